From an optimization exercise on the open Yosys and OpenROAD flow, aimed at small area; shortcuts taken in it are not production practice. Where RTL was checked, it was by simulation tests only, not by an equivalence proof against the original. The runs stand in the order in which they began. Some may have run side by side, so a run need not build on the results above it, and the first need not be the original design. The series may have gaps, and a smaller design here may also do less where the tests do not look. Only the layout flow was run in runs 3 and 18; the RTL was not checked for function there. The clock port is modelled as an ideal driver; clocking choices that lean on that would not hold on a real chip. No activity file was given, so power comes from the tool's default toggle rates.

==> design/flow/design.v <==
module keypad_scan(clk, rst, scan_rst, key_col, key_row, key_data);
  input clk, rst;  
  input scan_rst;
  input [3:0] key_row;
  output [2:0] key_col;
  output [11:0] key_data;
  reg [11:0] key_data;
  reg [2:0] state_q;
  wire [2:0] state;
  wire key_stop;
  parameter no_scan = 3'b000;
  parameter column1 = 3'b001;
  parameter column2 = 3'b010;
  parameter column3 = 3'b100;
  assign key_stop=key_row[0] | key_row[1] | key_row[2] | key_row[3];
  assign state = scan_rst ? no_scan : state_q;
  assign key_col = state;
  always @(posedge clk) begin
    if (rst) state_q <= no_scan;
    else begin
      if (!key_stop) begin
        case (state)
          no_scan: state_q <= column1;
          column1: state_q <= column2;
          column2: state_q <= column3;
          column3: state_q <= column1;
          default: state_q <= no_scan;
        endcase
      end
      else state_q <= state;
    end
  end
  always @ (posedge clk) begin
    if (rst) key_data <= 12'b0000_0000_0000;
    else
    case (state)
      column1: case(key_row)
        4'b0001: key_data <= 12'b0000_0000_0001;
        4'b0010: key_data <= 12'b0000_0000_1000;
        4'b0100: key_data <= 12'b0000_0100_0000;
        4'b1000: key_data <= 12'b0010_0000_0000;  
        default: key_data <= 12'b0000_0000_0000;
      endcase
      column2: case(key_row)
        4'b0001: key_data <= 12'b0000_0000_0010;
        4'b0010: key_data <= 12'b0000_0001_0000;
        4'b0100: key_data <= 12'b0000_1000_0000;
        4'b1000: key_data <= 12'b0100_0000_0000;  
        default: key_data <= 12'b0000_0000_0000;
      endcase
      column3: case(key_row)
        4'b0001: key_data <= 12'b0000_0000_0100;
        4'b0010: key_data <= 12'b0000_0010_0000;
        4'b0100: key_data <= 12'b0001_0000_0000;
        4'b1000: key_data <= 12'b1000_0000_0000;  
        default: key_data <= 12'b0000_0000_0000;
      endcase
      default: key_data <= 12'b0000_0000_0000;
    endcase
  end
endmodule
module demux(inData, switch, clk, rst, sw, t);
  input [11:0] inData;
  input switch, clk, rst;
  output [11:0] sw, t;
  reg [11:0] sw, t;
  always @ (posedge clk) begin
    if (rst) begin
      sw <= 0;
      t <= 0;
    end
    else if (switch) begin
      sw <= inData;
      t <= 0;
    end
    else begin
    sw <= 0;
    t <= inData;
    end
  end
endmodule
module mux(swData, tData, switch, clk, rst, O);
  input [23:0] swData, tData;
  input switch;
  input clk, rst;
  output [23:0] O;
  reg [23:0] O;
  always @ (posedge clk) begin
    if (rst) O <= 0;
    else if (switch) O <= swData;
    else O <= tData;
  end
endmodule
module smallMux(s, t, switch, clk, rst, out);
  input s, t, switch;
  input clk, rst;
  output out;
  reg out;
  always @ (posedge clk) begin
    if (rst) out <= 0;
    else if(switch == 0) out <= t;
    else out <= s;
  end
endmodule
module light_distributor(i, clk, rst, o);
  input i, clk, rst;
  output [7:0] o;
  reg [7:0] o;
  always @ (posedge clk) begin
    if (rst) o <= 8'b0;
    else if (i==1) begin
      o[0] <= 1;
      o[1] <= 1;
      o[2] <= 1;
      o[3] <= 1;
      o[4] <= 1;
      o[5] <= 1;
      o[6] <= 1;
      o[7] <= 1;
    end
    else begin
      o[0] <= 0;
      o[1] <= 0;
      o[2] <= 0;
      o[3] <= 0;
      o[4] <= 0;
      o[5] <= 0;
      o[6] <= 0;
      o[7] <= 0;
    end
  end
endmodule
module outBuffer(in_data, clk, rst, seg_data, seg_position);
  input [23:0] in_data;
  input clk, rst;
  output [7:0] seg_data;
  output [5:0] seg_position;
  reg		[13:0]	clk_counter;
	reg				slow_clk;
	reg				slow_rise;
	reg		[2:0]	state;
	reg [7:0] seg_data;
	reg [5:0] seg_position;
	reg		[3:0]	min_10, min_1, sec_10, sec_1, tm_10, tm_1;
  parameter tm_1_s = 0;
  parameter tm_10_s = 1;
  parameter sec_1_s = 2;
  parameter sec_10_s = 3;
  parameter min_1_s = 4;
  parameter min_10_s = 5;
  parameter SCAN_HALF = 8;
  parameter SCAN_FULL = 16;
  function [7:0] myfunc;
    input [3:0] digit;
    begin
      case (digit)
        0: myfunc = 8'b11111100;  
        1: myfunc = 8'b01100000; 
        2: myfunc = 8'b11011010;  
        3: myfunc = 8'b11110010;  
        4: myfunc = 8'b01100110;  
        5: myfunc = 8'b10110110;  
        6: myfunc = 8'b00111110;  
        7: myfunc = 8'b11100000;  
        8: myfunc = 8'b11111110;  
        9: myfunc = 8'b11100110;  
        default: myfunc = 8'b00000000;
      endcase 
    end
  endfunction
  always @(posedge clk) begin
		if (rst) begin
			clk_counter <= 0;
			slow_clk <= 0;
		end
		else begin
			slow_clk <= (clk_counter < SCAN_HALF);
			if (clk_counter + 14'd1 == SCAN_FULL) clk_counter <= 0;
			else clk_counter <= clk_counter + 14'd1;
		end
	end
	always @ (posedge clk) begin
	  if (rst) begin
	    tm_1 <= 0;
	    tm_10 <= 0;
	    sec_1 <= 0;
	    sec_10 <= 0;
	    min_1 <= 0;
	    min_10 <= 0;
	  end
	  else begin
	    tm_1 <= in_data[3:0];
	    tm_10 <= in_data[7:4];
	    sec_1 <= in_data[11:8];
	    sec_10 <= in_data[15:12];
	    min_1 <= in_data[19:16];
	    min_10 <= in_data[23:20];
	  end
	end
  always @(posedge clk) begin
		if (rst) begin
			seg_data <= 0;
			seg_position <= 0;
			state <= tm_1_s;
		end
		else if (!slow_clk && (clk_counter < SCAN_HALF)) begin
			case (state)
				tm_1_s: begin	seg_data <= myfunc(tm_1);	seg_position <= 6'b111110;	end
				tm_10_s: begin	seg_data <= myfunc(tm_10);	seg_position <= 6'b111101;	end
				sec_1_s: begin	seg_data <= myfunc(sec_1);	seg_position <= 6'b111011;	end
				sec_10_s: begin	seg_data <= myfunc(sec_10);	seg_position <= 6'b110111;	end
				min_1_s: begin	seg_data <= myfunc(min_1);	seg_position <= 6'b101111;	end
				min_10_s: begin	seg_data <= myfunc(min_10);	seg_position <= 6'b011111;	end
				default: ;
			endcase
			if (state == 3'd5 || state == 3'd6 || state == 3'd7) state <= 0;
			else state <= state + 3'd1;
		end
	end
endmodule
module stopWatch(clk, rst, switch, in_data, rst_out, out_data);
	input			clk;
	input rst;
	input switch;
	input [11:0] in_data;
	output rst_out;
	output [23:0] out_data;
	reg rst_out;
	reg [23:0] out_data;
	reg		[31:0]	cycle_cnt;
	reg		[6:0]	min;
	reg		[6:0]	sec;
	reg		[7:0]	tm_sec;
	reg		[12:0]	fnd_cnt;
	reg [1:0] state;
	reg [1:0] n_state;
	reg n_rst_out;
	reg [31:0] n_cycle_cnt;
	reg [12:0] n_fnd_cnt;
	reg [6:0] n_min, n_sec;
	reg [7:0] n_tm_sec;
	parameter disabled = 0;
	parameter reset_state = 1;
	parameter count_state = 2;
	parameter stop_state = 3;
	parameter CYC_HALF = 2;
	parameter CYC_FULL = 4;
	parameter TICK = 1;
	always @ (posedge clk) begin
	 if (rst) begin
	   state <= disabled;
	   rst_out <= 0;
	   out_data <= 0;
	   cycle_cnt <= 0;
	   fnd_cnt <= 0;
	   min <= 0;
	   sec <= 0;
	   tm_sec <= 0;
	 end
	 else begin
	 n_state = state;
	 n_rst_out = rst_out;
	 n_cycle_cnt = cycle_cnt;
	 n_fnd_cnt = fnd_cnt;
	 n_min = min;
	 n_sec = sec;
	 n_tm_sec = tm_sec;
	 if(switch == 1 && state == disabled) begin  
	   n_state = reset_state;
	 end
	 else if (switch == 0) begin
	   n_state = disabled;
	 end
	 if (in_data == 12'b0010_0000_0000) begin  
	   n_rst_out = 1;
	   n_state = reset_state;
	 end
	 else if (in_data == 12'b1000_0000_0000) begin  
	   n_rst_out = 1;
	   if (state == count_state)
	     n_state = stop_state;
	   else 
	     n_state = count_state;
	 end
	 else begin
	   n_rst_out = 0;
	 end
	 if (state == reset_state) begin
	   n_rst_out = 0;
	   n_cycle_cnt = 0;
	   n_fnd_cnt = 0;
	   n_min = 0;
	   n_sec = 0;
	   n_tm_sec = 0;
	 end
	 if (state == count_state) begin
		  if (n_cycle_cnt == CYC_HALF) n_fnd_cnt = n_fnd_cnt + 1;
		  n_cycle_cnt = n_cycle_cnt + 1;
		  if (n_cycle_cnt == CYC_FULL)		n_cycle_cnt = 0;
	   if (n_fnd_cnt == TICK)	begin	
		    n_tm_sec = n_tm_sec + 1;
		    n_fnd_cnt = 0;
	   end
	   if (n_tm_sec == 100) begin	
		    n_tm_sec = 0;	
		    n_sec = n_sec + 1;			
	   end
	   if (n_sec == 60) begin	
		    n_sec = 0;				
		    n_min = n_min + 1;			
	   end
	   if (n_min == 60) begin 	
		   n_min = 0;
	   end
	 end
	 state <= n_state;
	 rst_out <= n_rst_out;
	 cycle_cnt <= n_cycle_cnt;
	 fnd_cnt <= n_fnd_cnt;
	 min <= n_min;
	 sec <= n_sec;
	 tm_sec <= n_tm_sec;
	 out_data[3:0] <= n_tm_sec % 10; 
	 out_data[7:4] <= n_tm_sec / 10;
	 out_data[11:8] <= n_sec % 10;
	 out_data[15:12] <= n_sec / 10;
	 out_data[19:16] <= n_min % 10;
	 out_data[23:20] <= n_min / 10;
	 end
	end
endmodule
module timer(clk, rst, switch, in_data, rst_out, light_out, out_data);
  input clk;
  input rst;
  input switch;
  input [11:0] in_data;
  output rst_out;
  output light_out;
  output [23:0] out_data;
  reg rst_out;
  reg light_out;
  reg [23:0] out_data;
  reg		[31:0]	cycle_cnt;
  reg		[6:0]	min;
	reg		[6:0]	sec;
	reg		[7:0]	tm_sec;
	reg		[12:0]	fnd_cnt;
	reg [2:0] state;
	reg [2:0] n_state;
	reg n_rst_out, n_light_out, load;
	reg [23:0] n_out_data;
	reg [31:0] n_cycle_cnt;
	reg [12:0] n_fnd_cnt;
	reg [6:0] n_min, n_sec;
	reg [7:0] n_tm_sec;
	reg [3:0] digit;
	parameter disabled = 0;
  parameter reset_state = 1;
  parameter key_input_state = 2;
  parameter ready_state = 3;
  parameter countdown_state = 4;
  parameter zero_state = 5;
  parameter CYC_HALF = 2;
  parameter CYC_FULL = 4;
  parameter TICK = 1;
  parameter BLINK = 100;
	always @ (posedge clk) begin
	 if (rst) begin
	   state <= disabled;
	   rst_out <= 0;
	   light_out <= 0;
	   out_data <= 0;
	   cycle_cnt <= 0;
	   fnd_cnt <= 0;
	   min <= 0;
	   sec <= 0;
	   tm_sec <= 0;
	 end
	 else begin
	  n_state = state;
	  n_rst_out = rst_out;
	  n_light_out = light_out;
	  n_out_data = out_data;
	  n_cycle_cnt = cycle_cnt;
	  n_fnd_cnt = fnd_cnt;
	  n_min = min;
	  n_sec = sec;
	  n_tm_sec = tm_sec;
	  load = 0;
	  digit = 0;
	 if(switch == 0 && state==disabled) begin
	   n_state = reset_state;
	 end
	 else if (switch == 1) begin
	   n_state = disabled;
	 end
	 if (in_data == 12'b0010_0000_0000) begin  
	   n_rst_out = 1;
	   case (state)
	     reset_state: n_state = key_input_state;
	     key_input_state: begin
	       n_state = ready_state;
	       load = 1;
	     end
	     default: n_state = reset_state;
	   endcase  
	 end
	 else if (in_data == 12'b1000_0000_0000) begin  
	   n_rst_out = 1;
	   case (state)
	     ready_state: n_state = countdown_state;
	     countdown_state: n_state = ready_state;
	     default: n_state = reset_state;
	   endcase
	 end
	 else if (in_data == 12'b0000_0000_0000) begin  
	   n_rst_out = 0;
	 end
	 else begin  
	   if (state == key_input_state) begin
	     n_rst_out = 1;
	     case (in_data)
	       12'b0000_0000_0001: digit = 1;
	       12'b0000_0000_0010: digit = 2;
	       12'b0000_0000_0100: digit = 3;
	       12'b0000_0000_1000: digit = 4;
	       12'b0000_0001_0000: digit = 5;
	       12'b0000_0010_0000: digit = 6;
	       12'b0000_0100_0000: digit = 7;
	       12'b0000_1000_0000: digit = 8;
	       12'b0001_0000_0000: digit = 9;
	       default: digit = 0;
	     endcase
	     n_out_data = {out_data[19:0], digit};
	   end    
	  end
	  if (load) begin
	    n_min = out_data[23:20] * 7'd10 + out_data[19:16];
	    n_sec = out_data[15:12] * 7'd10 + out_data[11:8];
	    n_tm_sec = out_data[7:4] * 8'd10 + out_data[3:0];
	  end
	  if(state == reset_state) begin
	    n_rst_out = 0;
      n_light_out = 0;
      n_out_data = 0;
      n_cycle_cnt = 0;
      n_fnd_cnt = 0;
      n_min = 0;
      n_sec = 0;
      n_tm_sec = 0;
	  end
	  if (state == countdown_state || state == zero_state) begin
		  if (n_cycle_cnt == CYC_HALF) n_fnd_cnt = n_fnd_cnt + 1;
		  n_cycle_cnt = n_cycle_cnt + 1;
		  if (n_cycle_cnt == CYC_FULL)		n_cycle_cnt = 0;
	  end
	  if (state == countdown_state) begin
	    if (min==0 && sec==0 && tm_sec==0) begin
		    n_state = zero_state;
		    n_fnd_cnt = 0;
		    n_light_out = 1;
		  end
		  else if (n_fnd_cnt == TICK) begin
		    n_fnd_cnt = 0;
		    if (n_tm_sec != 0) n_tm_sec = n_tm_sec - 1;
		    else if (n_sec != 0) begin
		      n_sec = n_sec - 1;
		      n_tm_sec = 99;
		    end
		    else begin
		      n_min = n_min - 1;
		      n_sec = 59;
		      n_tm_sec = 99;
		    end
		  end
		end
		if (state == zero_state) begin
	   if (n_fnd_cnt == BLINK)	begin	
	     n_light_out = ~light_out;
		   n_fnd_cnt = 0;
		 end
	  end
	  if(state != key_input_state) begin
	   n_out_data[3:0] = n_tm_sec % 10; 
	   n_out_data[7:4] = n_tm_sec / 10;
	   n_out_data[11:8] = n_sec % 10;
	   n_out_data[15:12] = n_sec / 10;
	   n_out_data[19:16] = n_min % 10;
	   n_out_data[23:20] = n_min / 10;
	  end
	  state <= n_state;
	  rst_out <= n_rst_out;
	  light_out <= n_light_out;
	  out_data <= n_out_data;
	  cycle_cnt <= n_cycle_cnt;
	  fnd_cnt <= n_fnd_cnt;
	  min <= n_min;
	  sec <= n_sec;
	  tm_sec <= n_tm_sec;
	 end
	end
endmodule
module topModule(clk, rst, switch, key_row, key_col, seg_data, seg_position, light_out);
  input clk, rst, switch;
  input [3:0] key_row;
  output [2:0] key_col;
  output [7:0] seg_data;
  output [5:0] seg_position;
  output [7:0] light_out;
  wire [11:0] scannerToDemux;
  wire scannerRst;
  wire [11:0] toSWData, toTimerData;
  wire [23:0] fromSWData, fromTimerData, finalData;
  wire rst_out_s, rst_out_t;
  wire light;
  keypad_scan myks(clk, rst, scannerRst, key_col, key_row, scannerToDemux);
  demux mydemux(scannerToDemux, switch, clk, rst, toSWData, toTimerData);
  stopWatch mysw(clk, rst, switch, toSWData, rst_out_s, fromSWData);
  timer mytimer(clk, rst, switch, toTimerData, rst_out_t, light, fromTimerData);
  smallMux mysmallmux(rst_out_s, rst_out_t, switch, clk, rst, scannerRst);
  light_distributor myld(light, clk, rst, light_out);
  mux mymux(fromSWData, fromTimerData, switch, clk, rst, finalData);
  outBuffer mybuffer(finalData, clk, rst, seg_data, seg_position);
endmodule
==> design/flow/run.sh <==
#!/bin/bash
# synth_recipe.tcl (not shown) runs the flow's synth.tcl, then flattens the netlist and writes it again
# the make line also repeats each setting of config.mk as NAME=value (left out here)
make -C /OpenROAD-flow-scripts/flow DESIGN_CONFIG=/design/flow/config.mk WORK_HOME=/design/flow/orfs CLKGATE_MAP_FILE= SYNTH_SCRIPT=/design/flow/synth_recipe.tcl finish
==> design/flow/config.mk <==
export PLATFORM = sky130hd
export DESIGN_NAME = topModule
export DESIGN_NICKNAME = topModule
export VERILOG_FILES = /design/flow/design.v
export SDC_FILE = /design/flow/constraint.sdc
export NUM_CORES = 4
export LEC_CHECK = 0
export CAP_MARGIN = 20
export CORE_MARGIN = 2
export CORE_UTILIZATION = 40
export SLEW_MARGIN = 20
==> design/flow/constraint.sdc <==
create_clock -name core_clock -period 10.0 [get_ports {clk}]
set_input_delay 2.0000 -clock core_clock [delete_from_list [all_inputs] [get_ports {clk}]]
set_output_delay 2.0000 -clock core_clock [all_outputs]
set_load 0.01 [all_outputs]
==> summary.txt, run 1 <==
Status
  – Outcome: complete, no violations

Clock network
  – Worst-skew pair later-pin latency: 0.57 ns
  – Root buf cell: clkbuf_16
  – Setup bufs post-CTS: 0
  – Num CTS Buffers: 41
  – CTS tree: done
  – CTS sink count: 325
  – Longest Clk Path Bufs: 3
  – Htree depth: 2
  – # hold bufs at CTS: 0
  – Worst-path clk slew: 0.06 ns
  – Post-CTS Resized: 0

Worst setup path
  – CP dominant cell by count: ha_1
  – R2R depth: 26
  – Worst setup path end: mytimer.out_data[18]
  – R2R Path Start: mytimer.state[1]
  – Startpoint types: register
  – Top delay family on crit path: simple AND/OR/NAND/NOR gates
  – R2r setup slk: 1.31 ns
  – Crit path DAT: 9.14 ns
  – Crit. End Element: register
  – CP max stage cell: or3b_2
  – Worst path depth: 26
  – Max incr delay on CP: 0.81 ns
  – Crit Path Class: register to register
  – Worst Path Buf+Inv: 2
  – Worst Setup SP: mytimer.state[1]
  – Crit path max fanout: 39
  – Critical Path RT: 10.45 ns
  – Worst r2r dst: mytimer.out_data[18]

Detailed routing
  – DRC: 0
  – Routed via count: 21400
  – Routed wire length: 61.1 mm
  – Via-per-instance ratio: 5.95
  – Drt pass-1 iters: 7
  – Antenna-violating nets left: 0
  – WL/cell: 17.0 µm
  – DRT iter0 DRCs: 1601

Floorplan
  – Die Area: 0.0571 mm²
  – Die Y: 239 µm
  – Starting Density: 40.3%
  – # IOs: 32
  – Row count: 86
  – Core area: 0.0548 mm²
  – Die width: 239 µm

Synthesis
  – Yosys reg bits: 325
  – Synth Flop Type: dfxtp_1
  – Synthesized area per cell: 7.46 µm²
  – Synth Instances: 2958
  – Synth unique cells: 112
  – Async SR Flop Fraction: 0%
  – Syn Std Cell Area: 0.0221 mm²
  – Ranking of synthesized cells by area: dfxtp_1 29%, nor2_1 7.1%, nand2_1 5.5%, ha_1 4.8%, o21ai_0 3.6%
  – Synth top area share: 29.5%
  – YS warnings: 8
  – Syn Nets: 3055
  – Post-synthesis sequential area ratio: 29.5%
  – Number of enable flip-flop cells after synthesis: 0
  – Synth area leader: dfxtp_1

Job
  – Max-cap violations: 0

Timing
  – Final Hold Viols: 0
  – Clk_skew: 0.0268 ns
  – Unrepaired setup endpoints after global routing: false
  – Final period util: 86.9%
  – Max-slew violation count: 0
  – Slew @ Worst Pin: 1.07 ns
  – Max_slew headroom: 28.0%
  – Fmax: 0.115 GHz
  – Min Tclk post-route: 8.69 ns
  – Setup TNS Final: 0 ns
  – Setup Viol. Count Final: 0

Placed design
  – Port buffer count: 30
  – Placed Cells: 3514
  – RD Place Congestion: 0.883
  – Post-DP HPWL: 42.6 mm

Layout
  – Layout Cells excl Fill: 3586
  – Fraction of layout cells with a size suffix above 1: 5.59%
  – FILL cells: 5497
  – Fin nets: 2951
  – Area growth, synth to finish: 8.56%

Power
  – Int Pwr: 2220 µW
  – Power share of the combinational group: 4.4%
  – Pleak: 0.00890 µW
  – Sw power: 691 µW
  – Clock share of power: 50.5%
  – P per Cell Area: 122 mW/mm²
  – Part of the power in registers: 45.1%
  – Switching part of the total: 23.7%
  – Max VDD drop: 0.120 mV

Global routing
  – Overflow after GRT: 0
  – First-pass GRT wire length: 100 mm
  – Vias in the first global route: 20000
  – Initial antenna violation count: 0
  – GRT Total Usage: 21.1%
  – Pin count of the biggest net entering global routing: 98

Hold path
  – Worst hold path class: register to register
cell type report:
cell class,count,area (µm²),share of cell area (%)
multi-input combinational,2350,14500,60.3
sequential,325,6510,27.2
clock buffer,60,1230,5.13
tap,704,881,3.68
timing repair buffer,55,487,2.03
inverter,81,304,1.27
clock inverter,10,87.6,0.366
antenna,1,2.50,0.0104
power groups by stage:
stage | Combinational [µW] | Clock (µW) | Sequential (µW)
after global placement | 128 | 0 | 1340
after CTS | 130 | 1510 | 1310
after global routing | 141 | 1560 | 1310
final | 129 | 1470 | 1310
after detailed placement | 129 | 0 | 1340
after floorplan | 79.4 | 0 | 1340
kinds of logic after synthesis:
| family | count (synthesis) | share of synthesized area, % |
|---|---|---|
| AO/OA/AOI/OAI | 721 | 22.2 |
| buffers and inverters | 283 | 5.13 |
| flip-flops | 325 | 29.5 |
| adder cells (fa/ha/maj) | 95 | 5.54 |
| XOR/XNOR | 112 | 4.51 |
| other | 1 | 0.0170 |
| AND/OR/NAND/NOR | 1346 | 29.5 |
| multiplexers | 75 | 3.61 |
how the worst min path moves through the flow:
| stage | startpoint | to | slack (ns) | cells past startpoint |
|---|---|---|---|---|
| 5_1_grt | myks.key_data[5] | mydemux.sw[5] | 0.47 | 1 |
| 2_1_floorplan | myks.key_data[0] | mydemux.sw[0] | 0.42 | 1 |
| 4_1_cts | myks.key_data[5] | mydemux.sw[5] | 0.45 | 1 |
| 3_5_place_dp | myks.key_data[3] | mydemux.sw[3] | 0.44 | 1 |
| 3_3_place_gp | myks.key_data[6] | mydemux.sw[6] | 0.45 | 1 |
| 6_report | myks.key_data[5] | mydemux.sw[5] | 0.45 | 1 |
cell usage in the layout, fill, tap and decap left out, types with 32 or more instances in the layout:
master	n
nor2_1	416
nand2_1	324
dfxtp_1	323
o21ai_0	158
a21oi_1	149
nand3_1	127
nor3_1	87
ha_1	84
inv_1	74
xnor2_1	64
and2_1	57
mux2i_1	54
nor4_1	50
nand4_1	48
xor2_1	47
clkbuf_16	43
a211oi_1	42
nor2b_1	42
and3_1	42
o211ai_1	33
a22oi_1	33
a31oi_1	32
through the flow:
stage	cell area [µm²]	util, %	hold WS, ns	power, µW	setup WS, ns
after detailed placement	22600	41.3	0.437	1470	1.47
after global placement	22600	41.3	0.446	1470	1.77
after global routing	24000	43.7	0.472	3010	0.555
after CTS	23900	43.7	0.453	2950	1.41
after floorplan	22100	-	0.421	1420	1.88
final	24000	43.7	0.451	2910	1.31
metal layers:
metal,share of wire (%),vias up,global-route usage [%]
li1,-,10500,-
met5,0,-,0
met3,5.2,140,3.08
met4,3.5,0,8.43
met2,46,602,34.9
met1,46,10100,27.6
Yosys cell counts (20+ instances only):
| master | instances |
|---|---|
| nand4_1 | 48 |
| xnor2_1 | 64 |
| and2_1 | 57 |
| a311oi_1 | 20 |
| a31oi_1 | 32 |
| buf_2 | 20 |
| o22ai_1 | 23 |
| nand3_1 | 127 |
| nor4_1 | 51 |
| nor2b_1 | 42 |
| a211oi_1 | 42 |
| mux2i_1 | 54 |
| o21a_1 | 26 |
| nand2b_1 | 22 |
| or3_1 | 29 |
| clkbuf_1 | 153 |
| o21ai_0 | 158 |
| inv_1 | 75 |
| and3_1 | 42 |
| o31ai_1 | 22 |
| o211ai_1 | 33 |
| a22oi_1 | 33 |
| ha_1 | 84 |
| nand2_1 | 324 |
| dfxtp_1 | 325 |
| a21oi_1 | 150 |
| xor2_1 | 47 |
| nor2_1 | 416 |
| nor3_1 | 88 |
==> run 2: changes to the inputs <==
==> design/flow/design.v (replaced) <==
module keypad_scan(clk, rst, scan_rst, key_col, key_row, kc, kr);
  input clk, rst;
  input scan_rst;
  input [3:0] key_row;
  output [2:0] key_col;
  output reg [1:0] kc;
  output reg [1:0] kr;
  reg [1:0] sq;
  wire [1:0] s = scan_rst ? 2'd0 : sq;
  wire key_stop = |key_row;
  wire one_row = (key_row == 4'b0001) | (key_row == 4'b0010) |
                 (key_row == 4'b0100) | (key_row == 4'b1000);
  assign key_col = {s == 2'd3, s == 2'd2, s == 2'd1};
  always @(posedge clk) begin
    if (rst) sq <= 2'd0;
    else if (!key_stop) sq <= (s == 2'd3) ? 2'd1 : s + 2'd1;
    else sq <= s;
  end
  always @(posedge clk) begin
    if (rst) kc <= 2'd0;
    else kc <= one_row ? s : 2'd0;
    kr <= {key_row[3] | key_row[2], key_row[3] | key_row[1]};
  end
endmodule
module demux(clk, rst, switch, kc, kr, dc, dr, dsw);
  input clk, rst, switch;
  input [1:0] kc, kr;
  output reg [1:0] dc, dr;
  output reg dsw;
  always @(posedge clk) begin
    if (rst) dc <= 2'd0;
    else dc <= kc;
    dr <= kr;
    dsw <= switch;
  end
endmodule
module mux(switch, pos, sw_digits, t_digits, t_zero, digit);
  input switch;
  input [2:0] pos;
  input [21:0] sw_digits;
  input [23:0] t_digits;
  input t_zero;
  output reg [3:0] digit;
  always @(*) begin
    digit = 4'd0;
    if (switch) begin
      case (pos)
        3'd0: digit = sw_digits[3:0];
        3'd1: digit = sw_digits[7:4];
        3'd2: digit = sw_digits[11:8];
        3'd3: digit = {1'b0, sw_digits[14:12]};
        3'd4: digit = sw_digits[18:15];
        3'd5: digit = {1'b0, sw_digits[21:19]};
        default: digit = 4'd0;
      endcase
    end else begin
      case (pos)
        3'd0: digit = t_zero ? 4'd0 : t_digits[3:0];
        3'd1: digit = t_zero ? 4'd0 : t_digits[7:4];
        3'd2: digit = t_digits[11:8];
        3'd3: digit = t_digits[15:12];
        3'd4: digit = t_digits[19:16];
        3'd5: digit = t_digits[23:20];
        default: digit = 4'd0;
      endcase
    end
  end
endmodule
module smallMux(s, t, switch, clk, rst, out);
  input s, t, switch;
  input clk, rst;
  output reg out;
  always @(posedge clk) begin
    if (rst) out <= 1'b0;
    else out <= switch ? s : t;
  end
endmodule
module light_distributor(i, clk, rst, o);
  input i, clk, rst;
  output [7:0] o;
  reg l;
  always @(posedge clk) begin
    if (rst) l <= 1'b0;
    else l <= i;
  end
  assign o = {8{l}};
endmodule
module outBuffer(clk, rst, digit, pos, seg_data, seg_position);
  input clk, rst;
  input [3:0] digit;
  output [2:0] pos;
  output reg [7:0] seg_data;
  output [5:0] seg_position;
  reg [3:0] cnt;
  reg [2:0] q;
  reg [3:0] nd, sd;
  assign pos = (q == 3'd5 || q == 3'd7) ? 3'd0 : q + 3'd1;
  always @(posedge clk) begin
    if (rst) begin
      cnt <= 4'd0;
      q <= 3'd7;
      nd <= 4'd0;
      sd <= 4'd15;
    end else begin
      cnt <= cnt + 4'd1;
      if (cnt == 4'd14) nd <= digit;
      if (cnt == 4'd0) begin
        q <= pos;
        sd <= nd;
      end
    end
  end
  assign seg_position = {q != 3'd5 && q != 3'd7, q != 3'd4 && q != 3'd7, q != 3'd3 && q != 3'd7,
                         q != 3'd2 && q != 3'd7, q != 3'd1 && q != 3'd7, q != 3'd0 && q != 3'd7};
  always @(*) begin
    case (sd)
      4'd0: seg_data = 8'b11111100;
      4'd1: seg_data = 8'b01100000;
      4'd2: seg_data = 8'b11011010;
      4'd3: seg_data = 8'b11110010;
      4'd4: seg_data = 8'b01100110;
      4'd5: seg_data = 8'b10110110;
      4'd6: seg_data = 8'b00111110;
      4'd7: seg_data = 8'b11100000;
      4'd8: seg_data = 8'b11111110;
      4'd9: seg_data = 8'b11100110;
      default: seg_data = 8'b00000000;
    endcase
  end
endmodule
module stopWatch(clk, rst, switch, k_star, k_hash, rst_out, t1, t10, s1, s10, m1, m10);
  input clk, rst, switch;
  input k_star, k_hash;
  output reg rst_out;
  output reg [3:0] t1, t10, s1, m1;
  output reg [2:0] s10, m10;
  localparam DIS = 2'd0, RST = 2'd1, CNT = 2'd2, STP = 2'd3;
  reg [1:0] state, n_state;
  reg [1:0] cyc;
  always @(*) begin
    n_state = state;
    if (switch && state == DIS) n_state = RST;
    else if (!switch) n_state = DIS;
    if (k_star) n_state = RST;
    else if (k_hash) n_state = (state == CNT) ? STP : CNT;
  end
  wire tick = (state == CNT) && (cyc == 2'd2);
  wire t1_9 = (t1 == 4'd9), t10_9 = (t10 == 4'd9);
  wire s1_9 = (s1 == 4'd9), s10_5 = (s10 == 3'd5);
  wire m1_9 = (m1 == 4'd9), m10_5 = (m10 == 3'd5);
  always @(posedge clk) begin
    if (rst) begin
      state <= DIS; rst_out <= 1'b0; cyc <= 2'd0;
      t1 <= 0; t10 <= 0; s1 <= 0; s10 <= 0; m1 <= 0; m10 <= 0;
    end else begin
      state <= n_state;
      rst_out <= (k_star | k_hash) && (state != RST);
      if (state == RST) begin
        cyc <= 2'd0;
        t1 <= 0; t10 <= 0; s1 <= 0; s10 <= 0; m1 <= 0; m10 <= 0;
      end else if (state == CNT) begin
        cyc <= cyc + 2'd1;
        if (tick) begin
          t1 <= t1_9 ? 4'd0 : t1 + 4'd1;
          if (t1_9) begin
            t10 <= t10_9 ? 4'd0 : t10 + 4'd1;
            if (t10_9) begin
              s1 <= s1_9 ? 4'd0 : s1 + 4'd1;
              if (s1_9) begin
                s10 <= s10_5 ? 3'd0 : s10 + 3'd1;
                if (s10_5) begin
                  m1 <= m1_9 ? 4'd0 : m1 + 4'd1;
                  if (m1_9) m10 <= m10_5 ? 3'd0 : m10 + 3'd1;
                end
              end
            end
          end
        end
      end
    end
  end
endmodule
module timer(clk, rst, switch, k_star, k_hash, k_dig, digit, rst_out, light_out, zero,
             t1, t10, s1, s10, m1, m10);
  input clk, rst, switch;
  input k_star, k_hash, k_dig;
  input [3:0] digit;
  output reg rst_out;
  output reg light_out;
  output zero;
  output reg [3:0] t1, t10, s1, s10, m1, m10;
  localparam DIS = 3'd0, RST = 3'd1, KEY = 3'd2, RDY = 3'd3, CD = 3'd4, ZRO = 3'd5, DIS2 = 3'd6;
  reg [2:0] state, n_state;
  reg [1:0] cyc;
  wire dis = (state == DIS) || (state == DIS2);
  assign zero = (state == ZRO);
  always @(*) begin
    n_state = state;
    if (!switch && dis) n_state = RST;
    else if (switch) n_state = DIS;
    if (k_star) begin
      case (state)
        RST: n_state = KEY;
        KEY: n_state = RDY;
        default: n_state = RST;
      endcase
    end else if (k_hash) begin
      case (state)
        RDY: n_state = CD;
        CD: n_state = RDY;
        default: n_state = RST;
      endcase
    end
    if (state == CD && t1 == 0 && t10 == 0 && s1 == 0 && s10 == 0 && m1 == 0 && m10 == 0)
      n_state = ZRO;
    if (state == KEY && n_state == DIS) n_state = DIS2;
  end
  wire run = (state == CD) || (state == ZRO);
  wire tick = run && (cyc == 2'd2);
  wire tm0 = (t1 == 0) && (t10 == 0);
  wire sc0 = (s1 == 0) && (s10 == 0);
  wire [3:0] t1_d = (t1 == 0) ? 4'd9 : t1 - 4'd1;
  wire [3:0] t10_d = (t10 == 0) ? 4'd9 : t10 - 4'd1;
  wire [3:0] s1_d = (s1 == 0) ? 4'd9 : s1 - 4'd1;
  wire [3:0] s10_d = (s10 == 0) ? 4'd5 : s10 - 4'd1;
  wire [3:0] m1_d = (m1 == 0) ? 4'd9 : m1 - 4'd1;
  wire [3:0] m10_d = m10 - 4'd1;
  always @(posedge clk) begin
    if (rst) begin
      state <= DIS; rst_out <= 1'b0; light_out <= 1'b0; cyc <= 2'd0;
      t1 <= 0; t10 <= 0; s1 <= 0; s10 <= 0; m1 <= 0; m10 <= 0;
    end else begin
      state <= n_state;
      if (k_star | k_hash | (k_dig & (state == KEY))) rst_out <= 1'b1;
      else if (!k_dig) rst_out <= 1'b0;
      if (run) cyc <= cyc + 2'd1;
      if (state == RST) begin
        rst_out <= 1'b0; light_out <= 1'b0; cyc <= 2'd0;
        t1 <= 0; t10 <= 0; s1 <= 0; s10 <= 0; m1 <= 0; m10 <= 0;
      end else if (state == KEY) begin
        if (k_dig) begin
          m10 <= m1; m1 <= s10; s10 <= s1; s1 <= t10; t10 <= t1; t1 <= digit;
        end
      end else if (state == CD) begin
        if (n_state == ZRO) light_out <= 1'b1;
        else if (tick) begin
          t1 <= t1_d;
          if (t1 == 0) t10 <= t10_d;
          if (tm0) begin
            s1 <= s1_d;
            if (s1 == 0) s10 <= s10_d;
            if (sc0) begin
              m1 <= m1_d;
              if (m1 == 0) m10 <= m10_d;
            end
          end
        end
      end else if (state == ZRO) begin
        if (tick) begin
          if (t1 == 4'd1 && t10 == 0) light_out <= ~light_out;
          t1 <= t1_d;
          if (t1 == 0) t10 <= t10_d;
        end
        if (n_state != ZRO) begin
          t1 <= 0; t10 <= 0;
        end
      end else if (state == DIS2) begin
        t1 <= 0; t10 <= 0; s1 <= 0; s10 <= 0; m1 <= 0; m10 <= 0;
      end
    end
  end
endmodule
module topModule(clk, rst, switch, key_row, key_col, seg_data, seg_position, light_out);
  input clk, rst, switch;
  input [3:0] key_row;
  output [2:0] key_col;
  output [7:0] seg_data;
  output [5:0] seg_position;
  output [7:0] light_out;
  wire scannerRst;
  wire [1:0] kc, kr, dc, dr;
  wire dsw;
  wire rst_out_s, rst_out_t, light, t_zero;
  wire [3:0] st1, st10, ss1, sm1;
  wire [2:0] ss10, sm10;
  wire [3:0] tt1, tt10, ts1, ts10, tm1, tm10;
  wire [2:0] pos;
  wire [3:0] digit;
  wire valid = (dc != 2'd0);
  wire star = valid && dr == 2'd3 && dc == 2'd1;
  wire hash = valid && dr == 2'd3 && dc == 2'd3;
  wire dig = valid && !star && !hash;
  wire [3:0] dval = (dr == 2'd3) ? 4'd0 : {2'b00, dr} * 4'd3 + {2'b00, dc};
  keypad_scan myks(clk, rst, scannerRst, key_col, key_row, kc, kr);
  demux mydemux(clk, rst, switch, kc, kr, dc, dr, dsw);
  stopWatch mysw(clk, rst, switch, star & dsw, hash & dsw, rst_out_s,
                 st1, st10, ss1, ss10, sm1, sm10);
  timer mytimer(clk, rst, switch, star & !dsw, hash & !dsw, dig & !dsw, dval,
                rst_out_t, light, t_zero, tt1, tt10, ts1, ts10, tm1, tm10);
  smallMux mysmallmux(rst_out_s, rst_out_t, switch, clk, rst, scannerRst);
  light_distributor myld(light, clk, rst, light_out);
  mux mymux(switch, pos, {sm10, sm1, ss10, ss1, st10, st1},
            {tm10, tm1, ts10, ts1, tt10, tt1}, t_zero, digit);
  outBuffer mybuffer(clk, rst, digit, pos, seg_data, seg_position);
endmodule
==> run 2 against run 1 <==
Against the previous run: still clean; global-route usage shrank 1.6 points; combinational power grew 6%; hold slack lost 0.12 ns; first-iteration DRC count shrank 74%; sequential share of layout area grew 3.3 points; critical path depth shrank 22; via count shrank 77%; clock skew shrank 0.021 ns; utilization grew 2.0 points; maximum frequency grew 100%; critical path type is now register to primary output; largest power group is now sequential cells.
==> summary.txt, run 2 <==
Status
  – Outcome: complete, no violations (unchanged)

Global routing
  – Vias in the first global route: 4650 (was 20000)
  – Met1 GRT Util: 26.8% (was 27.6%)
  – Initial antenna violation count: 0 (unchanged)
  – Met2 usage: 30.7% (was 34.9%)
  – First-pass GRT wire length: 23.1 mm (was 100 mm)
  – Met3 Usage GRT: 2.77% (was 3.08%)
  – Pin count of the biggest net entering global routing: 26 (was 98)
  – GRT Total Usage: 19.4% (was 21.1%)
  – GRT busiest layer: met2 (unchanged)
  – Overflow after GRT: 0 (unchanged)

Hold path
  – Worst Hold Launch: myks.kr[1] (was myks.key_data[5])
  – Worst hold path class: register to register (unchanged)
  – Hold Crit Depth: 0 (was 1)
  – WHS Endpoint: mydemux.dr[1] (was mydemux.sw[5])

Layout
  – Fraction of layout cells with a size suffix above 1: 6.42% (was 5.59%)
  – Area growth, synth to finish: 10.8% (was 8.56%)
  – Largest register FFs: 7
  – Fin nets: 716 (was 2951)
  – Final design utilization: 45.8% (was 43.7%)
  – Number of diodes: 0 (was 1)
  – Commonest non-fill, non-tap cells in the layout: 93 x dfxtp_1, 67 x a21oi_1, 58 x nor2_1, 47 x nand2_1, 42 x inv_1 (was 416 x nor2_1, 324 x nand2_1, 323 x dfxtp_1, 158 x o21ai_0, 149 x a21oi_1)
  – Layout Cells excl Fill: 861 (was 3586)
  – Commonest non-fill, non-tap cell in the layout: dfxtp_1 (was nor2_1)

Timing
  – Setup TNS Final: 0 ns (unchanged)
  – Fmax: 0.232 GHz (was 0.115 GHz)
  – Max_slew headroom: 36.0% (was 28.0%)
  – Clk_skew: 0.00592 ns (was 0.0268 ns)
  – Hold Slack: 0.327 ns (was 0.451 ns)
  – Unrepaired setup endpoints after global routing: false (unchanged)
  – Slew @ Worst Pin: 0.958 ns (was 1.07 ns)
  – Max-slew violation count: 0 (unchanged)
  – Setup Viol. Count Final: 0 (unchanged)
  – Final period util: 43.0% (was 86.9%)
  – Final Hold Viols: 0 (unchanged)
  – Min Tclk post-route: 4.30 ns (was 8.69 ns)

Synthesis
  – Most frequent cell after synthesis: dfxtp_1 (was nor2_1)
  – Post-synthesis sequential area ratio: 33.8% (was 29.5%)
  – Async SR Flop Fraction: 0% (unchanged)
  – Post-synth top cells: 93 x dfxtp_1, 67 x a21oi_1, 58 x nor2_1, 47 x nand2_1, 42 x inv_1 (was 416 x nor2_1, 325 x dfxtp_1, 324 x nand2_1, 158 x o21ai_0, 153 x clkbuf_1)
  – YS warnings: 8 (unchanged)
  – Synth top area share: 33.8% (was 29.5%)
  – Synth Flop Type: dfxtp_1 (unchanged)
  – Ranking of synthesized cells by area: dfxtp_1 34%, a21oi_1 6.1%, ha_1 5.9%, nor2_1 3.9%, o21ai_0 3.4% (was dfxtp_1 29%, nor2_1 7.1%, nand2_1 5.5%, ha_1 4.8%, o21ai_0 3.6%)
  – Synth area leader: dfxtp_1 (unchanged)
  – Synth Instances: 685 (was 2958)
  – Syn Nets: 720 (was 3055)
  – Yosys reg bits: 93 (was 325)
  – Synth unique cells: 70 (was 112)
  – Number of enable flip-flop cells after synthesis: 0 (unchanged)
  – Synthesized area per cell: 8.05 µm² (was 7.46 µm²)
  – Syn Std Cell Area: 0.00551 mm² (was 0.0221 mm²)

Worst setup path
  – Worst Setup SP: mybuffer.q[0] (was mytimer.state[1])
  – Crit-path cells: ha_1 > ha_1 > a21oi_1 > clkdlybuf4s50_1
  – CP dominant cell by count: ha_1 (unchanged)
  – Startpoint types: register (unchanged)
  – Critical Path RT: 8.00 ns (was 10.45 ns)
  – Crit path max fanout: 8 (was 39)
  – R2R depth: 7 (was 26)
  – Crit Path Class: register to primary output (was register to register)
  – Crit. End Element: primary output (was register)
  – R2r setup slk: 6.84 ns (was 1.31 ns)
  – CP max stage cell: clkdlybuf4s50_1 (was or3b_2)
  – Crit path DAT: 2.30 ns (was 9.14 ns)
  – Worst r2r dst: mytimer.t1[1] (was mytimer.out_data[18])
  – Max incr delay on CP: 0.65 ns (was 0.81 ns)
  – R2R Path Start: mytimer.m1[0] (was mytimer.state[1])

Floorplan
  – Row count: 42 (was 86)
  – Die width: 121 µm (was 239 µm)
  – Core area: 0.0133 mm² (was 0.0548 mm²)
  – Die Y: 121 µm (was 239 µm)
  – # IOs: 32 (unchanged)
  – Die Area: 0.0147 mm² (was 0.0571 mm²)
  – Starting Density: 41.3% (was 40.3%)

Placed design
  – RD Place Congestion: 0.876 (was 0.883)
  – Placed Cells: 846 (was 3514)
  – Port buffer count: 30 (unchanged)
  – Post-DP HPWL: 9.67 mm (was 42.6 mm)

Job
  – Max-cap violations: 0 (unchanged)

Detailed routing
  – Antenna-violating nets left: 0 (unchanged)
  – Drt pass-1 iters: 5 (was 7)
  – WL/cell: 16.1 µm (was 17.0 µm)
  – Routed wire length: 13.8 mm (was 61.1 mm)
  – DRT iter0 DRCs: 418 (was 1601)
  – Via-per-instance ratio: 5.82 (was 5.95)
  – DRC: 0 (unchanged)
  – Routed via count: 5015 (was 21400)

Power
  – Tot Pwr: 854 µW (was 2910 µW)
  – P per Cell Area: 140 mW/mm² (was 122 mW/mm²)
  – Pleak: 0.00216 µW (was 0.00890 µW)
  – Max VDD drop: 0.0802 mV (was 0.120 mV)

Clock network
  – Num CTS Buffers: 9 (was 41)
  – Htree depth: 3 (was 2)
  – Worst-skew pair later-pin latency: 0.35 ns (was 0.57 ns)
  – Setup bufs post-CTS: 0 (unchanged)
  – Post-CTS Resized: 0 (unchanged)
  – Root buf cell: clkbuf_16 (unchanged)
  – Longest Clk Path Bufs: 2 (was 3)
  – CTS sink count: 93 (was 325)
  – Worst-path clk slew: 0.07 ns (was 0.06 ns)
  – CTS tree: done (unchanged)
  – # hold bufs at CTS: 0 (unchanged)
-- run 2: changes by cell type after synthesis, moves of 55 or more --
cell	delta
nand3_1	-108
and2_1	-56
a21oi_1	-83
o21ai_0	-120
dfxtp_1	-232
xnor2_1	-55
nor3_1	-64
nand2_1	-277
clkbuf_1	-118
nor2_1	-358
ha_1	-58
-- run 2: cell type report --
cell class	count	area, µm²
fillers	1289	7240
multi-input cells	500	3250
flip-flops and latches	93	1860
repair buffers	35	338
clock buffers	10	239
well taps	176	220
inverters	42	158
clock inverters	5	37.5
-- run 2: worst max-delay path: cells and delay by family, from the launching register on --
| family | cells | cell delay [ns] |
|---|---|---|
| AO/OA/AOI/OAI | 1 | 0.46 |
| adder cells (fa/ha/maj) | 2 | 0.49 |
| flip-flops | 1 | 0.36 |
| buffers and inverters | 1 | 0.65 |
-- run 2: cell families (layout without fill, tap and decap cells) --
logic type               count (synthesis)  in the layout  share of synthesized area [%]
AO/OA/AOI/OAI                          206            206                           24.9
XOR/XNOR                                14             14                           2.22
adder cells (fa/ha/maj)                 28             28                           6.63
buffers and inverters                   92             92                           7.19
flip-flops                              93             93                           33.8
multiplexers                            15             15                           2.81
other                                    1              1                         0.0680
AND/OR/NAND/NOR                        236            236                           22.4
-- run 2: worst max path at each step --
stage	depth (start not counted)	end	slack (ns)
after global routing	4	seg_position[5]	5.57
after global placement	8	seg_data[3]	5.97
after detailed placement	9	seg_data[4]	5.87
after floorplan	5	seg_position[0]	6.71
after CTS	4	seg_position[5]	5.70
final	4	seg_position[5]	5.70
-- run 2: routing by layer --
layer / part of all wire, % / routed length, µm
met1: 47 / 6530
met2: 46 / 6360
met3: 5.2 / 713
met4: 1.6 / 216
met5: 0 / 0
-- run 2: through the flow --
step	cell area [µm²]	worst slack (ns)
3_3_place_gp	5830	5.97
2_1_floorplan	5510	6.71
3_5_place_dp	5830	5.87
6_report	6110	5.70
5_1_grt	6110	5.57
4_1_cts	6110	5.70
-- run 2: report_power, final --
part | switching [µW] | internal (µW)
clock | 152 | 174
combinational | 82.4 | 54.4
sequential | 8.98 | 382
total | 243 | 611
==> run 3: changes to the inputs <==
--- a/design/flow/design.v
+++ b/design/flow/design.v
@@ -89,7 +89,7 @@
   input clk, rst;
   input [3:0] digit;
   output [2:0] pos;
-  output reg [7:0] seg_data;
+  output [7:0] seg_data;
   output [5:0] seg_position;
   reg [3:0] cnt;
   reg [2:0] q;
@@ -112,21 +112,15 @@
   end
   assign seg_position = {q != 3'd5 && q != 3'd7, q != 3'd4 && q != 3'd7, q != 3'd3 && q != 3'd7,
                          q != 3'd2 && q != 3'd7, q != 3'd1 && q != 3'd7, q != 3'd0 && q != 3'd7};
-  always @(*) begin
-    case (sd)
-      4'd0: seg_data = 8'b11111100;
-      4'd1: seg_data = 8'b01100000;
-      4'd2: seg_data = 8'b11011010;
-      4'd3: seg_data = 8'b11110010;
-      4'd4: seg_data = 8'b01100110;
-      4'd5: seg_data = 8'b10110110;
-      4'd6: seg_data = 8'b00111110;
-      4'd7: seg_data = 8'b11100000;
-      4'd8: seg_data = 8'b11111110;
-      4'd9: seg_data = 8'b11100110;
-      default: seg_data = 8'b00000000;
-    endcase
-  end
+  wire s3 = sd[3], s2 = sd[2], s1 = sd[1], s0 = sd[0];
+  assign seg_data[7] = ~(~s3 & ~s2 & ~s1 & s0 | s3 & s2 | s2 & ~s0);
+  assign seg_data[6] = ~s3 & s1 & s0 | ~s2 | ~s1 & ~s0;
+  assign seg_data[5] = ~s3 & s2 | ~s3 & s0 | ~s1;
+  assign seg_data[4] = ~s2 & s1 | ~s2 & ~s0 | s2 & ~s1 & s0 | s1 & ~s0;
+  assign seg_data[3] = ~(s2 & ~s1 | s0);
+  assign seg_data[2] = ~(~s3 & ~s2 & s0 | ~s2 & s1 | s1 & s0);
+  assign seg_data[1] = ~(~s3 & ~s2 & ~s1 | s2 & s1 & s0);
+  assign seg_data[0] = 1'b0;
 endmodule
 module stopWatch(clk, rst, switch, k_star, k_hash, rst_out, t1, t10, s1, s10, m1, m10);
   input clk, rst, switch;
--- a/design/flow/config.mk
+++ b/design/flow/config.mk
@@ -7,5 +7,6 @@
 export LEC_CHECK = 0
 export CAP_MARGIN = 20
 export CORE_MARGIN = 2
-export CORE_UTILIZATION = 40
+export CORE_UTILIZATION = 70
+export CTS_BUF_LIST = sky130_fd_sc_hd__clkbuf_8
 export SLEW_MARGIN = 20
==> run 3 against run 2 <==
Against the previous run: largest cell class unchanged; hold slack gained 0.0074 ns; synthesized area is 4.0% lower; via count fell by 0.76%; maximum frequency decreased by 7.4%; first-iteration DRC count decreased by 3.8%; largest power group unchanged; still clean; combinational power down 6%.
==> summary.txt, run 3 <==
Status
  – Outcome: complete, no violations (unchanged)

Layout
  – Commonest non-fill, non-tap cells in the layout: 86 x dfxtp_1, 68 x nor2_1, 55 x a21oi_1, 41 x nand2_1, 33 x inv_1 (was 93 x dfxtp_1, 67 x a21oi_1, 58 x nor2_1, 47 x nand2_1, 42 x inv_1)
  – Fin nets: 678 (was 716)
  – Area growth, synth to finish: 7.40% (was 10.8%)
  – Finished Cell Area: 0.00568 mm² (was 0.00611 mm²)
  – Fraction of layout cells with a size suffix above 1: 6.28% (was 6.42%)
  – FILL cells: 533 (was 1289)
  – FF/Latch Area: 0.00172 mm² (was 0.00186 mm²)
  – Number of diodes: 0 (unchanged)
  – Area occupied by multi-input gates: 0.00322 mm² (was 0.00325 mm²)
  – Commonest non-fill, non-tap cell in the layout: dfxtp_1 (unchanged)

Detailed routing
  – Routed via count: 4977 (was 5015)
  – DRC: 0 (unchanged)
  – Antenna-violating nets left: 0 (unchanged)
  – Routed wire length: 13.1 mm (was 13.8 mm)
  – Via-per-instance ratio: 6.62 (was 5.82)
  – DRT iter0 DRCs: 402 (was 418)
  – WL/cell: 17.4 µm (was 16.1 µm)
  – Drt pass-1 iters: 7 (was 5)

Worst setup path
  – Crit. End Element: primary output (unchanged)
  – Crit path max fanout: 14 (was 8)
  – Startpoint types: register (unchanged)
  – R2r setup slk: 6.78 ns (was 6.84 ns)
  – Worst Setup SP: mybuffer.q[0] (unchanged)
  – R2R depth: 7 (unchanged)
  – Critical Path RT: 8.00 ns (about the same)
  – Worst r2r dst: mybuffer.nd[2] (was mytimer.t1[1])
  – Crit path DAT: 2.65 ns (was 2.30 ns)
  – R2R Path Start: mybuffer.q[0] (was mytimer.m1[0])
  – Crit Path Class: register to primary output (unchanged)
  – Worst setup path end: seg_position[5] (unchanged)

Synthesis
  – Syn Std Cell Area: 0.00529 mm² (was 0.00551 mm²)
  – Yosys reg bits: 86 (was 93)
  – YS warnings: 8 (unchanged)
  – Synth unique cells: 75 (was 70)
  – Synth area leader: dfxtp_1 (unchanged)
  – Most frequent cell after synthesis: dfxtp_1 (unchanged)
  – Async SR Flop Fraction: 0% (unchanged)
  – Number of enable flip-flop cells after synthesis: 0 (unchanged)
  – Post-synth top cells: 86 x dfxtp_1, 68 x nor2_1, 55 x a21oi_1, 41 x nand2_1, 37 x clkbuf_1 (was 93 x dfxtp_1, 67 x a21oi_1, 58 x nor2_1, 47 x nand2_1, 42 x inv_1)
  – Ranking of synthesized cells by area: dfxtp_1 33%, a21oi_1 5.2%, ha_1 5.0%, nor2_1 4.8%, nand2_1 2.9% (was dfxtp_1 34%, a21oi_1 6.1%, ha_1 5.9%, nor2_1 3.9%, o21ai_0 3.4%)
  – Synthesized area per cell: 8.07 µm² (was 8.05 µm²)
  – Synth Instances: 656 (was 685)
  – Synth Flop Type: dfxtp_1 (unchanged)
  – Syn Nets: 686 (was 720)
  – Synth top area share: 32.5% (was 33.8%)
  – Post-synthesis sequential area ratio: 32.5% (was 33.8%)

Clock network
  – Htree depth: 3 (unchanged)
  – CTS tree: done (unchanged)
  – Num CTS Buffers: 9 (unchanged)
  – Root buf cell: clkbuf_8 (was clkbuf_16)
  – # hold bufs at CTS: 0 (unchanged)
  – Longest Clk Path Bufs: 2 (unchanged)
  – CTS sink count: 86 (was 93)
  – Worst-skew pair later-pin latency: 0.37 ns (was 0.35 ns)
  – Post-CTS Resized: 0 (unchanged)
  – Worst-path clk slew: 0.09 ns (was 0.07 ns)
  – Setup bufs post-CTS: 0 (unchanged)

Timing
  – Max_slew headroom: 35.0% (was 36.0%)
  – Smallest setup slack after layout: 5.35 ns (was 5.70 ns)
  – Fmax: 0.215 GHz (was 0.232 GHz)
  – Max-slew violation count: 0 (unchanged)
  – Setup TNS Final: 0 ns (unchanged)
  – Slew @ Worst Pin: 0.967 ns (was 0.958 ns)
  – Final Hold Viols: 0 (unchanged)
  – Clk_skew: 0.0101 ns (was 0.00592 ns)
  – Unrepaired setup endpoints after global routing: false (unchanged)
  – Setup Viol. Count Final: 0 (unchanged)
  – Min Tclk post-route: 4.65 ns (was 4.30 ns)
  – Final period util: 46.5% (was 43.0%)

Floorplan
  – Die width: 90.9 µm (was 121 µm)
  – Die Y: 90.9 µm (was 121 µm)
  – Core area: 0.00729 mm² (was 0.0133 mm²)
  – Starting Density: 72.6% (was 41.3%)
  – # IOs: 32 (unchanged)
  – Die Area: 0.00827 mm² (was 0.0147 mm²)
  – Row count: 31 (was 42)

Placed design
  – Dpl ws: 5.79 ns (was 5.87 ns)
  – Port buffer count: 30 (unchanged)
  – Post-DP HPWL: 9.31 mm (was 9.67 mm)
  – RD Place Congestion: 0.976 (was 0.876)
  – Placed cell areas: 0.00549 mm² (was 0.00583 mm²)

Global routing
  – GRT Total Usage: 32.4% (was 19.4%)
  – Pin count of the biggest net entering global routing: 32 (was 26)
  – Vias in the first global route: 4755 (was 4650)
  – Initial antenna violation count: 0 (unchanged)
  – Overflow after GRT: 0 (unchanged)
  – First-pass GRT wire length: 22.2 mm (was 23.1 mm)

Power
  – Switching part of the total: 30.9% (was 28.5%)
  – Max VDD drop: 0.109 mV (was 0.0802 mV)
  – Part of the power in registers: 49.7% (was 45.8%)
  – Sw power: 224 µW (was 243 µW)
  – Clock share of power: 32.6% (was 38.2%)
  – Int Pwr: 502 µW (was 611 µW)
  – P per Cell Area: 128 mW/mm² (was 140 mW/mm²)
  – Pleak: 0.00204 µW (was 0.00216 µW)
  – Power share of the combinational group: 17.7% (was 16.0%)

Hold path
  – Worst hold path class: register to register (unchanged)

Job
  – Max-cap violations: 0 (unchanged)
[run 3: cell types whose count changed in the layout (fill, tap and decap cells not counted), sizes merged, moves of 7 or more]
cell,before,now
a31oi,2,11
o211ai,9,2
dfxtp,93,86
a21oi,67,55
a22oi,15,8
o31ai,4,14
o21ai,40,25
nor2,58,69
[run 3: layer usage]
| layer | wire length (µm) | GRT usage [%] | up-vias |
|---|---|---|---|
| met5 | 0 | 0 | - |
| met4 | 323 | 12.2 | 0 |
| met3 | 875 | 6.64 | 45 |
| met2 | 6410 | 54.8 | 225 |
| met1 | 5450 | 40.6 | 2334 |
| li1 | - | - | 2373 |
[run 3: worst min-delay path by stage]
stage	slack, ns	depth (start not counted)	endpoint	start
2_1_floorplan	0.31	0	mydemux.dr[0]	myks.kr[0]
3_3_place_gp	0.31	0	mydemux.dr[0]	myks.kr[0]
3_5_place_dp	0.31	0	mydemux.dr[0]	myks.kr[0]
4_1_cts	0.33	0	mydemux.dr[0]	myks.kr[0]
5_1_grt	0.34	0	mydemux.dr[0]	myks.kr[0]
6_report	0.33	0	mydemux.dr[0]	myks.kr[0]
[run 3: cell families (layout without fill, tap and decap cells)]
family                   after synthesis  after routing  share of synthesized area [%]
AND/OR/NAND/NOR                      250            250                           25.4
adder cells (fa/ha/maj)               23             23                           5.72
other                                  1              1                         0.0709
buffers and inverters                 83             80                           6.67
XOR/XNOR                              16             16                           2.65
flip-flops                            86             86                           32.5
multiplexers                          12             12                           2.34
AO/OA/AOI/OAI                        185            185                           24.6
[run 3: cell type report]
class                           count  area share (%)
Sequential cell                    86            30.3
Timing Repair Buffer               31            5.42
Inverter                           33            2.18
Clock inverter                      6           0.903
Clock buffer                       10            2.42
Tap cell                           99            2.18
Multi-Input combinational cell    487            56.6
[run 3: power groups by stage]
stage,Clock (µW),Sequential [µW],Combinational [µW]
floorplan,0,361,89.9
global placement,0,368,123
detailed placement,0,369,127
CTS,240,361,127
global route,255,363,140
finish,236,361,129
[run 3: per-stage QoR]
| step | power (µW) | hold slack (ns) | util, % | std cells |
|---|---|---|---|---|
| after floorplan | 451 | 0.310 | - | 656 |
| after global placement | 490 | 0.311 | 75.3 | 736 |
| after detailed placement | 496 | 0.312 | 75.3 | 736 |
| after CTS | 728 | 0.335 | 77.9 | 752 |
| after global routing | 758 | 0.343 | 77.9 | 752 |
| final | 726 | 0.334 | 77.9 | 752 |
[run 3: worst max-delay path, cell delays in order, from the launching register on]
cell and delay [ns]:
dfxtp_1 0.37, ha_1 0.28, ha_1 0.24, a21oi_1 0.71
clkdlybuf4s50_1 0.69
==> run 4: changes to the inputs <==
--- a/design/flow/design.v
+++ b/design/flow/design.v
@@ -139,40 +139,40 @@
     else if (k_hash) n_state = (state == CNT) ? STP : CNT;
   end
   wire tick = (state == CNT) && (cyc == 2'd2);
-  wire t1_9 = (t1 == 4'd9), t10_9 = (t10 == 4'd9);
-  wire s1_9 = (s1 == 4'd9), s10_5 = (s10 == 3'd5);
-  wire m1_9 = (m1 == 4'd9), m10_5 = (m10 == 3'd5);
+  function [3:0] inc9;
+    input [3:0] b;
+    inc9 = {b[3] & ~b[0] | b[2] & b[1] & b[0], b[2] ^ (b[1] & b[0]), ~b[3] & (b[1] ^ b[0]), ~b[0]};
+  endfunction
+  function [2:0] inc5;
+    input [2:0] b;
+    inc5 = {b[2] & ~b[0] | b[1] & b[0], ~b[2] & (b[1] ^ b[0]), ~b[0]};
+  endfunction
+  wire t1_9 = t1[3] & t1[0], t10_9 = t10[3] & t10[0];
+  wire s1_9 = s1[3] & s1[0], s10_5 = s10[2] & s10[0];
+  wire m1_9 = m1[3] & m1[0], m10_5 = m10[2] & m10[0];
+  wire clr = (state == RST);
+  wire inc_t10 = tick && t1_9;
+  wire inc_s1 = inc_t10 && t10_9;
+  wire inc_s10 = inc_s1 && s1_9;
+  wire inc_m1 = inc_s10 && s10_5;
+  wire inc_m10 = inc_m1 && m1_9;
   always @(posedge clk) begin
     if (rst) begin
-      state <= DIS; rst_out <= 1'b0; cyc <= 2'd0;
-      t1 <= 0; t10 <= 0; s1 <= 0; s10 <= 0; m1 <= 0; m10 <= 0;
+      state <= DIS; rst_out <= 1'b0;
     end else begin
       state <= n_state;
-      rst_out <= (k_star | k_hash) && (state != RST);
-      if (state == RST) begin
-        cyc <= 2'd0;
-        t1 <= 0; t10 <= 0; s1 <= 0; s10 <= 0; m1 <= 0; m10 <= 0;
-      end else if (state == CNT) begin
-        cyc <= cyc + 2'd1;
-        if (tick) begin
-          t1 <= t1_9 ? 4'd0 : t1 + 4'd1;
-          if (t1_9) begin
-            t10 <= t10_9 ? 4'd0 : t10 + 4'd1;
-            if (t10_9) begin
-              s1 <= s1_9 ? 4'd0 : s1 + 4'd1;
-              if (s1_9) begin
-                s10 <= s10_5 ? 3'd0 : s10 + 3'd1;
-                if (s10_5) begin
-                  m1 <= m1_9 ? 4'd0 : m1 + 4'd1;
-                  if (m1_9) m10 <= m10_5 ? 3'd0 : m10 + 3'd1;
-                end
-              end
-            end
-          end
-        end
-      end
+      rst_out <= (k_star | k_hash) && !clr;
     end
   end
+  always @(posedge clk) begin
+    if (rst || clr) cyc <= 2'd0; else if (state == CNT) cyc <= cyc + 2'd1;
+    if (rst || clr) t1 <= 0; else if (tick) t1 <= inc9(t1);
+    if (rst || clr) t10 <= 0; else if (inc_t10) t10 <= inc9(t10);
+    if (rst || clr) s1 <= 0; else if (inc_s1) s1 <= inc9(s1);
+    if (rst || clr) s10 <= 0; else if (inc_s10) s10 <= inc5(s10);
+    if (rst || clr) m1 <= 0; else if (inc_m1) m1 <= inc9(m1);
+    if (rst || clr) m10 <= 0; else if (inc_m10) m10 <= inc5(m10);
+  end
 endmodule
 module timer(clk, rst, switch, k_star, k_hash, k_dig, digit, rst_out, light_out, zero,
              t1, t10, s1, s10, m1, m10);
@@ -213,56 +213,60 @@
   wire tick = run && (cyc == 2'd2);
   wire tm0 = (t1 == 0) && (t10 == 0);
   wire sc0 = (s1 == 0) && (s10 == 0);
-  wire [3:0] t1_d = (t1 == 0) ? 4'd9 : t1 - 4'd1;
-  wire [3:0] t10_d = (t10 == 0) ? 4'd9 : t10 - 4'd1;
-  wire [3:0] s1_d = (s1 == 0) ? 4'd9 : s1 - 4'd1;
-  wire [3:0] s10_d = (s10 == 0) ? 4'd5 : s10 - 4'd1;
-  wire [3:0] m1_d = (m1 == 0) ? 4'd9 : m1 - 4'd1;
-  wire [3:0] m10_d = m10 - 4'd1;
+  function [3:0] dec9;
+    input [3:0] b;
+    reg z;
+    begin
+      z = ~(b[3] | b[2] | b[1] | b[0]);
+      dec9 = {b[3] & b[0] | z, b[2] & (b[1] | b[0]) | b[3] & ~b[0],
+              b[1] & b[0] | ~b[1] & ~b[0] & (b[2] | b[3]), ~b[0]};
+    end
+  endfunction
+  function [3:0] dec5;
+    input [3:0] b;
+    reg z;
+    begin
+      z = ~(b[3] | b[2] | b[1] | b[0]);
+      dec5 = {b[3] & b[0], b[2] & (b[1] | b[0]) | b[3] & ~b[0] | z,
+              b[1] & b[0] | ~b[1] & ~b[0] & (b[2] | b[3]), ~b[0]};
+    end
+  endfunction
+  wire [3:0] t1_d = dec9(t1), t10_d = dec9(t10), s1_d = dec9(s1), s10_d = dec5(s10);
+  wire [3:0] m1_d = dec9(m1), m10_d = dec9(m10);
+  wire st_rst = (state == RST), st_key = (state == KEY), st_cd = (state == CD), st_zro = (state == ZRO);
+  wire allz = tm0 && sc0 && (m1 == 0) && (m10 == 0);
+  wire clr = st_rst || (state == DIS2);
+  wire clr_t = clr || (st_zro && (switch || k_star || k_hash));
+  wire shift = st_key && k_dig;
+  wire dec_t1 = tick && !(st_cd && allz);
+  wire dec_t10 = dec_t1 && (t1 == 0);
+  wire dec_s1 = tick && st_cd && tm0 && !allz;
+  wire dec_s10 = dec_s1 && (s1 == 0);
+  wire dec_m1 = dec_s1 && sc0;
+  wire dec_m10 = dec_m1 && (m1 == 0);
   always @(posedge clk) begin
     if (rst) begin
       state <= DIS; rst_out <= 1'b0; light_out <= 1'b0; cyc <= 2'd0;
-      t1 <= 0; t10 <= 0; s1 <= 0; s10 <= 0; m1 <= 0; m10 <= 0;
     end else begin
       state <= n_state;
-      if (k_star | k_hash | (k_dig & (state == KEY))) rst_out <= 1'b1;
+      if (st_rst) rst_out <= 1'b0;
+      else if (k_star | k_hash | (k_dig & st_key)) rst_out <= 1'b1;
       else if (!k_dig) rst_out <= 1'b0;
-      if (run) cyc <= cyc + 2'd1;
-      if (state == RST) begin
-        rst_out <= 1'b0; light_out <= 1'b0; cyc <= 2'd0;
-        t1 <= 0; t10 <= 0; s1 <= 0; s10 <= 0; m1 <= 0; m10 <= 0;
-      end else if (state == KEY) begin
-        if (k_dig) begin
-          m10 <= m1; m1 <= s10; s10 <= s1; s1 <= t10; t10 <= t1; t1 <= digit;
-        end
-      end else if (state == CD) begin
-        if (n_state == ZRO) light_out <= 1'b1;
-        else if (tick) begin
-          t1 <= t1_d;
-          if (t1 == 0) t10 <= t10_d;
-          if (tm0) begin
-            s1 <= s1_d;
-            if (s1 == 0) s10 <= s10_d;
-            if (sc0) begin
-              m1 <= m1_d;
-              if (m1 == 0) m10 <= m10_d;
-            end
-          end
-        end
-      end else if (state == ZRO) begin
-        if (tick) begin
-          if (t1 == 4'd1 && t10 == 0) light_out <= ~light_out;
-          t1 <= t1_d;
-          if (t1 == 0) t10 <= t10_d;
-        end
-        if (n_state != ZRO) begin
-          t1 <= 0; t10 <= 0;
-        end
-      end else if (state == DIS2) begin
-        t1 <= 0; t10 <= 0; s1 <= 0; s10 <= 0; m1 <= 0; m10 <= 0;
-      end
+      if (st_rst) cyc <= 2'd0;
+      else if (run) cyc <= cyc + 2'd1;
+      if (st_rst) light_out <= 1'b0;
+      else if (st_cd && allz) light_out <= 1'b1;
+      else if (st_zro && tick && t1 == 4'd1 && t10 == 0) light_out <= ~light_out;
     end
   end
+  always @(posedge clk) begin
+    if (rst || clr_t) t1 <= 0; else if (shift) t1 <= digit; else if (dec_t1) t1 <= t1_d;
+    if (rst || clr_t) t10 <= 0; else if (shift) t10 <= t1; else if (dec_t10) t10 <= t10_d;
+    if (rst || clr) s1 <= 0; else if (shift) s1 <= t10; else if (dec_s1) s1 <= s1_d;
+    if (rst || clr) s10 <= 0; else if (shift) s10 <= s1; else if (dec_s10) s10 <= s10_d;
+    if (rst || clr) m1 <= 0; else if (shift) m1 <= s10; else if (dec_m1) m1 <= m1_d;
+    if (rst || clr) m10 <= 0; else if (shift) m10 <= m1; else if (dec_m10) m10 <= m10_d;
+  end
 endmodule
 module topModule(clk, rst, switch, key_row, key_col, seg_data, seg_position, light_out);
   input clk, rst, switch;
==> design/flow/flow/run.sh (new file) <==
#!/bin/bash
# Standard layout, with the smallest buffer on the ports and a clock tree
# of few large buffers without dummy loads.
export BUFFER_PORTS_ARGS="-buffer_cell sky130_fd_sc_hd__buf_1"
export CTS_ARGS="-sink_clustering_enable -repair_clock_nets -dont_use_dummy_load -buf_list sky130_fd_sc_hd__clkbuf_16 -sink_clustering_size 50 -sink_clustering_max_diameter 300"
bash standard.sh > standard.log 2>&1
==> design/flow/standard.sh (new file) <==
#!/bin/bash
# synth_recipe.tcl (not shown) runs the flow's synth.tcl, then flattens the netlist and writes it again
# the make line also repeats each setting of config.mk as NAME=value (left out here)
make -C /OpenROAD-flow-scripts/flow DESIGN_CONFIG=/design/flow/config.mk WORK_HOME=/design/flow/orfs CLKGATE_MAP_FILE= SYNTH_SCRIPT=/design/flow/synth_recipe.tcl "${@:-finish}"
--- a/design/flow/config.mk
+++ b/design/flow/config.mk
@@ -8,5 +8,4 @@
 export CAP_MARGIN = 20
 export CORE_MARGIN = 2
 export CORE_UTILIZATION = 70
-export CTS_BUF_LIST = sky130_fd_sc_hd__clkbuf_8
 export SLEW_MARGIN = 20
removed: design/flow/run.sh
==> run 4 against run 3 <==
Against the previous run: sequential share of layout area up 3.4 points; sequential power about the same; first-iteration DRC count down 35%; combinational power down 13%; non-clock buffer count up 2; synthesized cell count down 11%; count of clock-buffer cells in the layout down 1.
==> summary.txt, run 4 <==
Timing
  – Max-slew violation count: 0 (unchanged)
  – Final period util: 42.5% (was 46.5%)
  – Hold Slack: 0.331 ns (was 0.334 ns)
  – Smallest setup slack after layout: 5.75 ns (was 5.35 ns)
  – Unrepaired setup endpoints after global routing: false (unchanged)
  – Setup TNS Final: 0 ns (unchanged)
  – Fmax: 0.235 GHz (was 0.215 GHz)
  – Clk_skew: 0.0138 ns (was 0.0101 ns)
  – Slew @ Worst Pin: 1.07 ns (was 0.967 ns)
  – Max_slew headroom: 28.4% (was 35.0%)
  – Setup Viol. Count Final: 0 (unchanged)
  – Final Hold Viols: 0 (unchanged)
  – Min Tclk post-route: 4.25 ns (was 4.65 ns)

Floorplan
  – Row count: 30 (was 31)
  – Starting Density: 72.0% (was 72.6%)
  – Die Area: 0.00763 mm² (was 0.00827 mm²)
  – Die width: 87.4 µm (was 90.9 µm)
  – Die Y: 87.4 µm (was 90.9 µm)
  – Core area: 0.00676 mm² (was 0.00729 mm²)
  – # IOs: 32 (unchanged)

Worst setup path
  – Crit. End Element: primary output (unchanged)
  – Worst Path Buf+Inv: 1 (unchanged)
  – Startpoint types: register (unchanged)
  – Top delay family on crit path: compound AO/OA/AOI/OAI gates (unchanged)
  – CP max stage cell: a21oi_1 (unchanged)
  – Max incr delay on CP: 0.82 ns (was 0.71 ns)
  – Critical Path RT: 8.00 ns (about the same)
  – Crit path max fanout: 15 (was 14)
  – Crit path DAT: 2.25 ns (was 2.65 ns)
  – Crit Path Class: register to primary output (unchanged)
  – CP dominant cell by count: ha_1 (unchanged)
  – Crit-path cells: ha_1 > ha_1 > a21oi_1 > buf_1 (was ha_1 > ha_1 > a21oi_1 > clkdlybuf4s50_1)

Power
  – Max VDD drop: 0.110 mV (was 0.109 mV)
  – P per Cell Area: 147 mW/mm² (was 128 mW/mm²)
  – Pleak: 0.00188 µW (was 0.00204 µW)

Detailed routing
  – Drt pass-1 iters: 5 (was 7)
  – Routed wire length: 10.7 mm (was 13.1 mm)
  – DRT iter0 DRCs: 260 (was 402)
  – Routed via count: 4264 (was 4977)
  – Antenna-violating nets left: 0 (unchanged)
  – WL/cell: 16.2 µm (was 17.4 µm)
  – DRC: 0 (unchanged)
  – Via-per-instance ratio: 6.47 (was 6.62)

Synthesis
  – Syn Std Cell Area: 0.00486 mm² (was 0.00529 mm²)
  – Synth unique cells: 70 (was 75)
  – Post-synthesis sequential area ratio: 35.4% (was 32.5%)
  – Synthesized area per cell: 8.36 µm² (was 8.07 µm²)
  – Compound-Gate Fraction of Synth Area: 21.5% (was 24.6%)
  – Xor/xnor cell area share of the yosys netlist: 3.42% (was 2.65%)
  – Yosys reg bits: 86 (unchanged)
  – Most frequent cell after synthesis: dfxtp_1 (unchanged)
  – Synthesized-area fraction occupied by adder cells: 6.22% (was 5.72%)
  – Post-synthesis mux area share: 3.16% (was 2.34%)
  – Syn Nets: 612 (was 686)
  – YS warnings: 8 (unchanged)
  – Synth Instances: 582 (was 656)
  – Synth Flop Type: dfxtp_1 (unchanged)
  – Synth top area share: 35.4% (was 32.5%)
  – Ranking of synthesized cells by area: dfxtp_1 35%, ha_1 5.4%, nor2_1 4.8%, o21ai_0 4.1%, a21oi_1 3.5% (was dfxtp_1 33%, a21oi_1 5.2%, ha_1 5.0%, nor2_1 4.8%, nand2_1 2.9%)
  – Combinational family with the most area after synthesis: simple AND/OR/NAND/NOR gates (unchanged)
  – Synth area leader: dfxtp_1 (unchanged)
  – Simple-Gate Fraction of Synth Area: 23.8% (was 25.4%)
  – Post-synth top cells: 86 x dfxtp_1, 62 x nor2_1, 44 x nand2_1, 40 x o21ai_0, 34 x a21oi_1 (was 86 x dfxtp_1, 68 x nor2_1, 55 x a21oi_1, 41 x nand2_1, 37 x clkbuf_1)
  – Async SR Flop Fraction: 0% (unchanged)
  – Number of enable flip-flop cells after synthesis: 0 (unchanged)

Clock network
  – Num CTS Buffers: 9 (unchanged)
  – Setup bufs post-CTS: 0 (unchanged)
  – Htree depth: 3 (unchanged)
  – Worst-path clk slew: 0.05 ns (was 0.09 ns)
  – Post-CTS Resized: 0 (unchanged)
  – # hold bufs at CTS: 0 (unchanged)
  – Root buf cell: clkbuf_16 (was clkbuf_8)
  – CTS tree: done (unchanged)
  – Longest Clk Path Bufs: 2 (unchanged)
  – CTS sink count: 86 (unchanged)
  – Worst-skew pair later-pin latency: 0.34 ns (was 0.37 ns)

Layout
  – Fin nets: 611 (was 678)
  – FF/Latch Area: 0.00172 mm² (unchanged)
  – Commonest non-fill, non-tap cell in the layout: dfxtp_1 (unchanged)
  – Final design utilization: 75.6% (was 77.9%)
  – FILL cells: 521 (was 533)
  – Commonest non-fill, non-tap cells in the layout: 86 x dfxtp_1, 62 x nor2_1, 44 x nand2_1, 40 x o21ai_0, 34 x a21oi_1 (was 86 x dfxtp_1, 68 x nor2_1, 55 x a21oi_1, 41 x nand2_1, 33 x inv_1)
  – Area occupied by multi-input gates: 0.00283 mm² (was 0.00322 mm²)
  – Fraction of layout cells with a size suffix above 1: 5.18% (was 6.28%)
  – Area growth, synth to finish: 5.04% (was 7.40%)
  – Number of diodes: 0 (unchanged)

Global routing
  – Initial antenna violation count: 0 (unchanged)
  – Overflow after GRT: 0 (unchanged)
  – First-pass GRT wire length: 18.6 mm (was 22.2 mm)
  – GRT busiest layer: met2 (unchanged)
  – GRT Total Usage: 30.2% (was 32.4%)
  – Met2 usage: 51.8% (was 54.8%)
  – Vias in the first global route: 3945 (was 4755)
  – Met3 Usage GRT: 4.64% (was 6.64%)
  – Pin count of the biggest net entering global routing: 36 (was 32)
  – Met1 GRT Util: 38.9% (was 40.6%)

Job
  – Max-cap violations: 0 (unchanged)

Hold path
  – Worst hold path class: register to register (unchanged)

Status
  – Outcome: complete, no violations (unchanged)

Placed design
  – Post-DP HPWL: 7.54 mm (was 9.31 mm)
  – Dpl ws: 6.18 ns (was 5.79 ns)
  – Port buffer count: 30 (unchanged)
  – RD Place Congestion: 0.870 (was 0.976)
-- run 4: cell count changes after synthesis, sizes merged, moves of 8 or more --
cell	delta
a21oi	-21
clkbuf	-10
inv	-8
nor3	-10
nor3b	-8
o21ai	+15
o31ai	-9
-- run 4: worst reg2reg max path: stages, from the launching register on --
cell and delay (ns):
dfxtp_1 0.36, ha_1 0.28, ha_1 0.23, a21oi_1 0.82, nand2_1 0.60, a32o_1 0.44, a2111oi_0 0.60, o31ai_1 0.11
-- run 4: logic make-up (layout without fill, tap and decap cells) --
group / Yosys count / count (layout)
muxes: 15 / 15
DFF: 86 / 86
adders and majority gates: 23 / 23
and+or+nand+nor: 210 / 210
buffers and inverters: 70 / 67
xor gates and xnor gates: 19 / 19
other: 1 / 1
AOI/OAI and AO/OA: 158 / 158
-- run 4: path summary, 6_finish.rpt --
| path | slack (ns) | end | depth (start not counted) | start |
|---|---|---|---|---|
| min reg2reg | 0.33 | mydemux.dr[1] | 0 | myks.kr[1] |
| max | 5.75 | seg_position[5] | 4 | mybuffer.q[0] |
| min | 0.33 | mydemux.dr[1] | 0 | myks.kr[1] |
| max reg2reg | 6.42 | mybuffer.nd[0] | 7 | mybuffer.q[0] |
-- run 4: where the power goes --
part / leakage (µW) / switching (µW) / internal [µW]
clock network: 0.000111 / 118 / 158
registers: 0.000698 / 10.9 / 350
logic: 0.00107 / 77.1 / 35.0
total: 0.00188 / 206 / 543
-- run 4: area by class of cell --
| class | instances | area share, % |
|---|---|---|
| Sequential cell | 86 | 33.7 |
| Inverter | 25 | 1.84 |
| Tap cell | 80 | 1.96 |
| Clock buffer | 9 | 4.41 |
| Multi-Input combinational cell | 426 | 55.5 |
| Timing Repair Buffer | 33 | 2.64 |
-- run 4: per-layer routing --
metal  up-vias  share of wire (%)
li1       2101                  -
met1      2035                 45
met2       115                 49
met3        13                4.4
met4         0                1.3
met5         -                  0
-- run 4: through the flow --
| stage | instance area [µm²] | cells | power (µW) |
|---|---|---|---|
| 4_1_cts | 5100 | 659 | 746 |
| 6_report | 5110 | 659 | 749 |
| 3_5_place_dp | 4880 | 650 | 476 |
| 5_1_grt | 5110 | 659 | 781 |
| 2_1_floorplan | 4860 | 582 | 449 |
| 3_3_place_gp | 4880 | 650 | 471 |
==> run 5: changes to the inputs <==
==> design/flow/flow/run.sh (replaced) <==
#!/bin/bash
# Standard layout, with the smallest buffer on the ports and a clock tree
# of small clusters without dummy loads.
export BUFFER_PORTS_ARGS="-buffer_cell sky130_fd_sc_hd__buf_1"
export CTS_ARGS="-sink_clustering_enable -repair_clock_nets -dont_use_dummy_load -buf_list {sky130_fd_sc_hd__clkbuf_4 sky130_fd_sc_hd__clkbuf_8} -sink_clustering_size 12"
bash standard.sh > standard.log 2>&1
==> run 5 against run 4 <==
Against the previous run: via count hardly changed; global-route usage fell by 1.1 points; synthesized cell count is the same; still clean on timing, DRC and antenna; maximum frequency decreased by 1.2%; synthesized area unchanged.
==> summary.txt, run 5 <==
Clock network
  – # hold bufs at CTS: 0 (unchanged)
  – Root buf cell: clkbuf_8 (was clkbuf_16)
  – Worst-path clk slew: 0.07 ns (was 0.05 ns)
  – Setup bufs post-CTS: 0 (unchanged)
  – Longest Clk Path Bufs: 2 (unchanged)
  – Num CTS Buffers: 9 (unchanged)
  – Post-CTS Resized: 0 (unchanged)
  – Htree depth: 3 (unchanged)
  – CTS tree: done (unchanged)
  – Worst-skew pair later-pin latency: 0.35 ns (was 0.34 ns)
  – CTS sink count: 86 (unchanged)

Hold path
  – Worst Hold Launch: myks.kr[0] (was myks.kr[1])
  – WHS Endpoint: mydemux.dr[0] (was mydemux.dr[1])
  – Hold Crit Depth: 0 (unchanged)
  – Worst hold path class: register to register (unchanged)

Synthesis
  – Synthesized area per cell: 8.36 µm² (unchanged)
  – Syn Std Cell Area: 0.00486 mm² (unchanged)
  – Post-synthesis mux area share: 3.16% (unchanged)
  – Yosys reg bits: 86 (unchanged)
  – Ranking of synthesized cells by area: dfxtp_1 35%, ha_1 5.4%, nor2_1 4.8%, o21ai_0 4.1%, a21oi_1 3.5% (unchanged)
  – Post-synthesis sequential area ratio: 35.4% (unchanged)
  – Synth area leader: dfxtp_1 (unchanged)
  – Syn Nets: 612 (unchanged)
  – Synth top area share: 35.4% (unchanged)
  – Most frequent cell after synthesis: dfxtp_1 (unchanged)
  – YS warnings: 8 (unchanged)
  – Synth Instances: 582 (unchanged)
  – Xor/xnor cell area share of the yosys netlist: 3.42% (unchanged)
  – Number of enable flip-flop cells after synthesis: 0 (unchanged)
  – Post-synth top cells: 86 x dfxtp_1, 62 x nor2_1, 44 x nand2_1, 40 x o21ai_0, 34 x a21oi_1 (unchanged)
  – Synth unique cells: 70 (unchanged)
  – Simple-Gate Fraction of Synth Area: 23.8% (unchanged)
  – Async SR Flop Fraction: 0% (unchanged)
  – Combinational family with the most area after synthesis: simple AND/OR/NAND/NOR gates (unchanged)
  – Synth Flop Type: dfxtp_1 (unchanged)
  – Synthesized-area fraction occupied by adder cells: 6.22% (unchanged)
  – Compound-Gate Fraction of Synth Area: 21.5% (unchanged)

Worst setup path
  – Crit Path Class: register to primary output (unchanged)
  – R2r setup slk: 6.35 ns (was 6.42 ns)
  – Max incr delay on CP: 0.85 ns (was 0.82 ns)
  – Top delay family on crit path: compound AO/OA/AOI/OAI gates (unchanged)
  – Worst path depth: 4 (unchanged)
  – R2R depth: 7 (unchanged)
  – R2R Path Start: mybuffer.q[0] (unchanged)
  – Worst r2r dst: mybuffer.nd[0] (unchanged)
  – Crit. End Element: primary output (unchanged)
  – CP dominant cell by count: ha_1 (unchanged)
  – Crit path DAT: 2.30 ns (was 2.25 ns)
  – Startpoint types: register (unchanged)
  – Worst Path Buf+Inv: 1 (unchanged)
  – Critical Path RT: 8.00 ns (about the same)
  – Crit-path cells: ha_1 > ha_1 > a21oi_1 > buf_1 (unchanged)
  – Crit path max fanout: 15 (unchanged)
  – CP max stage cell: a21oi_1 (unchanged)

Timing
  – Min Tclk post-route: 4.30 ns (was 4.25 ns)
  – Unrepaired setup endpoints after global routing: false (unchanged)
  – Final Hold Viols: 0 (unchanged)
  – Setup Viol. Count Final: 0 (unchanged)
  – Max-slew violation count: 0 (unchanged)
  – Final period util: 43.0% (was 42.5%)
  – Max_slew headroom: 26.2% (was 28.4%)
  – Slew @ Worst Pin: 1.11 ns (was 1.07 ns)
  – Setup TNS Final: 0 ns (unchanged)
  – Clk_skew: 0.0174 ns (was 0.0138 ns)
  – Fmax: 0.232 GHz (was 0.235 GHz)

Layout
  – Commonest non-fill, non-tap cell in the layout: dfxtp_1 (unchanged)
  – Final design utilization: 74.1% (was 75.6%)
  – Commonest non-fill, non-tap cells in the layout: 86 x dfxtp_1, 62 x nor2_1, 44 x nand2_1, 40 x o21ai_0, 34 x a21oi_1 (unchanged)
  – Area occupied by multi-input gates: 0.00283 mm² (unchanged)
  – Fraction of layout cells with a size suffix above 1: 5.18% (unchanged)
  – FILL cells: 542 (was 521)
  – Number of diodes: 0 (unchanged)
  – Area growth, synth to finish: 2.96% (was 5.04%)
  – Fin nets: 611 (unchanged)
  – FF/Latch Area: 0.00172 mm² (unchanged)

Power
  – P per Cell Area: 132 mW/mm² (was 147 mW/mm²)
  – Pleak: 0.00184 µW (was 0.00188 µW)
  – Sw power: 195 µW (was 206 µW)
  – Int Pwr: 465 µW (was 543 µW)
  – Part of the power in registers: 54.6% (was 48.1%)
  – Max VDD drop: 0.0985 mV (was 0.110 mV)
  – Switching part of the total: 29.5% (was 27.5%)
  – Power share of the combinational group: 17.0% (was 15.0%)
  – Clock share of power: 28.4% (was 36.9%)

Detailed routing
  – Via-per-instance ratio: 6.47 (about the same)
  – WL/cell: 15.9 µm (was 16.2 µm)
  – Routed wire length: 10.5 mm (was 10.7 mm)
  – Drt pass-1 iters: 5 (unchanged)
  – DRC: 0 (unchanged)
  – DRT iter0 DRCs: 267 (was 260)
  – Routed via count: 4267 (was 4264)
  – Antenna-violating nets left: 0 (unchanged)

Global routing
  – Vias in the first global route: 3942 (was 3945)
  – GRT Total Usage: 29.1% (was 30.2%)
  – First-pass GRT wire length: 18.1 mm (was 18.6 mm)
  – Overflow after GRT: 0 (unchanged)
  – Pin count of the biggest net entering global routing: 36 (unchanged)
  – Initial antenna violation count: 0 (unchanged)

Floorplan
  – Starting Density: 72.0% (unchanged)
  – Core area: 0.00676 mm² (unchanged)
  – Die Area: 0.00763 mm² (unchanged)
  – # IOs: 32 (unchanged)
  – Die Y: 87.4 µm (unchanged)
  – Die width: 87.4 µm (unchanged)
  – Row count: 30 (unchanged)

Placed design
  – Post-DP HPWL: 7.54 mm (unchanged)
  – RD Place Congestion: 0.870 (unchanged)
  – Port buffer count: 30 (unchanged)

Status
  – Outcome: complete, no violations (unchanged)

Job
  – Max-cap violations: 0 (unchanged)
==> run 5: changes by cell type in the layout (fill, tap and decap cells not counted) <==
cell,previous run,this run
clkbuf_8,0,9
clkbuf_16,9,0
==> run 5: cell families (layout without fill, tap and decap cells) <==
| group | after synthesis | count (layout) |
|---|---|---|
| fa+ha+maj | 23 | 23 |
| xor+xnor | 19 | 19 |
| other cells | 1 | 1 |
| flops | 86 | 86 |
| compound gates | 158 | 158 |
| simple gates | 210 | 210 |
| buf+inv | 70 | 67 |
| mux | 15 | 15 |
==> run 5: worst max path at each step <==
stage | startpoint | to
5_1_grt | mybuffer.q[0] | seg_position[5]
4_1_cts | mybuffer.q[0] | seg_position[5]
6_report | mybuffer.q[0] | seg_position[5]
3_3_place_gp | mybuffer.q[0] | seg_position[5]
3_5_place_dp | mybuffer.q[0] | seg_position[5]
2_1_floorplan | mybuffer.q[0] | seg_position[5]
==> run 5: area by class of cell <==
type | instances | share of cell area (%)
multi-input combinational | 426 | 56.6
sequential | 86 | 34.4
timing repair buffer | 33 | 2.70
clock buffer | 9 | 2.47
tap | 80 | 2.00
inverter | 25 | 1.87
==> run 5: routing by layer <==
metal	GRT usage, %	routed length [µm]	up-vias
met2	49.0	5080	131
met3	4.27	515	16
met1	38.2	4760	2020
li1	-	-	2100
met5	0	0	-
met4	9.93	136	0
==> run 5: power by group through the flow <==
stage	Clock (µW)	Combinational [µW]	Sequential, µW
2_1_floorplan	0	87.2	361
3_3_place_gp	0	104	367
3_5_place_dp	0	108	368
4_1_cts	189	108	360
5_1_grt	206	125	362
6_report	187	112	360
==> run 5: per-stage QoR <==
stage	setup WS [ns]	std cells	hold slack [ns]	total power, µW	instance area, µm²
global route	5.57	659	0.342	692	5010
finish	5.70	659	0.334	660	5010
detailed placement	6.18	650	0.322	476	4880
global placement	6.27	650	0.311	471	4880
floorplan	6.62	582	0.310	449	4860
CTS	5.80	659	0.337	657	5000
==> run 6: changes to the inputs <==
--- a/design/flow/design.v
+++ b/design/flow/design.v
@@ -34,37 +34,20 @@
     dsw <= switch;
   end
 endmodule
-module mux(switch, pos, sw_digits, t_digits, t_zero, digit);
+module mux(switch, sel, sw_digits, t_digits, t_zero, digit);
   input switch;
-  input [2:0] pos;
+  input [5:0] sel;
   input [21:0] sw_digits;
   input [23:0] t_digits;
   input t_zero;
-  output reg [3:0] digit;
-  always @(*) begin
-    digit = 4'd0;
-    if (switch) begin
-      case (pos)
-        3'd0: digit = sw_digits[3:0];
-        3'd1: digit = sw_digits[7:4];
-        3'd2: digit = sw_digits[11:8];
-        3'd3: digit = {1'b0, sw_digits[14:12]};
-        3'd4: digit = sw_digits[18:15];
-        3'd5: digit = {1'b0, sw_digits[21:19]};
-        default: digit = 4'd0;
-      endcase
-    end else begin
-      case (pos)
-        3'd0: digit = t_zero ? 4'd0 : t_digits[3:0];
-        3'd1: digit = t_zero ? 4'd0 : t_digits[7:4];
-        3'd2: digit = t_digits[11:8];
-        3'd3: digit = t_digits[15:12];
-        3'd4: digit = t_digits[19:16];
-        3'd5: digit = t_digits[23:20];
-        default: digit = 4'd0;
-      endcase
-    end
-  end
+  output [3:0] digit;
+  wire [3:0] sw_d = {4{sel[0]}} & sw_digits[3:0] | {4{sel[1]}} & sw_digits[7:4] |
+                    {4{sel[2]}} & sw_digits[11:8] | {4{sel[3]}} & {1'b0, sw_digits[14:12]} |
+                    {4{sel[4]}} & sw_digits[18:15] | {4{sel[5]}} & {1'b0, sw_digits[21:19]};
+  wire [3:0] t_d = {4{sel[0] & ~t_zero}} & t_digits[3:0] | {4{sel[1] & ~t_zero}} & t_digits[7:4] |
+                   {4{sel[2]}} & t_digits[11:8] | {4{sel[3]}} & t_digits[15:12] |
+                   {4{sel[4]}} & t_digits[19:16] | {4{sel[5]}} & t_digits[23:20];
+  assign digit = switch ? sw_d : t_d;
 endmodule
 module smallMux(s, t, switch, clk, rst, out);
   input s, t, switch;
@@ -85,33 +68,33 @@
   end
   assign o = {8{l}};
 endmodule
-module outBuffer(clk, rst, digit, pos, seg_data, seg_position);
+module outBuffer(clk, rst, digit, sel, seg_data, seg_position);
   input clk, rst;
   input [3:0] digit;
-  output [2:0] pos;
+  output [5:0] sel;
   output [7:0] seg_data;
   output [5:0] seg_position;
   reg [3:0] cnt;
-  reg [2:0] q;
+  reg [5:0] p;
   reg [3:0] nd, sd;
-  assign pos = (q == 3'd5 || q == 3'd7) ? 3'd0 : q + 3'd1;
+  wire z = ~p[0] & ~p[1];
+  assign seg_position = p;
+  assign sel = ~{p[4:0], p[5]};
   always @(posedge clk) begin
     if (rst) begin
       cnt <= 4'd0;
-      q <= 3'd7;
+      p <= 6'd0;
       nd <= 4'd0;
       sd <= 4'd15;
     end else begin
       cnt <= cnt + 4'd1;
       if (cnt == 4'd14) nd <= digit;
       if (cnt == 4'd0) begin
-        q <= pos;
+        p <= z ? 6'b111110 : {p[4:0], p[5]};
         sd <= nd;
       end
     end
   end
-  assign seg_position = {q != 3'd5 && q != 3'd7, q != 3'd4 && q != 3'd7, q != 3'd3 && q != 3'd7,
-                         q != 3'd2 && q != 3'd7, q != 3'd1 && q != 3'd7, q != 3'd0 && q != 3'd7};
   wire s3 = sd[3], s2 = sd[2], s1 = sd[1], s0 = sd[0];
   assign seg_data[7] = ~(~s3 & ~s2 & ~s1 & s0 | s3 & s2 | s2 & ~s0);
   assign seg_data[6] = ~s3 & s1 & s0 | ~s2 | ~s1 & ~s0;
@@ -282,7 +265,7 @@
   wire [3:0] st1, st10, ss1, sm1;
   wire [2:0] ss10, sm10;
   wire [3:0] tt1, tt10, ts1, ts10, tm1, tm10;
-  wire [2:0] pos;
+  wire [5:0] sel;
   wire [3:0] digit;
   wire valid = (dc != 2'd0);
   wire star = valid && dr == 2'd3 && dc == 2'd1;
@@ -297,7 +280,7 @@
                 rst_out_t, light, t_zero, tt1, tt10, ts1, ts10, tm1, tm10);
   smallMux mysmallmux(rst_out_s, rst_out_t, switch, clk, rst, scannerRst);
   light_distributor myld(light, clk, rst, light_out);
-  mux mymux(switch, pos, {sm10, sm1, ss10, ss1, st10, st1},
+  mux mymux(switch, sel, {sm10, sm1, ss10, ss1, st10, st1},
             {tm10, tm1, ts10, ts1, tt10, tt1}, t_zero, digit);
-  outBuffer mybuffer(clk, rst, digit, pos, seg_data, seg_position);
-endmodule
+  outBuffer mybuffer(clk, rst, digit, sel, seg_data, seg_position);
+endmodule
==> design/flow/flow/run.sh (replaced) <==
#!/bin/bash
# Synthesis: the standard script with an area-oriented ABC recipe
# (flow/abc_area.script) and no adder extraction; registers are then given
# the instance names the standard synthesis gives them. Layout: the standard
# flow with the smallest buffer on the ports and a clock tree of small
# clusters without dummy loads.
set -euo pipefail
W=$PWD
R=$W/orfs/results/$FLOW_PLATFORM/topModule/base
# 1. standard synthesis, kept for its register names
bash standard.sh synth > $W/synth_standard.log 2>&1
cp $R/1_2_yosys.v $W/standard_synth.v
rm -f $R/1_2_yosys.v $R/1_synth.odb $R/1_synth.sdc
# 2. area-oriented synthesis
rm -rf $W/scripts_area
cp -r $FLOW_HOME/scripts $W/scripts_area
cp $W/flow/abc_area.script $W/scripts_area/abc_area.script
SCRIPTS_DIR=$W/scripts_area ABC_AREA=1 ADDER_MAP_FILE= bash standard.sh $R/1_2_yosys.v > $W/synth_area.log 2>&1
python3 $W/flow/rename_regs.py $W/standard_synth.v $R/1_2_yosys.v > $W/rename_regs.log 2>&1
# 3. layout
export BUFFER_PORTS_ARGS="-buffer_cell sky130_fd_sc_hd__buf_1"
export CTS_ARGS="-sink_clustering_enable -repair_clock_nets -dont_use_dummy_load -buf_list {sky130_fd_sc_hd__clkbuf_4 sky130_fd_sc_hd__clkbuf_8} -sink_clustering_size 12"
bash standard.sh > $W/layout.log 2>&1
==> design/flow/flow/abc_area.script (new file) <==
strash
&get -n
&deepsyn -T 30
&put
dch -f
&get -n
&nf -R 1000 -p -F 8 -A 4 -a
&put
==> design/flow/flow/rename_regs.py (new file) <==
import re, sys

cell_re = re.compile(r'^(\s*)(sky130_fd_sc_hd__\w+)\s+(\\\S+\s|\S+)\s*\(', re.M)

def cells(text):
    # yields (start, end, cell type, instance name, body) for each instance
    out = []
    for m in cell_re.finditer(text):
        end = text.index(');', m.end())
        out.append((m.start(3), m.end(3), m.group(2), m.group(3).strip(), text[m.end():end]))
    return out

def q_net(body):
    m = re.search(r'\.Q\((.*?)\)\s*(,|$)', body, re.S)
    return m.group(1).strip() if m else None

ref = open(sys.argv[1]).read()
net = open(sys.argv[2]).read()
ref_names = {}
for s, e, typ, name, body in cells(ref):
    if '__df' in typ:
        ref_names[q_net(body)] = name
wanted = set(ref_names.values())
new = []
pos = 0
n_reg = 0
for s, e, typ, name, body in cells(net):
    if '__df' in typ:
        q = q_net(body)
        if q not in ref_names:
            sys.exit('register %s (Q %s) has no match in the reference' % (name, q))
        repl = ref_names[q]
        n_reg += 1
    elif name in wanted:
        repl = name.rstrip() + '_c' if not name.startswith('\\') else name + '_c'
    else:
        continue
    new.append(net[pos:s])
    new.append(repl + ' ')
    pos = e
new.append(net[pos:])
if n_reg != len(ref_names):
    sys.exit('register count differs: %d vs %d' % (n_reg, len(ref_names)))
open(sys.argv[2], 'w').write(''.join(new))
print('renamed %d registers' % n_reg)
==> run 6 against run 5 <==
Against the previous run: still clean; synthesized cell count decreased by 23%; global-route usage increased by 1.4 points; clock skew increased by 0.0039 ns; non-clock buffer count decreased by 1; first-iteration DRC count increased by 24%; hold slack got worse by 0.0013 ns; die area decreased by 19%; combinational power decreased by about 50%; sequential power increased by 4%; power decreased by 6.5%; register-to-register slack got worse by 0.27 ns; final cell count decreased by 16%; largest cell class unchanged; highest routed layer unchanged.
==> summary.txt, run 6 <==
Layout
  – Area occupied by multi-input gates: 0.00201 mm² (was 0.00283 mm²)
  – Area growth, synth to finish: 7.16% (was 2.96%)
  – FF/Latch Area: 0.00178 mm² (was 0.00172 mm²)
  – FILL cells: 408 (was 542)
  – Final design utilization: 77.1% (was 74.1%)
  – Fin nets: 491 (was 611)
  – Fraction of layout cells with a size suffix above 1: 2.49% (was 5.18%)
  – Commonest non-fill, non-tap cell in the layout: dfxtp_1 (unchanged)
  – Number of diodes: 0 (unchanged)
  – Commonest non-fill, non-tap cells in the layout: 89 x dfxtp_1, 51 x nor2_1, 37 x a21oi_1, 32 x nand2_1, 30 x buf_1 (was 86 x dfxtp_1, 62 x nor2_1, 44 x nand2_1, 40 x o21ai_0, 34 x a21oi_1)
  – Layout Cells excl Fill: 554 (was 659)

Synthesis
  – Synth area leader: dfxtp_1 (unchanged)
  – Synth unique cells: 50 (was 70)
  – Syn Nets: 457 (was 612)
  – Post-synth top cells: 89 x dfxtp_1, 51 x nor2_1, 37 x a21oi_1, 32 x nand2_1, 27 x o21ai_0 (was 86 x dfxtp_1, 62 x nor2_1, 44 x nand2_1, 40 x o21ai_0, 34 x a21oi_1)
  – Synth Flop Type: dfxtp_1 (unchanged)
  – Ranking of synthesized cells by area: dfxtp_1 46%, nor2_1 4.9%, a21oi_1 4.7%, a22o_1 4.0%, o21ai_0 3.5% (was dfxtp_1 35%, ha_1 5.4%, nor2_1 4.8%, o21ai_0 4.1%, a21oi_1 3.5%)
  – Async SR Flop Fraction: 0% (unchanged)
  – Post-synthesis sequential area ratio: 45.5% (was 35.4%)
  – Synth Instances: 450 (was 582)
  – Yosys reg bits: 89 (was 86)
  – YS warnings: 7 (was 8)
  – Synth top area share: 45.5% (was 35.4%)
  – Synthesized area per cell: 8.70 µm² (was 8.36 µm²)
  – Most frequent cell after synthesis: dfxtp_1 (unchanged)
  – Syn Std Cell Area: 0.00391 mm² (was 0.00486 mm²)
  – Number of enable flip-flop cells after synthesis: 0 (unchanged)

Job
  – Max-cap violations: 0 (unchanged)

Timing
  – Unrepaired setup endpoints after global routing: false (unchanged)
  – Setup Viol. Count Final: 0 (unchanged)
  – Final period util: 43.2% (was 43.0%)
  – Max_slew headroom: 32.9% (was 26.2%)
  – Slew @ Worst Pin: 1.00 ns (was 1.11 ns)
  – Max-slew violation count: 0 (unchanged)
  – Clk_skew: 0.0214 ns (was 0.0174 ns)
  – Smallest setup slack after layout: 5.68 ns (was 5.70 ns)
  – Fmax: 0.232 GHz (about the same)
  – Setup TNS Final: 0 ns (unchanged)
  – Final Hold Viols: 0 (unchanged)
  – Min Tclk post-route: 4.32 ns (was 4.30 ns)

Placed design
  – RD Place Congestion: 0.898 (was 0.870)
  – Post-DP HPWL: 6.26 mm (was 7.54 mm)
  – Dpl ws: 5.46 ns (was 6.18 ns)
  – Port buffer count: 30 (unchanged)
  – Placed Cells: 545 (was 650)

Worst setup path
  – R2R Path Start: mytimer.s10[1] (was mybuffer.q[0])
  – CP dominant cell by count: o21bai_1 (was ha_1)
  – Startpoint types: primary input (was register)
  – Crit path max fanout: 29 (was 15)
  – CP max stage cell: nor2_1 (was a21oi_1)
  – Crit. End Element: register (was primary output)
  – Top delay family on crit path: compound AO/OA/AOI/OAI gates (unchanged)
  – Worst Setup SP: rst (was mybuffer.q[0])
  – Critical Path RT: 10.24 ns (was 8.00 ns)
  – Worst Path Buf+Inv: 2 (was 1)
  – Crit Path Class: primary input to register (was register to primary output)
  – Crit-path cells: buf_1 > buf_4 > o21bai_1 > o21bai_1 > nor2_1 > o21ai_0 > o32ai_1 (was ha_1 > ha_1 > a21oi_1 > buf_1)
  – Crit path DAT: 4.56 ns (was 2.30 ns)
  – Max incr delay on CP: 0.78 ns (was 0.85 ns)

Clock network
  – Worst-path clk slew: 0.07 ns (about the same)
  – Htree depth: 3 (unchanged)
  – Post-CTS Resized: 0 (unchanged)
  – CTS tree: done (unchanged)
  – Setup bufs post-CTS: 0 (unchanged)
  – CTS sink count: 89 (was 86)
  – Root buf cell: clkbuf_8 (unchanged)
  – Num CTS Buffers: 9 (unchanged)
  – # hold bufs at CTS: 0 (unchanged)
  – Longest Clk Path Bufs: 2 (unchanged)
  – Worst-skew pair later-pin latency: 0.35 ns (about the same)

Floorplan
  – Die Area: 0.00621 mm² (was 0.00763 mm²)
  – Row count: 27 (was 30)
  – Die Y: 78.8 µm (was 87.4 µm)
  – # IOs: 32 (unchanged)
  – Die width: 78.8 µm (was 87.4 µm)
  – Core area: 0.00544 mm² (was 0.00676 mm²)
  – Starting Density: 72.0% (about the same)

Detailed routing
  – DRT iter0 DRCs: 332 (was 267)
  – WL/cell: 16.3 µm (was 15.9 µm)
  – DRC: 0 (unchanged)
  – Antenna-violating nets left: 0 (unchanged)
  – Routed wire length: 9.01 mm (was 10.5 mm)
  – Via-per-instance ratio: 6.32 (was 6.47)
  – Routed via count: 3504 (was 4267)
  – Drt pass-1 iters: 7 (was 5)

Power
  – Tot Pwr: 617 µW (was 660 µW)
  – Max VDD drop: 0.111 mV (was 0.0985 mV)
  – P per Cell Area: 147 mW/mm² (was 132 mW/mm²)
  – Pleak: 0.00153 µW (was 0.00184 µW)

Global routing
  – GRT Total Usage: 30.5% (was 29.1%)
  – Initial antenna violation count: 0 (unchanged)
  – Pin count of the biggest net entering global routing: 30 (was 36)
  – First-pass GRT wire length: 14.9 mm (was 18.1 mm)
  – Overflow after GRT: 0 (unchanged)
  – Vias in the first global route: 3172 (was 3942)

Status
  – Outcome: complete, no violations (unchanged)

Hold path
  – Worst Hold Launch: myks.kr[1] (was myks.kr[0])
  – Worst hold path class: register to register (unchanged)
-- run 6: changes by cell type after synthesis, sizes merged, moves of 10 or more --
cell / change
clkbuf: -27
a22o: +18
inv: -25
a31oi: -15
ha: -21
clkinv: +16
o21ai: -13
nor2: -11
nand2: -12
nand2b: +15
mux2i: -11
nand4: -10
-- run 6: where the power goes --
| group | switching [µW] | internal [µW] |
|---|---|---|
| sequential | 11.9 | 363 |
| combinational | 37.8 | 18.0 |
| clock | 106 | 80.6 |
-- run 6: cells by family after synthesis --
kind of cell           synth area share [%]
AO/OA/AOI/OAI                          24.7
XOR/XNOR                               2.46
buffers and inverters                  3.26
flip-flops                             45.5
multiplexers                          0.543
other                                0.0958
AND/OR/NAND/NOR                        23.4
-- run 6: final timing paths --
kind / to / slack [ns] / depth (start not counted)
hold reg to reg: mydemux.dr[1] / 0.33 / 0
setup / recovery: mytimer.t1[1] / 5.68 / 7
hold / removal: mydemux.dr[1] / 0.33 / 0
setup reg to reg: mytimer.m10[2] / 6.08 / 14
-- run 6: area by class of cell --
class,instances,share of cell area [%]
inverters,16,1.43
multi-input cells,336,47.9
well taps,72,2.15
repair buffers,32,3.04
clock buffers,9,2.95
flip-flops and latches,89,42.5
-- run 6: layer usage --
layer | track usage (%) | part of all wire [%] | vias to the layer above | wire (µm)
li1 | - | - | 1729 | -
met1 | 40.7 | 44 | 1587 | 3940
met2 | 47.7 | 46 | 163 | 4170
met3 | 5.68 | 7.1 | 25 | 639
met4 | 15.1 | 2.9 | 0 | 258
met5 | 0 | 0 | - | 0
-- run 6: worst register-to-register path: cells and delay by family (launching register included) --
kind / cells / cell delay [ns]
AO/OA/AOI/OAI: 2 / 0.66
AND/OR/NAND/NOR: 12 / 2.69
flip-flops: 1 / 0.44
-- run 6: stage by stage --
stage	hold slack (ns)	instance area, µm²
after floorplan	0.310	3910
after global placement	0.315	4060
after detailed placement	0.316	4060
after CTS	0.333	4190
after global routing	0.345	4190
final	0.333	4190
==> run 7: changes to the inputs <==
--- a/design/flow/design.v
+++ b/design/flow/design.v
@@ -34,20 +34,37 @@
     dsw <= switch;
   end
 endmodule
-module mux(switch, sel, sw_digits, t_digits, t_zero, digit);
+module mux(switch, pos, sw_digits, t_digits, t_zero, digit);
   input switch;
-  input [5:0] sel;
+  input [2:0] pos;
   input [21:0] sw_digits;
   input [23:0] t_digits;
   input t_zero;
-  output [3:0] digit;
-  wire [3:0] sw_d = {4{sel[0]}} & sw_digits[3:0] | {4{sel[1]}} & sw_digits[7:4] |
-                    {4{sel[2]}} & sw_digits[11:8] | {4{sel[3]}} & {1'b0, sw_digits[14:12]} |
-                    {4{sel[4]}} & sw_digits[18:15] | {4{sel[5]}} & {1'b0, sw_digits[21:19]};
-  wire [3:0] t_d = {4{sel[0] & ~t_zero}} & t_digits[3:0] | {4{sel[1] & ~t_zero}} & t_digits[7:4] |
-                   {4{sel[2]}} & t_digits[11:8] | {4{sel[3]}} & t_digits[15:12] |
-                   {4{sel[4]}} & t_digits[19:16] | {4{sel[5]}} & t_digits[23:20];
-  assign digit = switch ? sw_d : t_d;
+  output reg [3:0] digit;
+  always @(*) begin
+    digit = 4'd0;
+    if (switch) begin
+      case (pos)
+        3'd0: digit = sw_digits[3:0];
+        3'd1: digit = sw_digits[7:4];
+        3'd2: digit = sw_digits[11:8];
+        3'd3: digit = {1'b0, sw_digits[14:12]};
+        3'd4: digit = sw_digits[18:15];
+        3'd5: digit = {1'b0, sw_digits[21:19]};
+        default: digit = 4'd0;
+      endcase
+    end else begin
+      case (pos)
+        3'd0: digit = t_zero ? 4'd0 : t_digits[3:0];
+        3'd1: digit = t_zero ? 4'd0 : t_digits[7:4];
+        3'd2: digit = t_digits[11:8];
+        3'd3: digit = t_digits[15:12];
+        3'd4: digit = t_digits[19:16];
+        3'd5: digit = t_digits[23:20];
+        default: digit = 4'd0;
+      endcase
+    end
+  end
 endmodule
 module smallMux(s, t, switch, clk, rst, out);
   input s, t, switch;
@@ -68,33 +85,33 @@
   end
   assign o = {8{l}};
 endmodule
-module outBuffer(clk, rst, digit, sel, seg_data, seg_position);
+module outBuffer(clk, rst, digit, pos, seg_data, seg_position);
   input clk, rst;
   input [3:0] digit;
-  output [5:0] sel;
+  output [2:0] pos;
   output [7:0] seg_data;
   output [5:0] seg_position;
   reg [3:0] cnt;
-  reg [5:0] p;
+  reg [2:0] q;
   reg [3:0] nd, sd;
-  wire z = ~p[0] & ~p[1];
-  assign seg_position = p;
-  assign sel = ~{p[4:0], p[5]};
+  assign pos = (q == 3'd5 || q == 3'd7) ? 3'd0 : q + 3'd1;
   always @(posedge clk) begin
     if (rst) begin
       cnt <= 4'd0;
-      p <= 6'd0;
+      q <= 3'd7;
       nd <= 4'd0;
       sd <= 4'd15;
     end else begin
       cnt <= cnt + 4'd1;
       if (cnt == 4'd14) nd <= digit;
       if (cnt == 4'd0) begin
-        p <= z ? 6'b111110 : {p[4:0], p[5]};
+        q <= pos;
         sd <= nd;
       end
     end
   end
+  assign seg_position = {q != 3'd5 && q != 3'd7, q != 3'd4 && q != 3'd7, q != 3'd3 && q != 3'd7,
+                         q != 3'd2 && q != 3'd7, q != 3'd1 && q != 3'd7, q != 3'd0 && q != 3'd7};
   wire s3 = sd[3], s2 = sd[2], s1 = sd[1], s0 = sd[0];
   assign seg_data[7] = ~(~s3 & ~s2 & ~s1 & s0 | s3 & s2 | s2 & ~s0);
   assign seg_data[6] = ~s3 & s1 & s0 | ~s2 | ~s1 & ~s0;
@@ -111,7 +128,7 @@
   output reg rst_out;
   output reg [3:0] t1, t10, s1, m1;
   output reg [2:0] s10, m10;
-  localparam DIS = 2'd0, RST = 2'd1, CNT = 2'd2, STP = 2'd3;
+  localparam DIS = 2'd0, RST = 2'd3, CNT = 2'd1, STP = 2'd2;
   reg [1:0] state, n_state;
   reg [1:0] cyc;
   always @(*) begin
@@ -166,7 +183,7 @@
   output reg light_out;
   output zero;
   output reg [3:0] t1, t10, s1, s10, m1, m10;
-  localparam DIS = 3'd0, RST = 3'd1, KEY = 3'd2, RDY = 3'd3, CD = 3'd4, ZRO = 3'd5, DIS2 = 3'd6;
+  localparam DIS = 3'd0, RST = 3'd1, KEY = 3'd3, RDY = 3'd2, CD = 3'd6, ZRO = 3'd7, DIS2 = 3'd5;
   reg [2:0] state, n_state;
   reg [1:0] cyc;
   wire dis = (state == DIS) || (state == DIS2);
@@ -265,7 +282,7 @@
   wire [3:0] st1, st10, ss1, sm1;
   wire [2:0] ss10, sm10;
   wire [3:0] tt1, tt10, ts1, ts10, tm1, tm10;
-  wire [5:0] sel;
+  wire [2:0] pos;
   wire [3:0] digit;
   wire valid = (dc != 2'd0);
   wire star = valid && dr == 2'd3 && dc == 2'd1;
@@ -280,7 +297,7 @@
                 rst_out_t, light, t_zero, tt1, tt10, ts1, ts10, tm1, tm10);
   smallMux mysmallmux(rst_out_s, rst_out_t, switch, clk, rst, scannerRst);
   light_distributor myld(light, clk, rst, light_out);
-  mux mymux(switch, sel, {sm10, sm1, ss10, ss1, st10, st1},
+  mux mymux(switch, pos, {sm10, sm1, ss10, ss1, st10, st1},
             {tm10, tm1, ts10, ts1, tt10, tt1}, t_zero, digit);
-  outBuffer mybuffer(clk, rst, digit, sel, seg_data, seg_position);
-endmodule
+  outBuffer mybuffer(clk, rst, digit, pos, seg_data, seg_position);
+endmodule
==> run 7 against run 6 <==
Against the previous run: power down 1.9%; combinational power is 6.3% higher; critical path depth is 6 higher; synthesized area fell by 1.5%; final area shrank 1.2%; hold slack better by 0.020 ns; still clean on timing, DRC and antenna; die area shrank 1.4%; highest routed layer unchanged; sequential share of layout area is 0.94 points lower.
==> summary.txt, run 7 <==
Floorplan
  – Core area: 0.00541 mm² (was 0.00544 mm²)
  – Die Area: 0.00612 mm² (was 0.00621 mm²)
  – Die width: 78.2 µm (was 78.8 µm)
  – # IOs: 32 (unchanged)
  – Die Y: 78.2 µm (was 78.8 µm)
  – Row count: 27 (unchanged)
  – Starting Density: 71.3% (was 72.0%)

Timing
  – Smallest setup slack after layout: 5.89 ns (was 5.68 ns)
  – Unrepaired setup endpoints after global routing: false (unchanged)
  – Setup TNS Final: 0 ns (unchanged)
  – Max-slew violation count: 0 (unchanged)
  – Setup Viol. Count Final: 0 (unchanged)
  – Slew @ Worst Pin: 1.04 ns (was 1.00 ns)
  – Hold Slack: 0.353 ns (was 0.333 ns)
  – Max_slew headroom: 30.6% (was 32.9%)
  – Min Tclk post-route: 4.11 ns (was 4.32 ns)
  – Clk_skew: 0.0217 ns (was 0.0214 ns)
  – Final period util: 41.1% (was 43.2%)
  – Final Hold Viols: 0 (unchanged)
  – Fmax: 0.243 GHz (was 0.232 GHz)

Worst setup path
  – Crit. End Element: register (unchanged)
  – R2r setup slk: 5.89 ns (was 6.08 ns)
  – Crit-path cells: nor4_1 > nand3b_1 > nor3_1 > or4_1 > or4_1 > nor4_1 > nand2b_1 > nor2_1 > nand3b_1 > nor2_1 > nand2_1 > o311ai_0 > o311ai_0 (was buf_1 > buf_4 > o21bai_1 > o21bai_1 > nor2_1 > o21ai_0 > o32ai_1)
  – Startpoint types: register (was primary input)
  – Crit path max fanout: 9 (was 29)
  – Top delay family on crit path: simple AND/OR/NAND/NOR gates (was compound AO/OA/AOI/OAI gates)
  – Crit path DAT: 4.30 ns (was 4.56 ns)
  – Worst Path Buf+Inv: 0 (was 2)
  – Crit Path Class: register to register (was primary input to register)
  – Critical Path RT: 10.19 ns (was 10.24 ns)
  – CP max stage cell: or4_1 (was nor2_1)
  – Max incr delay on CP: 0.63 ns (was 0.78 ns)

Clock network
  – Worst-skew pair later-pin latency: 0.35 ns (about the same)
  – Setup bufs post-CTS: 0 (unchanged)
  – CTS sink count: 86 (was 89)
  – Num CTS Buffers: 9 (unchanged)
  – Worst-path clk slew: 0.09 ns (was 0.07 ns)
  – Htree depth: 3 (unchanged)
  – Longest Clk Path Bufs: 2 (unchanged)
  – Root buf cell: clkbuf_8 (unchanged)
  – # hold bufs at CTS: 0 (unchanged)
  – CTS tree: done (unchanged)
  – Post-CTS Resized: 0 (unchanged)

Layout
  – Finished Cell Area: 0.00414 mm² (was 0.00419 mm²)
  – Final design utilization: 76.7% (was 77.1%)
  – Fin nets: 498 (was 491)
  – Fraction of layout cells with a size suffix above 1: 2.66% (was 2.49%)
  – Commonest non-fill, non-tap cells in the layout: 86 x dfxtp_1, 56 x nor2_1, 41 x nand2_1, 40 x a21oi_1, 30 x buf_1 (was 89 x dfxtp_1, 51 x nor2_1, 37 x a21oi_1, 32 x nand2_1, 30 x buf_1)
  – Number of diodes: 0 (unchanged)
  – Commonest non-fill, non-tap cell in the layout: dfxtp_1 (unchanged)
  – FILL cells: 416 (was 408)
  – Area growth, synth to finish: 7.50% (was 7.16%)

Synthesis
  – Synth Instances: 455 (was 450)
  – Post-synth top cells: 86 x dfxtp_1, 56 x nor2_1, 41 x nand2_1, 40 x a21oi_1, 27 x o21ai_0 (was 89 x dfxtp_1, 51 x nor2_1, 37 x a21oi_1, 32 x nand2_1, 27 x o21ai_0)
  – Async SR Flop Fraction: 0% (unchanged)
  – Synth Flop Type: dfxtp_1 (unchanged)
  – Synth area leader: dfxtp_1 (unchanged)
  – YS warnings: 8 (was 7)
  – Synth unique cells: 50 (unchanged)
  – Yosys reg bits: 86 (was 89)
  – Most frequent cell after synthesis: dfxtp_1 (unchanged)
  – Syn Std Cell Area: 0.00385 mm² (was 0.00391 mm²)
  – Ranking of synthesized cells by area: dfxtp_1 45%, nor2_1 5.5%, a21oi_1 5.2%, nand2_1 4.0%, o21ai_0 3.5% (was dfxtp_1 46%, nor2_1 4.9%, a21oi_1 4.7%, a22o_1 4.0%, o21ai_0 3.5%)
  – Syn Nets: 462 (was 457)
  – Synthesized area per cell: 8.47 µm² (was 8.70 µm²)
  – Post-synthesis sequential area ratio: 44.7% (was 45.5%)
  – Number of enable flip-flop cells after synthesis: 0 (unchanged)
  – Synth top area share: 44.7% (was 45.5%)

Detailed routing
  – Via-per-instance ratio: 6.51 (was 6.32)
  – DRT iter0 DRCs: 272 (was 332)
  – DRC: 0 (unchanged)
  – WL/cell: 15.8 µm (was 16.3 µm)
  – Drt pass-1 iters: 6 (was 7)
  – Routed wire length: 8.88 mm (was 9.01 mm)
  – Antenna-violating nets left: 0 (unchanged)
  – Routed via count: 3651 (was 3504)

Global routing
  – Met3 Usage GRT: 5.86% (was 5.68%)
  – GRT Total Usage: 30.2% (was 30.5%)
  – First-pass GRT wire length: 14.9 mm (unchanged)
  – Overflow after GRT: 0 (unchanged)
  – Met2 usage: 49.0% (was 47.7%)
  – Vias in the first global route: 3321 (was 3172)
  – Met1 GRT Util: 39.5% (was 40.7%)
  – GRT busiest layer: met2 (unchanged)
  – Pin count of the biggest net entering global routing: 26 (was 30)
  – Initial antenna violation count: 0 (unchanged)

Power
  – P per Cell Area: 146 mW/mm² (was 147 mW/mm²)
  – Max VDD drop: 0.136 mV (was 0.111 mV)
  – Pleak: 0.00147 µW (was 0.00153 µW)

Status
  – Outcome: complete, no violations (unchanged)

Placed design
  – Post-DP HPWL: 6.26 mm (about the same)
  – RD Place Congestion: 0.903 (was 0.898)
  – Placed cell areas: 0.00402 mm² (was 0.00406 mm²)
  – Port buffer count: 30 (unchanged)
  – Dpl ws: 6.02 ns (was 5.46 ns)

Hold path
  – Worst hold path class: register to register (unchanged)

Job
  – Max-cap violations: 0 (unchanged)
run 7: changes by cell type in the layout (fill, tap and decap cells not counted), sizes merged, moves of 5 or more:
cell | previous run | this run
a31oi | 1 | 7
nand4 | 0 | 6
nor2 | 51 | 56
and3 | 11 | 6
nand2b | 20 | 8
nand2 | 32 | 41
nor3b | 3 | 8
a22o | 18 | 8
run 7: worst paths after layout:
check / start / to / cells after the start
hold / removal: myks.kr[0] / mydemux.dr[0] / 0
setup reg to reg: mytimer.t1[1] / mytimer.m10[2] / 13
setup / recovery: mytimer.t1[1] / mytimer.m10[2] / 13
hold reg to reg: myks.kr[0] / mydemux.dr[0] / 0
run 7: logic make-up after synthesis:
logic type	Yosys count	synth area share, %
mux	4	1.07
simple gates	195	25.0
flops	86	44.7
compound gates	142	24.9
buf+inv	21	2.92
xor+xnor	6	1.36
other cells	1	0.0973
run 7: cell type report:
type                            instances  area (µm²)  share of cell area (%)
Clock buffer                            9         124                    2.99
Inverter                               12        45.0                    1.09
Multi-Input combinational cell        348        2020                    48.8
Sequential cell                        86        1720                    41.5
Tap cell                               72        90.1                    2.17
Timing Repair Buffer                   34         143                    3.44
run 7: worst reg2reg max path, delay by kind of cell, from the launching register on:
family	cells	cell delay, ns
flip-flops	1	0.44
AO/OA/AOI/OAI	2	0.47
AND/OR/NAND/NOR	11	3.04
run 7: power by group:
part           switching, µW  internal, µW  total (µW)
logic                   38.1          21.3        59.4
clock network            104          80.6         185
registers               11.6           350         361
total                    154           452         606
run 7: per-layer routing:
| metal | wire length (µm) | up-vias |
|---|---|---|
| li1 | - | 1769 |
| met2 | 4170 | 149 |
| met1 | 3950 | 1712 |
| met5 | 0 | - |
| met3 | 552 | 21 |
| met4 | 199 | 0 |
run 7: stage by stage:
| stage | power [µW] | std cells |
|---|---|---|
| detailed placement | 428 | 552 |
| floorplan | 406 | 455 |
| global route | 628 | 561 |
| CTS | 608 | 561 |
| global placement | 426 | 552 |
| finish | 606 | 561 |
==> run 8: changes to the inputs <==
--- a/design/flow/flow/run.sh
+++ b/design/flow/flow/run.sh
@@ -3,7 +3,8 @@
 # (flow/abc_area.script) and no adder extraction; registers are then given
 # the instance names the standard synthesis gives them. Layout: the standard
 # flow with the smallest buffer on the ports and a clock tree of small
-# clusters without dummy loads.
+# clusters without dummy loads, whose buffers are then downsized as far as the
+# flip-flop clock-pin slew allows (flow/downsize_clk.tcl).
 set -euo pipefail
 W=$PWD
 R=$W/orfs/results/$FLOW_PLATFORM/topModule/base
@@ -19,5 +20,6 @@
 python3 $W/flow/rename_regs.py $W/standard_synth.v $R/1_2_yosys.v > $W/rename_regs.log 2>&1
 # 3. layout
 export BUFFER_PORTS_ARGS="-buffer_cell sky130_fd_sc_hd__buf_1"
+export POST_CTS_TCL=$W/flow/downsize_clk.tcl
 export CTS_ARGS="-sink_clustering_enable -repair_clock_nets -dont_use_dummy_load -buf_list {sky130_fd_sc_hd__clkbuf_4 sky130_fd_sc_hd__clkbuf_8} -sink_clustering_size 12"
 bash standard.sh > $W/layout.log 2>&1
==> design/flow/flow/downsize_clk.tcl (new file) <==
# Downsize each clock-tree buffer to the smallest clkbuf that keeps every
# flip-flop clock pin's slew (placement-estimated) under a limit.
proc my_clk_max_slew {} {
  estimate_parasitics -placement
  set mx 0
  foreach pin [get_pins -hierarchical */CLK] {
    set s [get_property $pin slew_max]
    if {$s > $mx} { set mx $s }
  }
  return $mx
}
set my_slew_limit 0.110
set my_block [ord::get_db_block]
foreach my_inst [$my_block getInsts] {
  set my_name [$my_inst getName]
  if {![string match clkbuf_* $my_name]} continue
  set my_orig [[$my_inst getMaster] getName]
  foreach my_size {2 4 8 16} {
    set my_try sky130_fd_sc_hd__clkbuf_$my_size
    if {$my_try == $my_orig} break
    replace_cell $my_name $my_try
    if {[my_clk_max_slew] <= $my_slew_limit} break
    replace_cell $my_name $my_orig
  }
  puts "clock buffer $my_name: $my_orig -> [[$my_inst getMaster] getName]"
}
puts "clock pin slew after downsizing: [my_clk_max_slew]"
==> design/flow/config.mk (replaced) <==
export PLATFORM = sky130hd
export DESIGN_NAME = topModule
export DESIGN_NICKNAME = topModule
export VERILOG_FILES = /design/flow/design.v
export SDC_FILE = /design/flow/constraint.sdc
export NUM_CORES = 4
export LEC_CHECK = 0
export CAP_MARGIN = 0
export CORE_MARGIN = 2
export CORE_UTILIZATION = 85
export SLEW_MARGIN = 0
==> run 8 against run 7 <==
Against the previous run: the flow now stops in global placement without I/O (3_1_place_gp_skip_io); synthesized cell count did not move; synthesized area unchanged.
==> summary.txt, run 8 <==
Synthesis
  – Synth area leader: dfxtp_1 (unchanged)
  – Ranking of synthesized cells by area: dfxtp_1 45%, nor2_1 5.5%, a21oi_1 5.2%, nand2_1 4.0%, o21ai_0 3.5% (unchanged)
  – Synth top area share: 44.7% (unchanged)
  – Number of enable flip-flop cells after synthesis: 0 (unchanged)
  – Post-synthesis sequential area ratio: 44.7% (unchanged)
  – Syn Std Cell Area: 0.00385 mm² (unchanged)
  – Syn Nets: 462 (unchanged)
  – Async SR Flop Fraction: 0% (unchanged)
  – Synthesized area per cell: 8.47 µm² (unchanged)
  – Yosys reg bits: 86 (unchanged)
  – Synth Flop Type: dfxtp_1 (unchanged)
  – Post-synth top cells: 86 x dfxtp_1, 56 x nor2_1, 41 x nand2_1, 40 x a21oi_1, 27 x o21ai_0 (unchanged)
  – Synth unique cells: 50 (unchanged)
  – YS warnings: 8 (unchanged)
  – Synth Instances: 455 (unchanged)
  – Most frequent cell after synthesis: dfxtp_1 (unchanged)

Status
  – Outcome: did not finish (was complete, no violations)
  – Fail Step: global placement without I/O (3_1_place_gp_skip_io)
  – Run Error: [ERROR GPL-0301] Utilization 102.584 % exceeds 100%.

Floorplan
  – Row count: 24 (was 27)
  – Die width: 71.3 µm (was 78.2 µm)
  – Starting Density: 88.5% (was 71.3%)
  – Die Y: 71.3 µm (was 78.2 µm)
## run 8: cell counts after synthesis
No cell type changed its count.
## run 8: cell families after synthesis
group	after synthesis	share of synthesized area [%]
simple gates	195	25.0
compound gates	142	24.9
flops	86	44.7
buf+inv	21	2.92
xor+xnor	6	1.36
mux	4	1.07
other cells	1	0.0973
==> run 9: changes to the inputs <==
--- a/design/flow/config.mk
+++ b/design/flow/config.mk
@@ -7,5 +7,5 @@
 export LEC_CHECK = 0
 export CAP_MARGIN = 0
 export CORE_MARGIN = 2
-export CORE_UTILIZATION = 85
+export CORE_UTILIZATION = 70
 export SLEW_MARGIN = 0
==> run 9 against run 8 <==
Against the previous run: the run now finishes clean; synthesized cell count unchanged; synthesized area is the same.
==> summary.txt, run 9 <==
Status
  – Outcome: complete, no violations (was did not finish)

Synthesis
  – Ranking of synthesized cells by area: dfxtp_1 45%, nor2_1 5.5%, a21oi_1 5.2%, nand2_1 4.0%, o21ai_0 3.5% (unchanged)
  – Post-synth top cells: 86 x dfxtp_1, 56 x nor2_1, 41 x nand2_1, 40 x a21oi_1, 27 x o21ai_0 (unchanged)
  – Synth Instances: 455 (unchanged)
  – Synth top area share: 44.7% (unchanged)
  – Synth area leader: dfxtp_1 (unchanged)
  – Number of enable flip-flop cells after synthesis: 0 (unchanged)
  – Post-synthesis sequential area ratio: 44.7% (unchanged)
  – YS warnings: 8 (unchanged)
  – Synthesized area per cell: 8.47 µm² (unchanged)
  – Yosys reg bits: 86 (unchanged)
  – Synth Flop Type: dfxtp_1 (unchanged)
  – Syn Std Cell Area: 0.00385 mm² (unchanged)
  – Synth unique cells: 50 (unchanged)
  – Syn Nets: 462 (unchanged)
  – Most frequent cell after synthesis: dfxtp_1 (unchanged)
  – Async SR Flop Fraction: 0% (unchanged)

Clock network
  – Worst-path clk slew: 0.10 ns
  – CTS tree: done
  – Worst-skew pair later-pin latency: 0.52 ns
  – CTS sink count: 86

Timing
  – Slew @ Worst Pin: 1.02 ns
  – Setup TNS Final: 0 ns
  – Final period util: 41.0%
  – Unrepaired setup endpoints after global routing: false
  – Smallest setup slack after layout: 5.90 ns
  – Max-slew violation count: 0
  – Final Hold Viols: 0
  – Setup Viol. Count Final: 0
  – Min Tclk post-route: 4.10 ns
  – Clk_skew: 0.0326 ns
  – Fmax: 0.244 GHz
  – Max_slew headroom: 31.9%

Worst setup path
  – Crit Path Class: register to register
  – Crit-path cells: nand2_1 > nand4b_1 > nor3_1 > or4_1 > or4_1 > nor4_1 > nand2b_1 > nor2_1 > nand3b_1 > nor2_1 > nand2_1 > o311ai_0 > o311ai_0
  – Startpoint types: register
  – Crit path DAT: 4.47 ns
  – Worst Setup SP: mytimer.state[2]
  – Top delay family on crit path: simple AND/OR/NAND/NOR gates
  – R2R depth: 13
  – CP max stage cell: or4_1
  – Worst path depth: 13
  – Critical Path RT: 10.37 ns
  – Worst Path Buf+Inv: 0
  – R2R Path Start: mytimer.state[2]
  – Max incr delay on CP: 0.63 ns
  – Crit path max fanout: 9
  – Crit. End Element: register

Floorplan
  – Starting Density: 71.3% (was 88.5%)
  – Die width: 78.2 µm (was 71.3 µm)
  – Die Y: 78.2 µm (was 71.3 µm)
  – Core area: 0.00541 mm²
  – Die Area: 0.00612 mm²
  – Row count: 27 (was 24)
  – # IOs: 32

Detailed routing
  – Via-per-instance ratio: 6.56
  – Routed via count: 3680
  – Routed wire length: 8.87 mm
  – DRT iter0 DRCs: 270
  – DRC: 0
  – Drt pass-1 iters: 6
  – Antenna-violating nets left: 0
  – WL/cell: 15.8 µm

Placed design
  – RD Place Congestion: 0.903
  – Placed cell areas: 0.00402 mm²
  – Dpl ws: 6.02 ns
  – Post-DP HPWL: 6.26 mm
  – Port buffer count: 30

Global routing
  – Pin count of the biggest net entering global routing: 26
  – GRT Total Usage: 30.2%
  – First-pass GRT wire length: 14.9 mm
  – Overflow after GRT: 0
  – Vias in the first global route: 3319
  – Initial antenna violation count: 0

Power
  – Pleak: 0.00146 µW
  – P per Cell Area: 140 mW/mm²
  – Tot Pwr: 575 µW
  – Max VDD drop: 0.135 mV

Layout
  – Fraction of layout cells with a size suffix above 1: 2.66%
  – Number of diodes: 0
  – Commonest non-fill, non-tap cell in the layout: dfxtp_1
  – Finished Cell Area: 0.00410 mm²
  – Fin nets: 498
  – Area growth, synth to finish: 6.46%
  – Commonest non-fill, non-tap cells in the layout: 86 x dfxtp_1, 56 x nor2_1, 41 x nand2_1, 40 x a21oi_1, 30 x buf_1

Hold path
  – Worst hold path class: register to register
  – Worst Hold Launch: myks.kr[0]
  – Hold Crit Depth: 0

Job
  – Max-cap violations: 0
==> run 9: layout make-up <==
class | instances | area, µm²
fillers | 422 | 1300
well taps | 72 | 90.1
multi-input cells | 348 | 2020
inverters | 12 | 45.0
clock buffers | 9 | 83.8
flip-flops and latches | 86 | 1720
repair buffers | 34 | 143
==> run 9: stage by stage <==
stage               util [%]  instances  hold slack [ns]
finish                  75.9        561            0.354
global route            75.9        561            0.355
detailed placement      74.4        552            0.327
global placement        74.4        552            0.314
floorplan                  -        455            0.310
==> run 9: metal layers <==
| layer | GRT usage [%] | share of wire (%) | up-vias |
|---|---|---|---|
| met2 | 48.9 | 47 | 173 |
| met1 | 39.5 | 44 | 1722 |
| met3 | 5.98 | 6.7 | 19 |
| li1 | - | - | 1766 |
| met4 | 13.3 | 2.1 | 0 |
| met5 | 0 | 0 | - |
==> run 9: final timing paths <==
path                     to  slack (ns)
min reg2reg   mydemux.dr[0]        0.35
min           mydemux.dr[0]        0.35
max reg2reg  mytimer.m10[2]        5.90
max          mytimer.m10[2]        5.90
==> run 9: logic make-up (layout without fill, tap and decap cells) <==
group	count (synthesis)	count (layout)	share of synthesized area [%]
flops	86	86	44.7
mux	4	4	1.07
other cells	1	1	0.0973
compound gates	142	142	24.9
simple gates	195	195	25.0
xor+xnor	6	6	1.36
buf+inv	21	55	2.92
==> run 9: report_power, final <==
group	internal (µW)	total, µW	switching (µW)
logic	21.3	59.7	38.4
clock network	51.8	154	102
registers	350	361	11.7
total	423	575	152
==> run 10: changes to the inputs <==
--- a/design/flow/config.mk
+++ b/design/flow/config.mk
@@ -5,7 +5,7 @@
 export SDC_FILE = /design/flow/constraint.sdc
 export NUM_CORES = 4
 export LEC_CHECK = 0
-export CAP_MARGIN = 0
+export CAP_MARGIN = 20
 export CORE_MARGIN = 2
 export CORE_UTILIZATION = 70
-export SLEW_MARGIN = 0
+export SLEW_MARGIN = 20
==> run 10 against run 9 <==
Against the previous run: global-route usage fell by 0.71 points; worst setup slack got worse by 0.12 ns; still clean; utilization rose by 2.7 points; final area fell by 0.31%; register-to-register slack improved by 0.19 ns; routed wire length fell by 4.5%; final cell count fell by 1.8%; flip-flop and latch count did not move; clock power rose by 5%; non-clock buffer count fell by 1.
==> summary.txt, run 10 <==
Status
  – Outcome: complete, no violations (unchanged)

Timing
  – Max_slew headroom: 30.1% (was 31.9%)
  – Min Tclk post-route: 4.22 ns (was 4.10 ns)
  – Clk_skew: 0.0234 ns (was 0.0326 ns)
  – Smallest setup slack after layout: 5.78 ns (was 5.90 ns)
  – Setup Viol. Count Final: 0 (unchanged)
  – Slew @ Worst Pin: 1.05 ns (was 1.02 ns)
  – Unrepaired setup endpoints after global routing: false (unchanged)
  – Setup TNS Final: 0 ns (unchanged)
  – Fmax: 0.237 GHz (was 0.244 GHz)
  – Final Hold Viols: 0 (unchanged)
  – Final period util: 42.2% (was 41.0%)
  – Max-slew violation count: 0 (unchanged)

Hold path
  – Worst hold path class: register to register (unchanged)

Layout
  – Layout Cells excl Fill: 551 (was 561)
  – FILL cells: 391 (was 422)
  – Area occupied by multi-input gates: 0.00203 mm² (was 0.00202 mm²)
  – Fraction of layout cells with a size suffix above 1: 2.49% (was 2.66%)
  – Number of diodes: 0 (unchanged)
  – Commonest non-fill, non-tap cell in the layout: dfxtp_1 (unchanged)
  – FF/Latch Area: 0.00172 mm² (unchanged)
  – Area growth, synth to finish: 6.55% (was 6.46%)
  – Fin nets: 490 (was 498)
  – Commonest non-fill, non-tap cells in the layout: 86 x dfxtp_1, 49 x nor2_1, 43 x nand2_1, 30 x buf_1, 29 x a21oi_1 (was 86 x dfxtp_1, 56 x nor2_1, 41 x nand2_1, 40 x a21oi_1, 30 x buf_1)

Floorplan
  – Die Area: 0.00609 mm² (was 0.00612 mm²)
  – Core area: 0.00520 mm² (was 0.00541 mm²)
  – Die width: 78.1 µm (was 78.2 µm)
  – Row count: 26 (was 27)
  – Die Y: 78.1 µm (was 78.2 µm)
  – Starting Density: 73.8% (was 71.3%)
  – # IOs: 32 (unchanged)

Synthesis
  – Synth Flop Type: dfxtp_1 (unchanged)
  – Simple-Gate Fraction of Synth Area: 26.7% (was 25.0%)
  – Number of enable flip-flop cells after synthesis: 0 (unchanged)
  – Synthesized area per cell: 8.57 µm² (was 8.47 µm²)
  – Yosys reg bits: 86 (unchanged)
  – Combinational family with the most area after synthesis: simple AND/OR/NAND/NOR gates (unchanged)
  – Async SR Flop Fraction: 0% (unchanged)
  – Synth area leader: dfxtp_1 (unchanged)
  – Post-synth top cells: 86 x dfxtp_1, 49 x nor2_1, 43 x nand2_1, 29 x a21oi_1, 27 x o21ai_0 (was 86 x dfxtp_1, 56 x nor2_1, 41 x nand2_1, 40 x a21oi_1, 27 x o21ai_0)
  – YS warnings: 8 (unchanged)
  – Post-synthesis sequential area ratio: 44.8% (was 44.7%)
  – Post-synthesis mux area share: 1.56% (was 1.07%)
  – Synth top area share: 44.8% (was 44.7%)
  – Synthesized-area fraction occupied by adder cells: 0% (unchanged)
  – Syn Std Cell Area: 0.00384 mm² (was 0.00385 mm²)
  – Syn Nets: 455 (was 462)
  – Synth Instances: 448 (was 455)
  – Most frequent cell after synthesis: dfxtp_1 (unchanged)
  – Synth unique cells: 46 (was 50)
  – Ranking of synthesized cells by area: dfxtp_1 45%, nor2_1 4.8%, nand2_1 4.2%, a21oi_1 3.8%, o21ai_0 3.5% (was dfxtp_1 45%, nor2_1 5.5%, a21oi_1 5.2%, nand2_1 4.0%, o21ai_0 3.5%)
  – Xor/xnor cell area share of the yosys netlist: 2.74% (was 1.36%)
  – Compound-Gate Fraction of Synth Area: 21.7% (was 24.9%)

Clock network
  – CTS tree: done (unchanged)
  – Worst-skew pair later-pin latency: 0.49 ns (was 0.52 ns)
  – Worst-path clk slew: 0.08 ns (was 0.10 ns)
  – CTS sink count: 86 (unchanged)

Global routing
  – Vias in the first global route: 3167 (was 3319)
  – Overflow after GRT: 0 (unchanged)
  – Pin count of the biggest net entering global routing: 26 (unchanged)
  – First-pass GRT wire length: 14.6 mm (was 14.9 mm)
  – GRT Total Usage: 29.5% (was 30.2%)
  – Initial antenna violation count: 0 (unchanged)

Placed design
  – Post-DP HPWL: 6.04 mm (was 6.26 mm)
  – RD Place Congestion: 0.922 (was 0.903)
  – Dpl ws: 6.26 ns (was 6.02 ns)
  – Port buffer count: 30 (unchanged)
  – Placed Cells: 542 (was 552)

Detailed routing
  – Met2 WL post-DR: 3.93 mm (was 4.19 mm)
  – WL/cell: 15.4 µm (was 15.8 µm)
  – DRT iter0 DRCs: 272 (was 270)
  – DRC: 0 (unchanged)
  – Drt pass-1 iters: 7 (was 6)
  – Met3 wire length: 524 µm (was 594 µm)
  – Met1 wire length: 3.89 mm (was 3.90 mm)
  – Routed wire length: 8.47 mm (was 8.87 mm)
  – Via-per-instance ratio: 6.38 (was 6.56)
  – Antenna-violating nets left: 0 (unchanged)
  – Routed via count: 3515 (was 3680)
  – DR top layer: met4 (unchanged)

Job
  – Max-cap violations: 0 (unchanged)

Worst setup path
  – Startpoint types: register (unchanged)
  – Worst Path Buf+Inv: 1 (was 0)
  – Crit path max fanout: 12 (was 9)
  – Crit Path Class: register to primary output (was register to register)
  – Top delay family on crit path: simple AND/OR/NAND/NOR gates (unchanged)
  – Crit path DAT: 2.22 ns (was 4.47 ns)
  – CP max stage cell: nor3b_1 (was or4_1)
  – Max incr delay on CP: 0.85 ns (was 0.63 ns)
  – Crit-path cells: nor3b_1 > nor2_1 > buf_1 (was nand2_1 > nand4b_1 > nor3_1 > or4_1 > or4_1 > nor4_1 > nand2b_1 > nor2_1 > nand3b_1 > nor2_1 > nand2_1 > o311ai_0 > o311ai_0)
  – Critical Path RT: 8.00 ns (was 10.37 ns)
  – Crit. End Element: primary output (was register)

Power
  – Max VDD drop: 0.125 mV (was 0.135 mV)
  – Pleak: 0.00143 µW (was 0.00146 µW)
  – P per Cell Area: 142 mW/mm² (was 140 mW/mm²)
  – Tot Pwr: 581 µW (was 575 µW)
==> run 10: changes by cell type after synthesis, sizes merged, moves of 5 or more <==
| cell | before | now |
|---|---|---|
| and2 | 2 | 7 |
| nor3 | 16 | 21 |
| nor2 | 56 | 49 |
| clkinv | 12 | 6 |
| or2 | 9 | 4 |
| nand2b | 8 | 16 |
| a21oi | 40 | 29 |
==> run 10: through the flow <==
stage          hold WS (ns)  util [%]  instance area (µm²)
3_5_place_dp          0.312      76.8                 4000
2_1_floorplan         0.310         -                 3840
5_1_grt               0.349      78.6                 4090
3_3_place_gp          0.313      76.8                 4000
6_report              0.337      78.6                 4090
==> run 10: cells by family (layout without fill, tap and decap cells) <==
group / count (synthesis) / count (layout)
xor+xnor: 12 / 12
mux: 6 / 6
simple gates: 205 / 205
other cells: 1 / 1
buf+inv: 15 / 48
compound gates: 123 / 123
flops: 86 / 86
==> run 10: path summary, 6_finish.rpt <==
| kind | slack [ns] | endpoint | start | cells after the start |
|---|---|---|---|---|
| setup / recovery | 5.78 | seg_position[4] | mybuffer.q[2] | 3 |
| hold / removal | 0.34 | mydemux.dr[1] | myks.kr[1] | 0 |
| setup reg to reg | 6.09 | mytimer.m10[2] | mytimer.t10[1] | 14 |
| hold reg to reg | 0.34 | mydemux.dr[1] | myks.kr[1] | 0 |
==> run 10: power by group <==
| part | internal (µW) | switching [µW] | total, µW | leakage, µW |
|---|---|---|---|---|
| clock | 60.2 | 100 | 161 | 0.0000539 |
| combinational | 21.4 | 37.6 | 59.0 | 0.000678 |
| sequential | 349 | 11.7 | 361 | 0.000698 |
| total | 431 | 150 | 581 | 0.00143 |
==> run 10: area by class of cell <==
class,count,area share (%)
Sequential cell,86,42.1
Inverter,6,0.550
Multi-Input combinational cell,347,49.6
Clock buffer,9,2.35
Timing Repair Buffer,33,3.30
Tap cell,70,2.14
==> run 10: metal layers <==
metal  up-vias  GRT usage [%]
li1       1737              -
met1      1621           40.1
met2       141           48.4
met3        16           6.32
met4         0           7.19
met5         -              0
==> run 11: changes to the inputs <==
--- a/design/flow/config.mk
+++ b/design/flow/config.mk
@@ -8,4 +8,6 @@
 export CAP_MARGIN = 20
 export CORE_MARGIN = 2
 export CORE_UTILIZATION = 70
+export GPL_ROUTABILITY_DRIVEN = 0
+export GPL_TIMING_DRIVEN = 0
 export SLEW_MARGIN = 20
==> run 11 against run 10 <==
Against the previous run: combinational power about the same; sequential power about the same; power decreased by 1.3%; final cell count increased by 2.7%; die area increased by 0.37%; hold slack got worse by 0.020 ns; global-route usage decreased by 0.50 points; count of clock-buffer cells in the layout unchanged; clock power decreased by 6%; flip-flop and latch count unchanged; first-iteration DRC count decreased by 3.7%; routed wire length about the same; critical endpoint unchanged; largest power group unchanged.
==> summary.txt, run 11 <==
Clock network
  – Worst-path clk slew: 0.09 ns (was 0.08 ns)
  – CTS sink count: 86 (unchanged)
  – CTS tree: done (unchanged)
  – Worst-skew pair later-pin latency: 0.49 ns (about the same)

Worst setup path
  – CP max stage cell: nor3b_1 (unchanged)
  – Critical Path RT: 8.00 ns (about the same)
  – Crit path DAT: 2.24 ns (was 2.22 ns)
  – Crit-path cells: nor3b_1 > nor2_1 > buf_1 (unchanged)
  – Crit path max fanout: 12 (unchanged)
  – Startpoint types: register (unchanged)
  – Max incr delay on CP: 0.92 ns (was 0.85 ns)
  – Crit Path Class: register to primary output (unchanged)
  – Top delay family on crit path: simple AND/OR/NAND/NOR gates (unchanged)
  – Crit. End Element: primary output (unchanged)
  – Worst Path Buf+Inv: 1 (unchanged)

Timing
  – Unrepaired setup endpoints after global routing: false (unchanged)
  – Slew @ Worst Pin: 1.09 ns (was 1.05 ns)
  – Smallest setup slack after layout: 5.76 ns (was 5.78 ns)
  – Max_slew headroom: 27.4% (was 30.1%)
  – Max-slew violation count: 0 (unchanged)
  – Clk_skew: 0.0372 ns (was 0.0234 ns)
  – Setup TNS Final: 0 ns (unchanged)
  – Final Hold Viols: 0 (unchanged)
  – Min Tclk post-route: 4.24 ns (was 4.22 ns)
  – Setup Viol. Count Final: 0 (unchanged)
  – Fmax: 0.236 GHz (was 0.237 GHz)
  – Final period util: 42.4% (was 42.2%)

Layout
  – Final design utilization: 76.8% (was 78.6%)
  – Commonest non-fill, non-tap cell in the layout: dfxtp_1 (unchanged)
  – Area occupied by multi-input gates: 0.00203 mm² (unchanged)
  – Fin nets: 503 (was 490)
  – Area growth, synth to finish: 7.63% (was 6.55%)
  – FILL cells: 433 (was 391)
  – Fraction of layout cells with a size suffix above 1: 4.05% (was 2.49%)
  – FF/Latch Area: 0.00172 mm² (unchanged)
  – Commonest non-fill, non-tap cells in the layout: 86 x dfxtp_1, 55 x nor2_1, 41 x nand2_1, 40 x a21oi_1, 30 x buf_1 (was 86 x dfxtp_1, 49 x nor2_1, 43 x nand2_1, 30 x buf_1, 29 x a21oi_1)
  – Number of diodes: 0 (unchanged)

Hold path
  – Worst hold path class: register to register (unchanged)

Synthesis
  – Syn Nets: 462 (was 455)
  – YS warnings: 8 (unchanged)
  – Synthesized area per cell: 8.47 µm² (was 8.57 µm²)
  – Synth Flop Type: dfxtp_1 (unchanged)
  – Ranking of synthesized cells by area: dfxtp_1 45%, nor2_1 5.5%, a21oi_1 5.2%, nand2_1 4.0%, o21ai_0 3.5% (was dfxtp_1 45%, nor2_1 4.8%, nand2_1 4.2%, a21oi_1 3.8%, o21ai_0 3.5%)
  – Synth unique cells: 50 (was 46)
  – Most frequent cell after synthesis: dfxtp_1 (unchanged)
  – Post-synthesis sequential area ratio: 44.7% (was 44.8%)
  – Syn Std Cell Area: 0.00385 mm² (was 0.00384 mm²)
  – Synth Instances: 455 (was 448)
  – Synth top area share: 44.7% (was 44.8%)
  – Number of enable flip-flop cells after synthesis: 0 (unchanged)
  – Yosys reg bits: 86 (unchanged)
  – Synth area leader: dfxtp_1 (unchanged)
  – Async SR Flop Fraction: 0% (unchanged)
  – Post-synth top cells: 86 x dfxtp_1, 56 x nor2_1, 41 x nand2_1, 40 x a21oi_1, 27 x o21ai_0 (was 86 x dfxtp_1, 49 x nor2_1, 43 x nand2_1, 29 x a21oi_1, 27 x o21ai_0)

Floorplan
  – Die width: 78.2 µm (was 78.1 µm)
  – Die Y: 78.2 µm (was 78.1 µm)
  – Die Area: 0.00612 mm² (was 0.00609 mm²)
  – # IOs: 32 (unchanged)
  – Starting Density: 71.3% (was 73.8%)
  – Core area: 0.00541 mm² (was 0.00520 mm²)
  – Row count: 27 (was 26)

Detailed routing
  – DR top layer: met4 (unchanged)
  – WL/cell: 15.0 µm (was 15.4 µm)
  – Routed via count: 3584 (was 3515)
  – DRC: 0 (unchanged)
  – Antenna-violating nets left: 0 (unchanged)
  – Met2 WL post-DR: 4.03 mm (was 3.93 mm)
  – Routed wire length: 8.47 mm (about the same)
  – DRT iter0 DRCs: 262 (was 272)
  – Via-per-instance ratio: 6.33 (was 6.38)
  – Met1 wire length: 3.84 mm (was 3.89 mm)
  – Drt pass-1 iters: 5 (was 7)
  – Met3 wire length: 497 µm (was 524 µm)

Power
  – Pleak: 0.00149 µW (was 0.00143 µW)
  – Max VDD drop: 0.112 mV (was 0.125 mV)
  – P per Cell Area: 138 mW/mm² (was 142 mW/mm²)

Placed design
  – Dpl ws: 5.79 ns (was 6.26 ns)
  – Port buffer count: 30 (unchanged)
  – Post-DP HPWL: 5.98 mm (was 6.04 mm)

Global routing
  – Overflow after GRT: 0 (unchanged)
  – First-pass GRT wire length: 14.4 mm (was 14.6 mm)
  – Vias in the first global route: 3171 (was 3167)
  – Pin count of the biggest net entering global routing: 26 (unchanged)
  – GRT Total Usage: 29.0% (was 29.5%)
  – Initial antenna violation count: 0 (unchanged)

Job
  – Max-cap violations: 0 (unchanged)

Status
  – Outcome: complete, no violations (unchanged)
-- run 11: changes by cell type after synthesis, sizes merged, moves of 3 or more --
| cell | before | now |
|---|---|---|
| nor2 | 49 | 56 |
| a22o | 5 | 8 |
| or2 | 4 | 9 |
| nand2b | 16 | 8 |
| and2 | 7 | 2 |
| clkinv | 6 | 12 |
| nor3 | 21 | 16 |
| nand4 | 10 | 6 |
| xnor2 | 6 | 2 |
| mux2i | 6 | 3 |
| a21oi | 29 | 40 |
-- run 11: kinds of logic after synthesis --
kind of cell | share of synthesized area [%]
flip-flops | 44.7
multiplexers | 1.07
AO/OA/AOI/OAI | 24.9
buffers and inverters | 2.92
other | 0.0973
XOR/XNOR | 1.36
AND/OR/NAND/NOR | 25.0
-- run 11: metrics by stage --
| stage | power (µW) | instance area (µm²) | std cells | hold WS (ns) |
|---|---|---|---|---|
| after floorplan | 406 | 3850 | 455 | 0.310 |
| after global routing | 598 | 4150 | 566 | 0.329 |
| after global placement | 425 | 4060 | 557 | 0.313 |
| after detailed placement | 428 | 4060 | 557 | 0.317 |
| final | 573 | 4150 | 566 | 0.317 |
-- run 11: per-layer routing --
| layer | vias up | global-route usage, % |
|---|---|---|
| met4 | 0 | 11.1 |
| li1 | 1781 | - |
| met3 | 10 | 5.98 |
| met2 | 143 | 46.7 |
| met5 | - | 0 |
| met1 | 1650 | 38.6 |
-- run 11: report_power, final --
part	internal, µW	switching [µW]
Combinational	20.9	38.4
Sequential	350	11.7
Clock	51.9	100
Total	423	151
-- run 11: layout make-up --
type,instances,share of cell area (%)
buffer,9,1.63
inverter,12,1.09
multi-input combinational,348,48.9
sequential,86,41.5
timing repair buffer,30,2.71
tap,72,2.17
clock buffer,9,2.02
-- run 11: final timing paths --
kind              slack (ns)  cells after the start             start              end
hold reg to reg         0.32                      0        myks.kr[1]    mydemux.dr[1]
hold / removal          0.32                      0        myks.kr[1]    mydemux.dr[1]
setup / recovery        5.76                      3     mybuffer.q[2]  seg_position[4]
setup reg to reg        5.79                     13  mytimer.state[1]   mytimer.m10[2]
-- run 11: worst register-to-register path: cells and delay by family (launching register included) --
family	cells	cell delay [ns]
simple gates	11	3.20
compound gates	2	0.49
flops	1	0.40
==> run 12: changes to the inputs <==
==> design/flow/flow/run.sh (replaced) <==
#!/bin/bash
# Synthesis: the standard script run with each of several area-oriented ABC
# recipes (flow/abc_*.script) and no adder extraction; the smallest result is
# kept, and its registers are given the instance names the standard synthesis
# gives them. Layout: the standard flow with the smallest buffer on the ports
# and a clock tree of small clusters without dummy loads, whose buffers are
# then downsized as far as the flip-flop clock-pin slew allows
# (flow/downsize_clk.tcl).
set -euo pipefail
W=$PWD
P=results/$FLOW_PLATFORM/topModule/base
R=$W/orfs/$P
# 1. standard synthesis, kept for its register names
bash standard.sh synth > $W/synth_standard.log 2>&1
cp $R/1_2_yosys.v $W/standard_synth.v
rm -f $R/1_2_yosys.v $R/1_synth.odb $R/1_synth.sdc
# 2. area-oriented syntheses, four at a time
MK=$(grep '^make -C' standard.sh | sed 's/ "\${@:-finish}"$//')
variant() {
  local k=$1 d=$W/syn_$1
  rm -rf $d; mkdir -p $d
  cp -r $FLOW_HOME/scripts $d/scripts
  cp $W/flow/abc_$k.script $d/scripts/abc_area.script
  local cmd=$(echo "$MK" | sed "s#WORK_HOME=[^ ]*#WORK_HOME=$d/orfs#")
  SCRIPTS_DIR=$d/scripts ABC_AREA=1 ADDER_MAP_FILE= bash -c "$cmd $d/orfs/$P/1_2_yosys.v" > $W/synth_$k.log 2>&1 || true
}
n=0
for f in $W/flow/abc_*.script; do
  k=$(basename $f .script); k=${k#abc_}
  variant $k &
  n=$((n+1))
  if (( n % 4 == 0 )); then wait; fi
done
wait
best=""; best_area=""
for f in $W/flow/abc_*.script; do
  k=$(basename $f .script); k=${k#abc_}
  s=$W/syn_$k/orfs/reports/$FLOW_PLATFORM/topModule/base/synth_stat.txt
  [[ -f $s && -f $W/syn_$k/orfs/$P/1_2_yosys.v ]] || continue
  a=$(sed -n "s/.*Chip area for module.*: *\([0-9.]*\).*/\1/p" $s | tail -1)
  echo "variant $k area $a" >> $W/synth_variants.log
  if [[ -z "$best" ]] || awk "BEGIN {exit !($a < $best_area)}"; then best=$k; best_area=$a; fi
done
echo "kept variant $best area $best_area" >> $W/synth_variants.log
cp $W/syn_$best/orfs/$P/1_2_yosys.v $R/1_2_yosys.v
python3 $W/flow/rename_regs.py $W/standard_synth.v $R/1_2_yosys.v > $W/rename_regs.log 2>&1
# 3. layout
export BUFFER_PORTS_ARGS="-buffer_cell sky130_fd_sc_hd__buf_1"
export POST_CTS_TCL=$W/flow/downsize_clk.tcl
export CTS_ARGS="-sink_clustering_enable -repair_clock_nets -dont_use_dummy_load -buf_list {sky130_fd_sc_hd__clkbuf_4 sky130_fd_sc_hd__clkbuf_8} -sink_clustering_size 12"
bash standard.sh > $W/layout.log 2>&1
==> design/flow/flow/abc_a0.script (new file) <==
strash
&get -n
&deepsyn -T 30 -S 0
&put
dch -f
&get -n
&nf -R 1000 -p -F 8 -A 4 -a
&put
==> design/flow/flow/abc_a1.script (new file) <==
strash
&get -n
&deepsyn -T 30 -S 1
&put
dch -f
&get -n
&nf -R 1000 -p -F 8 -A 4 -a
&put
==> design/flow/flow/abc_a2.script (new file) <==
strash
&get -n
&deepsyn -T 30 -S 2
&put
dch -f
&get -n
&nf -R 1000 -p -F 8 -A 4 -a
&put
==> design/flow/flow/abc_a3.script (new file) <==
strash
&get -n
&deepsyn -T 30 -S 3
&put
dch -f
&get -n
&nf -R 1000 -p -F 8 -A 4 -a
&put
==> design/flow/flow/abc_b0.script (new file) <==
strash
&get -n
&deepsyn -T 30 -S 0
&put
dch -f
&get -n
&nf -R 1000 -p
&put
==> design/flow/flow/abc_b1.script (new file) <==
strash
&get -n
&deepsyn -T 30 -S 1
&put
dch -f
&get -n
&nf -R 1000 -p
&put
==> design/flow/flow/abc_b2.script (new file) <==
strash
&get -n
&deepsyn -T 30 -S 2
&put
dch -f
&get -n
&nf -R 1000 -p
&put
==> design/flow/flow/abc_b3.script (new file) <==
strash
&get -n
&deepsyn -T 30 -S 3
&put
dch -f
&get -n
&nf -R 1000 -p
&put
--- a/design/flow/config.mk
+++ b/design/flow/config.mk
@@ -8,6 +8,4 @@
 export CAP_MARGIN = 20
 export CORE_MARGIN = 2
 export CORE_UTILIZATION = 70
-export GPL_ROUTABILITY_DRIVEN = 0
-export GPL_TIMING_DRIVEN = 0
 export SLEW_MARGIN = 20
removed: design/flow/flow/abc_area.script
==> run 12 against run 11 <==
Against the previous run: synthesized area decreased by 0.36%; maximum frequency down 0.94%; count of clock-buffer cells in the layout is the same; via count fell by 0.92%; global-route usage is 1.4 points higher; clock skew fell by 0.0020 ns; register-to-register slack better by 0.39 ns; still clean.
==> summary.txt, run 12 <==
Job
  – Max-cap violations: 0 (unchanged)

Power
  – Int Pwr: 430 µW (was 423 µW)
  – Power share of the combinational group: 10.1% (was 10.3%)
  – Max VDD drop: 0.130 mV (was 0.112 mV)
  – P per Cell Area: 143 mW/mm² (was 138 mW/mm²)
  – Pleak: 0.00144 µW (was 0.00149 µW)
  – Clock share of power: 28.1% (was 26.6%)
  – Part of the power in registers: 61.8% (was 63.1%)
  – Sw power: 154 µW (was 151 µW)
  – Switching part of the total: 26.3% (about the same)

Timing
  – Slew @ Worst Pin: 1.12 ns (was 1.09 ns)
  – Setup TNS Final: 0 ns (unchanged)
  – Setup Viol. Count Final: 0 (unchanged)
  – Min Tclk post-route: 4.28 ns (was 4.24 ns)
  – Final period util: 42.8% (was 42.4%)
  – Unrepaired setup endpoints after global routing: false (unchanged)
  – Final Hold Viols: 0 (unchanged)
  – Clk_skew: 0.0353 ns (was 0.0372 ns)
  – Fmax: 0.234 GHz (was 0.236 GHz)
  – Max_slew headroom: 25.4% (was 27.4%)
  – Max-slew violation count: 0 (unchanged)

Layout
  – Final design utilization: 78.6% (was 76.8%)
  – Area growth, synth to finish: 6.55% (was 7.63%)
  – Commonest non-fill, non-tap cell in the layout: dfxtp_1 (unchanged)
  – Fin nets: 497 (was 503)
  – Commonest non-fill, non-tap cells in the layout: 86 x dfxtp_1, 56 x nor2_1, 45 x nand2_1, 30 x buf_1, 29 x a21oi_1 (was 86 x dfxtp_1, 55 x nor2_1, 41 x nand2_1, 40 x a21oi_1, 30 x buf_1)
  – FILL cells: 398 (was 433)
  – Fraction of layout cells with a size suffix above 1: 2.46% (was 4.05%)
  – Number of diodes: 0 (unchanged)
  – FF/Latch Area: 0.00172 mm² (unchanged)
  – Area occupied by multi-input gates: 0.00204 mm² (was 0.00203 mm²)

Synthesis
  – Synthesized area per cell: 8.44 µm² (was 8.47 µm²)
  – YS warnings: 8 (unchanged)
  – Synth Instances: 455 (unchanged)
  – Syn Std Cell Area: 0.00384 mm² (was 0.00385 mm²)
  – Syn Nets: 462 (unchanged)

Detailed routing
  – Antenna-violating nets left: 0 (unchanged)
  – Drt pass-1 iters: 6 (was 5)
  – Via-per-instance ratio: 6.36 (was 6.33)
  – Routed via count: 3551 (was 3584)
  – WL/cell: 15.6 µm (was 15.0 µm)
  – Routed wire length: 8.73 mm (was 8.47 mm)
  – DRT iter0 DRCs: 275 (was 262)
  – DRC: 0 (unchanged)

Global routing
  – Vias in the first global route: 3217 (was 3171)
  – Initial antenna violation count: 0 (unchanged)
  – Overflow after GRT: 0 (unchanged)
  – First-pass GRT wire length: 14.9 mm (was 14.4 mm)
  – GRT Total Usage: 30.5% (was 29.0%)
  – Pin count of the biggest net entering global routing: 26 (unchanged)

Worst setup path
  – CP max stage cell: nor3b_1 (unchanged)
  – Max incr delay on CP: 0.94 ns (was 0.92 ns)
  – Crit Path Class: register to primary output (unchanged)
  – Crit. End Element: primary output (unchanged)
  – Crit path DAT: 2.28 ns (was 2.24 ns)
  – Worst Path Buf+Inv: 1 (unchanged)
  – Top delay family on crit path: simple AND/OR/NAND/NOR gates (unchanged)
  – Critical Path RT: 8.00 ns (about the same)
  – Crit-path cells: nor3b_1 > nor2_1 > buf_1 (unchanged)
  – Startpoint types: register (unchanged)
  – Crit path max fanout: 12 (unchanged)

Floorplan
  – Die Area: 0.00610 mm² (was 0.00612 mm²)
  – Core area: 0.00520 mm² (was 0.00541 mm²)
  – Row count: 26 (was 27)
  – Die Y: 78.1 µm (was 78.2 µm)
  – # IOs: 32 (unchanged)
  – Die width: 78.1 µm (was 78.2 µm)
  – Starting Density: 73.8% (was 71.3%)

Clock network
  – Worst-path clk slew: 0.09 ns (about the same)
  – Worst-skew pair later-pin latency: 0.54 ns (was 0.49 ns)
  – CTS sink count: 86 (unchanged)
  – CTS tree: done (unchanged)

Status
  – Outcome: complete, no violations (unchanged)

Placed design
  – Port buffer count: 30 (unchanged)
  – RD Place Congestion: 0.871
  – Post-DP HPWL: 6.17 mm (was 5.98 mm)

Hold path
  – Worst hold path class: register to register (unchanged)
==> run 12: cell type report <==
type,instances,area share [%]
Timing Repair Buffer,33,3.30
Inverter,4,0.367
Multi-Input combinational cell,356,49.8
Tap cell,70,2.14
Clock buffer,9,2.35
Sequential cell,86,42.1
==> run 12: path summary, 6_finish.rpt <==
kind                                     start         endpoint  slack [ns]  depth (start not counted)
worst max-delay path             mybuffer.q[2]  seg_position[4]        5.72                          3
worst min-delay path                myks.kr[1]    mydemux.dr[1]        0.34                          0
worst max register to register  mytimer.t10[0]   mytimer.m10[2]        6.18                         13
worst min register to register      myks.kr[1]    mydemux.dr[1]        0.34                          0
==> run 12: power by group through the flow <==
| stage | clock [µW] | combinational, µW | sequential [µW] |
|---|---|---|---|
| floorplan | 0 | 38.8 | 366 |
| global placement | 0 | 56.5 | 367 |
| detailed placement | 0 | 58.3 | 368 |
| global route | 180 | 65.7 | 362 |
| finish | 164 | 59.1 | 361 |
==> run 12: metrics by stage <==
step	hold slack [ns]	power, µW	setup slack, ns	std cells	cell area [µm²]
global placement	0.313	424	6.36	549	4000
detailed placement	0.318	427	6.29	549	4000
global route	0.355	608	5.65	558	4090
floorplan	0.310	404	6.70	455	3840
finish	0.336	584	5.72	558	4090
==> run 12: per-layer routing <==
layer | GRT usage, % | share of wire, % | routed length [µm]
met5 | 0 | 0 | 0
met4 | 11.1 | 2.5 | 216
met3 | 7.36 | 6.1 | 531
met2 | 50.6 | 48 | 4170
met1 | 38.8 | 44 | 3820
==> run 13: changes to the inputs <==
--- a/design/flow/flow/run.sh
+++ b/design/flow/flow/run.sh
@@ -2,10 +2,11 @@
 # Synthesis: the standard script run with each of several area-oriented ABC
 # recipes (flow/abc_*.script) and no adder extraction; the smallest result is
 # kept, and its registers are given the instance names the standard synthesis
-# gives them. Layout: the standard flow with the smallest buffer on the ports
-# and a clock tree of small clusters without dummy loads, whose buffers are
-# then downsized as far as the flip-flop clock-pin slew allows
-# (flow/downsize_clk.tcl).
+# gives them. Layout: the standard flow with the smallest buffer on the ports,
+# without the buffers timing-driven placement adds where no design rule needs
+# them (flow/pre_resize.tcl), and a clock tree of small clusters without
+# dummy loads, whose buffers are then downsized as far as the flip-flop
+# clock-pin slew allows (flow/downsize_clk.tcl).
 set -euo pipefail
 W=$PWD
 P=results/$FLOW_PLATFORM/topModule/base
@@ -46,6 +47,7 @@
 python3 $W/flow/rename_regs.py $W/standard_synth.v $R/1_2_yosys.v > $W/rename_regs.log 2>&1
 # 3. layout
 export BUFFER_PORTS_ARGS="-buffer_cell sky130_fd_sc_hd__buf_1"
+export PRE_RESIZE_TCL=$W/flow/pre_resize.tcl
 export POST_CTS_TCL=$W/flow/downsize_clk.tcl
 export CTS_ARGS="-sink_clustering_enable -repair_clock_nets -dont_use_dummy_load -buf_list {sky130_fd_sc_hd__clkbuf_4 sky130_fd_sc_hd__clkbuf_8} -sink_clustering_size 12"
 bash standard.sh > $W/layout.log 2>&1
==> design/flow/flow/pre_resize.tcl (new file) <==
# Remove the buffers timing-driven global placement inserted (named place*);
# the repair_design that follows adds back any that a design rule needs.
set my_names {}
foreach my_inst [get_cells place*] {
  if {[string match sky130_fd_sc_hd__buf_* [get_property $my_inst ref_name]]} {
    lappend my_names [get_full_name $my_inst]
  }
}
puts "removing [llength $my_names] placement buffers: $my_names"
if {[llength $my_names] > 0} { remove_buffers {*}$my_names }
==> run 13 against run 12 <==
Against the previous run: still clean on timing, DRC and antenna; maximum frequency shrank 1.1%; sequential share of layout area unchanged; flip-flop and latch count unchanged; clock skew fell by 0.010 ns; highest routed layer unchanged.
==> summary.txt, run 13 <==
Timing
  – Unrepaired setup endpoints after global routing: false (unchanged)
  – Max_slew headroom: 29.4% (was 25.4%)
  – Max-slew violation count: 0 (unchanged)
  – Setup Viol. Count Final: 0 (unchanged)
  – Final period util: 43.3% (was 42.8%)
  – Setup TNS Final: 0 ns (unchanged)
  – Clk_skew: 0.0251 ns (was 0.0353 ns)
  – Min Tclk post-route: 4.33 ns (was 4.28 ns)
  – Final Hold Viols: 0 (unchanged)
  – Slew @ Worst Pin: 1.06 ns (was 1.12 ns)
  – Fmax: 0.231 GHz (was 0.234 GHz)
  – Hold Slack: 0.329 ns (was 0.336 ns)

Hold path
  – Worst Hold Launch: myks.kr[0] (was myks.kr[1])
  – Hold Crit Depth: 0 (unchanged)
  – Worst hold path class: register to register (unchanged)
  – WHS Endpoint: mydemux.dr[0] (was mydemux.dr[1])

Layout
  – Commonest non-fill, non-tap cells in the layout: 86 x dfxtp_1, 48 x nor2_1, 43 x nand2_1, 30 x buf_1, 29 x a21oi_1 (was 86 x dfxtp_1, 56 x nor2_1, 45 x nand2_1, 30 x buf_1, 29 x a21oi_1)
  – Fin nets: 488 (was 497)
  – Area growth, synth to finish: 6.58% (was 6.55%)
  – Commonest non-fill, non-tap cell in the layout: dfxtp_1 (unchanged)
  – Finished Cell Area: 0.00409 mm² (unchanged)
  – Number of diodes: 0 (unchanged)
  – FILL cells: 408 (was 398)
  – Fraction of layout cells with a size suffix above 1: 2.71% (was 2.46%)

Clock network
  – CTS tree: done (unchanged)
  – Worst-skew pair later-pin latency: 0.54 ns (about the same)
  – Worst-path clk slew: 0.08 ns (was 0.09 ns)
  – CTS sink count: 86 (unchanged)

Worst setup path
  – Crit. End Element: primary output (unchanged)
  – Startpoint types: register (unchanged)
  – R2R depth: 14 (was 13)
  – Top delay family on crit path: simple AND/OR/NAND/NOR gates (unchanged)
  – CP max stage cell: nor3b_1 (unchanged)
  – Critical Path RT: 8.00 ns (about the same)
  – Crit Path Class: register to primary output (unchanged)
  – Crit-path cells: nor3b_1 > nor2_1 > buf_1 (unchanged)
  – Worst r2r dst: mytimer.m10[2] (unchanged)
  – Worst Path Buf+Inv: 1 (unchanged)
  – Max incr delay on CP: 0.90 ns (was 0.94 ns)
  – R2r setup slk: 6.16 ns (was 6.18 ns)
  – Crit path DAT: 2.33 ns (was 2.28 ns)
  – R2R Path Start: mytimer.t1[1] (was mytimer.t10[0])
  – Crit path max fanout: 12 (unchanged)

Floorplan
  – Core area: 0.00520 mm² (unchanged)
  – Die Area: 0.00609 mm² (was 0.00610 mm²)
  – # IOs: 32 (unchanged)
  – Die Y: 78.1 µm (about the same)
  – Die width: 78.1 µm (about the same)
  – Row count: 26 (unchanged)
  – Starting Density: 73.8% (about the same)

Detailed routing
  – Drt pass-1 iters: 6 (unchanged)
  – DRC: 0 (unchanged)
  – Met1 wire length: 3.84 mm (was 3.82 mm)
  – WL/cell: 15.9 µm (was 15.6 µm)
  – Routed wire length: 8.73 mm (about the same)
  – Met2 WL post-DR: 4.14 mm (was 4.17 mm)
  – Met3 wire length: 535 µm (was 531 µm)
  – Antenna-violating nets left: 0 (unchanged)
  – DRT iter0 DRCs: 197 (was 275)
  – DR top layer: met4 (unchanged)
  – Routed via count: 3525 (was 3551)
  – Via-per-instance ratio: 6.42 (was 6.36)

Global routing
  – Vias in the first global route: 3191 (was 3217)
  – GRT Total Usage: 29.7% (was 30.5%)
  – Overflow after GRT: 0 (unchanged)
  – Pin count of the biggest net entering global routing: 26 (unchanged)
  – Initial antenna violation count: 0 (unchanged)
  – First-pass GRT wire length: 14.5 mm (was 14.9 mm)

Power
  – Max VDD drop: 0.0992 mV (was 0.130 mV)
  – P per Cell Area: 144 mW/mm² (was 143 mW/mm²)
  – Part of the power in registers: 61.4% (was 61.8%)
  – Pleak: 0.00142 µW (was 0.00144 µW)
  – Sw power: 158 µW (was 154 µW)
  – Power share of the combinational group: 10.1% (about the same)
  – Int Pwr: 431 µW (was 430 µW)
  – Tot Pwr: 589 µW (was 584 µW)
  – Clock share of power: 28.5% (was 28.1%)
  – Switching part of the total: 26.8% (was 26.3%)

Job
  – Max-cap violations: 0 (unchanged)

Placed design
  – Post-DP HPWL: 6.06 mm (was 6.17 mm)
  – RD Place Congestion: 0.922 (was 0.871)
  – Placed cell areas: 0.00398 mm² (was 0.00400 mm²)
  – Port buffer count: 30 (unchanged)

Synthesis
  – Syn Nets: 455 (was 462)
  – Syn Std Cell Area: 0.00384 mm² (about the same)
  – Synth Instances: 448 (was 455)
  – YS warnings: 8 (unchanged)
  – Synthesized area per cell: 8.57 µm² (was 8.44 µm²)

Status
  – Outcome: complete, no violations (unchanged)
## run 13: cell count changes in the layout (fill, tap and decap cells not counted), sizes merged, moves of 3 or more
cell	before	now
a31oi	3	6
nand3	23	20
and3	8	5
nor2	56	49
nor2b	14	10
## run 13: area by class of cell
| class | count | area, µm² | area share (%) |
|---|---|---|---|
| Inverter | 6 | 22.5 | 0.550 |
| Clock buffer | 9 | 96.3 | 2.35 |
| Timing Repair Buffer | 31 | 124 | 3.03 |
| Tap cell | 70 | 87.6 | 2.14 |
| Multi-Input combinational cell | 347 | 2040 | 49.9 |
| Sequential cell | 86 | 1720 | 42.1 |
## run 13: metal layers
metal / vias up / track usage (%)
met2: 135 / 49.2
met4: 0 / 13.0
li1: 1726 / -
met5: - / 0
met3: 24 / 6.32
met1: 1640 / 37.4
## run 13: power groups by stage
stage	Clock, µW	Sequential (µW)	Combinational [µW]
6_report	168	362	59.7
5_1_grt	179	364	66.8
3_5_place_dp	0	369	58.0
3_3_place_gp	0	368	56.9
2_1_floorplan	0	366	39.6
## run 13: how the worst max path moves through the flow
| stage | from | endpoint | cells past startpoint |
|---|---|---|---|
| after floorplan | mybuffer.q[0] | seg_position[1] | 2 |
| after global placement | rst | mytimer.t1[1] | 6 |
| after detailed placement | rst | mytimer.t10[0] | 5 |
| after global routing | mybuffer.q[2] | seg_position[4] | 3 |
| final | mybuffer.q[2] | seg_position[4] | 3 |
## run 13: per-stage QoR
stage          setup slack [ns]  util (%)  instances
3_3_place_gp               6.35      76.8        542
3_5_place_dp               5.92      76.4        539
2_1_floorplan              6.70         -        448
5_1_grt                    5.53      78.6        549
6_report                   5.67      78.6        549
==> run 14: changes to the inputs <==
--- a/design/flow/flow/downsize_clk.tcl
+++ b/design/flow/flow/downsize_clk.tcl
@@ -9,7 +9,7 @@
   }
   return $mx
 }
-set my_slew_limit 0.110
+set my_slew_limit 0.118
 set my_block [ord::get_db_block]
 foreach my_inst [$my_block getInsts] {
   set my_name [$my_inst getName]
--- a/design/flow/config.mk
+++ b/design/flow/config.mk
@@ -7,5 +7,5 @@
 export LEC_CHECK = 0
 export CAP_MARGIN = 20
 export CORE_MARGIN = 2
-export CORE_UTILIZATION = 70
+export CORE_UTILIZATION = 78
 export SLEW_MARGIN = 20
==> run 14 against run 13 <==
Against the previous run: clock skew is 0.0033 ns higher; critical endpoint is now mytimer.m10[2]; power fell by 3.0%; sequential share of layout area up 0.36 points; critical path type is now register to register.
==> summary.txt, run 14 <==
Timing
  – Min Tclk post-route: 4.04 ns (was 4.33 ns)
  – Slew @ Worst Pin: 1.09 ns (was 1.06 ns)
  – Final Hold Viols: 0 (unchanged)
  – Max-slew violation count: 0 (unchanged)
  – Clk_skew: 0.0284 ns (was 0.0251 ns)
  – Setup TNS Final: 0 ns (unchanged)
  – Final period util: 40.4% (was 43.3%)
  – Setup Viol. Count Final: 0 (unchanged)
  – Unrepaired setup endpoints after global routing: false (unchanged)
  – Max_slew headroom: 27.1% (was 29.4%)
  – Fmax: 0.247 GHz (was 0.231 GHz)

Worst setup path
  – Top delay family on crit path: simple AND/OR/NAND/NOR gates (unchanged)
  – Critical Path RT: 10.17 ns (was 8.00 ns)
  – Crit Path Class: register to register (was register to primary output)
  – Max incr delay on CP: 0.71 ns (was 0.90 ns)
  – Worst path depth: 14 (was 3)
  – Startpoint types: register (unchanged)
  – R2R depth: 14 (unchanged)
  – Crit path DAT: 4.21 ns (was 2.33 ns)
  – Crit path max fanout: 7 (was 12)
  – CP dominant cell by count: nand2_1
  – CP max stage cell: nor3_1 (was nor3b_1)
  – Crit-path cells: nor3_1 > nand4_1 > nor4_1 > nor3_1 > nand2_1 > nor2_1 > and2_0 > nor2b_1 > nor2b_1 > nand2_1 > nor2_1 > nand2_1 > o311ai_0 > o311ai_0 (was nor3b_1 > nor2_1 > buf_1)
  – Crit. End Element: register (was primary output)
  – Worst Path Buf+Inv: 0 (was 1)

Global routing
  – Initial antenna violation count: 0 (unchanged)
  – Met1 GRT Util: 42.1% (was 37.4%)
  – Met2 usage: 57.1% (was 49.2%)
  – Overflow after GRT: 0 (unchanged)
  – Pin count of the biggest net entering global routing: 26 (unchanged)
  – Met3 Usage GRT: 5.28% (was 6.32%)
  – First-pass GRT wire length: 14.4 mm (was 14.5 mm)
  – GRT busiest layer: met2 (unchanged)
  – GRT Total Usage: 34.1% (was 29.7%)
  – Vias in the first global route: 3175 (was 3191)

Synthesis
  – YS warnings: 8 (unchanged)
  – Synth Instances: 455 (was 448)
  – Synthesized area per cell: 8.44 µm² (was 8.57 µm²)
  – Syn Nets: 462 (was 455)
  – Syn Std Cell Area: 0.00384 mm² (about the same)

Hold path
  – Hold Crit Depth: 0 (unchanged)
  – Worst hold path class: register to register (unchanged)

Layout
  – Area growth, synth to finish: 5.64% (was 6.58%)
  – Layout Cells excl Fill: 552 (was 549)
  – Finished Cell Area: 0.00406 mm² (was 0.00409 mm²)
  – Commonest non-fill, non-tap cells in the layout: 86 x dfxtp_1, 55 x nor2_1, 45 x nand2_1, 30 x buf_1, 29 x a21oi_1 (was 86 x dfxtp_1, 48 x nor2_1, 43 x nand2_1, 30 x buf_1, 29 x a21oi_1)
  – Fin nets: 494 (was 488)
  – Number of diodes: 0 (unchanged)
  – Commonest non-fill, non-tap cell in the layout: dfxtp_1 (unchanged)
  – Fraction of layout cells with a size suffix above 1: 2.27% (was 2.71%)

Power
  – Tot Pwr: 571 µW (was 589 µW)
  – Pleak: 0.00142 µW (about the same)
  – P per Cell Area: 141 mW/mm² (was 144 mW/mm²)
  – Part of the power in registers: 63.2% (was 61.4%)
  – Max VDD drop: 0.112 mV (was 0.0992 mV)
  – Power share of the combinational group: 10.3% (was 10.1%)
  – Switching part of the total: 26.2% (was 26.8%)
  – Sw power: 150 µW (was 158 µW)
  – Clock share of power: 26.5% (was 28.5%)
  – Int Pwr: 421 µW (was 431 µW)

Placed design
  – Placed cell areas: 0.00397 mm² (was 0.00398 mm²)
  – Post-DP HPWL: 6.19 mm (was 6.06 mm)
  – Port buffer count: 30 (unchanged)
  – Placed Cells: 543 (was 539)
  – RD Place Congestion: 0.916 (was 0.922)

Detailed routing
  – DRC: 0 (unchanged)
  – WL/cell: 16.0 µm (was 15.9 µm)
  – Via-per-instance ratio: 6.57 (was 6.42)
  – Antenna-violating nets left: 0 (unchanged)
  – Drt pass-1 iters: 8 (was 6)
  – Routed via count: 3625 (was 3525)
  – DRT iter0 DRCs: 348 (was 197)
  – Routed wire length: 8.82 mm (was 8.73 mm)

Floorplan
  – # IOs: 32 (unchanged)
  – Starting Density: 81.3% (was 73.8%)
  – Core area: 0.00472 mm² (was 0.00520 mm²)
  – Die Area: 0.00550 mm² (was 0.00609 mm²)
  – Row count: 25 (was 26)
  – Die width: 74.2 µm (was 78.1 µm)
  – Die Y: 74.2 µm (was 78.1 µm)

Clock network
  – CTS tree: done (unchanged)
  – CTS sink count: 86 (unchanged)
  – Worst-path clk slew: 0.12 ns (was 0.08 ns)
  – Worst-skew pair later-pin latency: 0.35 ns (was 0.54 ns)

Status
  – Outcome: complete, no violations (unchanged)

Job
  – Max-cap violations: 0 (unchanged)
[run 14: area by class of cell]
cell class	instances	area (µm²)
clock buffer	9	80.1
multi-input combinational	356	2040
sequential	86	1720
tap	67	83.8
inverter	4	15.0
timing repair buffer	30	113
fill	289	666
[run 14: layer usage]
layer,vias to the layer above,wire length [µm],share of wire (%)
met5,-,0,0
met4,0,337,3.8
met3,46,633,7.2
met2,200,4180,47
met1,1640,3670,42
li1,1739,-,-
[run 14: stage by stage]
| stage | util (%) | hold slack [ns] | worst slack, ns |
|---|---|---|---|
| floorplan | - | 0.310 | 6.70 |
| global placement | 84.5 | 0.312 | 6.40 |
| detailed placement | 84.1 | 0.325 | 5.98 |
| global route | 85.9 | 0.361 | 5.44 |
| finish | 85.9 | 0.350 | 5.96 |
[run 14: worst paths after layout]
check / from / to / slack, ns
worst max-delay path: mytimer.s10[3] / mytimer.m10[2] / 5.96
worst min-delay path: myks.kr[1] / mydemux.dr[1] / 0.35
worst max register to register: mytimer.s10[3] / mytimer.m10[2] / 5.96
worst min register to register: myks.kr[1] / mydemux.dr[1] / 0.35
[run 14: power by group through the flow]
stage | registers, µW | clock network [µW] | logic, µW
final | 361 | 151 | 58.8
after global routing | 363 | 162 | 65.4
after detailed placement | 368 | 0 | 57.8
after global placement | 367 | 0 | 56.4
after floorplan | 366 | 0 | 38.8
==> run 15: changes to the inputs <==
--- a/design/flow/config.mk
+++ b/design/flow/config.mk
@@ -7,5 +7,5 @@
 export LEC_CHECK = 0
 export CAP_MARGIN = 20
 export CORE_MARGIN = 2
-export CORE_UTILIZATION = 78
+export CORE_UTILIZATION = 70
 export SLEW_MARGIN = 20
==> run 15 against run 14 <==
Against the previous run: still clean; final area is 0.12% higher; worst setup slack worse by 0.11 ns; routed wire length down 2.0%; synthesized cell count unchanged; sequential share of layout area shrank 0.052 points; combinational power is 0.7% lower; sequential power about the same; power hardly changed; critical endpoint is now seg_position[2].
==> summary.txt, run 15 <==
Status
  – Outcome: complete, no violations (unchanged)

Synthesis
  – Syn Nets: 462 (unchanged)
  – Synthesized area per cell: 8.44 µm² (unchanged)
  – Syn Std Cell Area: 0.00384 mm² (unchanged)
  – Synth Instances: 455 (unchanged)
  – YS warnings: 8 (unchanged)

Timing
  – Max_slew headroom: 20.3% (was 27.1%)
  – Final period util: 41.5% (was 40.4%)
  – Setup TNS Final: 0 ns (unchanged)
  – Setup Viol. Count Final: 0 (unchanged)
  – Max-slew violation count: 0 (unchanged)
  – Fmax: 0.241 GHz (was 0.247 GHz)
  – Unrepaired setup endpoints after global routing: false (unchanged)
  – Final Hold Viols: 0 (unchanged)
  – Min Tclk post-route: 4.15 ns (was 4.04 ns)
  – Clk_skew: 0.0362 ns (was 0.0284 ns)
  – Slew @ Worst Pin: 1.19 ns (was 1.09 ns)

Global routing
  – GRT Total Usage: 29.8% (was 34.1%)
  – First-pass GRT wire length: 14.5 mm (was 14.4 mm)
  – Initial antenna violation count: 0 (unchanged)
  – Vias in the first global route: 3181 (was 3175)
  – Pin count of the biggest net entering global routing: 26 (unchanged)
  – Overflow after GRT: 0 (unchanged)

Floorplan
  – Row count: 26 (was 25)
  – Die width: 78.1 µm (was 74.2 µm)
  – Die Area: 0.00610 mm² (was 0.00550 mm²)
  – Starting Density: 73.8% (was 81.3%)
  – Core area: 0.00520 mm² (was 0.00472 mm²)
  – # IOs: 32 (unchanged)
  – Die Y: 78.1 µm (was 74.2 µm)

Worst setup path
  – Worst Setup SP: mybuffer.q[1] (was mytimer.s10[3])
  – Max incr delay on CP: 0.99 ns (was 0.71 ns)
  – R2R Path Start: mytimer.s1[1] (was mytimer.s10[3])
  – CP max stage cell: nor3b_1 (was nor3_1)
  – Crit-path cells: nor3b_1 > nor2_1 > buf_1 (was nor3_1 > nand4_1 > nor4_1 > nor3_1 > nand2_1 > nor2_1 > and2_0 > nor2b_1 > nor2b_1 > nand2_1 > nor2_1 > nand2_1 > o311ai_0 > o311ai_0)
  – Startpoint types: register (unchanged)
  – Worst path depth: 3 (was 14)
  – Crit path max fanout: 8 (was 7)
  – Critical Path RT: 8.00 ns (was 10.17 ns)
  – Worst setup path end: seg_position[2] (was mytimer.m10[2])
  – Crit path DAT: 2.15 ns (was 4.21 ns)
  – Worst Path Buf+Inv: 1 (was 0)
  – R2r setup slk: 6.25 ns (was 5.96 ns)
  – Crit Path Class: register to primary output (was register to register)
  – Top delay family on crit path: simple AND/OR/NAND/NOR gates (unchanged)
  – Worst r2r dst: mytimer.m10[2] (unchanged)
  – R2R depth: 14 (unchanged)
  – Crit. End Element: primary output (was register)

Layout
  – Area growth, synth to finish: 5.77% (was 5.64%)
  – Number of diodes: 0 (unchanged)
  – Fraction of layout cells with a size suffix above 1: 2.47% (was 2.27%)
  – Commonest non-fill, non-tap cells in the layout: 86 x dfxtp_1, 55 x nor2_1, 45 x nand2_1, 29 x a21oi_1, 29 x buf_1 (was 86 x dfxtp_1, 55 x nor2_1, 45 x nand2_1, 30 x buf_1, 29 x a21oi_1)
  – Fin nets: 494 (unchanged)
  – Commonest non-fill, non-tap cell in the layout: dfxtp_1 (unchanged)

Power
  – Max VDD drop: 0.116 mV (was 0.112 mV)
  – Pleak: 0.00142 µW (about the same)
  – Tot Pwr: 571 µW (about the same)
  – P per Cell Area: 141 mW/mm² (about the same)

Detailed routing
  – DRC: 0 (unchanged)
  – Antenna-violating nets left: 0 (unchanged)
  – Drt pass-1 iters: 7 (was 8)
  – Via-per-instance ratio: 6.39 (was 6.57)
  – WL/cell: 15.6 µm (was 16.0 µm)
  – DRT iter0 DRCs: 196 (was 348)
  – Routed wire length: 8.64 mm (was 8.82 mm)
  – Routed via count: 3548 (was 3625)

Placed design
  – Port buffer count: 30 (unchanged)
  – Post-DP HPWL: 6.11 mm (was 6.19 mm)
  – RD Place Congestion: 0.871 (was 0.916)

Clock network
  – Worst-skew pair later-pin latency: 0.42 ns (was 0.35 ns)
  – CTS tree: done (unchanged)
  – Worst-path clk slew: 0.11 ns (was 0.12 ns)
  – CTS sink count: 86 (unchanged)

Hold path
  – Worst hold path class: register to register (unchanged)

Job
  – Max-cap violations: 0 (unchanged)
==> run 15: metrics by stage <==
step / worst slack, ns / util [%] / hold WS (ns) / cell area [µm²] / cells
global route: 5.77 / 78.1 / 0.346 / 4060 / 555
global placement: 6.36 / 76.8 / 0.313 / 4000 / 549
finish: 5.85 / 78.1 / 0.330 / 4060 / 555
detailed placement: 5.95 / 76.5 / 0.317 / 3980 / 546
floorplan: 6.70 / - / 0.310 / 3840 / 455
==> run 15: layer usage <==
layer  global-route usage, %  routed length (µm)  up-vias
met5                       0                   0        -
met4                    9.65                 159        0
met3                    8.39                 505       16
met2                    50.6                4170      134
met1                    36.8                3800     1661
li1                        -                   -     1737
==> run 15: how the worst min path moves through the flow <==
| stage | endpoint | start | cells after the start |
|---|---|---|---|
| after global routing | mydemux.dr[1] | myks.kr[1] | 0 |
| after detailed placement | mydemux.dr[1] | myks.kr[1] | 0 |
| final | mydemux.dr[1] | myks.kr[1] | 0 |
| after global placement | mydemux.dr[1] | myks.kr[1] | 0 |
| after floorplan | mydemux.dr[0] | myks.kr[0] | 0 |
==> run 15: layout make-up <==
cell class,count,area (µm²)
multi-input combinational,356,2040
sequential,86,1720
fill,387,1140
timing repair buffer,30,114
tap,70,87.6
clock buffer,9,80.1
inverter,4,15.0
==> run 15: power breakdown <==
group | total [µW] | internal (µW) | leakage, µW | switching (µW)
Sequential | 361 | 350 | 0.000698 | 11.7
Combinational | 58.4 | 20.6 | 0.000679 | 37.9
Clock | 152 | 50.5 | 0.0000466 | 101
Total | 571 | 421 | 0.00142 | 151
==> run 15: worst reg2reg max path, delay by kind of cell, from the launching register on <==
family | cells | cell delay (ns)
simple gates | 12 | 2.67
compound gates | 2 | 0.46
flops | 1 | 0.47
==> run 16: changes to the inputs <==
==> design/flow/flow/abc_c0.script (new file) <==
strash
&get -n
&deepsyn -T 30 -S 0
&dch -f
&nf -R 1000 -p
&put
==> design/flow/flow/abc_c1.script (new file) <==
strash
&get -n
&deepsyn -T 30 -S 1
&dch -f
&nf -R 1000 -p
&put
==> design/flow/flow/abc_c2.script (new file) <==
strash
&get -n
&deepsyn -T 30 -S 2
&dch -f
&nf -R 1000 -p
&put
==> design/flow/flow/abc_c3.script (new file) <==
strash
&get -n
&deepsyn -T 30 -S 3
&dch -f
&nf -R 1000 -p
&put
==> design/flow/flow/abc_d0.script (new file) <==
strash
&get -n
&deepsyn -T 30 -S 0
&dch -f
&nf -R 1000 -p -F 8 -A 4 -a
&put
==> design/flow/flow/abc_d1.script (new file) <==
strash
&get -n
&deepsyn -T 30 -S 1
&dch -f
&nf -R 1000 -p -F 8 -A 4 -a
&put
==> design/flow/flow/abc_d2.script (new file) <==
strash
&get -n
&deepsyn -T 30 -S 2
&dch -f
&nf -R 1000 -p -F 8 -A 4 -a
&put
==> design/flow/flow/abc_d3.script (new file) <==
strash
&get -n
&deepsyn -T 30 -S 3
&dch -f
&nf -R 1000 -p -F 8 -A 4 -a
&put
removed: design/flow/flow/abc_a0.script
removed: design/flow/flow/abc_a1.script
removed: design/flow/flow/abc_a2.script
removed: design/flow/flow/abc_a3.script
removed: design/flow/flow/abc_b0.script
removed: design/flow/flow/abc_b1.script
removed: design/flow/flow/abc_b2.script
removed: design/flow/flow/abc_b3.script
==> run 16 against run 15 <==
Against the previous run: still clean on timing, DRC and antenna; worst setup slack lost 0.23 ns; count of clock-buffer cells in the layout unchanged; first-iteration DRC count up 77%; flip-flop and latch count stayed put; largest cell class unchanged; largest power group unchanged; highest routed layer unchanged.
==> summary.txt, run 16 <==
Clock network
  – CTS tree: done (unchanged)
  – CTS sink count: 86 (unchanged)
  – Worst-path clk slew: 0.10 ns (was 0.11 ns)
  – Worst-skew pair later-pin latency: 0.52 ns (was 0.42 ns)

Timing
  – Setup Viol. Count Final: 0 (unchanged)
  – Hold Slack: 0.338 ns (was 0.330 ns)
  – Final Hold Viols: 0 (unchanged)
  – Clk_skew: 0.0327 ns (was 0.0362 ns)
  – Fmax: 0.228 GHz (was 0.241 GHz)
  – Unrepaired setup endpoints after global routing: false (unchanged)
  – Max-slew violation count: 0 (unchanged)
  – Max_slew headroom: 24.8% (was 20.3%)
  – Min Tclk post-route: 4.38 ns (was 4.15 ns)
  – Setup TNS Final: 0 ns (unchanged)
  – Slew @ Worst Pin: 1.13 ns (was 1.19 ns)
  – Final period util: 43.8% (was 41.5%)

Worst setup path
  – Startpoint types: register (unchanged)
  – R2R depth: 14 (unchanged)
  – CP dominant cell by count: or4_1
  – Crit. End Element: register (was primary output)
  – Crit-path cells: nor4_1 > nand3b_1 > nor3_1 > or4_1 > or4_1 > nor4_1 > nand2b_1 > or2_0 > or4_1 > nor2_1 > nand2_1 > nor2_1 > xnor2_1 > o21ai_0 (was nor3b_1 > nor2_1 > buf_1)
  – Worst Path Buf+Inv: 0 (was 1)
  – Crit path DAT: 4.75 ns (was 2.15 ns)
  – Crit Path Class: register to register (was register to primary output)
  – Crit path max fanout: 9 (was 8)
  – CP max stage cell: or4_1 (was nor3b_1)
  – Top delay family on crit path: simple AND/OR/NAND/NOR gates (unchanged)
  – Critical Path RT: 10.37 ns (was 8.00 ns)
  – Worst path depth: 14 (was 3)
  – Max incr delay on CP: 0.62 ns (was 0.99 ns)

Hold path
  – Worst hold path class: register to register (unchanged)
  – Hold Crit Depth: 0 (unchanged)

Power
  – Tot Pwr: 573 µW (was 571 µW)
  – Max VDD drop: 0.116 mV (about the same)
  – Pleak: 0.00144 µW (was 0.00142 µW)
  – P per Cell Area: 142 mW/mm² (was 141 mW/mm²)

Global routing
  – GRT Total Usage: 30.1% (was 29.8%)
  – First-pass GRT wire length: 14.6 mm (was 14.5 mm)
  – Overflow after GRT: 0 (unchanged)
  – Vias in the first global route: 3201 (was 3181)
  – Pin count of the biggest net entering global routing: 25 (was 26)
  – Initial antenna violation count: 0 (unchanged)

Job
  – Max-cap violations: 0 (unchanged)

Layout
  – Fin nets: 490 (was 494)
  – Area growth, synth to finish: 6.02% (was 5.77%)
  – Commonest non-fill, non-tap cells in the layout: 86 x dfxtp_1, 49 x nor2_1, 43 x a21oi_1, 42 x nand2_1, 33 x o21ai_0 (was 86 x dfxtp_1, 55 x nor2_1, 45 x nand2_1, 29 x a21oi_1, 29 x buf_1)
  – Fraction of layout cells with a size suffix above 1: 2.49% (was 2.47%)
  – Number of diodes: 0 (unchanged)
  – Commonest non-fill, non-tap cell in the layout: dfxtp_1 (unchanged)

Floorplan
  – Starting Density: 73.6% (was 73.8%)
  – # IOs: 32 (unchanged)
  – Row count: 26 (unchanged)
  – Die width: 77.7 µm (was 78.1 µm)
  – Die Area: 0.00604 mm² (was 0.00610 mm²)
  – Die Y: 77.7 µm (was 78.1 µm)
  – Core area: 0.00517 mm² (was 0.00520 mm²)

Synthesis
  – YS warnings: 8 (unchanged)
  – Synthesized area per cell: 8.46 µm² (was 8.44 µm²)
  – Syn Std Cell Area: 0.00381 mm² (was 0.00384 mm²)
  – Synth Instances: 450 (was 455)
  – Syn Nets: 457 (was 462)

Detailed routing
  – Routed via count: 3515 (was 3548)
  – Drt pass-1 iters: 6 (was 7)
  – DRT iter0 DRCs: 346 (was 196)
  – DRC: 0 (unchanged)
  – WL/cell: 15.7 µm (was 15.6 µm)
  – Routed wire length: 8.65 mm (was 8.64 mm)
  – Antenna-violating nets left: 0 (unchanged)
  – Via-per-instance ratio: 6.38 (was 6.39)

Placed design
  – Post-DP HPWL: 6.14 mm (was 6.11 mm)
  – RD Place Congestion: 0.955 (was 0.871)
  – Port buffer count: 30 (unchanged)

Status
  – Outcome: complete, no violations (unchanged)
[run 16: power breakdown]
group | switching [µW] | internal [µW] | total [µW]
logic | 39.0 | 20.9 | 59.9
clock network | 103 | 47.6 | 150
registers | 12.6 | 350 | 363
[run 16: metrics by stage]
stage	utilization, %	worst slack, ns	instances	cell area (µm²)
final	78.0	5.62	551	4040
after global placement	76.6	5.92	544	3960
after global routing	78.0	5.29	551	4040
after detailed placement	76.2	5.73	541	3940
after floorplan	-	6.18	450	3810
[run 16: per-layer routing]
layer | GRT usage (%) | vias to the layer above | share of wire, %
met4 | 13.4 | 0 | 1.9
met1 | 40.3 | 1607 | 45
met2 | 48.2 | 149 | 47
li1 | - | 1741 | -
met5 | 0 | - | 0
met3 | 4.42 | 18 | 6.7
[run 16: final timing paths]
path / startpoint / endpoint / slack, ns
worst max-delay path: mytimer.t1[1] / mytimer.m10[1] / 5.62
worst min register to register: myks.kr[1] / mydemux.dr[1] / 0.34
worst max register to register: mytimer.t1[1] / mytimer.m10[1] / 5.62
worst min-delay path: myks.kr[1] / mydemux.dr[1] / 0.34
[run 16: final cells by class]
cell class / count / area, µm²
Clock buffer: 9 / 77.6
Tap cell: 70 / 87.6
Fill cell: 386 / 1140
Inverter: 11 / 41.3
Multi-Input combinational cell: 344 / 1980
Timing Repair Buffer: 31 / 124
Sequential cell: 86 / 1720
==> run 17: changes to the inputs <==
==> design/flow/flow/abc_c4.script (new file) <==
strash
&get -n
&deepsyn -T 30 -S 4
&dch -f
&nf -R 1000 -p
&put
==> design/flow/flow/abc_c5.script (new file) <==
strash
&get -n
&deepsyn -T 30 -S 5
&dch -f
&nf -R 1000 -p
&put
==> design/flow/flow/abc_d4.script (new file) <==
strash
&get -n
&deepsyn -T 30 -S 4
&dch -f
&nf -R 1000 -p -F 8 -A 4 -a
&put
==> design/flow/flow/abc_d5.script (new file) <==
strash
&get -n
&deepsyn -T 30 -S 5
&dch -f
&nf -R 1000 -p -F 8 -A 4 -a
&put
==> run 17 against run 16 <==
Against the previous run: still clean; global-route usage up 0.087 points; sequential share of layout area up 0.093 points; routed wire length up 1.1%; final cell count down 0.54%.
==> summary.txt, run 17 <==
Status
  – Outcome: complete, no violations (unchanged)

Detailed routing
  – Antenna-violating nets left: 0 (unchanged)
  – Routed wire length: 8.74 mm (was 8.65 mm)
  – DRC: 0 (unchanged)
  – Via-per-instance ratio: 6.44 (was 6.38)
  – Routed via count: 3531 (was 3515)
  – Drt pass-1 iters: 5 (was 6)
  – DRT iter0 DRCs: 323 (was 346)
  – WL/cell: 16.0 µm (was 15.7 µm)

Timing
  – Setup Viol. Count Final: 0 (unchanged)
  – Fmax: 0.209 GHz (was 0.228 GHz)
  – Slew @ Worst Pin: 1.03 ns (was 1.13 ns)
  – Max_slew headroom: 31.5% (was 24.8%)
  – Final period util: 47.9% (was 43.8%)
  – Setup TNS Final: 0 ns (unchanged)
  – Final Hold Viols: 0 (unchanged)
  – Min Tclk post-route: 4.79 ns (was 4.38 ns)
  – Unrepaired setup endpoints after global routing: false (unchanged)
  – Max-slew violation count: 0 (unchanged)
  – Clk_skew: 0.0359 ns (was 0.0327 ns)

Layout
  – Final design utilization: 77.8% (was 78.0%)
  – Fin nets: 487 (was 490)
  – FF/Latch Area: 0.00172 mm² (unchanged)
  – FILL cells: 376 (was 386)
  – Layout Cells excl Fill: 548 (was 551)
  – Area growth, synth to finish: 5.96% (was 6.02%)
  – Commonest non-fill, non-tap cells in the layout: 86 x dfxtp_1, 47 x nand2_1, 46 x nor2_1, 39 x a21oi_1, 30 x buf_1 (was 86 x dfxtp_1, 49 x nor2_1, 43 x a21oi_1, 42 x nand2_1, 33 x o21ai_0)
  – Number of diodes: 0 (unchanged)
  – Commonest non-fill, non-tap cell in the layout: dfxtp_1 (unchanged)
  – Area occupied by multi-input gates: 0.00199 mm² (was 0.00198 mm²)
  – Fraction of layout cells with a size suffix above 1: 2.30% (was 2.49%)
  – Finished Cell Area: 0.00403 mm² (was 0.00404 mm²)

Worst setup path
  – Crit path DAT: 5.25 ns (was 4.75 ns)
  – Max incr delay on CP: 0.75 ns (was 0.62 ns)
  – R2R depth: 14 (unchanged)
  – CP max stage cell: nor3b_2 (was or4_1)
  – Worst Path Buf+Inv: 1 (was 0)
  – Critical Path RT: 10.46 ns (was 10.37 ns)
  – Startpoint types: primary input (was register)
  – Crit. End Element: register (unchanged)
  – R2R Path Start: mytimer.t1[1] (unchanged)
  – Worst r2r dst: mytimer.m10[1] (unchanged)
  – Crit Path Class: primary input to register (was register to register)
  – Crit path max fanout: 25 (was 9)
  – Crit-path cells: buf_1 > o21bai_1 > nor3_1 > and3_1 > nor3b_2 > o21ai_0 > nor2_1 > a21oi_1 > a21oi_1 (was nor4_1 > nand3b_1 > nor3_1 > or4_1 > or4_1 > nor4_1 > nand2b_1 > or2_0 > or4_1 > nor2_1 > nand2_1 > nor2_1 > xnor2_1 > o21ai_0)
  – Top delay family on crit path: simple AND/OR/NAND/NOR gates (unchanged)
  – CP dominant cell by count: a21oi_1 (was or4_1)
  – R2r setup slk: 5.59 ns (was 5.62 ns)

Power
  – P per Cell Area: 143 mW/mm² (was 142 mW/mm²)
  – Pleak: 0.00143 µW (was 0.00144 µW)
  – Max VDD drop: 0.112 mV (was 0.116 mV)
  – Tot Pwr: 578 µW (was 573 µW)

Hold path
  – Worst hold path class: register to register (unchanged)
  – WHS Endpoint: mydemux.dr[1] (unchanged)
  – Worst Hold Launch: myks.kr[1] (unchanged)
  – Hold Crit Depth: 0 (unchanged)

Global routing
  – GRT Total Usage: 30.2% (was 30.1%)
  – First-pass GRT wire length: 14.6 mm (about the same)
  – Vias in the first global route: 3197 (was 3201)
  – Overflow after GRT: 0 (unchanged)
  – Pin count of the biggest net entering global routing: 26 (was 25)
  – Initial antenna violation count: 0 (unchanged)

Synthesis
  – Syn Nets: 455 (was 457)
  – Synth Instances: 448 (was 450)
  – YS warnings: 8 (unchanged)
  – Syn Std Cell Area: 0.00380 mm² (was 0.00381 mm²)
  – Synthesized area per cell: 8.48 µm² (was 8.46 µm²)

Placed design
  – Port buffer count: 30 (unchanged)
  – Placed cell areas: 0.00394 mm² (about the same)
  – RD Place Congestion: 0.902 (was 0.955)
  – Placed Cells: 539 (was 541)
  – Post-DP HPWL: 6.13 mm (was 6.14 mm)

Floorplan
  – Die Y: 77.7 µm (about the same)
  – Core area: 0.00517 mm² (unchanged)
  – Row count: 26 (unchanged)
  – Die width: 77.7 µm (about the same)
  – # IOs: 32 (unchanged)
  – Starting Density: 73.5% (was 73.6%)
  – Die Area: 0.00603 mm² (was 0.00604 mm²)

Clock network
  – CTS sink count: 86 (unchanged)
  – CTS tree: done (unchanged)
  – Worst-path clk slew: 0.10 ns (about the same)
  – Worst-skew pair later-pin latency: 0.53 ns (was 0.52 ns)

Job
  – Max-cap violations: 0 (unchanged)
## run 17: metrics by stage
step	hold WS (ns)	worst slack, ns
detailed placement	0.312	4.76
global placement	0.312	5.39
global route	0.346	4.96
finish	0.323	5.21
floorplan	0.310	5.76
## run 17: routing by layer
layer  global-route usage (%)  wire [µm]
met5                        0          0
met4                     12.5        172
met3                     4.53        642
met2                     50.6       4170
met1                     38.8       3760
## run 17: final cells by class
type                       count  area share, %
timing repair buffer          30           2.80
clock buffer                   9           2.08
sequential                    86           42.8
inverter                       7          0.653
multi-input combinational    346           49.5
tap                           70           2.18
## run 17: worst max path at each step
stage          startpoint        endpoint  slack (ns)  cells past startpoint
2_1_floorplan         rst        register        5.76                      8
3_3_place_gp          rst  mytimer.t10[1]        5.39                     10
3_5_place_dp          rst        register        4.76                      9
5_1_grt               rst        register        4.96                      9
6_report              rst        register        5.21                      9
## run 17: report_power, final
group,internal (µW),switching [µW],leakage (µW)
Sequential,350,12.5,0.000698
Clock,51.7,102,0.0000487
Combinational,21.4,39.8,0.000684
==> run 18: changes to the inputs <==
--- a/design/flow/design.v
+++ b/design/flow/design.v
@@ -71,8 +71,7 @@
   input clk, rst;
   output reg out;
   always @(posedge clk) begin
-    if (rst) out <= 1'b0;
-    else out <= switch ? s : t;
+    out <= switch ? s : t;
   end
 endmodule
 module light_distributor(i, clk, rst, o);
==> run 18 against run 17 <==
Against the previous run: hold slack better by 0.0097 ns; still clean; die area about the same; sequential share of layout area hardly changed; power is 0.80% lower; synthesized cell count decreased by 2.0%; count of clock-buffer cells in the layout stayed put; critical path type is now register to primary output; synthesized area about the same; first-iteration DRC count increased by 21%; non-clock buffer count did not move.
==> summary.txt, run 18 <==
Status
  – Outcome: complete, no violations (unchanged)

Detailed routing
  – WL/cell: 16.1 µm (was 16.0 µm)
  – DRT iter0 DRCs: 392 (was 323)
  – Via-per-instance ratio: 6.51 (was 6.44)
  – Routed wire length: 8.67 mm (was 8.74 mm)
  – DRC: 0 (unchanged)
  – Antenna-violating nets left: 0 (unchanged)
  – Drt pass-1 iters: 5 (unchanged)
  – Routed via count: 3510 (was 3531)

Floorplan
  – Starting Density: 73.4% (was 73.5%)
  – # IOs: 32 (unchanged)
  – Die Y: 77.7 µm (about the same)
  – Die Area: 0.00603 mm² (about the same)
  – Die width: 77.7 µm (about the same)
  – Core area: 0.00517 mm² (unchanged)
  – Row count: 26 (unchanged)

Clock network
  – CTS sink count: 86 (unchanged)
  – CTS tree: done (unchanged)
  – Worst-path clk slew: 0.10 ns (about the same)
  – Worst-skew pair later-pin latency: 0.52 ns (was 0.53 ns)

Timing
  – Max_slew headroom: 27.2% (was 31.5%)
  – Setup TNS Final: 0 ns (unchanged)
  – Clk_skew: 0.0349 ns (was 0.0359 ns)
  – Hold Slack: 0.333 ns (was 0.323 ns)
  – Max-slew violation count: 0 (unchanged)
  – Final period util: 42.8% (was 47.9%)
  – Setup Viol. Count Final: 0 (unchanged)
  – Slew @ Worst Pin: 1.09 ns (was 1.03 ns)
  – Unrepaired setup endpoints after global routing: false (unchanged)
  – Fmax: 0.234 GHz (was 0.209 GHz)
  – Min Tclk post-route: 4.28 ns (was 4.79 ns)
  – Final Hold Viols: 0 (unchanged)

Placed design
  – RD Place Congestion: 0.989 (was 0.902)
  – Post-DP HPWL: 6.01 mm (was 6.13 mm)
  – Placed cell areas: 0.00394 mm² (about the same)
  – Port buffer count: 30 (unchanged)

Hold path
  – Worst hold path class: register to register (unchanged)
  – Worst Hold Launch: myks.kr[0] (was myks.kr[1])
  – Hold Crit Depth: 0 (unchanged)
  – WHS Endpoint: mydemux.dr[0] (was mydemux.dr[1])

Global routing
  – Pin count of the biggest net entering global routing: 25 (was 26)
  – First-pass GRT wire length: 14.7 mm (was 14.6 mm)
  – Initial antenna violation count: 0 (unchanged)
  – Vias in the first global route: 3255 (was 3197)
  – Overflow after GRT: 0 (unchanged)
  – GRT Total Usage: 30.0% (was 30.2%)

Worst setup path
  – R2R Path Start: mytimer.t1[1] (unchanged)
  – Crit path max fanout: 12 (was 25)
  – Crit. End Element: primary output (was register)
  – R2r setup slk: 6.15 ns (was 5.59 ns)
  – Worst r2r dst: mytimer.m10[1] (unchanged)
  – R2R depth: 13 (was 14)
  – Crit path DAT: 2.28 ns (was 5.25 ns)
  – Critical Path RT: 8.00 ns (was 10.46 ns)
  – Crit Path Class: register to primary output (was primary input to register)
  – Startpoint types: register (was primary input)

Synthesis
  – Synth Instances: 439 (was 448)
  – Syn Std Cell Area: 0.00380 mm² (about the same)
  – YS warnings: 8 (unchanged)
  – Syn Nets: 446 (was 455)
  – Synthesized area per cell: 8.65 µm² (was 8.48 µm²)

Layout
  – Fraction of layout cells with a size suffix above 1: 2.56% (was 2.30%)
  – Finished Cell Area: 0.00402 mm² (was 0.00403 mm²)
  – Commonest non-fill, non-tap cell in the layout: dfxtp_1 (unchanged)
  – Fin nets: 478 (was 487)
  – Number of diodes: 0 (unchanged)
  – Area growth, synth to finish: 5.90% (was 5.96%)
  – FILL cells: 417 (was 376)
  – Final design utilization: 77.8% (about the same)
  – Commonest non-fill, non-tap cells in the layout: 86 x dfxtp_1, 51 x nor2_1, 35 x a21oi_1, 34 x nand2_1, 30 x buf_1 (was 86 x dfxtp_1, 47 x nand2_1, 46 x nor2_1, 39 x a21oi_1, 30 x buf_1)

Power
  – P per Cell Area: 142 mW/mm² (was 143 mW/mm²)
  – Max VDD drop: 0.103 mV (was 0.112 mV)
  – Pleak: 0.00145 µW (was 0.00143 µW)

Job
  – Max-cap violations: 0 (unchanged)
==> run 18: cell count changes in the layout (fill, tap and decap cells not counted), sizes merged, moves of 4 or more <==
cell / before / now
a21oi: 39 / 35
a22o: 3 / 12
nand2: 47 / 34
nand3: 29 / 24
nand4: 1 / 5
nor2: 46 / 52
nor3: 18 / 14
o21ai: 28 / 24
o221ai: 4 / 0
==> run 18: how the worst max path moves through the flow <==
stage	from	end	slack, ns	depth (start not counted)
floorplan	rst	mytimer.t1[1]	6.51	4
global placement	rst	mytimer.t1[0]	6.11	6
detailed placement	rst	mytimer.t10[2]	5.75	6
global route	mybuffer.q[2]	seg_position[4]	5.56	3
finish	mybuffer.q[2]	seg_position[4]	5.72	3
==> run 18: final cells by class <==
type	count	area [µm²]	area share (%)
clock buffer	9	77.6	1.93
inverter	8	30.0	0.747
multi-input combinational	336	1990	49.5
sequential	86	1720	42.8
tap	70	87.6	2.18
timing repair buffer	30	113	2.80
==> run 18: worst max-delay path, cell delays in order (launching register included) <==
cell and delay (ns):
dfxtp_1 0.57, nor3b_1 0.88, nor2_1 0.15, buf_1 0.17
==> run 18: metal layers <==
layer	vias to the layer above	GRT usage, %	share of wire (%)
met3	24	8.14	5.4
met4	0	12.1	2.4
met5	-	0	0
li1	1702	-	-
met2	120	49.2	48
met1	1664	37.5	44
==> run 18: per-stage QoR <==
stage	setup slack [ns]	instances	total power [µW]
3_5_place_dp	5.75	530	433
2_1_floorplan	6.51	439	409
3_3_place_gp	6.11	533	431
6_report	5.72	539	573
5_1_grt	5.56	539	597
==> run 18: power breakdown <==
part           total [µW]  internal, µW  switching (µW)
Clock                 147          47.6            99.0
Combinational        63.7          22.2            41.5
Sequential            363           350            12.5

==> afterwards: timing with drivers on the ports <==
The results above use ideal ports. As a check the final layouts listed here were re-extracted and re-timed, cells and wires unchanged. Step 1 sets driving cells, clkbuf_16 on the clock port and buf_2 on the other inputs (assumed; they add their load-dependent delay and slew). Step 2 times the ports against the registers' clock, not the clock port: input delays grow and output delays shrink by t, the midpoint of the rising clock arrivals with the driver on. Slacks: ideal / step 1 / step 2; pairs: ideal / step 1.
run	t (ns)	setup WS [ns]	worst setup path at the end	worst slew at a driven data input, ns
run 1	0.623	1.306 / 1.306 / 1.306	register to register	0.04
run 2	0.384	5.699 / 5.659 / 5.866	input to register	0.03
run 3	0.394	5.354 / 5.322 / 5.716	register to output	0.03
run 4	0.366	5.747 / 5.711 / 6.077	register to output	0.03
run 5	0.366	5.696 / 5.667 / 6.034	register to output	0.03
run 6	0.374	5.684 / 5.695 / 5.321	input to register	0.03
run 7	0.374	5.892 / 5.892 / 5.892	register to register	0.04
run 9	0.533	5.898 / 5.898 / 5.898	register to register	0.04
run 10	0.511	5.783 / 5.755 / 6.091	register to register	0.03
run 11	0.502	5.761 / 5.735 / 5.634	input to register	0.03
run 12	0.544	5.721 / 5.695 / 6.177	register to register	0.03
run 13	0.560	5.672 / 5.644 / 6.092	input to register	0.03
run 14	0.369	5.959 / 5.935 / 5.905	input to register	0.04
run 15	0.432	5.851 / 5.819 / 6.135	input to register	0.03
run 16	0.532	5.617 / 5.617 / 5.617	register to register	0.03
run 17	0.536	5.210 / 5.205 / 4.669	input to register	0.04
run 18	0.526	5.722 / 5.694 / 5.738	input to register	0.03
After both steps setup and hold are still met in every run listed. The setup slack of run 17, which loses most, moves by -0.005 ns with the drivers and by -0.541 ns with both steps.
